From an optimization exercise on the open Yosys and OpenROAD flow, aimed at small area; shortcuts taken in it are not production practice. At most, simulation tests tie the RTL to the original design; equivalence was not proved. The runs stand in the order in which they began. Some may have run side by side, so a run need not build on the results above it, and the first need not be the original design. Not every run is shown, and edits may drop behaviour that the tests do not exercise. The RTL of runs 6 and 22 was laid out without a check of its function. The clock port is modelled as an ideal driver; clocking choices that lean on that would not hold on a real chip.

==> design/flow/design.v <==
`timescale 1ns / 1ps
module PreG(Sys_CLK, Sys_RST, gateout, cnt
    );
input Sys_CLK;
input Sys_RST;
output gateout;
output [27:0] cnt;
reg [27:0] cnt1;
reg gatebuf;
always @(posedge Sys_CLK or negedge Sys_RST)
begin
	if (!Sys_RST)
	begin
	gatebuf <= 1'b0;
	cnt1 <= 28'd0;
	end
	else if (cnt1 == 28'd250)
	begin
	gatebuf <= ~gatebuf;
	cnt1 <= 28'd0;
	end
	else
	begin
	cnt1 <= cnt1 + 28'd1;
	end
end
assign gateout = gatebuf;
assign cnt = cnt1;
endmodule
`timescale 1ns / 1ps
module RealG(clk, rst_n, D_in, pregate, Realgate, d_rise
    );
input clk, rst_n, D_in, pregate;
output Realgate;
output d_rise;
reg Realgate;
reg d_buf, d_buf1;
always @(posedge clk or negedge rst_n)
begin
if (!rst_n)
begin
d_buf <= 1'b0;
d_buf1 <= 1'b0;
end
else
begin
d_buf <= D_in;
d_buf1 <= d_buf;
end
end
assign d_rise = d_buf & ~d_buf1;
always @(posedge clk or negedge rst_n)
begin
if (!rst_n)
Realgate <= 1'b0;
else if (d_rise)
Realgate <= pregate;
end
endmodule
`timescale 1ns / 1ps
module Count(clk, rst_n, ce, gate, cnt_out
    );
input clk, rst_n, ce, gate;
output [19:0] cnt_out;
reg [19:0] cnt, cnt_out;
reg gatebuf;     
always @(posedge clk or negedge rst_n)
begin
if (!rst_n)
gatebuf <= 1'b0;
else if (ce)
gatebuf <= gate;
end
always @(posedge clk or negedge rst_n)
begin
if (!rst_n)
begin
cnt <= 20'd0;
cnt_out <= 20'd0;
end
else if (ce)
begin
if ((gatebuf == 1'b0) && (gate == 1'b1))         
begin
cnt <= 20'd1;
end
else if ((gatebuf == 1'b1) && (gate == 1'b0))    
begin
cnt_out <= cnt;
end
else if (gatebuf == 1'b1)                        
begin
cnt <= cnt + 1'b1;
end
end
end
endmodule
`timescale 1ns / 1ps
module    rate(
        input                clk,
        input                rst_n,
        input                sig_in,
        input                fgate,
        output    reg    [19:0]    cnt_high,
        output    reg    [19:0]    cnt_low,
        output                high_pulse,
        output                low_pulse
);
reg        sig_in_buffer;
reg        sig_in_buffer1;
always @(posedge clk or negedge rst_n)
begin
    if(!rst_n)
    begin
        sig_in_buffer  <= 0;
        sig_in_buffer1 <= 0;
    end
    else
    begin
        sig_in_buffer  <= sig_in;
        sig_in_buffer1 <= sig_in_buffer;
    end
end
assign        high_pulse =  (sig_in_buffer == 1 && sig_in_buffer1 == 0) ? 1 : 0;
assign        low_pulse  =  (sig_in_buffer == 0 && sig_in_buffer1 == 1) ? 1 : 0;
reg        fstart;
reg        fstart_d;
always @(posedge clk or negedge rst_n)
begin
    if(!rst_n)
        fstart <= 0;
    else if(high_pulse)
        fstart <= fgate;
end
always @(posedge clk or negedge rst_n)
begin
    if(!rst_n)
        fstart_d <= 0;
    else
        fstart_d <= fstart;
end
wire       fstart_fall = fstart_d & ~fstart;
reg        [2:0]        state_high;
reg        [2:0]        state_low;
reg        [19:0]        cnt_high_temp;
reg        [19:0]        cnt_low_temp;
always @(posedge clk or negedge rst_n)
begin
    if(!rst_n)
        state_high <= 0;
    else
    case(state_high)
    2'd0 :
    begin
        if(high_pulse)
            state_high <= 2'd1;
        else
            state_high <= 2'd0;
    end
    2'd1 :
    begin
        if(low_pulse)
            state_high <= 2'd0;
        else
            state_high <= 2'd1;
    end
    default : ;
    endcase
end
always @(posedge clk or negedge rst_n)
begin
    if(!rst_n)
        state_low <= 0;
    else
    case(state_low)
    2'd0 :
    begin
        if(low_pulse)
            state_low <= 2'd1;
        else
            state_low <= 2'd0;
    end
    2'd1 :
    begin
        if(high_pulse)
            state_low <= 2'd0;
        else
            state_low <= 2'd1;
    end
    default : ;
    endcase
end
always @(posedge clk or negedge rst_n)
begin
    if(!rst_n)
        cnt_high_temp <= 0;
    else if(fstart)
    begin
        if(state_high == 1)
            cnt_high_temp <= cnt_high_temp + 1;
        else
            cnt_high_temp <= cnt_high_temp;
    end
    else
        cnt_high_temp <= 0;
end
always @(posedge clk or negedge rst_n)
begin
    if(!rst_n)
        cnt_low_temp <= 0;
    else if(fstart)
    begin
        if(state_low == 1)
            cnt_low_temp <= cnt_low_temp + 1;
        else
            cnt_low_temp <= cnt_low_temp;
    end
    else
        cnt_low_temp <= 0;
end
always @(posedge clk or negedge rst_n)
begin
    if(!rst_n)
    begin
        cnt_high <= 0;
        cnt_low <= 0;
    end
    else if(fstart_fall)
    begin
        cnt_high <= cnt_high_temp;
        cnt_low  <= cnt_low_temp;
    end
end
endmodule
`timescale 1ns / 1ps
module uart_clk(clk50, rst_n, tick_p, tick_n);
input clk50;
input rst_n;
output tick_p;
output tick_n;
reg [15:0] cnt;
always @(posedge clk50 or negedge rst_n)
begin
  if (!rst_n)
    cnt <= 16'd0;
  else if (cnt == 16'd3)
    cnt <= 16'd0;
  else
    cnt <= cnt + 16'd1;
end
assign tick_p = (cnt == 16'd1);
assign tick_n = (cnt == 16'd3);
endmodule
`timescale 1ns / 1ps
module uart_rx(clk, rst_n, ce, rx, dataout, rdsig, dataerror, frameerror);
input clk;
input rst_n;
input ce;               
input rx;               
output [7:0] dataout;   
output rdsig;
output dataerror;       
output frameerror;      
reg [7:0] dataout;
reg rdsig, dataerror;
reg frameerror;
reg [7:0] cnt;
reg rxbuf, rxfall, receive;
parameter paritymode = 1'b0;
reg presult, idle;
always @(posedge clk or negedge rst_n)    
begin
  if (!rst_n) begin
    rxbuf <= 1'b1;
    rxfall <= 1'b0;
  end
  else if (ce) begin
    rxbuf <= rx;
    rxfall <= rxbuf & (~rx);
  end
end
always @(posedge clk or negedge rst_n)
begin
  if (!rst_n)
    receive <= 1'b0;
  else if (ce) begin
    if (rxfall && (~idle)) begin
      receive <= 1'b1;
    end
    else if(cnt == 8'd168) begin
      receive <= 1'b0;
    end
  end
end
always @(posedge clk or negedge rst_n)
begin
  if (!rst_n) begin
    cnt <= 8'd0;
    idle <= 1'b0;
    rdsig <= 1'b0;
    dataout <= 8'd0;
    presult <= 1'b0;
    dataerror <= 1'b0;
    frameerror <= 1'b0;
  end
  else if (ce) begin
  if(receive == 1'b1) begin
   case (cnt)
   8'd0:begin
      idle <= 1'b1;
      cnt <= cnt + 8'd1;
      rdsig <= 1'b0;
   end
   8'd24:begin
      idle <= 1'b1;
      dataout[0] <= rx;
      presult <= paritymode^rx;
      cnt <= cnt + 8'd1;
      rdsig <= 1'b0;
   end
   8'd40:begin
      idle <= 1'b1;
      dataout[1] <= rx;
      presult <= presult^rx;
      cnt <= cnt + 8'd1;
      rdsig <= 1'b0;
   end
   8'd56:begin
      idle <= 1'b1;
      dataout[2] <= rx;
      presult <= presult^rx;
      cnt <= cnt + 8'd1;
      rdsig <= 1'b0;
   end
   8'd72:begin
      idle <= 1'b1;
      dataout[3] <= rx;
      presult <= presult^rx;
      cnt <= cnt + 8'd1;
      rdsig <= 1'b0;
   end
   8'd88:begin
      idle <= 1'b1;
      dataout[4] <= rx;
      presult <= presult^rx;
      cnt <= cnt + 8'd1;
      rdsig <= 1'b0;
   end
   8'd104:begin
      idle <= 1'b1;
      dataout[5] <= rx;
      presult <= presult^rx;
      cnt <= cnt + 8'd1;
      rdsig <= 1'b0;
   end
   8'd120:begin
      idle <= 1'b1;
      dataout[6] <= rx;
      presult <= presult^rx;
      cnt <= cnt + 8'd1;
      rdsig <= 1'b0;
   end
   8'd136:begin
      idle <= 1'b1;
      dataout[7] <= rx;
      presult <= presult^rx;
      cnt <= cnt + 8'd1;
      rdsig <= 1'b1;
   end
   8'd152:begin
      idle <= 1'b1;
      if(presult == rx)
        dataerror <= 1'b0;
      else
        dataerror <= 1'b1;
      cnt <= cnt + 8'd1;
      rdsig <= 1'b1;
   end
   8'd168:begin
     idle <= 1'b1;
     if(1'b1 == rx)
       frameerror <= 1'b0;
     else
       frameerror <= 1'b1;
     cnt <= cnt + 8'd1;
     rdsig <= 1'b1;
   end
   default: begin
      cnt <= cnt + 8'd1;
   end
   endcase
  end
  else begin
    cnt <= 8'd0;
    idle <= 1'b0;
    rdsig <= 1'b0;
  end
  end
end
endmodule
`timescale 1ns / 1ps
module uart_tx(clk, rst_n, ce, datain, wrsig, idle, tx);
input clk;
input rst_n;
input ce;                  
input [7:0] datain;        
input wrsig;               
output idle;               
output tx;                 
reg idle, tx;
reg send;
reg wrsigbuf, wrsigrise;
reg presult;
reg [7:0] cnt;
parameter paritymode = 1'b0;
always @(posedge clk or negedge rst_n)
begin
  if (!rst_n) begin
    wrsigbuf <= 1'b0;
    wrsigrise <= 1'b0;
  end
  else if (ce) begin
    wrsigbuf <= wrsig;
    wrsigrise <= (~wrsigbuf) & wrsig;
  end
end
always @(posedge clk or negedge rst_n)
begin
  if (!rst_n)
    send <= 1'b0;
  else if (ce) begin
    if (wrsigrise && (~idle))
    begin
      send <= 1'b1;
    end
    else if(cnt == 8'd168)
    begin
      send <= 1'b0;
    end
  end
end
always @(posedge clk or negedge rst_n)
begin
  if (!rst_n) begin
    tx <= 1'b1;
    cnt <= 8'd0;
    idle <= 1'b0;
    presult <= 1'b0;
  end
  else if (ce) begin
  if(send == 1'b1)  begin
    case(cnt)
    8'd0: begin
         tx <= 1'b0;          
         idle <= 1'b1;
         cnt <= cnt + 8'd1;
    end
    8'd16: begin
         tx <= datain[0];
         presult <= datain[0]^paritymode;
         idle <= 1'b1;
         cnt <= cnt + 8'd1;
    end
    8'd32: begin
         tx <= datain[1];
         presult <= datain[1]^presult;
         idle <= 1'b1;
         cnt <= cnt + 8'd1;
    end
    8'd48: begin
         tx <= datain[2];
         presult <= datain[2]^presult;
         idle <= 1'b1;
         cnt <= cnt + 8'd1;
    end
    8'd64: begin
         tx <= datain[3];
         presult <= datain[3]^presult;
         idle <= 1'b1;
         cnt <= cnt + 8'd1;
    end
    8'd80: begin
         tx <= datain[4];
         presult <= datain[4]^presult;
         idle <= 1'b1;
         cnt <= cnt + 8'd1;
    end
    8'd96: begin
         tx <= datain[5];
         presult <= datain[5]^presult;
         idle <= 1'b1;
         cnt <= cnt + 8'd1;
    end
    8'd112: begin
         tx <= datain[6];
         presult <= datain[6]^presult;
         idle <= 1'b1;
         cnt <= cnt + 8'd1;
    end
    8'd128: begin
         tx <= datain[7];
         presult <= datain[7]^presult;
         idle <= 1'b1;
         cnt <= cnt + 8'd1;
    end
    8'd144: begin
         tx <= presult;       
         presult <= datain[0]^paritymode;
         idle <= 1'b1;
         cnt <= cnt + 8'd1;
    end
    8'd160: begin
         tx <= 1'b1;          
         idle <= 1'b1;
         cnt <= cnt + 8'd1;
    end
    8'd168: begin
         tx <= 1'b1;
         idle <= 1'b0;
         cnt <= cnt + 8'd1;
    end
    default: begin
          cnt <= cnt + 8'd1;
    end
   endcase
  end
  else  begin
    tx <= 1'b1;
    cnt <= 8'd0;
    idle <= 1'b0;
  end
  end
end
endmodule
module uart_ctrl(
      input                   clk,
      input                   rst_n,
      input                   ce_p,                  
      input                   ce_n,                  
      input                   rdsig,                 
      input      [7:0]        rxdata,                
      output                  wrsig,                 
      output     [7:0]        dataout,               
      input      [27:0]       Num_x,
      input      [27:0]       Num_s,
      input      [31:0]       cnt_high,
      input      [31:0]       cnt_low
);
reg [17:0] uart_wait;
reg [15:0] uart_cnt;
reg rx_data_valid;
reg [159:0] store;                              
reg [2:0] uart_stat;
reg [8:0] k;                                    
reg [7:0] dataout_reg;
reg data_sel;
reg wrsig_reg;
assign dataout = data_sel ?  dataout_reg : rxdata ;
assign wrsig = data_sel ?  wrsig_reg : rdsig;
always @(posedge clk or negedge rst_n)
begin
  if (!rst_n)
    store <= 160'd0;
  else if (ce_p) begin
    store[8*0  +: 8] <= 8'h0a;
    store[8*1  +: 8] <= Num_x[7:0];
    store[8*2  +: 8] <= Num_x[15:8];
    store[8*3  +: 8] <= Num_x[23:16];
    store[8*4  +: 8] <= {4'b0, Num_x[27:24]};
    store[8*5  +: 8] <= 8'h0a;
    store[8*6  +: 8] <= Num_s[7:0];
    store[8*7  +: 8] <= Num_s[15:8];
    store[8*8  +: 8] <= Num_s[23:16];
    store[8*9  +: 8] <= {4'b0, Num_s[27:24]};
    store[8*10 +: 8] <= 8'h0a;
    store[8*11 +: 8] <= cnt_high[7:0];
    store[8*12 +: 8] <= cnt_high[15:8];
    store[8*13 +: 8] <= cnt_high[23:16];
    store[8*14 +: 8] <= cnt_high[31:24];
    store[8*15 +: 8] <= cnt_low[7:0];
    store[8*16 +: 8] <= cnt_low[15:8];
    store[8*17 +: 8] <= cnt_low[23:16];
    store[8*18 +: 8] <= cnt_low[31:24];
    store[8*19 +: 8] <= 8'h0a;
  end
end
always @(posedge clk or negedge rst_n)
begin
  if (!rst_n) begin
    uart_wait <= 0;
    rx_data_valid <= 1'b0;
  end
  else if (ce_n) begin
    if(rdsig == 1'b1) begin
      uart_wait <= 0;
      rx_data_valid <=1'b0;
    end
    else begin
      if (uart_wait == 18'h01fff) begin
        uart_wait <= 0;
        rx_data_valid <=1'b1;
      end
      else begin
        uart_wait <= uart_wait+1'b1;
        rx_data_valid <=1'b0;
      end
    end
  end
end
always @(posedge clk or negedge rst_n)
begin
  if (!rst_n) begin
    uart_cnt <= 0;
    uart_stat <= 3'b000;
    data_sel <= 1'b0;
    k <= 0;
    dataout_reg <= 8'd0;
    wrsig_reg <= 1'b0;
  end
  else if (ce_p) begin
  if(rdsig == 1'b1) begin
    uart_cnt <= 0;
    uart_stat <= 3'b000;
    data_sel<=1'b0;
    k<=0;
  end
  else begin
    case(uart_stat)
    3'b000: begin
       if (rx_data_valid == 1'b1) begin
         uart_stat <= 3'b001;
         data_sel<=1'b1;
       end
    end
    3'b001: begin
       if (k == 18 ) begin             
         if(uart_cnt ==0) begin
           dataout_reg <= store[8*18 +: 8];
           uart_cnt <= uart_cnt + 1'b1;
           wrsig_reg <= 1'b1;
         end
         else if(uart_cnt ==254) begin
           uart_cnt <= 0;
           wrsig_reg <= 1'b0;
           uart_stat <= 3'b010;
           k <= 0;
         end
         else begin
           uart_cnt <= uart_cnt + 1'b1;
           wrsig_reg <= 1'b0;
         end
       end
       else begin                      
         if(uart_cnt ==0) begin
           dataout_reg <= store[8*k +: 8];
           uart_cnt <= uart_cnt + 1'b1;
           wrsig_reg <= 1'b1;
         end
         else if(uart_cnt ==254) begin
           uart_cnt <= 0;
           wrsig_reg <= 1'b0;
           k <= k + 1'b1;
         end
         else begin
           uart_cnt <= uart_cnt + 1'b1;
           wrsig_reg <= 1'b0;
         end
       end
    end
    3'b010: begin
       uart_stat <= 3'b000;
       data_sel<=1'b0;
    end
    default:uart_stat <= 3'b000;
    endcase
  end
  end
end
endmodule
`timescale 1ns / 1ps
module uart_top(Sys_CLK, Uart_Rx, Uart_Tx, Sys_RST, Num_x, Num_s, cnt_high, cnt_low);
input Sys_CLK;
input Sys_RST;
input Uart_Rx;
output Uart_Tx;
input [27:0] Num_x, Num_s;
input [31:0] cnt_high, cnt_low;
wire tick_p, tick_n;
wire [7:0] txdata, rxdata;
wire idle;
wire rdsig, wrsig;
wire dataerror;
wire frameerror;
uart_clk u0 (
      .clk50                   (Sys_CLK),
      .rst_n                   (Sys_RST),
      .tick_p                  (tick_p),
      .tick_n                  (tick_n)
 );
uart_rx u1 (
      .clk                     (Sys_CLK),
      .rst_n                   (Sys_RST),
      .ce                      (tick_p),
      .rx                      (Uart_Rx),
      .dataout                 (rxdata),
      .rdsig                   (rdsig),
      .dataerror               (dataerror),
      .frameerror              (frameerror)
);
uart_tx u2 (
      .clk                     (Sys_CLK),
      .rst_n                   (Sys_RST),
      .ce                      (tick_p),
      .datain                  (txdata),
      .wrsig                   (wrsig),
      .idle                    (idle),
      .tx                      (Uart_Tx)
 );
uart_ctrl u3 (
      .clk                     (Sys_CLK),
      .rst_n                   (Sys_RST),
      .ce_p                    (tick_p),
      .ce_n                    (tick_n),
      .rdsig                   (rdsig),
      .rxdata                  (rxdata),
      .wrsig                   (wrsig),
      .dataout                 (txdata),
      .Num_x                   (Num_x),
      .Num_s                   (Num_s),
      .cnt_high                (cnt_high),
      .cnt_low                 (cnt_low)
 );
endmodule
`timescale 1ns / 1ps
module DFM(Sys_CLK, Sys_RST, D8, Uart_Tx);
input Sys_CLK, Sys_RST, D8;    
output Uart_Tx;                
wire Realgate1, pregateout, d8_rise;
wire [19:0] Num_s, Num_x;
wire [19:0] cnt_high, cnt_low;
wire high_pulse, low_pulse;
PreG PreG1 (
    .Sys_CLK(Sys_CLK),
    .Sys_RST(Sys_RST),
    .gateout(pregateout),
    .cnt()
    );
RealG RealG_1 (
    .clk(Sys_CLK),
    .rst_n(Sys_RST),
    .D_in(D8),
    .pregate(pregateout),
    .Realgate(Realgate1),
    .d_rise(d8_rise)
    );
Count Count_fs (
    .clk(Sys_CLK),
    .rst_n(Sys_RST),
    .ce(1'b1),
    .gate(Realgate1),
    .cnt_out(Num_s)
    );
Count Count_fx (
    .clk(Sys_CLK),
    .rst_n(Sys_RST),
    .ce(d8_rise),
    .gate(Realgate1),
    .cnt_out(Num_x)
    );
rate rate1 (
    .clk(Sys_CLK),
    .rst_n(Sys_RST),
    .sig_in(D8),
    .fgate(pregateout),
    .cnt_high(cnt_high),
    .cnt_low(cnt_low),
    .high_pulse(high_pulse),
    .low_pulse(low_pulse)
    );
uart_top uart_top1 (
    .Sys_CLK(Sys_CLK),
    .Uart_Rx(1'b1),
    .Uart_Tx(Uart_Tx),
    .Sys_RST(Sys_RST),
    .Num_x({8'b0, Num_x}),
    .Num_s({8'b0, Num_s}),
    .cnt_high({12'b0, cnt_high}),
    .cnt_low({12'b0, cnt_low})
    );
endmodule
==> design/flow/run.sh <==
#!/bin/bash
# synth_recipe.tcl (not shown) runs the flow's synth.tcl, then flattens the netlist and writes it again
# the make line also repeats each setting of config.mk as NAME=value (left out here)
make -C /OpenROAD-flow-scripts/flow DESIGN_CONFIG=/design/flow/config.mk WORK_HOME=/design/flow/orfs CLKGATE_MAP_FILE= SYNTH_SCRIPT=/design/flow/synth_recipe.tcl finish
==> design/flow/config.mk <==
export PLATFORM = sky130hd
export DESIGN_NAME = DFM
export DESIGN_NICKNAME = DFM
export VERILOG_FILES = /design/flow/design.v
export SDC_FILE = /design/flow/constraint.sdc
export NUM_CORES = 4
export LEC_CHECK = 0
export CAP_MARGIN = 20
export CORE_MARGIN = 2
export CORE_UTILIZATION = 40
export SLEW_MARGIN = 20
==> design/flow/constraint.sdc <==
create_clock -name core_clock -period 10.0 [get_ports {Sys_CLK}]
set_input_delay 2.0000 -clock core_clock [delete_from_list [all_inputs] [get_ports {Sys_CLK}]]
set_output_delay 2.0000 -clock core_clock [all_outputs]
set_load 0.01 [all_outputs]
==> impl_metrics.py, run 1 <==
metrics = {
    "run_status": {
        "outcome": "no timing/DRC/antenna violations",
    },
    "sta": {
        "worstMarginPinSlew_ns": 1.059,
        "tns_ns": 0,
        "setup_ws_ns": 6.399,
        "fin_crit_ns": 3.601,
        "relSlewSlack": 0.2939,
        "setup_viol": 0,
        "fmax_ghz": 0.2777,
        "hold_viol_final": 0,
        "rsz0062_at_grt": "no",
        "min_period_over_period": 0.3601,
        "drv_slew": 0,
        "skew_ns": 0.02615,
    },
    "global_route": {
        "grt_pass1_vias": 11570,
        "grt_first_pass_wirelength_um": 59080,
        "grt_overflow": 0,
        "grt_max_degree": 143,
        "antenna_found_initial": 0,
        "track_usage": 0.1631,
    },
    "clock_tree": {
        "cts-hold-fix-buffers": 0,
        "cts_root_buf": "clkbuf_16",
        "cts_max_level": 2,
        "post_cts_buffers": 0,
        "cts_resized": 0,
        "cts_buffers": 41,
        "cts_tree": "done",
        "cts.sink_count": 363,
        "insertion_delay_ns": 0.56,
        "clk_pin_slew_ns": 0.05,
        "cts.path.max_buffers": 3,
    },
    "placed_design": {
        "io_buffers": 3,
        "dp_slack_ns": 5.794,
        "placed_area_um2": 17370,
        "dp_cells": 2140,
        "routabilityCongestion": 0.8148,
        "hpwl_um": 22620,
    },
    "final_layout": {
        "drive_gt1_frac": 0.1154,
        "layout_commonest_cell": "nand2_1",
        "largestRegisters": "uart_top1.u3.store x81, PreG1.cnt1 x28",
        "largest_register": "uart_top1.u3.store",
        "final_cell_mix": "367 x nand2_1, 362 x dfrtp_1, 85 x nor2_1",
        "syn2layout_area_growth_pct": 10.90,
        "nNetsFinal": 1663,
        "fin_area_um2": 18710,
        "final_cells": 2212,
        "largest_reg_flops": 81,
        "diodes": 0,
    },
    "synth": {
        "async_reset_ff_frac": 1.000,
        "syn-num-nets": 1683,
        "yosysSeqAreaShare": 0.5385,
        "synth_area_um2": 16870,
        "synth.distinct_cells": 70,
        "postSynthRegisterBits": 363,
        "ys_warn_count": 8,
        "synthCells": 1664,
        "syn_avg_cell_area_um2": 10.14,
        "synth-edff-count": 0,
        "synth-main-ff-cell": "dfrtp_1",
    },
    "worst_setup_path": {
        "critPathMaxStageDelay_ns": 0.53,
        "slowest_stage": "clkdlybuf4s50_1",
        "crit_fanout": 2,
        "worst-path-buf-inv": 1,
        "crit_arrival_ns": 1.60,
        "crit_path_start_kind": "flip-flop",
        "path_delay_family": "buffers and inverters",
        "regToRegSetupSlack_ns": 6.65,
        "worstSetupEndpointType": "output port",
        "required_ns": 8.00,
        "crit_chain": "clkdlybuf4s50_1",
        "worstSetupPathType": "reg2out",
    },
    "routing": {
        "dr.pass1.iters": 5,
        "routed_wl_um": 34570,
        "drc_errors": 0,
        "postRouteAntennaNets": 0,
        "via_per_inst": 5.243,
        "drtIter0Drc": 768,
        "num_vias": 11600,
        "routedWlPerCell_um": 15.63,
    },
    "floorplanning": {
        "row_count": 75,
        "dieHeight_um": 209.4,
        "die_width_um": 209.4,
        "core_um2": 41760,
        "start_util": 0.4040,
        "dieArea_um2": 43840,
        "boundaryPins": 4,
    },
    "min_path": {
        "holdCritPathClass": "reg2reg",
    },
    "flow_run": {
        "drv_cap": 0,
    },
}
[synth_stat cells, types with 5 or more instances]
master,instances,area (um2)
nand2_1,367,1378
dfrtp_1,362,9059
nor2_1,85,319.1
mux2_2,84,945.9
o21ai_0,72,360.4
nand3_1,69,345.3
xnor2_1,66,578.1
clkbuf_1,48,180.2
xor2_1,48,420.4
nand4_1,38,237.7
and2_1,34,212.7
a21oi_1,30,150.1
inv_1,30,112.6
nor3_1,28,140.1
mux2i_1,27,270.3
and3_1,26,162.7
buf_2,25,125.1
nor4_1,24,150.1
o31ai_1,23,172.7
or3_1,20,125.1
ha_1,16,200.2
nor2b_1,11,68.82
and4_1,10,87.58
a21boi_0,9,67.56
a211oi_1,8,60.06
a31oi_1,7,43.79
nor4b_1,7,61.31
a22o_1,6,52.55
a221oi_1,5,43.79
nand2b_1,5,31.28
[per-stage QoR]
step                utilization  hold WS, ns
CTS                      0.4479       0.4498
global route             0.4481       0.4728
detailed placement       0.4161       0.4426
floorplan                     -       0.3529
finish                   0.4481       0.4471
global placement         0.4160       0.4380
[final cells by class]
class                           instances  area [um2]
Fill cell                            3947       23050
Sequential cell                       363        9085
Multi-Input combinational cell       1193        7375
Clock buffer                           60        1230
Tap cell                              539       674.4
Timing Repair Buffer                   14       130.1
Inverter                               31       116.4
Clock inverter                         12       100.1
[logic make-up (layout without fill, tap and decap cells)]
family | after synthesis | after routing | share of synthesized area
multiplexers | 113 | 113 | 0.07476
AND/OR/NAND/NOR | 759 | 759 | 0.2182
AO/OA/AOI/OAI | 189 | 189 | 0.07001
XOR/XNOR | 115 | 115 | 0.06015
adder cells (fa/ha/maj) | 17 | 17 | 0.01246
buffers and inverters | 108 | 117 | 0.02596
flip-flops | 363 | 363 | 0.5385
[per-layer routing]
metal | routed length (um) | part of all wire | vias to the layer above | global-route usage
met1 | 16880 | 0.49 | 5722 | 0.2278
met3 | 1046 | 0.030 | 57 | 0.02828
met4 | 822 | 0.024 | 0 | 0.05172
met2 | 15820 | 0.46 | 133 | 0.2597
met5 | 0 | 0 | - | 0
li1 | - | - | 5685 | -
[worst reg2reg max path, stage by stage, from the launching register on]
cell	delay (ns)
dfrtp_1	0.41
inv_1	0.07
ha_1	0.20
nor3b_1	0.40
and4_2	0.28
buf_4	0.69
nand3_1	0.59
nor4_1	0.47
xor2_1	0.17
[worst paths after layout]
| check | to | cells after the start | from |
|---|---|---|---|
| max in group asynchronous | Count_fx.cnt_out[10] | 3 | Sys_RST |
| worst min register to register | uart_top1.u2.wrsigrise | 1 | uart_top1.u2.wrsigbuf |
| min in group asynchronous | Count_fx.cnt[3] | 1 | Sys_RST |
| worst min-delay path | uart_top1.u2.wrsigrise | 1 | uart_top1.u2.wrsigbuf |
| worst max register to register | uart_top1.u3.k[5] | 8 | uart_top1.u0.cnt[1] |
| worst max-delay path | Uart_Tx | 1 | uart_top1.u2.tx |
Power of run 1 is not shown: the default activity estimate is doubtful for this run.
==> run 2: changes to the inputs <==
==> design/flow/design.v (replaced) <==
`timescale 1ns / 1ps
module DFM(Sys_CLK, Sys_RST, D8, Uart_Tx);
input Sys_CLK, Sys_RST, D8;
output Uart_Tx;
reg d_buf, d_buf1;
wire d_rise = d_buf & ~d_buf1;
reg [7:0] pc;       
reg pg;             
reg rg;             
reg rg_d;           
reg gb_x;           
reg [19:0] t_x, t_h, t_l;    
reg [19:0] num_x, c_h, c_l;  
always @(posedge Sys_CLK or negedge Sys_RST)
  if (!Sys_RST) begin
    d_buf <= 1'b0; d_buf1 <= 1'b0;
    pc <= 8'd0; pg <= 1'b0;
    rg <= 1'b0; rg_d <= 1'b0; gb_x <= 1'b0;
    t_x <= 20'd0; t_h <= 20'd0; t_l <= 20'd0;
    num_x <= 20'd0; c_h <= 20'd0; c_l <= 20'd0;
  end else begin
    d_buf <= D8; d_buf1 <= d_buf;
    if (pc == 8'd250) begin pc <= 8'd0; pg <= ~pg; end
    else pc <= pc + 8'd1;
    rg_d <= rg;
    if (d_rise) begin
      rg <= pg;
      gb_x <= rg;
      t_x <= rg ? t_x + 20'd1 : 20'd0;
      if (gb_x & ~rg) num_x <= t_x;
    end
    if (rg) begin
      t_h <= t_h + {19'd0, d_buf1};
      t_l <= t_l + {19'd0, ~d_buf1};
    end else begin
      t_h <= 20'd0;
      t_l <= 20'd0;
    end
    if (rg_d & ~rg) begin
      c_h <= t_h;
      c_l <= t_l;
    end
  end
wire [19:0] num_s = c_h + c_l;
reg [1:0] ph;       
reg [7:0] rr;       
reg [5:0] sl;       
reg armed;          
reg [7:0] snap;     
wire tick = (ph == 2'd1);
reg [7:0] nb;       
always @(*)
  case (sl)
    6'd0:  nb = num_x[7:0];
    6'd1:  nb = num_x[15:8];
    6'd2:  nb = {4'd0, num_x[19:16]};
    6'd5:  nb = num_s[7:0];
    6'd6:  nb = num_s[15:8];
    6'd7:  nb = {4'd0, num_s[19:16]};
    6'd10: nb = c_h[7:0];
    6'd11: nb = c_h[15:8];
    6'd12: nb = {4'd0, c_h[19:16]};
    6'd14: nb = c_l[7:0];
    6'd15: nb = c_l[15:8];
    6'd16: nb = {4'd0, c_l[19:16]};
    6'd3, 6'd8, 6'd13, 6'd17: nb = 8'd0;
    default: nb = 8'h0a;
  endcase
always @(posedge Sys_CLK or negedge Sys_RST)
  if (!Sys_RST) begin
    ph <= 2'd0; rr <= 8'd27; sl <= 6'd33; armed <= 1'b0; snap <= 8'd0;
  end else begin
    ph <= ph + 2'd1;
    if (tick) begin
      if (sl[5] && rr == 8'd28) begin
        sl <= 6'd0; rr <= 8'd252;
        if (!sl[0]) armed <= 1'b1;
      end else begin
        rr <= (rr == 8'd254) ? 8'd0 : rr + 8'd1;
        if (rr == 8'd251) sl <= sl + 6'd1;
      end
      if (rr == 8'd250 || (sl[5] && rr == 8'd27)) snap <= nb;
    end
  end
reg txb;
always @(*)
  case (rr[7:4])
    4'd0: txb = 1'b0;
    4'd1: txb = snap[0];
    4'd2: txb = snap[1];
    4'd3: txb = snap[2];
    4'd4: txb = snap[3];
    4'd5: txb = snap[4];
    4'd6: txb = snap[5];
    4'd7: txb = snap[6];
    4'd8: txb = snap[7];
    4'd9: txb = ^snap;
    default: txb = 1'b1;
  endcase
assign Uart_Tx = (armed && sl <= 6'd18) ? txb : 1'b1;
endmodule
==> run 2 against run 1 <==
Net effect: still clean on timing, DRC and antenna; global-route usage rose by 2.0 points; sequential share of layout area fell by 7.7 points; final cell count fell by 47%; worst hold slack got worse by 0.046 ns.
==> impl_metrics.py, run 2 <==
metrics = {
    "clock_tree": {
        "cts.sink_count": 159,
        "clk_pin_slew_ns": 0.06,
        "cts-hold-fix-buffers": 0,
        "cts_tree": "done",
        "cts.path.max_buffers": 2,
        "cts_resized": 0,
        "cts_max_level": 4,
        "cts_root_buf": "clkbuf_16",
        "post_cts_buffers": 0,
        "cts_buffers": 17,
        "insertion_delay_ns": 0.44,
    },
    "min_path": {
        "holdCritPathClass": "reg2reg",
        "worst_hold_startpoint": "d_buf",
    },
    "final_layout": {
        "drive_gt1_frac": 0.1344,
        "final_cell_mix": "153 x dfrtp_1, 85 x nand2_1, 61 x o21ai_0, 61 x mux2_2, 44 x nor2_1",
        "layout_commonest_cell": "dfrtp_1",
        "syn2layout_area_growth_pct": 9.466,
        "diodes": 0,
        "nNetsFinal": 919,
        "fillCellCount": 2116,
    },
    "synth": {
        "synth.distinct_cells": 72,
        "synth_fa_ha_area_frac": 0.05000,
        "synthTopCellsByArea": "dfrtp_1 43%, mux2_2 7.7%, ha_1 4.8%",
        "muxShareOfSynthArea": 0.08413,
        "yosys.cell_count.top_type": "dfrtp_1",
        "syn_avg_cell_area_um2": 9.976,
        "syn-num-nets": 931,
        "postSynthRegisterBits": 159,
        "yosys.area_share.simple": 0.1803,
        "ys_warn_count": 1,
        "yosysTopAreaCell": "dfrtp_1",
        "synth-edff-count": 0,
        "synthCells": 893,
        "synth_common_cells": "153 x dfrtp_1, 85 x nand2_1, 61 x mux2_2, 61 x o21ai_0, 44 x nor2_1",
        "synth-main-ff-cell": "dfrtp_1",
        "synth_area_um2": 8909,
        "synth-compound-area-share": 0.1524,
        "async_reset_ff_frac": 1.000,
        "synth_top_area_share": 0.4298,
        "yosysSeqAreaShare": 0.4475,
        "synth_top_family_by_area": "simple AND/OR/NAND/NOR gates",
        "synthXorXnorAreaFrac": 0.05702,
    },
    "global_route": {
        "track_usage": 0.1829,
        "grt_overflow": 0,
        "grt_first_pass_wirelength_um": 34490,
        "grt_max_degree": 88,
        "antenna_found_initial": 0,
        "grt_pass1_vias": 6387,
    },
    "sta": {
        "tns_ns": 0,
        "skew_ns": 0.01598,
        "min_period_over_period": 0.4543,
        "rsz0062_at_grt": "no",
        "relSlewSlack": 0.3006,
        "worstMarginPinSlew_ns": 1.049,
        "fmax_ghz": 0.2201,
        "setup_viol": 0,
        "drv_slew": 0,
        "fin_crit_ns": 4.543,
        "hold_viol_final": 0,
    },
    "floorplanning": {
        "boundaryPins": 4,
        "dieArea_um2": 23480,
        "core_um2": 21820,
        "dieHeight_um": 153.2,
        "die_width_um": 153.2,
        "start_util": 0.4082,
        "row_count": 54,
    },
    "run_status": {
        "outcome": "no timing/DRC/antenna violations",
    },
    "routing": {
        "routed_wl_um": 20470,
        "dr.pass1.iters": 5,
        "drtIter0Drc": 569,
        "via_per_inst": 5.627,
        "drc_errors": 0,
        "postRouteAntennaNets": 0,
        "num_vias": 6600,
        "routedWlPerCell_um": 17.45,
    },
    "worst_setup_path": {
        "timing.rr.end": "snap[2]",
        "worstSetupEndpointType": "output port",
        "crit_path_start_kind": "flip-flop",
        "r2r_start": "sl[2]",
        "cp-startpoint": "rr[4]",
        "worstSetupPathType": "reg2out",
        "crit_arrival_ns": 2.54,
        "crit_fanout": 10,
        "required_ns": 8.00,
        "crit_end": "Uart_Tx",
        "regToRegSetupSlack_ns": 7.29,
        "r2r_cells": 6,
    },
    "flow_run": {
        "drv_cap": 0,
    },
    "placed_design": {
        "io_buffers": 3,
        "hpwl_um": 14520,
        "routabilityCongestion": 0.9520,
    },
}
run 2: changes by cell type after synthesis, moves of 19 or more:
cell	delta
nand2_1	-282
dfrtp_1	-209
nor2_1	-41
nand3_1	-33
xor2_1	-29
xnor2_1	-27
mux2_2	-23
mux2i_1	-23
nor4_1	-23
nor3_1	-22
nand4_1	-21
buf_2	-19
clkbuf_1	-19
run 2: through the flow:
stage                     hold WS [ns]  setup WS [ns]  std cells    util  cell area, um2
after floorplan                 0.3519          6.402        893       -            8909
after global placement          0.3946          5.884       1142  0.4204            9174
after detailed placement        0.4001          5.897       1142  0.4204            9174
after CTS                       0.4142          5.426       1173  0.4469            9752
after global routing            0.4228          5.287       1173  0.4469            9752
final                           0.4007          5.457       1173  0.4469            9752
run 2: worst min path at each step:
stage | to | slack (ns) | cells past startpoint
global route | d_buf1 | 0.42 | 0
detailed placement | d_buf1 | 0.40 | 0
floorplan | rg_d | 0.35 | 0
CTS | d_buf1 | 0.41 | 0
global placement | d_buf1 | 0.39 | 0
finish | d_buf1 | 0.40 | 0
run 2: routing by layer:
metal | part of all wire | vias to the layer above | GRT usage
met2 | 0.45 | 132 | 0.2749
met5 | 0 | - | 0
met1 | 0.49 | 3221 | 0.2626
met3 | 0.038 | 35 | 0.04168
met4 | 0.022 | 0 | 0.05864
li1 | - | 3212 | -
run 2: final cells by class:
| class | count | area [um2] | area share |
|---|---|---|---|
| repair buffers | 7 | 61.31 | 0.006287 |
| clock buffers | 20 | 446.7 | 0.04580 |
| well taps | 280 | 350.3 | 0.03593 |
| flip-flops and latches | 159 | 3986 | 0.4088 |
| inverters | 27 | 101.3 | 0.01039 |
| multi-input cells | 669 | 4674 | 0.4793 |
| clock inverters | 11 | 131.4 | 0.01347 |
run 2: critical path, cell delays in order (launching register included):
cell and delay (ns):
dfstp_2 0.63, mux4_2 0.52, nand2_1 0.07, o21ai_0 0.07, o22ai_1 0.18, nand4_1 0.13
clkdlybuf4s50_1 0.49
run 2: logic make-up after synthesis:
logic type	count (synthesis)
and+or+nand+nor	305
AOI/OAI and AO/OA	205
DFF	159
muxes	66
buffers and inverters	65
xor gates and xnor gates	58
adders and majority gates	35
Power of run 2 is not shown: the default activity estimate is doubtful for this run.
==> run 3: changes to the inputs <==
==> design/flow/design.v (replaced) <==
`timescale 1ns / 1ps
module DFM(Sys_CLK, Sys_RST, D8, Uart_Tx);
input Sys_CLK, Sys_RST, D8;
output Uart_Tx;
function [19:0] inc20;
  input [19:0] t;
  input ci, clr;
  integer i;
  reg c;
  begin
    c = ci;
    for (i = 0; i < 20; i = i + 1) begin
      inc20[i] = ~clr & (t[i] ^ c);
      c = c & t[i];
    end
  end
endfunction
reg d_buf, d_buf1;
wire d_rise = d_buf & ~d_buf1;
reg [7:0] pc;       
reg pg;             
reg rg;             
reg rg_d;           
reg gb_x;           
reg [19:0] t_x, t_h, t_l;    
reg [19:0] num_x, c_h, c_l;  
reg [7:0] pc_n;
reg pcc;
integer j;
always @(*) begin
  pcc = 1'b1;
  for (j = 0; j < 8; j = j + 1) begin
    pc_n[j] = pc[j] ^ pcc;
    pcc = pcc & pc[j];
  end
end
reg z_a, z_b;
always @(posedge Sys_CLK or negedge Sys_RST)
  if (!Sys_RST) begin
    d_buf <= 1'b0; d_buf1 <= 1'b0;
    pc <= 8'd0; pg <= 1'b0;
    rg <= 1'b0; rg_d <= 1'b0; gb_x <= 1'b0;
    z_a <= 1'b1; z_b <= 1'b1;
  end else begin
    d_buf <= D8; d_buf1 <= d_buf;
    if (pc == 8'd250) begin pc <= 8'd0; pg <= ~pg; end
    else pc <= pc_n;
    rg_d <= rg;
    if (d_rise) begin
      rg <= pg;
      gb_x <= rg;
    end
    z_a <= 1'b0;
    z_b <= z_a;
  end
always @(posedge Sys_CLK) begin
  t_x <= inc20(t_x, d_rise & rg, ~rg & (d_rise | ~gb_x));
  if ((d_rise & gb_x & ~rg) | z_b) num_x <= t_x;
  t_h <= inc20(t_h, rg & d_buf1, ~rg);
  t_l <= inc20(t_l, rg & ~d_buf1, ~rg);
  if ((rg_d & ~rg) | z_b) begin
    c_h <= t_h;
    c_l <= t_l;
  end
end
reg [19:0] num_s;
reg sc;
always @(*) begin
  sc = 1'b0;
  for (j = 0; j < 20; j = j + 1) begin
    num_s[j] = c_h[j] ^ c_l[j] ^ sc;
    sc = (c_h[j] & c_l[j]) | (sc & (c_h[j] | c_l[j]));
  end
end
reg [1:0] ph;       
reg [7:0] rr;       
reg [5:0] sl;       
reg armed;          
reg [7:0] snap;     
wire tick = ~ph[1] & ph[0];
reg [7:0] rr_n;
reg [5:0] sl_n;
reg rc;
always @(*) begin
  rc = 1'b1;
  for (j = 0; j < 8; j = j + 1) begin
    rr_n[j] = rr[j] ^ rc;
    rc = rc & rr[j];
  end
  rc = 1'b1;
  for (j = 0; j < 6; j = j + 1) begin
    sl_n[j] = sl[j] ^ rc;
    rc = rc & sl[j];
  end
end
reg [7:0] nb;       
always @(*)
  case (sl)
    6'd0:  nb = num_x[7:0];
    6'd1:  nb = num_x[15:8];
    6'd2:  nb = {4'd0, num_x[19:16]};
    6'd5:  nb = num_s[7:0];
    6'd6:  nb = num_s[15:8];
    6'd7:  nb = {4'd0, num_s[19:16]};
    6'd10: nb = c_h[7:0];
    6'd11: nb = c_h[15:8];
    6'd12: nb = {4'd0, c_h[19:16]};
    6'd14: nb = c_l[7:0];
    6'd15: nb = c_l[15:8];
    6'd16: nb = {4'd0, c_l[19:16]};
    6'd3, 6'd8, 6'd13, 6'd17: nb = 8'd0;
    default: nb = 8'h0a;
  endcase
always @(posedge Sys_CLK or negedge Sys_RST)
  if (!Sys_RST) begin
    ph <= 2'd0; rr <= 8'd27; sl <= 6'd33; armed <= 1'b0;
  end else begin
    ph <= {ph[1] ^ ph[0], ~ph[0]};
    if (tick) begin
      if (sl[5] && rr == 8'd28) begin
        sl <= 6'd0; rr <= 8'd252;
        if (!sl[0]) armed <= 1'b1;
      end else begin
        rr <= (rr == 8'd254) ? 8'd0 : rr_n;
        if (rr == 8'd251) sl <= sl_n;
      end
    end
  end
always @(posedge Sys_CLK)
  if (tick && (rr == 8'd250 || (sl[5] && rr == 8'd27))) snap <= nb;
reg txb;
always @(*)
  case (rr[7:4])
    4'd0: txb = 1'b0;
    4'd1: txb = snap[0];
    4'd2: txb = snap[1];
    4'd3: txb = snap[2];
    4'd4: txb = snap[3];
    4'd5: txb = snap[4];
    4'd6: txb = snap[5];
    4'd7: txb = snap[6];
    4'd8: txb = snap[7];
    4'd9: txb = ^snap;
    default: txb = 1'b1;
  endcase
assign Uart_Tx = (armed && sl <= 6'd18) ? txb : 1'b1;
endmodule
==> run 3 against run 2 <==
Net effect: synthesized cell count fell by 35%; critical path type is now reg2reg; still clean on timing, DRC and antenna; core utilization grew 1.4 points; non-clock buffer count stayed put; global-route usage down 2.9 points; critical path depth increased by 23; die area down 17%; sequential share of layout area increased by 8.4 points; setup slack got worse by 3.9 ns; clock-buffer cell count rose by 2; highest routed layer unchanged.
==> impl_metrics.py, run 3 <==
metrics = {
    "run_status": {
        "outcome": "no timing/DRC/antenna violations",
    },
    "floorplanning": {
        "dieArea_um2": 19400,
        "core_um2": 17960,
        "row_count": 49,
        "start_util": 0.4075,
        "boundaryPins": 4,
        "dieHeight_um": 139.3,
        "die_width_um": 139.3,
    },
    "worst_setup_path": {
        "worstSetupEndpointType": "flip-flop",
        "path_delay_family": "adder cells",
        "crit_path_start_kind": "flip-flop",
        "timing.rr.end": "snap[3]",
        "r2r_cells": 29,
        "crit_fanout": 2,
        "r2r_start": "c_h[0]",
        "regToRegSetupSlack_ns": 1.54,
        "slowest_stage": "or4_1",
        "worst-path-buf-inv": 6,
        "worstSetupPathType": "reg2reg",
        "cp_common_cell": "fa_1",
        "required_ns": 10.17,
        "critPathMaxStageDelay_ns": 0.49,
        "crit_arrival_ns": 8.63,
    },
    "placed_design": {
        "routabilityCongestion": 0.8889,
        "io_buffers": 3,
        "hpwl_um": 9923,
    },
    "sta": {
        "setup_viol": 0,
        "drv_slew": 0,
        "fmax_ghz": 0.1182,
        "skew_ns": 0.01220,
        "worstMarginPinSlew_ns": 1.122,
        "relSlewSlack": 0.2451,
        "rsz0062_at_grt": "no",
        "hold_viol_final": 0,
        "fin_crit_ns": 8.462,
        "tns_ns": 0,
        "min_period_over_period": 0.8462,
    },
    "clock_tree": {
        "cts_max_level": 4,
        "cts-hold-fix-buffers": 0,
        "clk_pin_slew_ns": 0.06,
        "post_cts_buffers": 0,
        "cts_root_buf": "clkbuf_16",
        "cts_resized": 0,
        "insertion_delay_ns": 0.43,
        "cts.path.max_buffers": 2,
        "cts_tree": "done",
        "cts_buffers": 17,
        "cts.sink_count": 161,
    },
    "min_path": {
        "worst_hold_startpoint": "z_a",
        "holdCritPathClass": "reg2reg",
        "min_path_cells": 0,
        "hold_path_end": "z_b",
    },
    "routing": {
        "num_vias": 4244,
        "via_per_inst": 5.113,
        "dr.pass1.iters": 5,
        "postRouteAntennaNets": 0,
        "drtIter0Drc": 308,
        "routedWlPerCell_um": 16.42,
        "drc_errors": 0,
        "routed_wl_um": 13630,
    },
    "global_route": {
        "antenna_found_initial": 0,
        "track_usage": 0.1541,
        "grt_pass1_vias": 4371,
        "grtUsageMet2": 0.2503,
        "grt_overflow": 0,
        "use_met3": 0.03648,
        "grt_max_degree": 43,
        "grt.met1_usage": 0.2012,
        "busiest_layer": "met2",
        "grt_first_pass_wirelength_um": 23060,
    },
    "synth": {
        "ys_warn_count": 1,
        "syn-num-nets": 680,
        "synth_top_area_share": 0.2789,
        "syn_avg_cell_area_um2": 12.67,
        "synth-main-ff-cell": "edfxtp_1",
        "synth-edff-count": 68,
        "postSynthRegisterBits": 161,
        "synthTopCellsByArea": "edfxtp_1 28%, dfxtp_1 16%, ha_1 14%",
        "synth_area_um2": 7321,
        "synth.distinct_cells": 58,
        "synth_common_cells": "81 x ha_1, 68 x edfxtp_1, 60 x dfxtp_1",
        "yosysTopAreaCell": "edfxtp_1",
        "async_reset_ff_frac": 0.2050,
        "yosysSeqAreaShare": 0.5572,
        "synthCells": 578,
        "yosys.cell_count.top_type": "ha_1",
    },
    "final_layout": {
        "drive_gt1_frac": 0.08319,
        "multi_input_area_um2": 2973,
        "layout_commonest_cell": "ha_1",
        "syn2layout_area_growth_pct": 12.97,
        "diodes": 0,
        "nNetsFinal": 690,
        "final_cell_mix": "81 x ha_1, 68 x edfxtp_1, 60 x dfxtp_1",
        "fillCellCount": 1576,
        "ff_latch_area_um2": 4079,
    },
    "flow_run": {
        "drv_cap": 0,
    },
}
-- run 3: cell count changes after synthesis, sizes merged, moves of 24 or more --
cell / change
ha: +47
inv: +24
edfxtp: +68
dfxtp: +60
nand2: -57
mux2: -61
o21ai: -47
a21oi: -28
xnor2: -27
dfrtp: -128
-- run 3: per-layer routing --
| metal | vias to the layer above | share of wire |
|---|---|---|
| met2 | 104 | 0.48 |
| met3 | 20 | 0.048 |
| li1 | 2057 | - |
| met5 | - | 0 |
| met1 | 2063 | 0.46 |
| met4 | 0 | 0.019 |
-- run 3: cells by family (layout without fill, tap and decap cells) --
group,Yosys count,count (layout),synth area share
DFF,161,161,0.5572
and+or+nand+nor,164,164,0.1265
other,1,1,0.0005122
muxes,3,3,0.005811
xor gates and xnor gates,14,14,0.01675
AOI/OAI and AO/OA,69,69,0.06888
adders and majority gates,99,99,0.1877
buffers and inverters,67,90,0.03674
-- run 3: stage by stage --
step	utilization	hold WS, ns	instances	setup WS, ns	instance area, um2
floorplan	-	0.3452	578	2.085	7321
detailed placement	0.4225	0.3481	798	1.646	7590
CTS	0.4604	0.3577	830	1.631	8270
global placement	0.4225	0.3470	798	1.803	7590
global route	0.4604	0.3591	830	1.225	8270
finish	0.4604	0.3574	830	1.538	8270
-- run 3: worst max-delay path by stage --
| stage | depth (start not counted) | start | to |
|---|---|---|---|
| 2_1_floorplan | 29 | c_h[0] | snap[3] |
| 3_3_place_gp | 29 | c_h[0] | snap[3] |
| 3_5_place_dp | 29 | c_h[0] | snap[3] |
| 4_1_cts | 29 | c_h[0] | snap[3] |
| 5_1_grt | 29 | c_h[0] | snap[3] |
| 6_report | 29 | c_h[0] | snap[3] |
-- run 3: layout make-up --
class / count / area share
inverters: 51 / 0.02315
flip-flops and latches: 161 / 0.4932
well taps: 229 / 0.03464
clock buffers: 22 / 0.05885
repair buffers: 7 / 0.007262
multi-input cells: 350 / 0.3595
clock inverters: 10 / 0.02345
-- run 3: worst register-to-register path: cells and delay by family, from the launching register on --
kind / cells / cell delay [ns]
compound gates: 2 / 0.26
buf+inv: 6 / 0.43
fa+ha+maj: 19 / 6.52
xor+xnor: 1 / 0.17
flops: 1 / 0.36
simple gates: 1 / 0.49
Power of run 3 is not shown: the default activity estimate is doubtful for this run.
==> run 4: changes to the inputs <==
==> design/flow/design.v (replaced) <==
`timescale 1ns / 1ps
module DFM(Sys_CLK, Sys_RST, D8, Uart_Tx);
input Sys_CLK, Sys_RST, D8;
output Uart_Tx;
function [19:0] inc20;
  input [19:0] t;
  input ci, clr;
  integer i;
  reg c;
  begin
    c = ci;
    for (i = 0; i < 20; i = i + 1) begin
      inc20[i] = ~clr & (t[i] ^ c);
      c = c & t[i];
    end
  end
endfunction
integer j;
reg [1:0] q;        
reg [7:0] rr;       
reg [5:0] sl;       
reg armed;          
wire tick = q[1] & q[0];
wire z = sl[5] & sl[0];      
wire sl_end = sl[5] & (rr == 8'd28);
wire rr_wrap = (rr == 8'd254);
wire rr_251 = (rr == 8'd251);
reg [7:0] rr_n;
reg [5:0] sl_n;
reg rc;
always @(*) begin
  rc = tick;
  for (j = 0; j < 8; j = j + 1) begin
    rr_n[j] = rr[j] ^ rc;
    rc = rc & rr[j];
  end
  rc = tick & rr_251;
  for (j = 0; j < 6; j = j + 1) begin
    sl_n[j] = sl[j] ^ rc;
    rc = rc & sl[j];
  end
end
always @(posedge Sys_CLK or negedge Sys_RST)
  if (!Sys_RST) begin
    q <= 2'd2; rr <= 8'd27; sl <= 6'd33; armed <= 1'b0;
  end else begin
    q <= {q[1] ^ q[0], ~q[0]};
    if (tick & sl_end) begin
      rr <= 8'd252;
      sl <= 6'd0;
    end else begin
      rr <= (tick & rr_wrap) ? 8'd0 : rr_n;
      sl <= sl_n;
    end
    if (tick & sl_end & ~sl[0]) armed <= 1'b1;
  end
reg d_buf, d_buf1;
wire d_rise = d_buf & ~d_buf1;
reg [7:0] pc;       
reg pg;             
reg rg;             
reg rg_d;           
reg gb_x;           
reg [19:0] t_x, t_h, t_l;    
reg [19:0] num_x, c_h, c_l;  
wire pc_end = (pc[6:0] == 7'd0);
wire [7:0] pc_n = {pc[6:2], pc[1] | pc_end, pc[0], ~(pc[7] ^ pc[1] ^ pc[0])};
always @(posedge Sys_CLK or negedge Sys_RST)
  if (!Sys_RST) begin
    d_buf <= 1'b0; d_buf1 <= 1'b0;
    pc <= 8'h04; pg <= 1'b0;
    rg <= 1'b0; rg_d <= 1'b0; gb_x <= 1'b0;
  end else begin
    d_buf <= D8; d_buf1 <= d_buf;
    pc <= pc_n;
    if (pc_end) pg <= ~pg;
    rg_d <= rg;
    if (d_rise) begin
      rg <= pg;
      gb_x <= rg;
    end
  end
always @(posedge Sys_CLK) begin
  t_x <= inc20(t_x, d_rise & rg, ~rg & (d_rise | ~gb_x));
  if ((d_rise & gb_x & ~rg) | z) num_x <= t_x;
  t_h <= inc20(t_h, rg & d_buf1, ~rg);
  t_l <= inc20(t_l, rg & ~d_buf1, ~rg);
  if ((rg_d & ~rg) | z) begin
    c_h <= t_h;
    c_l <= t_l;
  end
end
reg [19:0] num_s;
reg sc;
always @(*) begin
  sc = 1'b0;
  for (j = 0; j < 20; j = j + 1) begin
    num_s[j] = c_h[j] ^ c_l[j] ^ sc;
    sc = (c_h[j] & c_l[j]) | (sc & (c_h[j] | c_l[j]));
  end
end
reg [7:0] nb;       
always @(*)
  case (sl)
    6'd0:  nb = num_x[7:0];
    6'd1:  nb = num_x[15:8];
    6'd2:  nb = {4'd0, num_x[19:16]};
    6'd5:  nb = num_s[7:0];
    6'd6:  nb = num_s[15:8];
    6'd7:  nb = {4'd0, num_s[19:16]};
    6'd10: nb = c_h[7:0];
    6'd11: nb = c_h[15:8];
    6'd12: nb = {4'd0, c_h[19:16]};
    6'd14: nb = c_l[7:0];
    6'd15: nb = c_l[15:8];
    6'd16: nb = {4'd0, c_l[19:16]};
    6'd3, 6'd8, 6'd13, 6'd17: nb = 8'd0;
    default: nb = 8'h0a;
  endcase
reg [7:0] snap;     
always @(posedge Sys_CLK)
  if (tick & ((rr == 8'd250) | (sl[5] & (rr == 8'd27)))) snap <= nb;
reg txb;
always @(*)
  case (rr[7:4])
    4'd0: txb = 1'b0;
    4'd1: txb = snap[0];
    4'd2: txb = snap[1];
    4'd3: txb = snap[2];
    4'd4: txb = snap[3];
    4'd5: txb = snap[4];
    4'd6: txb = snap[5];
    4'd7: txb = snap[6];
    4'd8: txb = snap[7];
    4'd9: txb = ^snap;
    default: txb = 1'b1;
  endcase
assign Uart_Tx = (armed && sl <= 6'd18) ? txb : 1'b1;
endmodule
==> run 4 against run 3 <==
Net effect: still clean on timing, DRC and antenna; maximum frequency increased by 4.3%; global-route usage fell by 0.49 points; first-iteration DRC count is 26% lower; register-to-register slack improved by 0.35 ns; clock-buffer cell count shrank 3; core utilization shrank 0.59 points; sequential share of layout area up 0.36 points; clock skew shrank 0.0051 ns; synthesized area is 1.4% lower; final cell count decreased by 3.0%; highest routed layer unchanged.
==> impl_metrics.py, run 4 <==
metrics = {
    "run_status": {
        "outcome": "no timing/DRC/antenna violations",
    },
    "final_layout": {
        "drive_gt1_frac": 0.1128,
        "diodes": 0,
        "fillCellCount": 1604,
        "nNetsFinal": 655,
        "multi_input_area_um2": 2930,
        "final_cells": 805,
        "layout_commonest_cell": "ha_1",
        "final_cell_mix": "71 x ha_1, 68 x edfxtp_1, 60 x dfxtp_1",
        "ff_latch_area_um2": 4029,
        "syn2layout_area_growth_pct": 12.34,
    },
    "global_route": {
        "antenna_found_initial": 0,
        "grt_pass1_vias": 4128,
        "track_usage": 0.1492,
        "grt_max_degree": 49,
        "grt_first_pass_wirelength_um": 22000,
        "grt_overflow": 0,
    },
    "clock_tree": {
        "insertion_delay_ns": 0.42,
        "clk_pin_slew_ns": 0.06,
        "cts.sink_count": 159,
        "cts-hold-fix-buffers": 0,
        "cts_resized": 0,
        "cts_tree": "done",
        "cts.path.max_buffers": 2,
        "cts_root_buf": "clkbuf_16",
        "post_cts_buffers": 0,
        "cts_max_level": 4,
        "cts_buffers": 17,
    },
    "worst_setup_path": {
        "crit_path_start_kind": "flip-flop",
        "crit_fanout": 2,
        "r2r_start": "c_h[0]",
        "cp_common_cell": "fa_1",
        "crit_arrival_ns": 8.27,
        "slowest_stage": "fa_1",
        "path_delay_family": "adder cells",
        "r2r_cells": 28,
        "worstSetupEndpointType": "flip-flop",
        "critPathMaxStageDelay_ns": 0.42,
        "worstSetupPathType": "reg2reg",
        "regToRegSetupSlack_ns": 1.89,
        "timing.rr.end": "snap[2]",
        "required_ns": 10.16,
        "worst-path-buf-inv": 6,
    },
    "sta": {
        "fin_crit_ns": 8.112,
        "hold_viol_final": 0,
        "hold_ws_ns": 0.3710,
        "drv_slew": 0,
        "fmax_ghz": 0.1233,
        "worstMarginPinSlew_ns": 0.8656,
        "rsz0062_at_grt": "no",
        "setup_viol": 0,
        "skew_ns": 0.007078,
        "relSlewSlack": 0.4215,
        "tns_ns": 0,
        "min_period_over_period": 0.8112,
    },
    "synth": {
        "yosysTopAreaCell": "edfxtp_1",
        "synthTopCellsByArea": "edfxtp_1 28%, dfxtp_1 17%, ha_1 12%",
        "synthXorXnorAreaFrac": 0.02063,
        "synth.distinct_cells": 57,
        "synthCells": 555,
        "syn-num-nets": 647,
        "synth_area_um2": 7218,
        "synth_fa_ha_area_frac": 0.1730,
        "syn_avg_cell_area_um2": 13.01,
        "synth-compound-area-share": 0.04888,
        "ys_warn_count": 1,
        "synth_top_family_by_area": "adder cells",
        "synth_common_cells": "71 x ha_1, 68 x edfxtp_1, 60 x dfxtp_1",
        "async_reset_ff_frac": 0.1950,
        "yosys.area_share.simple": 0.1387,
        "yosysSeqAreaShare": 0.5582,
        "synth-edff-count": 68,
        "synth-main-ff-cell": "edfxtp_1",
        "postSynthRegisterBits": 159,
        "synth_top_area_share": 0.2829,
        "yosys.cell_count.top_type": "ha_1",
        "muxShareOfSynthArea": 0.02236,
    },
    "placed_design": {
        "hpwl_um": 9699,
        "io_buffers": 3,
        "dp_cells": 773,
        "routabilityCongestion": 0.9065,
    },
    "floorplanning": {
        "core_um2": 17840,
        "boundaryPins": 4,
        "dieArea_um2": 19140,
        "dieHeight_um": 138.3,
        "row_count": 49,
        "die_width_um": 138.3,
        "start_util": 0.4046,
    },
    "routing": {
        "num_vias": 4022,
        "routedWlPerCell_um": 16.61,
        "dr.pass1.iters": 7,
        "via_per_inst": 4.996,
        "postRouteAntennaNets": 0,
        "drtIter0Drc": 227,
        "routed_wl_um": 13370,
        "drc_errors": 0,
    },
    "min_path": {
        "hold_path_end": "d_buf1",
        "worst_hold_startpoint": "d_buf",
        "min_path_cells": 0,
        "holdCritPathClass": "reg2reg",
    },
    "flow_run": {
        "drv_cap": 0,
    },
}
## run 4: worst register-to-register path: cells and delay by family (launching register included)
| kind | cells | cell delay, ns |
|---|---|---|
| buf+inv | 6 | 0.38 |
| compound gates | 1 | 0.20 |
| fa+ha+maj | 19 | 6.74 |
| simple gates | 2 | 0.16 |
| flops | 1 | 0.35 |
## run 4: cell families after synthesis
family,Yosys count
AOI/OAI and AO/OA,42
buffers and inverters,66
and+or+nand+nor,168
xor gates and xnor gates,17
adders and majority gates,89
muxes,14
DFF,159
## run 4: how the worst max path moves through the flow
stage	start	end	slack [ns]	depth (start not counted)
global placement	c_h[0]	snap[2]	2.08	28
global route	c_h[0]	snap[2]	1.54	28
floorplan	c_h[0]	snap[2]	2.37	28
detailed placement	c_l[0]	snap[2]	1.96	28
finish	c_h[0]	snap[2]	1.89	28
CTS	c_l[0]	snap[2]	1.92	28
## run 4: area by class of cell
class,count,area share
sequential,159,0.4968
multi-input combinational,330,0.3614
clock buffer,19,0.05724
tap,229,0.03533
inverter,44,0.02037
clock inverter,13,0.01774
timing repair buffer,11,0.01111
## run 4: layer usage
metal | track usage | up-vias | part of all wire
met5 | 0 | - | 0
li1 | - | 1966 | -
met2 | 0.2327 | 84 | 0.47
met1 | 0.1918 | 1944 | 0.46
met3 | 0.03879 | 28 | 0.042
met4 | 0.07895 | 0 | 0.032
## run 4: metrics by stage
step / worst slack (ns) / area, um2 / utilization
final: 1.888 / 8109 / 0.4545
after global routing: 1.541 / 8109 / 0.4545
after CTS: 1.917 / 8109 / 0.4545
after detailed placement: 1.960 / 7501 / 0.4204
after global placement: 2.077 / 7501 / 0.4204
after floorplan: 2.371 / 7218 / -
Power of run 4 is not shown: the default activity estimate is doubtful for this run.
==> run 5: changes to the inputs <==
==> design/flow/flow/run.sh (new file) <==
#!/bin/bash
export CTS_ARGS="-sink_clustering_enable -repair_clock_nets -dont_use_dummy_load -buf_list sky130_fd_sc_hd__clkbuf_8"
bash standard.sh > standard.log 2>&1
==> design/flow/standard.sh (new file) <==
#!/bin/bash
# synth_recipe.tcl (not shown) runs the flow's synth.tcl, then flattens the netlist and writes it again
# the make line also repeats each setting of config.mk as NAME=value (left out here)
make -C /OpenROAD-flow-scripts/flow DESIGN_CONFIG=/design/flow/config.mk WORK_HOME=/design/flow/orfs CLKGATE_MAP_FILE= SYNTH_SCRIPT=/design/flow/synth_recipe.tcl "${@:-finish}"
removed: design/flow/run.sh
==> run 5 against run 4 <==
Net effect: still clean on timing, DRC and antenna; worst hold slack better by 0.0039 ns; sequential cell count unchanged; core utilization decreased by 2.1 points; setup slack lost 0.017 ns; sequential share of layout area up 2.4 points; first-iteration DRC count fell by 17%; maximum frequency shrank 0.21%; cell area fell by 4.6%; clock-buffer cell count down 2; critical path type unchanged; largest cell class unchanged.
==> impl_metrics.py, run 5 <==
metrics = {
    "final_layout": {
        "final_cells": 790,
        "diodes": 0,
        "syn2layout_area_growth_pct": 7.159,
        "layout_commonest_cell": "ha_1",
        "drive_gt1_frac": 0.08913,
        "nNetsFinal": 655,
        "fillCellCount": 1634,
        "final_cell_mix": "71 x ha_1, 68 x edfxtp_1, 60 x dfxtp_1",
    },
    "floorplanning": {
        "dieArea_um2": 19140,
        "die_width_um": 138.3,
        "start_util": 0.4046,
        "core_um2": 17840,
        "dieHeight_um": 138.3,
        "row_count": 49,
        "boundaryPins": 4,
    },
    "synth": {
        "synth-main-ff-cell": "edfxtp_1",
        "synthTopCellsByArea": "edfxtp_1 28%, dfxtp_1 17%, ha_1 12%",
        "syn_avg_cell_area_um2": 13.01,
        "ys_warn_count": 1,
        "synth-edff-count": 68,
        "async_reset_ff_frac": 0.1950,
        "synth_top_area_share": 0.2829,
        "syn-num-nets": 647,
        "synthCells": 555,
        "synth_area_um2": 7218,
        "yosysTopAreaCell": "edfxtp_1",
        "yosysSeqAreaShare": 0.5582,
        "postSynthRegisterBits": 159,
        "yosys.cell_count.top_type": "ha_1",
        "synth.distinct_cells": 57,
        "synth_common_cells": "71 x ha_1, 68 x edfxtp_1, 60 x dfxtp_1",
    },
    "worst_setup_path": {
        "crit_path_start_kind": "flip-flop",
        "timing.rr.end": "snap[2]",
        "slowest_stage": "fa_1",
        "crit_arrival_ns": 8.30,
        "critPathMaxStageDelay_ns": 0.42,
        "worst-path-buf-inv": 6,
        "r2r_cells": 28,
        "cp_common_cell": "fa_1",
        "r2r_start": "c_h[0]",
        "worstSetupEndpointType": "flip-flop",
        "required_ns": 10.17,
        "crit_fanout": 2,
        "regToRegSetupSlack_ns": 1.87,
        "worstSetupPathType": "reg2reg",
        "cp-startpoint": "c_h[0]",
        "path_delay_family": "adder cells",
    },
    "sta": {
        "rsz0062_at_grt": "no",
        "skew_ns": 0.02655,
        "relSlewSlack": 0.4268,
        "tns_ns": 0,
        "worstMarginPinSlew_ns": 0.8577,
        "hold_viol_final": 0,
        "fmax_ghz": 0.1230,
        "fin_crit_ns": 8.129,
        "setup_viol": 0,
        "drv_slew": 0,
        "min_period_over_period": 0.8129,
    },
    "min_path": {
        "min_path_cells": 0,
        "holdCritPathClass": "reg2reg",
        "worst_hold_startpoint": "d_buf",
        "hold_path_end": "d_buf1",
    },
    "routing": {
        "dr.pass1.iters": 9,
        "routed_wl_um": 13220,
        "drc_errors": 0,
        "routedWlPerCell_um": 16.74,
        "drtIter0Drc": 188,
        "num_vias": 3934,
        "postRouteAntennaNets": 0,
        "via_per_inst": 4.980,
    },
    "global_route": {
        "grt_pass1_vias": 4056,
        "antenna_found_initial": 0,
        "grt_overflow": 0,
        "track_usage": 0.1488,
        "grt_first_pass_wirelength_um": 21890,
        "grt_max_degree": 49,
    },
    "clock_tree": {
        "cts-hold-fix-buffers": 0,
        "insertion_delay_ns": 0.46,
        "cts_tree": "done",
        "cts_max_level": 4,
        "clk_pin_slew_ns": 0.08,
        "cts.path.max_buffers": 2,
        "cts.sink_count": 159,
        "cts_resized": 0,
        "cts_buffers": 17,
        "post_cts_buffers": 0,
        "cts_root_buf": "clkbuf_8",
    },
    "placed_design": {
        "io_buffers": 3,
        "hpwl_um": 9699,
        "routabilityCongestion": 0.9065,
        "dp_cells": 773,
    },
    "run_status": {
        "outcome": "no timing/DRC/antenna violations",
    },
    "flow_run": {
        "drv_cap": 0,
    },
}
==> run 5: cell types whose count changed in the layout (fill, tap and decap cells not counted), sizes merged <==
cell      change
bufinv        -2
clkbuf        -2
clkinv        -1
clkinvlp      -1
inv           -9
==> run 5: area by class of cell <==
type,instances,area [um2],area share
clock buffers,17,234.0,0.03025
repair buffers,11,90.09,0.01165
well taps,229,286.5,0.03704
multi-input cells,330,2930,0.3788
flip-flops and latches,159,4029,0.5209
inverters,44,165.2,0.02135
==> run 5: cell families (layout without fill, tap and decap cells) <==
family | count (synthesis) | in the layout | synth area share
fa+ha+maj | 89 | 89 | 0.1730
mux | 14 | 14 | 0.02236
compound gates | 42 | 42 | 0.04888
flops | 159 | 159 | 0.5582
simple gates | 168 | 168 | 0.1387
buf+inv | 66 | 72 | 0.03831
xor+xnor | 17 | 17 | 0.02063
==> run 5: per-layer routing <==
metal | up-vias | GRT usage | wire [um]
met4 | 0 | 0.06552 | 297
met3 | 20 | 0.03914 | 475
met5 | - | 0 | 0
li1 | 1935 | - | -
met1 | 1911 | 0.1953 | 6112
met2 | 68 | 0.2335 | 6338
==> run 5: worst max path at each step <==
stage,cells after the start,to
after floorplan,28,snap[2]
after global placement,28,snap[2]
after detailed placement,28,snap[2]
after CTS,28,snap[2]
after global routing,28,snap[2]
final,28,snap[2]
==> run 5: per-stage QoR <==
step / instance area, um2 / hold WS [ns] / setup WS (ns) / utilization
floorplan: 7218 / 0.3465 / 2.371 / -
global route: 7735 / 0.3865 / 1.518 / 0.4336
CTS: 7735 / 0.3774 / 1.901 / 0.4336
global placement: 7501 / 0.3553 / 2.077 / 0.4204
finish: 7735 / 0.3749 / 1.871 / 0.4336
detailed placement: 7501 / 0.3595 / 1.960 / 0.4204
Power of run 5 is not shown: the default activity estimate is doubtful for this run.
==> run 6: changes to the inputs <==
--- a/design/flow/design.v
+++ b/design/flow/design.v
@@ -90,33 +90,43 @@
     c_l <= t_l;
   end
 end
-reg [19:0] num_s;
-reg sc;
+reg c8, c16, sc;
 always @(*) begin
   sc = 1'b0;
-  for (j = 0; j < 20; j = j + 1) begin
-    num_s[j] = c_h[j] ^ c_l[j] ^ sc;
+  c8 = 1'b0;
+  for (j = 0; j < 16; j = j + 1) begin
     sc = (c_h[j] & c_l[j]) | (sc & (c_h[j] | c_l[j]));
+    if (j == 7) c8 = sc;
+  end
+  c16 = sc;
+end
+wire gx = (sl <= 6'd2);
+wire gs = (sl >= 6'd5) & (sl <= 6'd7);
+wire gh = (sl >= 6'd10) & (sl <= 6'd12);
+wire gl = (sl >= 6'd14) & (sl <= 6'd16);
+reg [1:0] bj;
+always @(*)
+  case (sl)
+    6'd0, 6'd5, 6'd10, 6'd14: bj = 2'd0;
+    6'd1, 6'd6, 6'd11, 6'd15: bj = 2'd1;
+    default: bj = 2'd2;
+  endcase
+wire [7:0] xj = bj[1] ? {4'd0, num_x[19:16]} : bj[0] ? num_x[15:8] : num_x[7:0];
+wire [7:0] hj = bj[1] ? {4'd0, c_h[19:16]} : bj[0] ? c_h[15:8] : c_h[7:0];
+wire [7:0] lj = bj[1] ? {4'd0, c_l[19:16]} : bj[0] ? c_l[15:8] : c_l[7:0];
+wire [7:0] p = ({8{gx}} & xj) | ({8{gh | gs}} & hj);
+wire [7:0] qq = {8{gl | gs}} & lj;
+wire ci = gs & (bj[1] ? c16 : bj[0] ? c8 : 1'b0);
+reg [7:0] sm;
+always @(*) begin
+  sc = ci;
+  for (j = 0; j < 8; j = j + 1) begin
+    sm[j] = p[j] ^ qq[j] ^ sc;
+    sc = (p[j] & qq[j]) | (sc & (p[j] | qq[j]));
   end
 end
-reg [7:0] nb;       
-always @(*)
-  case (sl)
-    6'd0:  nb = num_x[7:0];
-    6'd1:  nb = num_x[15:8];
-    6'd2:  nb = {4'd0, num_x[19:16]};
-    6'd5:  nb = num_s[7:0];
-    6'd6:  nb = num_s[15:8];
-    6'd7:  nb = {4'd0, num_s[19:16]};
-    6'd10: nb = c_h[7:0];
-    6'd11: nb = c_h[15:8];
-    6'd12: nb = {4'd0, c_h[19:16]};
-    6'd14: nb = c_l[7:0];
-    6'd15: nb = c_l[15:8];
-    6'd16: nb = {4'd0, c_l[19:16]};
-    6'd3, 6'd8, 6'd13, 6'd17: nb = 8'd0;
-    default: nb = 8'h0a;
-  endcase
+wire hdr = ~(gx | gs | gh | gl) & (sl != 6'd3) & (sl != 6'd8) & (sl != 6'd13) & (sl != 6'd17);
+wire [7:0] nb = {sm[7:5], sm[4] & ~(gs & bj[1]), sm[3] | hdr, sm[2], sm[1] | hdr, sm[0]};
 reg [7:0] snap;     
 always @(posedge Sys_CLK)
   if (tick & ((rr == 8'd250) | (sl[5] & (rr == 8'd27)))) snap <= nb;
==> design/flow/flow/run.sh (replaced) <==
#!/bin/bash
export CTS_ARGS="-sink_clustering_enable -repair_clock_nets -dont_use_dummy_load -root_buf sky130_fd_sc_hd__clkbuf_8 -buf_list \"sky130_fd_sc_hd__clkbuf_4 sky130_fd_sc_hd__clkbuf_8\""
bash standard.sh > standard.log 2>&1
==> run 6 against run 5 <==
Net effect: maximum frequency is 42% higher; first-iteration DRC count decreased by 1.6%; non-clock buffer count down 4; critical path type unchanged; final cell count is 2.2% lower; clock skew grew 0.018 ns; clock-buffer cell count unchanged; core utilization up 0.55 points; cell area fell by 2.2%.
==> impl_metrics.py, run 6 <==
metrics = {
    "routing": {
        "routed_wl_um": 12340,
        "drc_errors": 0,
        "drtIter0Drc": 185,
        "postRouteAntennaNets": 0,
        "dr.pass1.iters": 5,
        "routedWlPerCell_um": 15.96,
        "via_per_inst": 5.088,
        "num_vias": 3933,
    },
    "worst_setup_path": {
        "worstSetupEndpointType": "flip-flop",
        "cp_common_cell": "fa_1",
        "critPathMaxStageDelay_ns": 0.77,
        "required_ns": 10.15,
        "crit_fanout": 25,
        "crit_arrival_ns": 5.89,
        "cp-startpoint": "sl[0]",
        "crit_chain": "inv_1 -> ha_1 -> mux2_4 -> o211ai_4 -> mux2i_1 -> o22ai_1 -> o21ai_0 -> fa_1 -> fa_1 -> fa_1 -> fa_1 -> fa_1 -> fa_1 -> inv_1 -> fa_1",
        "slowest_stage": "o211ai_4",
        "r2r_start": "sl[0]",
        "crit_path_start_kind": "flip-flop",
        "worstSetupPathType": "reg2reg",
    },
    "synth": {
        "synth_area_um2": 7046,
        "synth_top_family_by_area": "adder cells",
        "synth_common_cells": "74 x ha_1, 68 x edfxtp_1, 60 x dfxtp_1",
        "yosys.cell_count.top_type": "ha_1",
        "yosys.area_share.simple": 0.1213,
        "synth-edff-count": 68,
        "syn-num-nets": 624,
        "synth_fa_ha_area_frac": 0.1556,
        "synthCells": 540,
        "synthXorXnorAreaFrac": 0.01989,
        "syn_avg_cell_area_um2": 13.05,
        "synth-main-ff-cell": "edfxtp_1",
        "synth-compound-area-share": 0.07334,
        "synth_top_area_share": 0.2898,
        "ys_warn_count": 3,
        "synth.distinct_cells": 56,
        "async_reset_ff_frac": 0.1950,
        "yosysSeqAreaShare": 0.5718,
        "synthTopCellsByArea": "edfxtp_1 29%, dfxtp_1 17%, ha_1 13%",
        "muxShareOfSynthArea": 0.04120,
        "yosysTopAreaCell": "edfxtp_1",
        "postSynthRegisterBits": 159,
    },
    "clock_tree": {
        "cts_resized": 0,
        "clk_pin_slew_ns": 0.06,
        "cts.path.max_buffers": 2,
        "cts_buffers": 17,
        "post_cts_buffers": 0,
        "cts-hold-fix-buffers": 0,
        "cts.sink_count": 159,
        "cts_root_buf": "clkbuf_8",
        "cts_max_level": 4,
        "insertion_delay_ns": 0.46,
        "cts_tree": "done",
    },
    "sta": {
        "fmax_ghz": 0.1742,
        "setup_viol": 0,
        "rsz0062_at_grt": "no",
        "hold_viol_final": 0,
        "tns_ns": 0,
        "relSlewSlack": 0.3427,
        "setup_ws_ns": 4.260,
        "skew_ns": 0.04407,
        "drv_slew": 0,
        "fin_crit_ns": 5.740,
        "min_period_over_period": 0.5740,
        "worstMarginPinSlew_ns": 0.9812,
    },
    "placed_design": {
        "routabilityCongestion": 0.9635,
        "dp_slack_ns": 4.325,
        "hpwl_um": 8913,
        "io_buffers": 3,
    },
    "floorplanning": {
        "core_um2": 17240,
        "start_util": 0.4088,
        "dieHeight_um": 136.7,
        "dieArea_um2": 18690,
        "boundaryPins": 4,
        "die_width_um": 136.7,
        "row_count": 48,
    },
    "final_layout": {
        "layout_commonest_cell": "ha_1",
        "syn2layout_area_growth_pct": 7.405,
        "fillCellCount": 1574,
        "drive_gt1_frac": 0.07664,
        "nNetsFinal": 634,
        "final_cell_mix": "74 x ha_1, 68 x edfxtp_1, 60 x dfxtp_1",
        "diodes": 0,
    },
    "min_path": {
        "holdCritPathClass": "reg2reg",
        "worst_hold_startpoint": "d_buf",
    },
    "global_route": {
        "grt_max_degree": 49,
        "antenna_found_initial": 0,
        "grt_first_pass_wirelength_um": 20710,
        "grt_overflow": 0,
        "grt_pass1_vias": 4037,
        "track_usage": 0.1482,
    },
    "run_status": {
        "outcome": "no timing/DRC/antenna violations",
    },
    "flow_run": {
        "drv_cap": 0,
    },
}
run 6: final cells by class:
class / instances / area, um2 / share of cell area
clock buffer: 17 / 234.0 / 0.03092
inverter: 13 / 48.80 / 0.006448
multi-input combinational: 352 / 2914 / 0.3851
sequential: 159 / 4029 / 0.5324
tap: 225 / 281.5 / 0.03720
timing repair buffer: 7 / 60.06 / 0.007937
run 6: worst max-delay path: cells and delay by family (launching register included):
kind	cells	cell delay, ns
flops	1	0.60
mux	2	0.51
compound gates	3	1.06
buf+inv	2	0.18
fa+ha+maj	8	3.11
run 6: cell families (layout without fill, tap and decap cells):
group	Yosys count	after routing
flip-flops	159	159
AND/OR/NAND/NOR	152	152
adder cells (fa/ha/maj)	84	84
AO/OA/AOI/OAI	73	73
buffers and inverters	29	37
multiplexers	27	27
XOR/XNOR	16	16
run 6: metal layers:
metal  part of all wire  GRT usage  vias to the layer above
li1                   -          -                     1955
met1               0.47     0.1926                     1886
met2               0.46     0.2294                       64
met3              0.040    0.04556                       28
met4              0.028    0.06250                        0
met5                  0          0                        -
run 6: stage by stage:
step,cell area [um2],hold slack [ns],util,cells
finish,7567,0.3787,0.4390,773
global route,7567,0.3971,0.4390,773
CTS,7562,0.3851,0.4387,773
detailed placement,7328,0.3613,0.4252,756
global placement,7328,0.3554,0.4252,756
floorplan,7046,0.3465,-,540
run 6: worst paths after layout:
| path | endpoint | slack [ns] | cells after the start |
|---|---|---|---|
| setup reg to reg | snap[6] | 4.26 | 15 |
| hold / removal | d_buf1 | 0.38 | 0 |
| hold reg to reg | d_buf1 | 0.38 | 0 |
| setup / recovery | snap[6] | 4.26 | 15 |
| min in group asynchronous | pc[3] | 1.96 | 2 |
| max in group asynchronous | sl[0] | 7.70 | 2 |
Power of run 6 is not shown: the default activity estimate is doubtful for this run.
==> run 7: changes to the inputs <==
--- a/design/flow/design.v
+++ b/design/flow/design.v
@@ -90,15 +90,16 @@
     c_l <= t_l;
   end
 end
-reg c8, c16, sc;
+reg c8, c16, cc;
+integer k;
 always @(*) begin
-  sc = 1'b0;
+  cc = 1'b0;
   c8 = 1'b0;
-  for (j = 0; j < 16; j = j + 1) begin
-    sc = (c_h[j] & c_l[j]) | (sc & (c_h[j] | c_l[j]));
-    if (j == 7) c8 = sc;
+  for (k = 0; k < 16; k = k + 1) begin
+    cc = (c_h[k] & c_l[k]) | (cc & (c_h[k] | c_l[k]));
+    if (k == 7) c8 = cc;
   end
-  c16 = sc;
+  c16 = cc;
 end
 wire gx = (sl <= 6'd2);
 wire gs = (sl >= 6'd5) & (sl <= 6'd7);
@@ -118,11 +119,13 @@
 wire [7:0] qq = {8{gl | gs}} & lj;
 wire ci = gs & (bj[1] ? c16 : bj[0] ? c8 : 1'b0);
 reg [7:0] sm;
+reg sc;
+integer m;
 always @(*) begin
   sc = ci;
-  for (j = 0; j < 8; j = j + 1) begin
-    sm[j] = p[j] ^ qq[j] ^ sc;
-    sc = (p[j] & qq[j]) | (sc & (p[j] | qq[j]));
+  for (m = 0; m < 8; m = m + 1) begin
+    sm[m] = p[m] ^ qq[m] ^ sc;
+    sc = (p[m] & qq[m]) | (sc & (p[m] | qq[m]));
   end
 end
 wire hdr = ~(gx | gs | gh | gl) & (sl != 6'd3) & (sl != 6'd8) & (sl != 6'd13) & (sl != 6'd17);
==> design/flow/flow/run.sh (replaced) <==
#!/bin/bash
# Standard layout, with clock tree synthesis using clkbuf_8 buffers and no
# dummy loads (the default tree is built from clkbuf_16 plus balancing loads).
export CTS_ARGS="-sink_clustering_enable -repair_clock_nets -dont_use_dummy_load -root_buf sky130_fd_sc_hd__clkbuf_8 -buf_list sky130_fd_sc_hd__clkbuf_8"
bash standard.sh > standard.log 2>&1
==> run 7 against run 6 <==
Net effect: maximum frequency rose by 4.2%; synthesized cell count fell by 3.3%; synthesized area fell by 0.96%; wire length fell by 5.1%; critical path type unchanged.
==> impl_metrics.py, run 7 <==
metrics = {
    "global_route": {
        "track_usage": 0.1407,
        "grt_first_pass_wirelength_um": 19690,
        "grt_pass1_vias": 3873,
        "antenna_found_initial": 0,
        "grt_max_degree": 49,
        "grt_overflow": 0,
    },
    "routing": {
        "via_per_inst": 5.077,
        "routed_wl_um": 11700,
        "postRouteAntennaNets": 0,
        "num_vias": 3838,
        "dr.pass1.iters": 4,
        "drtIter0Drc": 226,
        "drc_errors": 0,
        "routedWlPerCell_um": 15.48,
    },
    "worst_setup_path": {
        "critPathMaxStageDelay_ns": 0.63,
        "worstSetupEndpointType": "flip-flop",
        "crit_fanout": 25,
        "path_delay_family": "adder cells",
        "worstSetupPathType": "reg2reg",
        "timing.rr.end": "snap[6]",
        "crit_arrival_ns": 5.70,
        "regToRegSetupSlack_ns": 4.49,
        "cp_common_cell": "fa_1",
        "crit_chain": "inv_1 -> ha_1 -> mux2_4 -> o211ai_4 -> a221oi_1 -> a21oi_1 -> o21ai_0 -> fa_1 -> fa_1 -> fa_1 -> fa_1 -> fa_1 -> fa_1 -> inv_1 -> fa_1",
        "crit_path_start_kind": "flip-flop",
        "worst-path-buf-inv": 2,
        "required_ns": 10.19,
        "slowest_stage": "o211ai_4",
        "r2r_start": "sl[0]",
        "r2r_cells": 15,
    },
    "clock_tree": {
        "cts-hold-fix-buffers": 0,
        "post_cts_buffers": 0,
        "clk_pin_slew_ns": 0.08,
        "insertion_delay_ns": 0.45,
        "cts_root_buf": "clkbuf_8",
        "cts.path.max_buffers": 2,
        "cts_buffers": 17,
        "cts_resized": 0,
        "cts_tree": "done",
        "cts_max_level": 4,
        "cts.sink_count": 159,
    },
    "final_layout": {
        "diodes": 0,
        "nNetsFinal": 617,
        "syn2layout_area_growth_pct": 7.638,
        "layout_commonest_cell": "ha_1",
        "drive_gt1_frac": 0.1055,
        "final_cell_mix": "74 x ha_1, 68 x edfxtp_1, 60 x dfxtp_1",
    },
    "sta": {
        "min_period_over_period": 0.5511,
        "fmax_ghz": 0.1815,
        "worstMarginPinSlew_ns": 0.8557,
        "fin_crit_ns": 5.511,
        "hold_viol_final": 0,
        "tns_ns": 0,
        "setup_viol": 0,
        "relSlewSlack": 0.4282,
        "skew_ns": 0.03869,
        "rsz0062_at_grt": "no",
        "drv_slew": 0,
    },
    "synth": {
        "synth_common_cells": "74 x ha_1, 68 x edfxtp_1, 60 x dfxtp_1",
        "synth-edff-count": 68,
        "ys_warn_count": 1,
        "syn-num-nets": 606,
        "synth_area_um2": 6978,
        "synthCells": 522,
        "synth-main-ff-cell": "edfxtp_1",
        "syn_avg_cell_area_um2": 13.37,
        "yosysSeqAreaShare": 0.5774,
        "synth_top_area_share": 0.2926,
        "synthTopCellsByArea": "edfxtp_1 29%, dfxtp_1 17%, ha_1 13%",
        "async_reset_ff_frac": 0.1950,
        "postSynthRegisterBits": 159,
        "yosysTopAreaCell": "edfxtp_1",
        "synth.distinct_cells": 56,
        "yosys.cell_count.top_type": "ha_1",
    },
    "floorplanning": {
        "dieHeight_um": 136.1,
        "start_util": 0.4062,
        "core_um2": 17180,
        "boundaryPins": 4,
        "dieArea_um2": 18520,
        "die_width_um": 136.1,
        "row_count": 48,
    },
    "min_path": {
        "worst_hold_startpoint": "pc[3]",
        "holdCritPathClass": "reg2reg",
        "min_path_cells": 0,
        "hold_path_end": "pc[4]",
    },
    "placed_design": {
        "hpwl_um": 8544,
        "routabilityCongestion": 0.9000,
        "io_buffers": 3,
    },
    "run_status": {
        "outcome": "no timing/DRC/antenna violations",
    },
    "flow_run": {
        "drv_cap": 0,
    },
}
run 7: cell count changes in the layout (fill, tap and decap cells not counted), sizes merged, moves of 6 or more:
cell,change
mux2,+9
nand2,-11
a211o,-6
mux2i,-16
nor2b,+7
a21o,+8
run 7: area by class of cell:
class / instances / area [um2]
timing repair buffer: 9 / 75.07
inverter: 11 / 41.29
tap: 225 / 281.5
multi-input combinational: 335 / 2850
clock buffer: 17 / 234.0
fill: 1592 / 9666
sequential: 159 / 4029
run 7: worst max path at each step:
stage | cells after the start | end | from | slack, ns
after floorplan | 16 | snap[6] | sl[0] | 5.05
after global placement | 15 | snap[6] | sl[0] | 4.71
after detailed placement | 15 | snap[6] | sl[0] | 4.55
after CTS | 15 | snap[6] | sl[0] | 4.52
after global routing | 15 | snap[6] | sl[0] | 4.26
final | 15 | snap[6] | sl[0] | 4.49
run 7: stage by stage:
| step | instance area, um2 | worst slack (ns) | hold slack, ns | utilization | cells |
|---|---|---|---|---|---|
| 2_1_floorplan | 6978 | 5.050 | 0.3465 | - | 522 |
| 3_3_place_gp | 7277 | 4.711 | 0.3596 | 0.4237 | 739 |
| 3_5_place_dp | 7277 | 4.547 | 0.3615 | 0.4237 | 739 |
| 4_1_cts | 7511 | 4.524 | 0.3660 | 0.4373 | 756 |
| 5_1_grt | 7511 | 4.262 | 0.3797 | 0.4373 | 756 |
| 6_report | 7511 | 4.489 | 0.3658 | 0.4373 | 756 |
run 7: cell families (layout without fill, tap and decap cells):
family,after synthesis,after routing,share of synthesized area
muxes,20,20,0.03371
DFF,159,159,0.5774
adders and majority gates,85,85,0.1590
AOI/OAI and AO/OA,74,74,0.07764
and+or+nand+nor,139,139,0.1142
buffers and inverters,28,37,0.01668
xor gates and xnor gates,17,17,0.02134
run 7: layer usage:
| layer | wire length, um | vias up | part of all wire | global-route usage |
|---|---|---|---|---|
| met1 | 5511 | 1846 | 0.47 | 0.1777 |
| met2 | 5496 | 79 | 0.47 | 0.2247 |
| met4 | 216 | 0 | 0.018 | 0.05729 |
| li1 | - | 1899 | - | - |
| met5 | 0 | - | 0 | 0 |
| met3 | 479 | 14 | 0.041 | 0.04362 |
Power of run 7 is not shown: the default activity estimate is doubtful for this run.
==> run 8: changes to the inputs <==
==> design/flow/flow/run.sh (replaced) <==
#!/bin/bash
# Standard layout, except for the clock tree: clkbuf_8 root, clkbuf_4 leaf
# buffers and no dummy loads; leaf buffers whose clock-pin slew would come out
# high are swapped for clkbuf_8 before routing.
set -e
export CTS_ARGS="-sink_clustering_enable -repair_clock_nets -dont_use_dummy_load -root_buf sky130_fd_sc_hd__clkbuf_8 -buf_list sky130_fd_sc_hd__clkbuf_4"
bash standard.sh cts > standard_cts.log 2>&1
openroad -no_init -exit flow/clkfix.tcl > clkfix.log 2>&1
bash standard.sh > standard_finish.log 2>&1
==> design/flow/flow/clkfix.tcl (new file) <==
# Swap clock leaf buffers (clkbuf_4) for clkbuf_8 where the estimated slew at
# a flip-flop clock pin they drive is over the limit below.
set limit_ps 95
set res orfs/results/sky130hd/DFM/base
set plat $::env(FLOW_HOME)/platforms/sky130hd
read_db $res/4_cts.odb
read_liberty $plat/lib/sky130_fd_sc_hd__tt_025C_1v80.lib
read_sdc $res/4_cts.sdc
source $plat/setRC.tcl
set_propagated_clock [all_clocks]
estimate_parasitics -placement
set block [ord::get_db_block]
set big [[ord::get_db] findMaster sky130_fd_sc_hd__clkbuf_8]
set changed 0
foreach inst [$block getInsts] {
  if {[[$inst getMaster] getName] ne "sky130_fd_sc_hd__clkbuf_4"} { continue }
  set net [[$inst findITerm X] getNet]
  if {$net eq "NULL"} { continue }
  set worst 0
  foreach pin [get_pins -of_objects [get_nets [$net getName]] -filter "direction == input"] {
    foreach p {slew_max_rise slew_max_fall} {
      set s [expr {[sta::time_sta_ui [get_property $pin $p]]}]
      set worst [expr {max($worst, $s)}]
    }
  }
  puts "[$inst getName] [$net getName] worst slew $worst"
  if {$worst * 1000.0 > $limit_ps} {
    $inst swapMaster $big
    incr changed
  }
}
puts "upsized $changed"
if {$changed} {
  detailed_placement
  check_placement
}
write_db $res/4_cts.odb
==> run 8 against run 7 <==
Net effect: clock skew shrank 0.0011 ns; non-clock buffer count is the same; maximum frequency shrank 0.32%; sequential cell count is the same; die area is the same; sequential share of layout area is the same; highest routed layer unchanged; register-to-register slack lost 0.02 ns; synthesized area is the same; critical path depth is the same.
==> impl_metrics.py, run 8 <==
metrics = {
    "routing": {
        "drc_errors": 0,
        "num_vias": 3826,
        "postRouteAntennaNets": 0,
        "dr.pass1.iters": 5,
        "drtIter0Drc": 206,
        "routed_wl_um": 11710,
        "via_per_inst": 5.061,
        "routedWlPerCell_um": 15.49,
    },
    "synth": {
        "synth_common_cells": "74 x ha_1, 68 x edfxtp_1, 60 x dfxtp_1",
        "synth_fa_ha_area_frac": 0.1590,
        "yosys.cell_count.top_type": "ha_1",
        "synthXorXnorAreaFrac": 0.02134,
        "syn_avg_cell_area_um2": 13.37,
        "synth-compound-area-share": 0.07764,
        "synthTopCellsByArea": "edfxtp_1 29%, dfxtp_1 17%, ha_1 13%",
        "synthCells": 522,
        "yosysTopAreaCell": "edfxtp_1",
        "yosysSeqAreaShare": 0.5774,
        "muxShareOfSynthArea": 0.03371,
        "yosys.area_share.simple": 0.1142,
        "postSynthRegisterBits": 159,
        "syn-num-nets": 606,
        "async_reset_ff_frac": 0.1950,
        "synth.distinct_cells": 56,
        "synth-edff-count": 68,
        "synth_area_um2": 6978,
        "synth_top_family_by_area": "adder cells",
        "synth-main-ff-cell": "edfxtp_1",
        "ys_warn_count": 1,
        "synth_top_area_share": 0.2926,
    },
    "sta": {
        "relSlewSlack": 0.4266,
        "setup_viol": 0,
        "fin_crit_ns": 5.528,
        "worstMarginPinSlew_ns": 0.8580,
        "skew_ns": 0.03756,
        "tns_ns": 0,
        "min_period_over_period": 0.5528,
        "hold_viol_final": 0,
        "rsz0062_at_grt": "no",
        "fmax_ghz": 0.1809,
        "drv_slew": 0,
    },
    "floorplanning": {
        "core_um2": 17180,
        "dieArea_um2": 18520,
        "dieHeight_um": 136.1,
        "start_util": 0.4062,
        "boundaryPins": 4,
        "die_width_um": 136.1,
        "row_count": 48,
    },
    "global_route": {
        "grt_first_pass_wirelength_um": 19720,
        "antenna_found_initial": 0,
        "grt_max_degree": 49,
        "grt_overflow": 0,
        "track_usage": 0.1406,
        "grt_pass1_vias": 3868,
    },
    "final_layout": {
        "fillCellCount": 1587,
        "diodes": 0,
        "layout_commonest_cell": "ha_1",
        "final_cell_mix": "74 x ha_1, 68 x edfxtp_1, 60 x dfxtp_1",
        "nNetsFinal": 617,
        "syn2layout_area_growth_pct": 7.638,
        "drive_gt1_frac": 0.1055,
    },
    "worst_setup_path": {
        "crit_fanout": 25,
        "crit_arrival_ns": 5.71,
        "crit_path_start_kind": "flip-flop",
        "worstSetupPathType": "reg2reg",
        "worstSetupEndpointType": "flip-flop",
        "required_ns": 10.18,
    },
    "clock_tree": {
        "cts_resized": 0,
        "post_cts_buffers": 0,
        "cts-hold-fix-buffers": 0,
        "cts_max_level": 4,
        "cts_root_buf": "clkbuf_8",
        "cts_tree": "done",
        "insertion_delay_ns": 0.45,
        "cts_buffers": 17,
        "cts.path.max_buffers": 2,
        "clk_pin_slew_ns": 0.08,
        "cts.sink_count": 159,
    },
    "flow_run": {
        "drv_cap": 0,
    },
    "placed_design": {
        "io_buffers": 3,
        "hpwl_um": 8544,
        "routabilityCongestion": 0.9000,
    },
    "min_path": {
        "holdCritPathClass": "reg2reg",
    },
    "run_status": {
        "outcome": "no timing/DRC/antenna violations",
    },
}
## run 8: critical path, stage by stage (launching register included)
cell      delay (ns)
dfstp_2         0.61
inv_1           0.11
ha_1            0.24
mux2_4          0.28
o211ai_4        0.63
a221oi_1        0.13
a21oi_1         0.18
o21ai_0         0.13
fa_1            0.48
fa_1            0.39
fa_1            0.40
fa_1            0.41
fa_1            0.40
fa_1            0.37
inv_1           0.08
fa_1            0.40
## run 8: metal layers
layer | vias up | track usage | wire [um] | share of wire
met5 | - | 0 | 0 | 0
met4 | 0 | 0.05208 | 210 | 0.018
met3 | 13 | 0.04362 | 372 | 0.032
met2 | 61 | 0.2253 | 5575 | 0.48
met1 | 1856 | 0.1791 | 5556 | 0.47
li1 | 1896 | - | - | -
## run 8: path summary, 6_finish.rpt
path / from / to / slack, ns / depth (start not counted)
hold / removal: pc[3] / pc[4] / 0.37 / 0
max in group asynchronous: Sys_RST / rr[4] / 7.69 / 2
hold reg to reg: pc[3] / pc[4] / 0.37 / 0
setup / recovery: sl[0] / snap[6] / 4.47 / 15
setup reg to reg: sl[0] / snap[6] / 4.47 / 15
min in group asynchronous: Sys_RST / rr[6] / 1.97 / 2
## run 8: area by class of cell
class	count	area (um2)	area share
repair buffers	9	75.07	0.009995
well taps	225	281.5	0.03748
flip-flops and latches	159	4029	0.5364
inverters	11	41.29	0.005497
multi-input cells	335	2850	0.3795
clock buffers	17	234.0	0.03115
## run 8: cell families after synthesis
kind of cell,after synthesis
xor+xnor,17
mux,20
buf+inv,28
fa+ha+maj,85
flops,159
simple gates,139
compound gates,74
## run 8: per-stage QoR
stage / worst slack [ns] / hold slack, ns / std cells / util / cell area [um2]
2_1_floorplan: 5.050 / 0.3465 / 522 / - / 6978
3_3_place_gp: 4.711 / 0.3596 / 739 / 0.4237 / 7277
3_5_place_dp: 4.547 / 0.3615 / 739 / 0.4237 / 7277
4_1_cts: 4.514 / 0.3616 / 756 / 0.4315 / 7411
5_1_grt: 4.263 / 0.3801 / 756 / 0.4373 / 7511
6_report: 4.472 / 0.3669 / 756 / 0.4373 / 7511
Power of run 8 is not shown: the default activity estimate is doubtful for this run.
==> run 9: changes to the inputs <==
--- a/design/flow/flow/clkfix.tcl
+++ b/design/flow/flow/clkfix.tcl
@@ -19,7 +19,7 @@
   set worst 0
   foreach pin [get_pins -of_objects [get_nets [$net getName]] -filter "direction == input"] {
     foreach p {slew_max_rise slew_max_fall} {
-      set s [expr {[sta::time_sta_ui [get_property $pin $p]]}]
+      set s [get_property $pin $p]
       set worst [expr {max($worst, $s)}]
     }
   }
==> run 9 against run 8 <==
Net effect: still clean on timing, DRC and antenna; synthesized cell count unchanged; clock-buffer cell count unchanged; critical path type unchanged; critical endpoint unchanged; die area unchanged.
==> impl_metrics.py, run 9 <==
metrics = {
    "synth": {
        "async_reset_ff_frac": 0.1950,
        "synthXorXnorAreaFrac": 0.02134,
        "yosys.cell_count.top_type": "ha_1",
        "syn_avg_cell_area_um2": 13.37,
        "syn-num-nets": 606,
        "postSynthRegisterBits": 159,
        "synth_top_area_share": 0.2926,
        "ys_warn_count": 1,
        "synth.distinct_cells": 56,
        "synth_top_family_by_area": "adder cells",
        "muxShareOfSynthArea": 0.03371,
        "yosysSeqAreaShare": 0.5774,
        "synth_common_cells": "74 x ha_1, 68 x edfxtp_1, 60 x dfxtp_1",
        "synthCells": 522,
        "yosysTopAreaCell": "edfxtp_1",
        "synth-main-ff-cell": "edfxtp_1",
        "synthTopCellsByArea": "edfxtp_1 29%, dfxtp_1 17%, ha_1 13%",
        "yosys.area_share.simple": 0.1142,
        "synth_area_um2": 6978,
        "synth-edff-count": 68,
        "synth_fa_ha_area_frac": 0.1590,
        "synth-compound-area-share": 0.07764,
    },
    "worst_setup_path": {
        "worstSetupEndpointType": "flip-flop",
        "cp-startpoint": "sl[0]",
        "crit_path_start_kind": "flip-flop",
        "worstSetupPathType": "reg2reg",
        "crit_arrival_ns": 5.70,
        "r2r_cells": 15,
        "r2r_start": "sl[0]",
        "crit_fanout": 25,
        "required_ns": 10.16,
    },
    "sta": {
        "fmax_ghz": 0.1806,
        "hold_viol_final": 0,
        "skew_ns": 0.02573,
        "drv_slew": 0,
        "min_period_over_period": 0.5537,
        "worstMarginPinSlew_ns": 0.8613,
        "tns_ns": 0,
        "fin_crit_ns": 5.537,
        "setup_viol": 0,
        "rsz0062_at_grt": "no",
        "relSlewSlack": 0.4244,
    },
    "placed_design": {
        "hpwl_um": 8544,
        "io_buffers": 3,
        "routabilityCongestion": 0.9000,
        "placed_area_um2": 7277,
    },
    "floorplanning": {
        "boundaryPins": 4,
        "die_width_um": 136.1,
        "row_count": 48,
        "core_um2": 17180,
        "start_util": 0.4062,
        "dieHeight_um": 136.1,
        "dieArea_um2": 18520,
    },
    "routing": {
        "num_vias": 3818,
        "routedWlPerCell_um": 15.50,
        "postRouteAntennaNets": 0,
        "via_per_inst": 5.050,
        "drc_errors": 0,
        "routed_wl_um": 11720,
        "dr.pass1.iters": 4,
        "drtIter0Drc": 181,
    },
    "global_route": {
        "grt_pass1_vias": 3882,
        "antenna_found_initial": 0,
        "track_usage": 0.1406,
        "grt_max_degree": 49,
        "grt_first_pass_wirelength_um": 19730,
        "grt_overflow": 0,
    },
    "clock_tree": {
        "cts_resized": 0,
        "post_cts_buffers": 0,
        "cts.sink_count": 159,
        "cts_buffers": 17,
        "cts.path.max_buffers": 2,
        "cts_root_buf": "clkbuf_8",
        "cts_max_level": 4,
        "insertion_delay_ns": 0.43,
        "cts_tree": "done",
        "cts-hold-fix-buffers": 0,
        "clk_pin_slew_ns": 0.08,
    },
    "final_layout": {
        "diodes": 0,
        "final_cell_mix": "74 x ha_1, 68 x edfxtp_1, 60 x dfxtp_1",
        "fin_area_um2": 7473,
        "fillCellCount": 1595,
        "syn2layout_area_growth_pct": 7.101,
        "nNetsFinal": 617,
        "multi_input_area_um2": 2850,
        "layout_commonest_cell": "ha_1",
        "drive_gt1_frac": 0.1055,
        "ff_latch_area_um2": 4029,
    },
    "flow_run": {
        "drv_cap": 0,
    },
    "min_path": {
        "holdCritPathClass": "reg2reg",
        "min_path_cells": 0,
        "worst_hold_startpoint": "pc[3]",
    },
    "run_status": {
        "outcome": "no timing/DRC/antenna violations",
    },
}
-- run 9: cell counts after synthesis --
Identical to the previous run, type by type.
-- run 9: area by class of cell --
type	count	area share
Clock buffer	17	0.02628
Timing Repair Buffer	9	0.01005
Inverter	11	0.005525
Multi-Input combinational cell	335	0.3814
Tap cell	225	0.03767
Sequential cell	159	0.5391
-- run 9: logic make-up (layout without fill, tap and decap cells) --
group	count (synthesis)	after routing
flops	159	159
simple gates	139	139
fa+ha+maj	85	85
compound gates	74	74
buf+inv	28	37
mux	20	20
xor+xnor	17	17
-- run 9: per-layer routing --
layer,vias to the layer above,track usage,wire [um]
li1,1898,-,-
met1,1852,0.1784,5582
met2,54,0.2261,5584
met3,14,0.03915,342
met4,0,0.05903,207
met5,-,0,0
-- run 9: worst paths after layout --
kind                                end  slack [ns]
worst max-delay path            snap[6]        4.46
worst min-delay path              pc[4]        0.37
worst max register to register  snap[6]        4.46
worst min register to register    pc[4]        0.37
max in group asynchronous         rr[4]        7.67
min in group asynchronous         sl[4]        1.98
-- run 9: per-stage QoR --
step                utilization  cells  setup slack (ns)  hold WS [ns]
global route             0.4351    756             4.263        0.3802
detailed placement       0.4237    739             4.547        0.3615
floorplan                     -    522             5.050        0.3465
CTS                      0.4315    756             4.514        0.3616
finish                   0.4351    756             4.463        0.3669
global placement         0.4237    739             4.711        0.3596
-- run 9: critical path, stage by stage (launching register included) --
cell	delay, ns
dfstp_2	0.61
inv_1	0.12
ha_1	0.24
mux2_4	0.28
o211ai_4	0.63
a221oi_1	0.14
a21oi_1	0.18
o21ai_0	0.13
fa_1	0.48
fa_1	0.39
fa_1	0.40
fa_1	0.41
fa_1	0.40
fa_1	0.37
inv_1	0.08
fa_1	0.40
Power of run 9 is not shown: the default activity estimate is doubtful for this run.
==> run 10: changes to the inputs <==
==> design/flow/design.v (replaced) <==
`timescale 1ns / 1ps
module DFM(Sys_CLK, Sys_RST, D8, Uart_Tx);
input Sys_CLK, Sys_RST, D8;
output Uart_Tx;
function [19:0] inc20;
  input [19:0] t;
  input ci, clr;
  integer i;
  reg c;
  begin
    c = ci;
    for (i = 0; i < 20; i = i + 1) begin
      inc20[i] = ~clr & (t[i] ^ c);
      c = c & t[i];
    end
  end
endfunction
integer j;
reg [1:0] q;
reg [7:0] v;
reg [5:0] sl;
reg armed;          
wire tick = ~q[1] & q[0];
wire z = (sl == 6'd23);      
wire sl_end = sl_last & (v == 8'd44);
reg [7:0] v_n;
reg [5:0] sl_n;
reg rc;
always @(*) begin
  rc = tick;
  for (j = 0; j < 8; j = j + 1) begin
    v_n[j] = v[j] ^ rc;
    rc = rc & v[j];
  end
  v_n[0] = v_n[0] | rc;       
  rc = tick & (v == 8'd12);
  for (j = 0; j < 6; j = j + 1) begin
    sl_n[j] = sl[j] ^ rc;
    rc = rc & sl[j];
  end
end
always @(posedge Sys_CLK or negedge Sys_RST)
  if (!Sys_RST) begin
    q <= 2'd0; v <= 8'd43; sl <= 6'd23; armed <= 1'b0;
  end else begin
    q <= {q[1] ^ q[0], ~q[0]};
    if (tick & sl_end) begin
      v <= 8'd13;
      sl <= 6'd54;
    end else begin
      v <= v_n;
      sl <= sl_n;
    end
    if (tick & sl_end & ~z) armed <= 1'b1;
  end
reg d_buf, d_buf1;
wire d_rise = d_buf & ~d_buf1;
reg [7:0] pc;       
reg pg;             
reg rg;             
reg rg_d;           
reg gb_x;           
reg [19:0] t_x, t_h, t_l;    
reg [19:0] num_x, c_h, c_l;  
wire pc_end = pc[7] & ~pc[6] & ~pc[5] & (pc[3:0] == 4'd0);
wire [7:0] pc_n = {pc[6:5], pc[4] & ~pc_end, pc[3:0], ~(pc[7] ^ pc[6] ^ pc[5])};
always @(posedge Sys_CLK or negedge Sys_RST)
  if (!Sys_RST) begin
    d_buf <= 1'b0; d_buf1 <= 1'b0;
    pc <= 8'h00; pg <= 1'b0;
    rg <= 1'b0; rg_d <= 1'b0; gb_x <= 1'b0;
  end else begin
    d_buf <= D8; d_buf1 <= d_buf;
    pc <= pc_n;
    if (pc_end) pg <= ~pg;
    rg_d <= rg;
    if (d_rise) begin
      rg <= pg;
      gb_x <= rg;
    end
  end
always @(posedge Sys_CLK) begin
  t_x <= inc20(t_x, d_rise & rg, ~rg & (d_rise | ~gb_x));
  if ((d_rise & gb_x & ~rg) | z) num_x <= t_x;
  t_h <= inc20(t_h, rg & d_buf1, ~rg);
  t_l <= inc20(t_l, rg & ~d_buf1, ~rg);
  if ((rg_d & ~rg) | z) begin
    c_h <= t_h;
    c_l <= t_l;
  end
end
reg c8, c16, cc;
integer k;
always @(*) begin
  cc = 1'b0;
  c8 = 1'b0;
  for (k = 0; k < 16; k = k + 1) begin
    cc = (c_h[k] & c_l[k]) | (cc & (c_h[k] | c_l[k]));
    if (k == 7) c8 = cc;
  end
  c16 = cc;
end
wire sl_last = (sl == 6'd22) | (sl == 6'd23);
reg gx, gs, gh, gl, hdr, txon;
reg [1:0] bj;
always @(*)
  case (sl)
    6'd54: begin {gx, gs, gh, gl, hdr} = 5'b10000; bj = 2'd0; txon = 1'b1; end
    6'd55: begin {gx, gs, gh, gl, hdr} = 5'b10000; bj = 2'd1; txon = 1'b1; end
    6'd56: begin {gx, gs, gh, gl, hdr} = 5'b10000; bj = 2'd2; txon = 1'b1; end
    6'd57: begin {gx, gs, gh, gl, hdr} = 5'b00000; bj = 2'd2; txon = 1'b1; end
    6'd58: begin {gx, gs, gh, gl, hdr} = 5'b00001; bj = 2'd2; txon = 1'b1; end
    6'd59: begin {gx, gs, gh, gl, hdr} = 5'b01000; bj = 2'd0; txon = 1'b1; end
    6'd60: begin {gx, gs, gh, gl, hdr} = 5'b01000; bj = 2'd1; txon = 1'b1; end
    6'd61: begin {gx, gs, gh, gl, hdr} = 5'b01000; bj = 2'd2; txon = 1'b1; end
    6'd62: begin {gx, gs, gh, gl, hdr} = 5'b00000; bj = 2'd2; txon = 1'b1; end
    6'd63: begin {gx, gs, gh, gl, hdr} = 5'b00001; bj = 2'd2; txon = 1'b1; end
    6'd0: begin {gx, gs, gh, gl, hdr} = 5'b00100; bj = 2'd0; txon = 1'b1; end
    6'd1: begin {gx, gs, gh, gl, hdr} = 5'b00100; bj = 2'd1; txon = 1'b1; end
    6'd2: begin {gx, gs, gh, gl, hdr} = 5'b00100; bj = 2'd2; txon = 1'b1; end
    6'd3: begin {gx, gs, gh, gl, hdr} = 5'b00000; bj = 2'd2; txon = 1'b1; end
    6'd4: begin {gx, gs, gh, gl, hdr} = 5'b00010; bj = 2'd0; txon = 1'b1; end
    6'd5: begin {gx, gs, gh, gl, hdr} = 5'b00010; bj = 2'd1; txon = 1'b1; end
    6'd6: begin {gx, gs, gh, gl, hdr} = 5'b00010; bj = 2'd2; txon = 1'b1; end
    6'd7: begin {gx, gs, gh, gl, hdr} = 5'b00000; bj = 2'd2; txon = 1'b1; end
    6'd8: begin {gx, gs, gh, gl, hdr} = 5'b00001; bj = 2'd2; txon = 1'b1; end
    6'd9: begin {gx, gs, gh, gl, hdr} = 5'b00001; bj = 2'd2; txon = 1'b0; end
    6'd10: begin {gx, gs, gh, gl, hdr} = 5'b00001; bj = 2'd2; txon = 1'b0; end
    6'd11: begin {gx, gs, gh, gl, hdr} = 5'b00001; bj = 2'd2; txon = 1'b0; end
    6'd12: begin {gx, gs, gh, gl, hdr} = 5'b00001; bj = 2'd2; txon = 1'b0; end
    6'd13: begin {gx, gs, gh, gl, hdr} = 5'b00001; bj = 2'd2; txon = 1'b0; end
    6'd14: begin {gx, gs, gh, gl, hdr} = 5'b00001; bj = 2'd2; txon = 1'b0; end
    6'd15: begin {gx, gs, gh, gl, hdr} = 5'b00001; bj = 2'd2; txon = 1'b0; end
    6'd16: begin {gx, gs, gh, gl, hdr} = 5'b00001; bj = 2'd2; txon = 1'b0; end
    6'd17: begin {gx, gs, gh, gl, hdr} = 5'b00001; bj = 2'd2; txon = 1'b0; end
    6'd18: begin {gx, gs, gh, gl, hdr} = 5'b00001; bj = 2'd2; txon = 1'b0; end
    6'd19: begin {gx, gs, gh, gl, hdr} = 5'b00001; bj = 2'd2; txon = 1'b0; end
    6'd20: begin {gx, gs, gh, gl, hdr} = 5'b00001; bj = 2'd2; txon = 1'b0; end
    6'd21: begin {gx, gs, gh, gl, hdr} = 5'b00001; bj = 2'd2; txon = 1'b0; end
    6'd22: begin {gx, gs, gh, gl, hdr} = 5'b00001; bj = 2'd2; txon = 1'b0; end
    6'd23: begin {gx, gs, gh, gl, hdr} = 5'b00001; bj = 2'd2; txon = 1'b0; end
    6'd24: begin {gx, gs, gh, gl, hdr} = 5'b00001; bj = 2'd2; txon = 1'b0; end
    6'd25: begin {gx, gs, gh, gl, hdr} = 5'b00001; bj = 2'd2; txon = 1'b0; end
    6'd26: begin {gx, gs, gh, gl, hdr} = 5'b00001; bj = 2'd2; txon = 1'b0; end
    6'd27: begin {gx, gs, gh, gl, hdr} = 5'b00001; bj = 2'd2; txon = 1'b0; end
    6'd28: begin {gx, gs, gh, gl, hdr} = 5'b00001; bj = 2'd2; txon = 1'b0; end
    6'd29: begin {gx, gs, gh, gl, hdr} = 5'b00001; bj = 2'd2; txon = 1'b0; end
    6'd30: begin {gx, gs, gh, gl, hdr} = 5'b00001; bj = 2'd2; txon = 1'b0; end
    6'd31: begin {gx, gs, gh, gl, hdr} = 5'b00001; bj = 2'd2; txon = 1'b0; end
    6'd32: begin {gx, gs, gh, gl, hdr} = 5'b00001; bj = 2'd2; txon = 1'b0; end
    6'd33: begin {gx, gs, gh, gl, hdr} = 5'b00001; bj = 2'd2; txon = 1'b0; end
    6'd34: begin {gx, gs, gh, gl, hdr} = 5'b00001; bj = 2'd2; txon = 1'b0; end
    6'd35: begin {gx, gs, gh, gl, hdr} = 5'b00001; bj = 2'd2; txon = 1'b0; end
    6'd36: begin {gx, gs, gh, gl, hdr} = 5'b00001; bj = 2'd2; txon = 1'b0; end
    6'd37: begin {gx, gs, gh, gl, hdr} = 5'b00001; bj = 2'd2; txon = 1'b0; end
    6'd38: begin {gx, gs, gh, gl, hdr} = 5'b00001; bj = 2'd2; txon = 1'b0; end
    6'd39: begin {gx, gs, gh, gl, hdr} = 5'b00001; bj = 2'd2; txon = 1'b0; end
    6'd40: begin {gx, gs, gh, gl, hdr} = 5'b00001; bj = 2'd2; txon = 1'b0; end
    6'd41: begin {gx, gs, gh, gl, hdr} = 5'b00001; bj = 2'd2; txon = 1'b0; end
    6'd42: begin {gx, gs, gh, gl, hdr} = 5'b00001; bj = 2'd2; txon = 1'b0; end
    6'd43: begin {gx, gs, gh, gl, hdr} = 5'b00001; bj = 2'd2; txon = 1'b0; end
    6'd44: begin {gx, gs, gh, gl, hdr} = 5'b00001; bj = 2'd2; txon = 1'b0; end
    6'd45: begin {gx, gs, gh, gl, hdr} = 5'b00001; bj = 2'd2; txon = 1'b0; end
    6'd46: begin {gx, gs, gh, gl, hdr} = 5'b00001; bj = 2'd2; txon = 1'b0; end
    6'd47: begin {gx, gs, gh, gl, hdr} = 5'b00001; bj = 2'd2; txon = 1'b0; end
    6'd48: begin {gx, gs, gh, gl, hdr} = 5'b00001; bj = 2'd2; txon = 1'b0; end
    6'd49: begin {gx, gs, gh, gl, hdr} = 5'b00001; bj = 2'd2; txon = 1'b0; end
    6'd50: begin {gx, gs, gh, gl, hdr} = 5'b00001; bj = 2'd2; txon = 1'b0; end
    6'd51: begin {gx, gs, gh, gl, hdr} = 5'b00001; bj = 2'd2; txon = 1'b0; end
    6'd52: begin {gx, gs, gh, gl, hdr} = 5'b00001; bj = 2'd2; txon = 1'b0; end
    6'd53: begin {gx, gs, gh, gl, hdr} = 5'b00001; bj = 2'd2; txon = 1'b0; end
  endcase
wire [2:0] lane = {bj == 2'd2, bj == 2'd1, bj == 2'd0};
wire [2:0] sx = {3{gx}} & lane;
wire [2:0] shh = {3{gh | gs}} & lane;
wire [2:0] sll = {3{gl | gs}} & lane;
wire [19:0] xz = num_x, hz = c_h, lz = c_l;
reg [7:0] p, qq;
integer n;
always @(*)
  for (n = 0; n < 8; n = n + 1) begin
    p[n] = (sx[0] & xz[n]) | (sx[1] & xz[8+n]) | (shh[0] & hz[n]) | (shh[1] & hz[8+n]);
    qq[n] = (sll[0] & lz[n]) | (sll[1] & lz[8+n]);
    if (n < 4) begin
      p[n] = p[n] | (sx[2] & xz[16+n]) | (shh[2] & hz[16+n]);
      qq[n] = qq[n] | (sll[2] & lz[16+n]);
    end
  end
wire ci = gs & (bj[1] ? c16 : bj[0] ? c8 : 1'b0);
reg [7:0] sm;
reg sc;
integer m;
always @(*) begin
  sc = ci;
  for (m = 0; m < 8; m = m + 1) begin
    sm[m] = p[m] ^ qq[m] ^ sc;
    sc = (p[m] & qq[m]) | (sc & (p[m] | qq[m]));
  end
end
wire [7:0] nb = {sm[7:5], sm[4] & ~(gs & bj[1]), sm[3] | hdr, sm[2], sm[1] | hdr, sm[0]};
reg [7:0] snap;     
always @(posedge Sys_CLK)
  if (tick & ((v == 8'd11) | (sl_last & (v == 8'd43)))) snap <= nb;
reg txb;
always @(*)
  case (v[7:4])
    4'd1: txb = 1'b0;
    4'd2: txb = snap[0];
    4'd3: txb = snap[1];
    4'd4: txb = snap[2];
    4'd5: txb = snap[3];
    4'd6: txb = snap[4];
    4'd7: txb = snap[5];
    4'd8: txb = snap[6];
    4'd9: txb = snap[7];
    4'd10: txb = ^snap;
    default: txb = 1'b1;
  endcase
assign Uart_Tx = (armed & txon) ? txb : 1'b1;
endmodule
==> design/flow/flow/run.sh (replaced) <==
#!/bin/bash
# Standard layout, except:
#  * ports are buffered with buf_1 instead of the default buffer cell;
#  * the clock tree uses a clkbuf_8 root and clkbuf_4 leaf buffers, without
#    dummy loads; leaf buffers whose clock-pin slew would come out high are
#    swapped for clkbuf_8 before routing (flow/clkfix.tcl).
set -e
export BUFFER_PORTS_ARGS="-buffer_cell sky130_fd_sc_hd__buf_1"
export CTS_ARGS="-sink_clustering_enable -repair_clock_nets -dont_use_dummy_load -root_buf sky130_fd_sc_hd__clkbuf_8 -buf_list sky130_fd_sc_hd__clkbuf_4"
bash standard.sh cts > standard_cts.log 2>&1
openroad -no_init -exit flow/clkfix.tcl > clkfix.log 2>&1
bash standard.sh > standard_finish.log 2>&1
==> run 10 against run 9 <==
Net effect: still clean; register-to-register slack gained 0.32 ns; core utilization grew 0.32 points; synthesized cell count shrank 1.3%; setup slack gained 0.32 ns; wire length grew 0.71%; clock skew grew 0.0029 ns; sequential cell count is the same; clock-buffer cell count is the same; critical path type unchanged; largest cell class unchanged.
==> impl_metrics.py, run 10 <==
metrics = {
    "routing": {
        "postRouteAntennaNets": 0,
        "dr.pass1.iters": 7,
        "drc_errors": 0,
        "routed_wl_um": 11800,
        "via_per_inst": 5.142,
        "routedWlPerCell_um": 15.86,
        "num_vias": 3826,
        "drtIter0Drc": 293,
    },
    "sta": {
        "hold_ws_ns": 0.3785,
        "fin_crit_ns": 5.221,
        "rsz0062_at_grt": "no",
        "tns_ns": 0,
        "min_period_over_period": 0.5221,
        "hold_viol_final": 0,
        "drv_slew": 0,
        "skew_ns": 0.02862,
        "relSlewSlack": 0.4440,
        "setup_ws_ns": 4.779,
        "setup_viol": 0,
        "worstMarginPinSlew_ns": 0.8320,
        "fmax_ghz": 0.1915,
    },
    "floorplanning": {
        "boundaryPins": 4,
        "dieHeight_um": 134.6,
        "core_um2": 16640,
        "start_util": 0.4100,
        "die_width_um": 134.6,
        "row_count": 47,
        "dieArea_um2": 18120,
    },
    "clock_tree": {
        "insertion_delay_ns": 0.44,
        "post_cts_buffers": 0,
        "cts_tree": "done",
        "cts_buffers": 17,
        "cts-hold-fix-buffers": 0,
        "cts_max_level": 4,
        "cts_resized": 0,
        "clk_pin_slew_ns": 0.09,
        "cts_root_buf": "clkbuf_8",
        "cts.sink_count": 159,
        "cts.path.max_buffers": 2,
    },
    "synth": {
        "synth_common_cells": "72 x ha_1, 68 x edfxtp_1, 60 x dfxtp_1",
        "synthCells": 515,
        "synth.distinct_cells": 59,
        "ys_warn_count": 1,
        "synth-edff-count": 68,
        "synth_area_um2": 6824,
        "yosysSeqAreaShare": 0.5904,
        "syn-num-nets": 597,
        "postSynthRegisterBits": 159,
        "yosys.cell_count.top_type": "ha_1",
        "synth-main-ff-cell": "edfxtp_1",
        "synth_top_area_share": 0.2992,
        "yosysTopAreaCell": "edfxtp_1",
        "synthTopCellsByArea": "edfxtp_1 30%, dfxtp_1 18%, ha_1 13%",
        "async_reset_ff_frac": 0.1950,
        "syn_avg_cell_area_um2": 13.25,
    },
    "worst_setup_path": {
        "worst-path-buf-inv": 1,
        "crit_chain": "a222oi_1 -> a21boi_2 -> o21bai_1 -> a211o_1 -> a221o_1 -> fa_1 -> fa_1 -> fa_1 -> fa_1 -> fa_1 -> fa_1 -> inv_1 -> fa_1 -> xor2_1 -> xnor2_1",
        "path_delay_family": "adder cells",
        "required_ns": 10.17,
        "crit_fanout": 3,
        "critPathMaxStageDelay_ns": 0.48,
        "crit_path_start_kind": "flip-flop",
        "cp_common_cell": "fa_1",
        "r2r_start": "c_l[4]",
        "worstSetupPathType": "reg2reg",
        "cp-startpoint": "c_l[4]",
        "crit_arrival_ns": 5.39,
        "worstSetupEndpointType": "flip-flop",
        "slowest_stage": "fa_1",
    },
    "min_path": {
        "worst_hold_startpoint": "pc[0]",
        "holdCritPathClass": "reg2reg",
    },
    "final_layout": {
        "multi_input_area_um2": 2703,
        "syn2layout_area_growth_pct": 6.894,
        "nNetsFinal": 608,
        "drive_gt1_frac": 0.09542,
        "fillCellCount": 1495,
        "ff_latch_area_um2": 4029,
        "final_cell_mix": "72 x ha_1, 68 x edfxtp_1, 60 x dfxtp_1",
        "diodes": 0,
        "layout_commonest_cell": "ha_1",
    },
    "global_route": {
        "grt_pass1_vias": 3816,
        "grt_first_pass_wirelength_um": 19890,
        "grt_overflow": 0,
        "antenna_found_initial": 0,
        "track_usage": 0.1439,
        "grt_max_degree": 49,
    },
    "placed_design": {
        "hpwl_um": 8595,
        "io_buffers": 3,
        "dp_slack_ns": 4.776,
        "routabilityCongestion": 0.9065,
    },
    "run_status": {
        "outcome": "no timing/DRC/antenna violations",
    },
    "flow_run": {
        "drv_cap": 0,
    },
}
[run 10: changes by cell type after synthesis, sizes merged, moves of 4 or more]
cell    previous run  this run
a21oi             13         9
o211ai             7         0
nand4              0         4
a22oi              9        18
nor2              13        21
a222oi             0         5
nand2             20        13
nor4               5         1
a21o               9         3
or2                2         9
mux2              12         2
inv               11        15
[run 10: through the flow]
stage          instance area (um2)  instances  utilization
4_1_cts                       7219        744       0.4338
6_report                      7295        744       0.4383
2_1_floorplan                 6824        515            -
3_3_place_gp                  7086        727       0.4258
5_1_grt                       7295        744       0.4383
3_5_place_dp                  7086        727       0.4258
[run 10: logic make-up after synthesis]
group,count (synthesis),share of synthesized area
compound gates,74,0.07921
xor+xnor,15,0.01925
fa+ha+maj,81,0.1555
buf+inv,29,0.01797
flops,159,0.5904
mux,7,0.01063
simple gates,150,0.1271
[run 10: worst paths after layout]
check | to | slack (ns) | depth (start not counted)
setup / recovery | snap[7] | 4.78 | 15
hold / removal | pc[1] | 0.38 | 0
setup reg to reg | snap[7] | 4.78 | 15
hold reg to reg | pc[1] | 0.38 | 0
max in group asynchronous | rg | 7.86 | 1
min in group asynchronous | gb_x | 1.63 | 1
[run 10: cell type report]
class,count,area share
Tap cell,220,0.03774
Sequential cell,159,0.5523
Inverter,15,0.007719
Clock buffer,17,0.02693
Multi-Input combinational cell,327,0.3705
Timing Repair Buffer,6,0.004803
[run 10: metal layers]
layer	vias up	track usage	share of wire
li1	1868	-	-
met1	1846	0.1936	0.47
met2	84	0.2225	0.46
met3	28	0.03078	0.039
met4	0	0.06901	0.028
met5	-	0	0
[run 10: worst reg2reg max path: stages (launching register included)]
cell	delay, ns
edfxtp_1	0.43
a222oi_1	0.35
a21boi_2	0.23
o21bai_1	0.10
a211o_1	0.31
a221o_1	0.38
fa_1	0.46
fa_1	0.46
fa_1	0.48
fa_1	0.47
fa_1	0.44
fa_1	0.36
inv_1	0.08
fa_1	0.17
xor2_1	0.16
xnor2_1	0.09
Power of run 10 is not shown: the default activity estimate is doubtful for this run.
==> run 11: changes to the inputs <==
--- a/design/flow/flow/clkfix.tcl
+++ b/design/flow/flow/clkfix.tcl
@@ -1,6 +1,6 @@
 # Swap clock leaf buffers (clkbuf_4) for clkbuf_8 where the estimated slew at
 # a flip-flop clock pin they drive is over the limit below.
-set limit_ps 95
+set limit_ps 115
 set res orfs/results/sky130hd/DFM/base
 set plat $::env(FLOW_HOME)/platforms/sky130hd
 read_db $res/4_cts.odb
==> run 11 against run 10 <==
Net effect: via count fell by 0.21%; synthesized cell count is the same; clock skew is 0.0098 ns higher; global-route usage about the same; critical path depth unchanged; final cell count unchanged; clock-buffer cell count stayed put; largest cell class unchanged; setup slack got worse by 0.029 ns; cell area is 0.43% lower.
==> impl_metrics.py, run 11 <==
metrics = {
    "worst_setup_path": {
        "required_ns": 10.15,
        "crit_arrival_ns": 5.40,
        "crit_fanout": 3,
        "regToRegSetupSlack_ns": 4.75,
        "worstSetupEndpointType": "flip-flop",
        "worstSetupPathType": "reg2reg",
        "crit_path_start_kind": "flip-flop",
    },
    "routing": {
        "via_per_inst": 5.132,
        "routed_wl_um": 11790,
        "num_vias": 3818,
        "routedWlPerCell_um": 15.85,
        "wl_met3_um": 508,
        "drc_errors": 0,
        "wl_met2_um": 5420,
        "dr.pass1.iters": 5,
        "wl_met1_um": 5571,
        "postRouteAntennaNets": 0,
        "top_layer": "met4",
        "drtIter0Drc": 251,
    },
    "sta": {
        "skew_ns": 0.03842,
        "hold_ws_ns": 0.3782,
        "setup_viol": 0,
        "fin_crit_ns": 5.250,
        "tns_ns": 0,
        "rsz0062_at_grt": "no",
        "worstMarginPinSlew_ns": 0.8387,
        "drv_slew": 0,
        "hold_viol_final": 0,
        "min_period_over_period": 0.5250,
        "relSlewSlack": 0.4395,
        "fmax_ghz": 0.1905,
    },
    "clock_tree": {
        "cts-hold-fix-buffers": 0,
        "cts.sink_count": 159,
        "insertion_delay_ns": 0.44,
        "cts.path.max_buffers": 2,
        "clk_pin_slew_ns": 0.10,
        "cts_root_buf": "clkbuf_8",
        "cts_resized": 0,
        "post_cts_buffers": 0,
        "cts_buffers": 17,
        "cts_max_level": 4,
        "cts_tree": "done",
    },
    "floorplanning": {
        "core_um2": 16640,
        "boundaryPins": 4,
        "start_util": 0.4100,
        "dieHeight_um": 134.6,
        "row_count": 47,
        "die_width_um": 134.6,
        "dieArea_um2": 18120,
    },
    "synth": {
        "synthCells": 515,
        "synthTopCellsByArea": "edfxtp_1 30%, dfxtp_1 18%, ha_1 13%",
        "synth_top_area_share": 0.2992,
        "syn-num-nets": 597,
        "synth.distinct_cells": 59,
        "postSynthRegisterBits": 159,
        "synth-edff-count": 68,
        "async_reset_ff_frac": 0.1950,
        "yosysTopAreaCell": "edfxtp_1",
        "synth_area_um2": 6824,
        "ys_warn_count": 1,
        "synth-main-ff-cell": "edfxtp_1",
        "yosys.cell_count.top_type": "ha_1",
        "yosysSeqAreaShare": 0.5904,
        "synth_common_cells": "72 x ha_1, 68 x edfxtp_1, 60 x dfxtp_1",
        "syn_avg_cell_area_um2": 13.25,
    },
    "final_layout": {
        "diodes": 0,
        "utilization": 0.4364,
        "syn2layout_area_growth_pct": 6.436,
        "final_cell_mix": "72 x ha_1, 68 x edfxtp_1, 60 x dfxtp_1",
        "fin_area_um2": 7263,
        "nNetsFinal": 608,
        "layout_commonest_cell": "ha_1",
        "drive_gt1_frac": 0.09542,
    },
    "global_route": {
        "track_usage": 0.1441,
        "grt_overflow": 0,
        "grt_first_pass_wirelength_um": 19880,
        "grt_pass1_vias": 3834,
        "antenna_found_initial": 0,
        "grt_max_degree": 49,
    },
    "placed_design": {
        "routabilityCongestion": 0.9065,
        "io_buffers": 3,
        "hpwl_um": 8595,
        "placed_area_um2": 7086,
    },
    "flow_run": {
        "drv_cap": 0,
    },
    "min_path": {
        "holdCritPathClass": "reg2reg",
    },
    "run_status": {
        "outcome": "no timing/DRC/antenna violations",
    },
}
## run 11: cell counts after synthesis
Identical to the previous run, type by type.
## run 11: critical path: stages (launching register included)
cell      delay, ns
edfxtp_1       0.43
a222oi_1       0.33
a21boi_2       0.23
o21bai_1       0.10
a211o_1        0.31
a221o_1        0.38
fa_1           0.46
fa_1           0.46
fa_1           0.48
fa_1           0.48
fa_1           0.44
fa_1           0.36
inv_1          0.08
fa_1           0.18
xor2_1         0.16
xnor2_1        0.09
## run 11: cells by family after synthesis
kind of cell             count (synthesis)  synth area share
AO/OA/AOI/OAI                           74           0.07921
XOR/XNOR                                15           0.01925
adder cells (fa/ha/maj)                 81            0.1555
buffers and inverters                   29           0.01797
flip-flops                             159            0.5904
multiplexers                             7           0.01063
AND/OR/NAND/NOR                        150            0.1271
## run 11: final cells by class
cell class,instances,area [um2]
well taps,220,275.3
flip-flops and latches,159,4029
repair buffers,6,35.03
clock buffers,17,165.2
inverters,15,56.30
multi-input cells,327,2703
fillers,1494,9379
## run 11: worst paths after layout
path / from / depth (start not counted) / endpoint
worst max-delay path: c_h[4] / 15 / snap[7]
worst min-delay path: pc[0] / 0 / pc[1]
worst max register to register: c_h[4] / 15 / snap[7]
worst min register to register: pc[0] / 0 / pc[1]
max in group asynchronous: Sys_RST / 1 / v[4]
min in group asynchronous: Sys_RST / 1 / v[6]
## run 11: routing by layer
metal / GRT usage / up-vias
li1: - / 1861
met1: 0.1929 / 1857
met2: 0.2211 / 75
met3: 0.04204 / 25
met4: 0.05731 / 0
met5: 0 / -
## run 11: stage by stage
stage / setup slack (ns) / instances
2_1_floorplan: 5.049 / 515
6_report: 4.750 / 744
4_1_cts: 4.750 / 744
5_1_grt: 4.498 / 744
3_5_place_dp: 4.776 / 727
3_3_place_gp: 4.879 / 727
Power of run 11 is not shown: the default activity estimate is doubtful for this run.
==> run 12: changes to the inputs <==
==> design/flow/design.v (replaced) <==
`timescale 1ns / 1ps
module DFM(Sys_CLK, Sys_RST, D8, Uart_Tx);
input Sys_CLK, Sys_RST, D8;
output Uart_Tx;
function [19:0] inc20;
  input [19:0] t;
  input ci, clr;
  integer i;
  reg c;
  begin
    c = ci;
    for (i = 0; i < 20; i = i + 1) begin
      inc20[i] = ~clr & (t[i] ^ c);
      c = c & t[i];
    end
  end
endfunction
integer j;
reg [1:0] q;
reg [7:0] v;
reg [5:0] sl;
reg armed;          
wire tick = ~q[1] & q[0];
wire z = (sl == 6'd47);      
wire sl_end = sl_last & (v == 8'd44);
reg [7:0] v_n;
reg [5:0] sl_n;
reg rc;
always @(*) begin
  rc = tick;
  for (j = 0; j < 8; j = j + 1) begin
    v_n[j] = v[j] ^ rc;
    rc = rc & v[j];
  end
  v_n[0] = v_n[0] | rc;       
  rc = tick & (v == 8'd12);
  for (j = 0; j < 6; j = j + 1) begin
    sl_n[j] = sl[j] ^ rc;
    rc = rc & sl[j];
  end
end
always @(posedge Sys_CLK or negedge Sys_RST)
  if (!Sys_RST) begin
    q <= 2'd0; v <= 8'd43; sl <= 6'd47; armed <= 1'b0;
  end else begin
    q <= {q[1] ^ q[0], ~q[0]};
    if (tick & sl_end) begin
      v <= 8'd13;
      sl <= 6'd14;
    end else begin
      v <= v_n;
      sl <= sl_n;
    end
    if (tick & sl_end & ~z) armed <= 1'b1;
  end
reg d_buf, d_buf1;
wire d_rise = d_buf & ~d_buf1;
reg [7:0] pc;       
reg pg;             
reg rg;             
reg rg_d;           
reg gb_x;           
reg [19:0] t_x, t_h, t_l;    
reg [19:0] num_x, c_h, c_l;  
wire pc_end = pc[7] & ~pc[6] & ~pc[5] & (pc[3:0] == 4'd0);
wire [7:0] pc_n = {pc[6:5], pc[4] & ~pc_end, pc[3:0], ~(pc[7] ^ pc[6] ^ pc[5])};
always @(posedge Sys_CLK) begin
  d_buf <= D8; d_buf1 <= d_buf;
  rg_d <= rg;
end
always @(posedge Sys_CLK or negedge Sys_RST)
  if (!Sys_RST) begin
    pc <= 8'h00; pg <= 1'b0;
    rg <= 1'b0; gb_x <= 1'b0;
  end else begin
    pc <= pc_n;
    if (pc_end) pg <= ~pg;
    if (d_rise) begin
      rg <= pg;
      gb_x <= rg;
    end
  end
always @(posedge Sys_CLK) begin
  t_x <= inc20(t_x, d_rise & rg, ~rg & (d_rise | ~gb_x));
  if ((d_rise & gb_x & ~rg) | z) num_x <= t_x;
  t_h <= inc20(t_h, rg & d_buf1, ~rg);
  t_l <= inc20(t_l, rg & ~d_buf1, ~rg);
  if ((rg_d & ~rg) | z) begin
    c_h <= t_h;
    c_l <= t_l;
  end
end
reg c8, c16, cc;
integer k;
always @(*) begin
  cc = 1'b0;
  c8 = 1'b0;
  for (k = 0; k < 16; k = k + 1) begin
    cc = (c_h[k] & c_l[k]) | (cc & (c_h[k] | c_l[k]));
    if (k == 7) c8 = cc;
  end
  c16 = cc;
end
wire sl_last = (sl == 6'd46) | (sl == 6'd47);
reg gx, gs, gh, gl, hdr, txon;
reg [1:0] bj;
always @(*)
  case (sl)
    6'd14: begin {gx, gs, gh, gl, hdr} = 5'b10000; bj = 2'd0; txon = 1'b1; end
    6'd15: begin {gx, gs, gh, gl, hdr} = 5'b10000; bj = 2'd1; txon = 1'b1; end
    6'd16: begin {gx, gs, gh, gl, hdr} = 5'b10000; bj = 2'd2; txon = 1'b1; end
    6'd17: begin {gx, gs, gh, gl, hdr} = 5'b00000; bj = 2'd2; txon = 1'b1; end
    6'd18: begin {gx, gs, gh, gl, hdr} = 5'b00001; bj = 2'd2; txon = 1'b1; end
    6'd19: begin {gx, gs, gh, gl, hdr} = 5'b01000; bj = 2'd0; txon = 1'b1; end
    6'd20: begin {gx, gs, gh, gl, hdr} = 5'b01000; bj = 2'd1; txon = 1'b1; end
    6'd21: begin {gx, gs, gh, gl, hdr} = 5'b01000; bj = 2'd2; txon = 1'b1; end
    6'd22: begin {gx, gs, gh, gl, hdr} = 5'b00000; bj = 2'd2; txon = 1'b1; end
    6'd23: begin {gx, gs, gh, gl, hdr} = 5'b00001; bj = 2'd2; txon = 1'b1; end
    6'd24: begin {gx, gs, gh, gl, hdr} = 5'b00100; bj = 2'd0; txon = 1'b1; end
    6'd25: begin {gx, gs, gh, gl, hdr} = 5'b00100; bj = 2'd1; txon = 1'b1; end
    6'd26: begin {gx, gs, gh, gl, hdr} = 5'b00100; bj = 2'd2; txon = 1'b1; end
    6'd27: begin {gx, gs, gh, gl, hdr} = 5'b00000; bj = 2'd2; txon = 1'b1; end
    6'd28: begin {gx, gs, gh, gl, hdr} = 5'b00010; bj = 2'd0; txon = 1'b1; end
    6'd29: begin {gx, gs, gh, gl, hdr} = 5'b00010; bj = 2'd1; txon = 1'b1; end
    6'd30: begin {gx, gs, gh, gl, hdr} = 5'b00010; bj = 2'd2; txon = 1'b1; end
    6'd31: begin {gx, gs, gh, gl, hdr} = 5'b00000; bj = 2'd2; txon = 1'b1; end
    6'd32: begin {gx, gs, gh, gl, hdr} = 5'b00001; bj = 2'd2; txon = 1'b1; end
    6'd33: begin {gx, gs, gh, gl, hdr} = 5'b00001; bj = 2'd2; txon = 1'b0; end
    6'd34: begin {gx, gs, gh, gl, hdr} = 5'b00001; bj = 2'd2; txon = 1'b0; end
    6'd35: begin {gx, gs, gh, gl, hdr} = 5'b00001; bj = 2'd2; txon = 1'b0; end
    6'd36: begin {gx, gs, gh, gl, hdr} = 5'b00001; bj = 2'd2; txon = 1'b0; end
    6'd37: begin {gx, gs, gh, gl, hdr} = 5'b00001; bj = 2'd2; txon = 1'b0; end
    6'd38: begin {gx, gs, gh, gl, hdr} = 5'b00001; bj = 2'd2; txon = 1'b0; end
    6'd39: begin {gx, gs, gh, gl, hdr} = 5'b00001; bj = 2'd2; txon = 1'b0; end
    6'd40: begin {gx, gs, gh, gl, hdr} = 5'b00001; bj = 2'd2; txon = 1'b0; end
    6'd41: begin {gx, gs, gh, gl, hdr} = 5'b00001; bj = 2'd2; txon = 1'b0; end
    6'd42: begin {gx, gs, gh, gl, hdr} = 5'b00001; bj = 2'd2; txon = 1'b0; end
    6'd43: begin {gx, gs, gh, gl, hdr} = 5'b00001; bj = 2'd2; txon = 1'b0; end
    6'd44: begin {gx, gs, gh, gl, hdr} = 5'b00001; bj = 2'd2; txon = 1'b0; end
    6'd45: begin {gx, gs, gh, gl, hdr} = 5'b00001; bj = 2'd2; txon = 1'b0; end
    6'd46: begin {gx, gs, gh, gl, hdr} = 5'b00001; bj = 2'd2; txon = 1'b0; end
    6'd47: begin {gx, gs, gh, gl, hdr} = 5'b00001; bj = 2'd2; txon = 1'b0; end
    6'd48: begin {gx, gs, gh, gl, hdr} = 5'b00001; bj = 2'd2; txon = 1'b0; end
    6'd49: begin {gx, gs, gh, gl, hdr} = 5'b00001; bj = 2'd2; txon = 1'b0; end
    6'd50: begin {gx, gs, gh, gl, hdr} = 5'b00001; bj = 2'd2; txon = 1'b0; end
    6'd51: begin {gx, gs, gh, gl, hdr} = 5'b00001; bj = 2'd2; txon = 1'b0; end
    6'd52: begin {gx, gs, gh, gl, hdr} = 5'b00001; bj = 2'd2; txon = 1'b0; end
    6'd53: begin {gx, gs, gh, gl, hdr} = 5'b00001; bj = 2'd2; txon = 1'b0; end
    6'd54: begin {gx, gs, gh, gl, hdr} = 5'b00001; bj = 2'd2; txon = 1'b0; end
    6'd55: begin {gx, gs, gh, gl, hdr} = 5'b00001; bj = 2'd2; txon = 1'b0; end
    6'd56: begin {gx, gs, gh, gl, hdr} = 5'b00001; bj = 2'd2; txon = 1'b0; end
    6'd57: begin {gx, gs, gh, gl, hdr} = 5'b00001; bj = 2'd2; txon = 1'b0; end
    6'd58: begin {gx, gs, gh, gl, hdr} = 5'b00001; bj = 2'd2; txon = 1'b0; end
    6'd59: begin {gx, gs, gh, gl, hdr} = 5'b00001; bj = 2'd2; txon = 1'b0; end
    6'd60: begin {gx, gs, gh, gl, hdr} = 5'b00001; bj = 2'd2; txon = 1'b0; end
    6'd61: begin {gx, gs, gh, gl, hdr} = 5'b00001; bj = 2'd2; txon = 1'b0; end
    6'd62: begin {gx, gs, gh, gl, hdr} = 5'b00001; bj = 2'd2; txon = 1'b0; end
    6'd63: begin {gx, gs, gh, gl, hdr} = 5'b00001; bj = 2'd2; txon = 1'b0; end
    6'd0: begin {gx, gs, gh, gl, hdr} = 5'b00001; bj = 2'd2; txon = 1'b0; end
    6'd1: begin {gx, gs, gh, gl, hdr} = 5'b00001; bj = 2'd2; txon = 1'b0; end
    6'd2: begin {gx, gs, gh, gl, hdr} = 5'b00001; bj = 2'd2; txon = 1'b0; end
    6'd3: begin {gx, gs, gh, gl, hdr} = 5'b00001; bj = 2'd2; txon = 1'b0; end
    6'd4: begin {gx, gs, gh, gl, hdr} = 5'b00001; bj = 2'd2; txon = 1'b0; end
    6'd5: begin {gx, gs, gh, gl, hdr} = 5'b00001; bj = 2'd2; txon = 1'b0; end
    6'd6: begin {gx, gs, gh, gl, hdr} = 5'b00001; bj = 2'd2; txon = 1'b0; end
    6'd7: begin {gx, gs, gh, gl, hdr} = 5'b00001; bj = 2'd2; txon = 1'b0; end
    6'd8: begin {gx, gs, gh, gl, hdr} = 5'b00001; bj = 2'd2; txon = 1'b0; end
    6'd9: begin {gx, gs, gh, gl, hdr} = 5'b00001; bj = 2'd2; txon = 1'b0; end
    6'd10: begin {gx, gs, gh, gl, hdr} = 5'b00001; bj = 2'd2; txon = 1'b0; end
    6'd11: begin {gx, gs, gh, gl, hdr} = 5'b00001; bj = 2'd2; txon = 1'b0; end
    6'd12: begin {gx, gs, gh, gl, hdr} = 5'b00001; bj = 2'd2; txon = 1'b0; end
    6'd13: begin {gx, gs, gh, gl, hdr} = 5'b00001; bj = 2'd2; txon = 1'b0; end
  endcase
wire [2:0] lane = {bj == 2'd2, bj == 2'd1, bj == 2'd0};
wire [2:0] sx = {3{gx}} & lane;
wire [2:0] shh = {3{gh | gs}} & lane;
wire [2:0] sll = {3{gl | gs}} & lane;
wire [19:0] xz = num_x, hz = c_h, lz = c_l;
reg [7:0] p, qq;
integer n;
always @(*)
  for (n = 0; n < 8; n = n + 1) begin
    p[n] = (sx[0] & xz[n]) | (sx[1] & xz[8+n]) | (shh[0] & hz[n]) | (shh[1] & hz[8+n]);
    qq[n] = (sll[0] & lz[n]) | (sll[1] & lz[8+n]);
    if (n < 4) begin
      p[n] = p[n] | (sx[2] & xz[16+n]) | (shh[2] & hz[16+n]);
      qq[n] = qq[n] | (sll[2] & lz[16+n]);
    end
  end
wire ci = gs & (bj[1] ? c16 : bj[0] ? c8 : 1'b0);
reg [7:0] sm;
reg sc;
integer m;
always @(*) begin
  sc = ci;
  for (m = 0; m < 8; m = m + 1) begin
    sm[m] = p[m] ^ qq[m] ^ sc;
    sc = (p[m] & qq[m]) | (sc & (p[m] | qq[m]));
  end
end
wire [7:0] nb = {sm[7:5], sm[4] & ~(gs & bj[1]), sm[3] | hdr, sm[2], sm[1] | hdr, sm[0]};
reg [7:0] snap;     
always @(posedge Sys_CLK)
  if (tick & ((v == 8'd11) | (sl_last & (v == 8'd43)))) snap <= nb;
reg txb;
always @(*)
  case (v[7:4])
    4'd1: txb = 1'b0;
    4'd2: txb = snap[0];
    4'd3: txb = snap[1];
    4'd4: txb = snap[2];
    4'd5: txb = snap[3];
    4'd6: txb = snap[4];
    4'd7: txb = snap[5];
    4'd8: txb = snap[6];
    4'd9: txb = snap[7];
    4'd10: txb = ^snap;
    default: txb = 1'b1;
  endcase
assign Uart_Tx = (armed & txon) ? txb : 1'b1;
endmodule
==> run 12 against run 11 <==
Net effect: global-route usage is 0.48 points lower; final cell count is 0.40% lower; synthesized area is 0.48% higher; still clean; worst hold slack worse by 0.022 ns; via count is 1.8% lower; first-iteration DRC count is 20% lower; cell area is 0.28% higher; clock skew is 0.012 ns lower; synthesized cell count is 0.58% lower; die area is 0.46% higher; clock-buffer cell count stayed put.
==> impl_metrics.py, run 12 <==
metrics = {
    "run_status": {
        "outcome": "no timing/DRC/antenna violations",
    },
    "min_path": {
        "worst_hold_startpoint": "d_buf",
        "hold_path_end": "d_buf1",
        "min_path_cells": 0,
        "holdCritPathClass": "reg2reg",
    },
    "routing": {
        "routed_wl_um": 11330,
        "routedWlPerCell_um": 15.29,
        "via_per_inst": 5.058,
        "drc_errors": 0,
        "postRouteAntennaNets": 0,
        "dr.pass1.iters": 5,
        "num_vias": 3748,
        "drtIter0Drc": 201,
    },
    "final_layout": {
        "multi_input_area_um2": 2733,
        "syn2layout_area_growth_pct": 6.223,
        "final_cell_mix": "72 x ha_1, 68 x edfxtp_1, 63 x dfxtp_1",
        "drive_gt1_frac": 0.09597,
        "final_cells": 741,
        "nNetsFinal": 605,
        "fillCellCount": 1526,
        "layout_commonest_cell": "ha_1",
        "diodes": 0,
        "ff_latch_area_um2": 4015,
    },
    "placed_design": {
        "routabilityCongestion": 0.8831,
        "hpwl_um": 8327,
        "dp_cells": 724,
        "io_buffers": 3,
    },
    "sta": {
        "min_period_over_period": 0.5237,
        "hold_viol_final": 0,
        "skew_ns": 0.02681,
        "fin_crit_ns": 5.237,
        "rsz0062_at_grt": "no",
        "worstMarginPinSlew_ns": 0.9193,
        "fmax_ghz": 0.1909,
        "hold_ws_ns": 0.3566,
        "drv_slew": 0,
        "setup_viol": 0,
        "tns_ns": 0,
        "relSlewSlack": 0.3860,
    },
    "synth": {
        "synth_common_cells": "72 x ha_1, 68 x edfxtp_1, 63 x dfxtp_1",
        "synth_area_um2": 6857,
        "yosys.cell_count.top_type": "ha_1",
        "synth.distinct_cells": 64,
        "synthCells": 512,
        "yosysSeqAreaShare": 0.5856,
        "syn-num-nets": 594,
        "ys_warn_count": 1,
        "synth-main-ff-cell": "edfxtp_1",
        "postSynthRegisterBits": 159,
        "yosysTopAreaCell": "edfxtp_1",
        "synth_top_area_share": 0.2978,
        "synth-edff-count": 68,
        "async_reset_ff_frac": 0.1761,
        "synthTopCellsByArea": "edfxtp_1 30%, dfxtp_1 18%, ha_1 13%",
        "syn_avg_cell_area_um2": 13.39,
    },
    "clock_tree": {
        "cts.sink_count": 159,
        "cts.path.max_buffers": 2,
        "cts_max_level": 4,
        "cts_root_buf": "clkbuf_8",
        "clk_pin_slew_ns": 0.10,
        "cts_tree": "done",
        "cts-hold-fix-buffers": 0,
        "post_cts_buffers": 0,
        "cts_resized": 0,
        "cts_buffers": 17,
        "insertion_delay_ns": 0.43,
    },
    "worst_setup_path": {
        "crit_path_start_kind": "flip-flop",
        "crit_arrival_ns": 5.41,
        "r2r_cells": 14,
        "regToRegSetupSlack_ns": 4.76,
        "timing.rr.end": "snap[7]",
        "r2r_start": "sl[0]",
        "worstSetupPathType": "reg2reg",
        "required_ns": 10.18,
        "worstSetupEndpointType": "flip-flop",
        "crit_fanout": 24,
    },
    "flow_run": {
        "drv_cap": 0,
    },
    "floorplanning": {
        "row_count": 47,
        "boundaryPins": 4,
        "start_util": 0.4120,
        "die_width_um": 134.9,
        "dieArea_um2": 18200,
        "core_um2": 16640,
        "dieHeight_um": 134.9,
    },
    "global_route": {
        "grt_first_pass_wirelength_um": 19000,
        "grt_overflow": 0,
        "antenna_found_initial": 0,
        "track_usage": 0.1393,
        "grt_pass1_vias": 3762,
        "grt_max_degree": 41,
    },
}
-- run 12: cell types whose count changed in the layout (fill, tap and decap cells not counted), sizes merged, moves of 5 or more --
| cell | previous run | this run |
|---|---|---|
| a22oi | 18 | 8 |
| mux2i | 5 | 11 |
| a221oi | 3 | 8 |
| o21ai | 13 | 8 |
-- run 12: kinds of logic after synthesis --
| family | Yosys count | share of synthesized area |
|---|---|---|
| AO/OA/AOI/OAI | 64 | 0.07445 |
| XOR/XNOR | 14 | 0.01788 |
| adder cells (fa/ha/maj) | 79 | 0.1518 |
| buffers and inverters | 31 | 0.01843 |
| flip-flops | 159 | 0.5856 |
| multiplexers | 14 | 0.02099 |
| AND/OR/NAND/NOR | 151 | 0.1308 |
-- run 12: final cells by class --
type / count / area share
sequential: 159 / 0.5513
multi-input combinational: 322 / 0.3752
tap: 220 / 0.03779
clock buffer: 17 / 0.02182
inverter: 16 / 0.008246
timing repair buffer: 7 / 0.005669
-- run 12: worst max-delay path: stages (launching register included) --
cell,delay (ns)
dfstp_2,0.85
nor2b_1,0.36
nor4_4,0.13
a222oi_1,0.32
inv_1,0.11
fa_1,0.44
fa_1,0.48
fa_1,0.47
fa_1,0.46
fa_1,0.46
fa_1,0.38
inv_1,0.09
fa_1,0.18
xor2_1,0.18
xnor2_1,0.09
-- run 12: per-stage QoR --
stage	util	cell area (um2)	setup WS [ns]
2_1_floorplan	-	6857	5.227
3_3_place_gp	0.4281	7124	4.937
3_5_place_dp	0.4281	7124	4.749
4_1_cts	0.4361	7258	4.739
5_1_grt	0.4376	7283	4.515
6_report	0.4376	7283	4.763
-- run 12: routing by layer --
layer  share of wire  global-route usage  vias to the layer above
met5               0                   0                        -
met4           0.023             0.06433                        0
met3           0.040             0.03604                       17
met2            0.48              0.2225                       65
met1            0.46              0.1777                     1811
li1                -                   -                     1855
-- run 12: worst max-delay path by stage --
stage,endpoint,cells after the start,start
floorplan,snap[7],16,sl[0]
global placement,snap[7],14,sl[0]
detailed placement,snap[7],14,sl[0]
CTS,snap[7],14,sl[0]
global route,snap[7],14,sl[0]
finish,snap[7],14,sl[0]
Power of run 12 is not shown: the default activity estimate is doubtful for this run.
==> run 13: changes to the inputs <==
--- a/design/flow/flow/clkfix.tcl
+++ b/design/flow/flow/clkfix.tcl
@@ -1,6 +1,6 @@
 # Swap clock leaf buffers (clkbuf_4) for clkbuf_8 where the estimated slew at
 # a flip-flop clock pin they drive is over the limit below.
-set limit_ps 115
+set limit_ps 130
 set res orfs/results/sky130hd/DFM/base
 set plat $::env(FLOW_HOME)/platforms/sky130hd
 read_db $res/4_cts.odb
==> run 13 against run 12 <==
Net effect: non-clock buffer count unchanged; synthesized cell count unchanged; global-route usage about the same.
==> impl_metrics.py, run 13 <==
metrics = {
    "global_route": {
        "grt_pass1_vias": 3759,
        "grt_max_degree": 41,
        "grtUsageMet2": 0.2225,
        "use_met3": 0.03829,
        "grt_overflow": 0,
        "grt_first_pass_wirelength_um": 19010,
        "grt.met1_usage": 0.1780,
        "antenna_found_initial": 0,
        "track_usage": 0.1389,
        "busiest_layer": "met2",
    },
    "routing": {
        "drc_errors": 0,
        "via_per_inst": 5.055,
        "dr.pass1.iters": 5,
        "drtIter0Drc": 203,
        "num_vias": 3746,
        "routed_wl_um": 11300,
        "routedWlPerCell_um": 15.26,
        "postRouteAntennaNets": 0,
    },
    "worst_setup_path": {
        "slowest_stage": "dfstp_2",
        "cp-startpoint": "sl[0]",
        "required_ns": 10.16,
        "crit_chain": "nor2b_1 -> nor4_4 -> a222oi_1 -> inv_1 -> fa_1 -> fa_1 -> fa_1 -> fa_1 -> fa_1 -> fa_1 -> inv_1 -> fa_1 -> xor2_1 -> xnor2_1",
        "critPathMaxStageDelay_ns": 0.86,
        "r2r_start": "sl[0]",
        "worst-path-buf-inv": 2,
        "crit_arrival_ns": 5.43,
        "worstSetupPathType": "reg2reg",
        "path_delay_family": "adder cells",
        "crit_path_start_kind": "flip-flop",
        "cp_common_cell": "fa_1",
        "worstSetupEndpointType": "flip-flop",
        "crit_fanout": 24,
    },
    "placed_design": {
        "routabilityCongestion": 0.8831,
        "hpwl_um": 8327,
        "placed_area_um2": 7124,
        "dp_cells": 724,
        "io_buffers": 3,
    },
    "clock_tree": {
        "cts_tree": "done",
        "cts-hold-fix-buffers": 0,
        "cts.path.max_buffers": 2,
        "cts_max_level": 4,
        "insertion_delay_ns": 0.42,
        "clk_pin_slew_ns": 0.10,
        "post_cts_buffers": 0,
        "cts_root_buf": "clkbuf_8",
        "cts_resized": 0,
        "cts.sink_count": 159,
        "cts_buffers": 17,
    },
    "final_layout": {
        "fin_area_um2": 7264,
        "layout_commonest_cell": "ha_1",
        "final_cell_mix": "72 x ha_1, 68 x edfxtp_1, 63 x dfxtp_1",
        "final_cells": 741,
        "utilization": 0.4365,
        "fillCellCount": 1528,
        "nNetsFinal": 605,
        "diodes": 0,
        "drive_gt1_frac": 0.09597,
        "syn2layout_area_growth_pct": 5.949,
    },
    "sta": {
        "setup_viol": 0,
        "fmax_ghz": 0.1898,
        "rsz0062_at_grt": "no",
        "relSlewSlack": 0.3864,
        "tns_ns": 0,
        "skew_ns": 0.03386,
        "hold_viol_final": 0,
        "min_period_over_period": 0.5268,
        "worstMarginPinSlew_ns": 0.9186,
        "fin_crit_ns": 5.268,
        "drv_slew": 0,
    },
    "floorplanning": {
        "row_count": 47,
        "start_util": 0.4120,
        "dieArea_um2": 18200,
        "boundaryPins": 4,
        "core_um2": 16640,
        "dieHeight_um": 134.9,
        "die_width_um": 134.9,
    },
    "synth": {
        "synth_area_um2": 6857,
        "yosysSeqAreaShare": 0.5856,
        "postSynthRegisterBits": 159,
        "synthTopCellsByArea": "edfxtp_1 30%, dfxtp_1 18%, ha_1 13%",
        "synth_top_area_share": 0.2978,
        "synth_common_cells": "72 x ha_1, 68 x edfxtp_1, 63 x dfxtp_1",
        "synth.distinct_cells": 64,
        "async_reset_ff_frac": 0.1761,
        "yosys.cell_count.top_type": "ha_1",
        "synthCells": 512,
        "syn_avg_cell_area_um2": 13.39,
        "ys_warn_count": 1,
        "synth-edff-count": 68,
        "synth-main-ff-cell": "edfxtp_1",
        "syn-num-nets": 594,
        "yosysTopAreaCell": "edfxtp_1",
    },
    "run_status": {
        "outcome": "no timing/DRC/antenna violations",
    },
    "flow_run": {
        "drv_cap": 0,
    },
    "min_path": {
        "worst_hold_startpoint": "d_buf",
        "holdCritPathClass": "reg2reg",
    },
}
[run 13: final timing paths]
| kind | to | slack, ns | depth (start not counted) |
|---|---|---|---|
| setup / recovery | snap[7] | 4.73 | 14 |
| hold / removal | d_buf1 | 0.35 | 0 |
| setup reg to reg | snap[7] | 4.73 | 14 |
| hold reg to reg | d_buf1 | 0.35 | 0 |
| max in group asynchronous | sl[2] | 8.12 | 2 |
| min in group asynchronous | q[1] | 1.55 | 2 |
[run 13: through the flow]
stage	hold WS, ns	setup WS, ns
2_1_floorplan	0.3235	5.227
3_3_place_gp	0.3319	4.937
3_5_place_dp	0.3355	4.749
4_1_cts	0.3560	4.739
5_1_grt	0.3596	4.515
6_report	0.3538	4.732
[run 13: kinds of logic (layout without fill, tap and decap cells)]
family                     Yosys count  in the layout  share of synthesized area
AOI/OAI and AO/OA                   64             64                    0.07445
adders and majority gates           79             79                     0.1518
muxes                               14             14                    0.02099
and+or+nand+nor                    151            151                     0.1308
DFF                                159            159                     0.5856
buffers and inverters               31             40                    0.01843
xor gates and xnor gates            14             14                    0.01788
[run 13: cell type report]
cell class,instances,area [um2],area share
Timing Repair Buffer,7,41.29,0.005684
Sequential cell,159,4015,0.5527
Inverter,16,60.06,0.008267
Tap cell,220,275.3,0.03789
Multi-Input combinational cell,322,2733,0.3762
Clock buffer,17,140.1,0.01929
[run 13: layer usage]
layer / vias up / wire, um
li1: 1859 / -
met5: - / 0
met4: 0 / 250
met1: 1803 / 5186
met3: 18 / 495
met2: 66 / 5371
[run 13: worst reg2reg max path: cells and delay by family (launching register included)]
family / cells / cell delay [ns]
buffers and inverters: 2 / 0.20
xor gates and xnor gates: 2 / 0.27
and+or+nand+nor: 2 / 0.50
DFF: 1 / 0.86
AOI/OAI and AO/OA: 1 / 0.34
adders and majority gates: 7 / 2.87
Power of run 13 is not shown: the default activity estimate is doubtful for this run.
==> run 14: changes to the inputs <==
==> design/flow/config.mk (replaced) <==
export PLATFORM = sky130hd
export DESIGN_NAME = DFM
export DESIGN_NICKNAME = DFM
export VERILOG_FILES = /design/flow/design.v
export SDC_FILE = /design/flow/constraint.sdc
export NUM_CORES = 4
export LEC_CHECK = 0
export CAP_MARGIN = 0
export CORE_MARGIN = 2
export CORE_UTILIZATION = 40
export SLEW_MARGIN = 0
==> run 14 against run 13 <==
Net effect: critical endpoint unchanged; clock skew unchanged; non-clock buffer count unchanged; maximum frequency unchanged; wire length unchanged; still clean; sequential share of layout area unchanged; global-route usage unchanged; die area unchanged; via count unchanged; highest routed layer unchanged; core utilization unchanged; final cell count unchanged; register-to-register slack about the same.
==> impl_metrics.py, run 14 <==
metrics = {
    "synth": {
        "synth-edff-count": 68,
        "synthTopCellsByArea": "edfxtp_1 30%, dfxtp_1 18%, ha_1 13%",
        "syn_avg_cell_area_um2": 13.39,
        "synth-main-ff-cell": "edfxtp_1",
        "synth.distinct_cells": 64,
        "syn-num-nets": 594,
        "yosys.cell_count.top_type": "ha_1",
        "synthCells": 512,
        "ys_warn_count": 1,
        "synth_fa_ha_area_frac": 0.1518,
        "synth_top_area_share": 0.2978,
        "synth_area_um2": 6857,
        "async_reset_ff_frac": 0.1761,
        "yosysSeqAreaShare": 0.5856,
        "postSynthRegisterBits": 159,
        "synth_common_cells": "72 x ha_1, 68 x edfxtp_1, 63 x dfxtp_1",
        "synthXorXnorAreaFrac": 0.01788,
        "synth_top_family_by_area": "adder cells",
        "yosysTopAreaCell": "edfxtp_1",
        "yosys.area_share.simple": 0.1308,
        "muxShareOfSynthArea": 0.02099,
        "synth-compound-area-share": 0.07445,
    },
    "sta": {
        "fmax_ghz": 0.1898,
        "tns_ns": 0,
        "relSlewSlack": 0.3864,
        "fin_crit_ns": 5.268,
        "worstMarginPinSlew_ns": 0.9186,
        "rsz0062_at_grt": "no",
        "skew_ns": 0.03386,
        "setup_viol": 0,
        "min_period_over_period": 0.5268,
        "hold_viol_final": 0,
        "drv_slew": 0,
    },
    "floorplanning": {
        "dieHeight_um": 134.9,
        "core_um2": 16640,
        "row_count": 47,
        "die_width_um": 134.9,
        "start_util": 0.4120,
        "boundaryPins": 4,
        "dieArea_um2": 18200,
    },
    "final_layout": {
        "final_cell_mix": "72 x ha_1, 68 x edfxtp_1, 63 x dfxtp_1",
        "fin_area_um2": 7264,
        "layout_commonest_cell": "ha_1",
        "nNetsFinal": 605,
        "drive_gt1_frac": 0.09597,
        "syn2layout_area_growth_pct": 5.949,
        "diodes": 0,
    },
    "min_path": {
        "holdCritPathClass": "reg2reg",
    },
    "clock_tree": {
        "clk_pin_slew_ns": 0.10,
        "cts_resized": 0,
        "cts_tree": "done",
        "cts.sink_count": 159,
        "insertion_delay_ns": 0.42,
        "cts_buffers": 17,
        "cts.path.max_buffers": 2,
        "cts_max_level": 4,
        "post_cts_buffers": 0,
        "cts-hold-fix-buffers": 0,
        "cts_root_buf": "clkbuf_8",
    },
    "routing": {
        "drc_errors": 0,
        "dr.pass1.iters": 5,
        "num_vias": 3746,
        "drtIter0Drc": 203,
        "postRouteAntennaNets": 0,
        "routed_wl_um": 11300,
        "routedWlPerCell_um": 15.26,
        "via_per_inst": 5.055,
    },
    "global_route": {
        "grt_overflow": 0,
        "grt_pass1_vias": 3759,
        "track_usage": 0.1389,
        "antenna_found_initial": 0,
        "grt_first_pass_wirelength_um": 19010,
        "grt_max_degree": 41,
    },
    "worst_setup_path": {
        "slowest_stage": "dfstp_2",
        "critPathMaxStageDelay_ns": 0.86,
        "worstSetupEndpointType": "flip-flop",
        "crit_chain": "nor2b_1 -> nor4_4 -> a222oi_1 -> inv_1 -> fa_1 -> fa_1 -> fa_1 -> fa_1 -> fa_1 -> fa_1 -> inv_1 -> fa_1 -> xor2_1 -> xnor2_1",
        "crit_fanout": 24,
        "crit_arrival_ns": 5.43,
        "worstSetupPathType": "reg2reg",
        "crit_path_start_kind": "flip-flop",
        "cp_common_cell": "fa_1",
        "required_ns": 10.16,
    },
    "placed_design": {
        "io_buffers": 3,
        "hpwl_um": 8327,
        "routabilityCongestion": 0.8831,
        "placed_area_um2": 7124,
    },
    "run_status": {
        "outcome": "no timing/DRC/antenna violations",
    },
    "flow_run": {
        "drv_cap": 0,
    },
}
run 14: cell counts in the layout (fill, tap and decap cells not counted):
Identical to the previous run, type by type.
run 14: cells by family (layout without fill, tap and decap cells):
logic type / after synthesis / in the layout
adder cells (fa/ha/maj): 79 / 79
AO/OA/AOI/OAI: 64 / 64
XOR/XNOR: 14 / 14
buffers and inverters: 31 / 40
multiplexers: 14 / 14
flip-flops: 159 / 159
AND/OR/NAND/NOR: 151 / 151
run 14: final cells by class:
| type | count | area [um2] |
|---|---|---|
| sequential | 159 | 4015 |
| timing repair buffer | 7 | 41.29 |
| tap | 220 | 275.3 |
| fill | 1528 | 9378 |
| multi-input combinational | 322 | 2733 |
| inverter | 16 | 60.06 |
| clock buffer | 17 | 140.1 |
run 14: per-stage QoR:
stage          hold WS [ns]  utilization  setup slack, ns  std cells
6_report             0.3538       0.4365            4.732        741
5_1_grt              0.3596       0.4365            4.515        741
4_1_cts              0.3560       0.4361            4.739        741
3_5_place_dp         0.3355       0.4281            4.749        724
3_3_place_gp         0.3319       0.4281            4.937        724
2_1_floorplan        0.3235            -            5.227        512
run 14: worst paths after layout:
| check | cells past startpoint | start | slack, ns | to |
|---|---|---|---|---|
| max in group asynchronous | 2 | Sys_RST | 8.12 | sl[2] |
| setup reg to reg | 14 | sl[0] | 4.73 | snap[7] |
| setup / recovery | 14 | sl[0] | 4.73 | snap[7] |
| min in group asynchronous | 2 | Sys_RST | 1.55 | q[1] |
| hold reg to reg | 0 | d_buf | 0.35 | d_buf1 |
| hold / removal | 0 | d_buf | 0.35 | d_buf1 |
run 14: critical path, delay by kind of cell (launching register included):
family / cells / cell delay (ns)
buffers and inverters: 2 / 0.20
adder cells (fa/ha/maj): 7 / 2.87
AND/OR/NAND/NOR: 2 / 0.49
AO/OA/AOI/OAI: 1 / 0.34
XOR/XNOR: 2 / 0.27
flip-flops: 1 / 0.86
run 14: routing by layer:
metal	GRT usage	part of all wire	vias to the layer above
met5	0	0	-
met4	0.05731	0.022	0
met3	0.03829	0.044	18
met2	0.2225	0.48	66
met1	0.1780	0.46	1803
li1	-	-	1859
Power of run 14 is not shown: the default activity estimate is doubtful for this run.
==> run 15: changes to the inputs <==
==> design/flow/config.mk (replaced) <==
export PLATFORM = sky130hd
export DESIGN_NAME = DFM
export DESIGN_NICKNAME = DFM
export VERILOG_FILES = /design/flow/design.v
export SDC_FILE = /design/flow/constraint.sdc
export NUM_CORES = 4
export LEC_CHECK = 0
export CAP_MARGIN = 20
export CORE_MARGIN = 2
export CORE_UTILIZATION = 65
export SLEW_MARGIN = 20
==> run 15 against run 14 <==
Net effect: critical path type unchanged; sequential share of layout area rose by 0.84 points; still clean; maximum frequency rose by 1.0%; final cell count fell by 11%; setup slack improved by 0.053 ns.
==> impl_metrics.py, run 15 <==
metrics = {
    "clock_tree": {
        "clk_pin_slew_ns": 0.10,
        "post_cts_buffers": 0,
        "cts.path.max_buffers": 2,
        "cts_root_buf": "clkbuf_8",
        "cts_tree": "done",
        "cts-hold-fix-buffers": 0,
        "cts.sink_count": 159,
        "insertion_delay_ns": 0.42,
        "cts_resized": 0,
        "cts_max_level": 4,
        "cts_buffers": 17,
    },
    "synth": {
        "synth.distinct_cells": 64,
        "syn-num-nets": 594,
        "synth_top_area_share": 0.2978,
        "syn_avg_cell_area_um2": 13.39,
        "synthTopCellsByArea": "edfxtp_1 30%, dfxtp_1 18%, ha_1 13%",
        "async_reset_ff_frac": 0.1761,
        "synth-main-ff-cell": "edfxtp_1",
        "yosysTopAreaCell": "edfxtp_1",
        "synth_area_um2": 6857,
        "synth-edff-count": 68,
        "yosysSeqAreaShare": 0.5856,
        "ys_warn_count": 1,
        "synthCells": 512,
        "postSynthRegisterBits": 159,
        "synth_common_cells": "72 x ha_1, 68 x edfxtp_1, 63 x dfxtp_1",
        "yosys.cell_count.top_type": "ha_1",
    },
    "placed_design": {
        "routabilityCongestion": 0.8847,
        "hpwl_um": 8276,
        "dp_cells": 641,
        "io_buffers": 3,
    },
    "floorplanning": {
        "boundaryPins": 4,
        "row_count": 37,
        "core_um2": 10280,
        "dieHeight_um": 106.7,
        "start_util": 0.6672,
        "dieArea_um2": 11390,
        "die_width_um": 106.7,
    },
    "global_route": {
        "grt_overflow": 0,
        "grt_max_degree": 49,
        "grt_first_pass_wirelength_um": 18840,
        "grt_pass1_vias": 3901,
        "track_usage": 0.2209,
        "antenna_found_initial": 0,
    },
    "sta": {
        "drv_slew": 0,
        "relSlewSlack": 0.4179,
        "hold_viol_final": 0,
        "worstMarginPinSlew_ns": 0.8710,
        "skew_ns": 0.04076,
        "rsz0062_at_grt": "no",
        "setup_viol": 0,
        "fin_crit_ns": 5.215,
        "hold_ws_ns": 0.3576,
        "tns_ns": 0,
        "min_period_over_period": 0.5215,
        "fmax_ghz": 0.1918,
    },
    "worst_setup_path": {
        "crit_fanout": 24,
        "timing.rr.end": "snap[7]",
        "required_ns": 10.13,
        "worstSetupPathType": "reg2reg",
        "r2r_start": "sl[0]",
        "crit_path_start_kind": "flip-flop",
        "worstSetupEndpointType": "flip-flop",
        "cp-startpoint": "sl[0]",
        "crit_end": "snap[7]",
        "regToRegSetupSlack_ns": 4.79,
        "r2r_cells": 14,
        "crit_arrival_ns": 5.34,
    },
    "min_path": {
        "holdCritPathClass": "reg2reg",
        "worst_hold_startpoint": "d_buf",
    },
    "final_layout": {
        "diodes": 0,
        "nNetsFinal": 606,
        "drive_gt1_frac": 0.09579,
        "syn2layout_area_growth_pct": 4.361,
        "layout_commonest_cell": "ha_1",
        "final_cells": 658,
        "final_cell_mix": "72 x ha_1, 68 x edfxtp_1, 63 x dfxtp_1",
        "utilization": 0.6963,
    },
    "routing": {
        "postRouteAntennaNets": 0,
        "wl_met1_um": 5022,
        "top_layer": "met4",
        "wl_met3_um": 426,
        "drc_errors": 0,
        "drtIter0Drc": 244,
        "wl_met2_um": 5446,
        "via_per_inst": 5.722,
        "dr.pass1.iters": 5,
        "num_vias": 3765,
        "routedWlPerCell_um": 16.98,
        "routed_wl_um": 11170,
    },
    "run_status": {
        "outcome": "no timing/DRC/antenna violations",
    },
    "flow_run": {
        "drv_cap": 0,
    },
}
==> run 15: cell type report <==
cell class	instances	area [um2]
Sequential cell	159	4015
Inverter	16	60.06
Timing Repair Buffer	8	48.80
Multi-Input combinational cell	322	2728
Fill cell	756	3122
Tap cell	136	170.2
Clock buffer	17	133.9
==> run 15: cell families after synthesis <==
| family | after synthesis | synth area share |
|---|---|---|
| AOI/OAI and AO/OA | 64 | 0.07445 |
| muxes | 14 | 0.02099 |
| DFF | 159 | 0.5856 |
| xor gates and xnor gates | 14 | 0.01788 |
| and+or+nand+nor | 151 | 0.1308 |
| adders and majority gates | 79 | 0.1518 |
| buffers and inverters | 31 | 0.01843 |
==> run 15: critical path, cell delays in order, from the launching register on <==
cell,delay [ns]
dfstp_2,0.87
nor2b_1,0.37
nor4_4,0.13
a222oi_1,0.31
inv_1,0.11
fa_1,0.44
fa_1,0.46
fa_1,0.46
fa_1,0.46
fa_1,0.44
fa_1,0.37
inv_1,0.07
fa_1,0.17
xor2_1,0.17
xnor2_1,0.09
==> run 15: metal layers <==
| metal | vias up | GRT usage |
|---|---|---|
| met5 | - | 0 |
| met1 | 1814 | 0.2859 |
| met3 | 25 | 0.05897 |
| met2 | 64 | 0.3553 |
| li1 | 1862 | - |
| met4 | 0 | 0.09091 |
==> run 15: how the worst min path moves through the flow <==
stage | endpoint | cells after the start
2_1_floorplan | d_buf1 | 0
3_3_place_gp | d_buf1 | 0
3_5_place_dp | d_buf1 | 0
4_1_cts | d_buf1 | 0
5_1_grt | d_buf1 | 0
6_report | d_buf1 | 0
==> run 15: stage by stage <==
| stage | setup WS [ns] | cell area [um2] |
|---|---|---|
| 2_1_floorplan | 5.227 | 6857 |
| 3_3_place_gp | 4.938 | 7022 |
| 3_5_place_dp | 4.827 | 7022 |
| 4_1_cts | 4.783 | 7156 |
| 5_1_grt | 4.522 | 7156 |
| 6_report | 4.785 | 7156 |
Power of run 15 is not shown: the default activity estimate is doubtful for this run.
==> run 16: changes to the inputs <==
--- a/design/flow/flow/clkfix.tcl
+++ b/design/flow/flow/clkfix.tcl
@@ -30,8 +30,10 @@
   }
 }
 puts "upsized $changed"
-if {$changed} {
-  detailed_placement
-  check_placement
-}
+# Downsize logic cells that synthesis sized up for speed, where timing allows.
+set_dont_use [get_lib_cells {sky130_fd_sc_hd__probe* sky130_fd_sc_hd__lpflow_*}]
+estimate_parasitics -placement
+repair_timing -recover_power 100 -verbose
+detailed_placement
+check_placement
 write_db $res/4_cts.odb
--- a/design/flow/config.mk
+++ b/design/flow/config.mk
@@ -7,5 +7,5 @@
 export LEC_CHECK = 0
 export CAP_MARGIN = 20
 export CORE_MARGIN = 2
-export CORE_UTILIZATION = 65
+export CORE_UTILIZATION = 40
 export SLEW_MARGIN = 20
==> run 16 against run 15 <==
Net effect: critical path depth did not move; clock skew down 0.0076 ns; first-iteration DRC count shrank 16%; worst hold slack got worse by 0.0037 ns; synthesized area stayed put; final cell count rose by 13%; sequential cell count stayed put; cell area rose by 1.6%; sequential share of layout area shrank 0.90 points.
==> impl_metrics.py, run 16 <==
metrics = {
    "placed_design": {
        "io_buffers": 3,
        "routabilityCongestion": 0.8831,
        "hpwl_um": 8327,
    },
    "sta": {
        "min_period_over_period": 0.5512,
        "tns_ns": 0,
        "drv_slew": 0,
        "fin_crit_ns": 5.512,
        "skew_ns": 0.03315,
        "setup_viol": 0,
        "relSlewSlack": 0.3898,
        "fmax_ghz": 0.1814,
        "worstMarginPinSlew_ns": 0.9154,
        "hold_viol_final": 0,
        "rsz0062_at_grt": "no",
    },
    "routing": {
        "postRouteAntennaNets": 0,
        "drc_errors": 0,
        "drtIter0Drc": 205,
        "top_layer": "met4",
        "routedWlPerCell_um": 15.24,
        "wl_met1_um": 5268,
        "wl_met2_um": 5391,
        "dr.pass1.iters": 4,
        "routed_wl_um": 11320,
        "num_vias": 3731,
        "wl_met3_um": 426,
        "via_per_inst": 5.022,
    },
    "flow_run": {
        "drv_cap": 0,
    },
    "synth": {
        "yosysTopAreaCell": "edfxtp_1",
        "ys_warn_count": 1,
        "synthCells": 512,
        "yosys.cell_count.top_type": "ha_1",
        "synth-edff-count": 68,
        "postSynthRegisterBits": 159,
        "yosysSeqAreaShare": 0.5856,
        "synth_top_area_share": 0.2978,
        "synthTopCellsByArea": "edfxtp_1 30%, dfxtp_1 18%, ha_1 13%",
        "synth_area_um2": 6857,
        "syn-num-nets": 594,
        "synth-main-ff-cell": "edfxtp_1",
        "synth.distinct_cells": 64,
        "synth_common_cells": "72 x ha_1, 68 x edfxtp_1, 63 x dfxtp_1",
        "syn_avg_cell_area_um2": 13.39,
        "async_reset_ff_frac": 0.1761,
    },
    "global_route": {
        "antenna_found_initial": 0,
        "grt_pass1_vias": 3755,
        "track_usage": 0.1388,
        "grt_first_pass_wirelength_um": 19000,
        "grt_max_degree": 41,
        "grt_overflow": 0,
    },
    "worst_setup_path": {
        "worst-path-buf-inv": 2,
        "cp_common_cell": "fa_1",
        "crit_chain": "nor2b_1 -> nor4_2 -> a222oi_1 -> inv_1 -> fa_1 -> fa_1 -> fa_1 -> fa_1 -> fa_1 -> fa_1 -> inv_1 -> fa_1 -> xor2_1 -> xnor2_1",
        "required_ns": 10.17,
        "worstSetupPathType": "reg2reg",
        "slowest_stage": "dfstp_1",
        "crit_fanout": 24,
        "path_delay_family": "adder cells",
        "crit_path_start_kind": "flip-flop",
        "crit_arrival_ns": 5.68,
        "critPathMaxStageDelay_ns": 1.12,
        "worstSetupEndpointType": "flip-flop",
    },
    "clock_tree": {
        "insertion_delay_ns": 0.42,
        "cts-hold-fix-buffers": 0,
        "cts_resized": 0,
        "cts.sink_count": 159,
        "cts_max_level": 4,
        "cts.path.max_buffers": 2,
        "cts_buffers": 17,
        "post_cts_buffers": 0,
        "clk_pin_slew_ns": 0.10,
        "cts_root_buf": "clkbuf_8",
        "cts_tree": "done",
    },
    "floorplanning": {
        "start_util": 0.4120,
        "core_um2": 16640,
        "row_count": 47,
        "dieHeight_um": 134.9,
        "boundaryPins": 4,
        "dieArea_um2": 18200,
        "die_width_um": 134.9,
    },
    "final_layout": {
        "diodes": 0,
        "layout_commonest_cell": "ha_1",
        "nNetsFinal": 607,
        "final_cell_mix": "72 x ha_1, 68 x edfxtp_1, 63 x dfxtp_1",
        "syn2layout_area_growth_pct": 6.058,
        "drive_gt1_frac": 0.09369,
    },
    "run_status": {
        "outcome": "no timing/DRC/antenna violations",
    },
    "min_path": {
        "holdCritPathClass": "reg2reg",
    },
}
## run 16: cell types whose count changed in the layout (fill, tap and decap cells not counted), sizes merged
cell    delta
clkbuf     +3
buf        -2
## run 16: final timing paths
kind | cells after the start | slack (ns) | from | endpoint
setup / recovery | 14 | 4.49 | sl[0] | snap[7]
hold / removal | 0 | 0.35 | d_buf | d_buf1
setup reg to reg | 14 | 4.49 | sl[0] | snap[7]
hold reg to reg | 0 | 0.35 | d_buf | d_buf1
max in group asynchronous | 2 | 7.88 | Sys_RST | sl[4]
min in group asynchronous | 2 | 1.67 | Sys_RST | q[1]
## run 16: logic make-up after synthesis
| logic type | after synthesis | share of synthesized area |
|---|---|---|
| buffers and inverters | 31 | 0.01843 |
| AND/OR/NAND/NOR | 151 | 0.1308 |
| adder cells (fa/ha/maj) | 79 | 0.1518 |
| flip-flops | 159 | 0.5856 |
| XOR/XNOR | 14 | 0.01788 |
| multiplexers | 14 | 0.02099 |
| AO/OA/AOI/OAI | 64 | 0.07445 |
## run 16: metal layers
layer | track usage | vias up
met5 | 0 | -
met2 | 0.2219 | 59
met3 | 0.03829 | 16
li1 | - | 1864
met1 | 0.1782 | 1792
met4 | 0.05731 | 0
## run 16: cell type report
type,count,area [um2]
Fill cell,1532,9370
Inverter,16,60.06
Tap cell,220,275.3
Multi-Input combinational cell,322,2723
Timing Repair Buffer,9,58.81
Sequential cell,159,4015
Clock buffer,17,140.1
## run 16: through the flow
stage | worst slack (ns) | std cells | hold WS, ns | util | instance area, um2
finish | 4.488 | 743 | 0.3539 | 0.4370 | 7272
global route | 4.171 | 743 | 0.3596 | 0.4370 | 7272
CTS | 4.739 | 741 | 0.3560 | 0.4361 | 7258
detailed placement | 4.749 | 724 | 0.3355 | 0.4281 | 7124
global placement | 4.937 | 724 | 0.3319 | 0.4281 | 7124
floorplan | 5.227 | 512 | 0.3235 | - | 6857
Power of run 16 is not shown: the default activity estimate is doubtful for this run.
==> run 17: changes to the inputs <==
--- a/design/flow/flow/clkfix.tcl
+++ b/design/flow/flow/clkfix.tcl
@@ -30,10 +30,33 @@
   }
 }
 puts "upsized $changed"
-# Downsize logic cells that synthesis sized up for speed, where timing allows.
+# Synthesis sizes some logic cells up for speed; the clock period leaves
+# plenty of slack, so swap them back to the smallest size of the same cell
+# and let repair_design fix any slew or capacitance limit this breaks.
+set db [ord::get_db]
+set down 0
+foreach inst [$block getInsts] {
+  set name [[$inst getMaster] getName]
+  if {[$inst isFixed]} { continue }
+  if {![regexp {^(sky130_fd_sc_hd__[a-z0-9]+)_([0-9]+)$} $name -> base size]} { continue }
+  if {$size <= 1} { continue }
+  if {[regexp {clkbuf|clkinv|^sky130_fd_sc_hd__df|^sky130_fd_sc_hd__edf|tap|fill|decap} $name]} { continue }
+  if {[regexp {^(input|output)} [$inst getName]]} { continue }
+  set best ""
+  foreach s {0 1} {
+    set m [$db findMaster ${base}_$s]
+    if {$m ne "NULL"} { set best $m; break }
+  }
+  if {$best ne "" && [$best getWidth] < [[$inst getMaster] getWidth]} {
+    $inst swapMaster $best
+    incr down
+  }
+}
+puts "downsized $down"
+estimate_parasitics -placement
 set_dont_use [get_lib_cells {sky130_fd_sc_hd__probe* sky130_fd_sc_hd__lpflow_*}]
-estimate_parasitics -placement
-repair_timing -recover_power 100 -verbose
+repair_design
+puts "setup slack [worst_slack -max] hold slack [worst_slack -min]"
 detailed_placement
 check_placement
 write_db $res/4_cts.odb
==> run 17 against run 16 <==
Net effect: cell area decreased by 0.76%; via count increased by 0.88%; sequential share of layout area increased by 0.42 points; synthesized area unchanged; critical path depth unchanged; setup slack improved by 0.25 ns; final cell count decreased by 0.13%; clock skew about the same; critical path type unchanged; critical endpoint unchanged; highest routed layer unchanged.
==> impl_metrics.py, run 17 <==
metrics = {
    "sta": {
        "tns_ns": 0,
        "setup_viol": 0,
        "relSlewSlack": 0.3868,
        "rsz0062_at_grt": "no",
        "worstMarginPinSlew_ns": 0.9181,
        "drv_slew": 0,
        "fin_crit_ns": 5.259,
        "fmax_ghz": 0.1901,
        "skew_ns": 0.03281,
        "hold_ws_ns": 0.3537,
        "hold_viol_final": 0,
        "min_period_over_period": 0.5259,
    },
    "floorplanning": {
        "core_um2": 16640,
        "dieHeight_um": 134.9,
        "start_util": 0.4120,
        "die_width_um": 134.9,
        "dieArea_um2": 18200,
        "boundaryPins": 4,
        "row_count": 47,
    },
    "global_route": {
        "track_usage": 0.1387,
        "antenna_found_initial": 0,
        "grt_max_degree": 37,
        "grt_overflow": 0,
        "grt.met1_usage": 0.1758,
        "grt_pass1_vias": 3760,
        "grtUsageMet2": 0.2248,
        "use_met3": 0.03829,
        "busiest_layer": "met2",
        "grt_first_pass_wirelength_um": 19000,
    },
    "clock_tree": {
        "cts_tree": "done",
        "clk_pin_slew_ns": 0.10,
        "cts_resized": 0,
        "cts_buffers": 17,
        "cts_root_buf": "clkbuf_8",
        "cts.path.max_buffers": 2,
        "cts-hold-fix-buffers": 0,
        "post_cts_buffers": 0,
        "cts.sink_count": 159,
        "cts_max_level": 4,
        "insertion_delay_ns": 0.42,
    },
    "routing": {
        "drtIter0Drc": 234,
        "via_per_inst": 5.073,
        "routed_wl_um": 11340,
        "postRouteAntennaNets": 0,
        "num_vias": 3764,
        "routedWlPerCell_um": 15.28,
        "drc_errors": 0,
        "dr.pass1.iters": 5,
    },
    "synth": {
        "synthTopCellsByArea": "edfxtp_1 30%, dfxtp_1 18%, ha_1 13%",
        "synth_common_cells": "72 x ha_1, 68 x edfxtp_1, 63 x dfxtp_1",
        "ys_warn_count": 1,
        "syn-num-nets": 594,
        "synth_top_area_share": 0.2978,
        "yosysSeqAreaShare": 0.5856,
        "synth-edff-count": 68,
        "synthCells": 512,
        "yosys.cell_count.top_type": "ha_1",
        "async_reset_ff_frac": 0.1761,
        "syn_avg_cell_area_um2": 13.39,
        "synth-main-ff-cell": "edfxtp_1",
        "synth.distinct_cells": 64,
        "postSynthRegisterBits": 159,
        "yosysTopAreaCell": "edfxtp_1",
        "synth_area_um2": 6857,
    },
    "run_status": {
        "outcome": "no timing/DRC/antenna violations",
    },
    "final_layout": {
        "fillCellCount": 1544,
        "drive_gt1_frac": 0.07663,
        "final_cell_mix": "72 x ha_1, 68 x edfxtp_1, 63 x dfxtp_1",
        "layout_commonest_cell": "ha_1",
        "ff_latch_area_um2": 4015,
        "diodes": 0,
        "syn2layout_area_growth_pct": 5.255,
        "final_cells": 742,
        "nNetsFinal": 606,
        "multi_input_area_um2": 2676,
    },
    "worst_setup_path": {
        "worstSetupPathType": "reg2reg",
        "r2r_start": "sl[0]",
        "crit_fanout": 24,
        "required_ns": 10.16,
        "crit_arrival_ns": 5.41,
        "r2r_cells": 14,
        "worstSetupEndpointType": "flip-flop",
        "timing.rr.end": "snap[7]",
        "crit_path_start_kind": "flip-flop",
        "regToRegSetupSlack_ns": 4.74,
    },
    "min_path": {
        "hold_path_end": "d_buf1",
        "min_path_cells": 0,
        "holdCritPathClass": "reg2reg",
        "worst_hold_startpoint": "d_buf",
    },
    "flow_run": {
        "drv_cap": 0,
    },
    "placed_design": {
        "io_buffers": 3,
        "dp_cells": 724,
        "hpwl_um": 8327,
        "routabilityCongestion": 0.8831,
    },
}
run 17: cells by family after synthesis:
group,after synthesis,share of synthesized area
compound gates,64,0.07445
xor+xnor,14,0.01788
fa+ha+maj,79,0.1518
buf+inv,31,0.01843
flops,159,0.5856
mux,14,0.02099
simple gates,151,0.1308
run 17: critical path, cell delays in order (launching register included):
cell and delay (ns):
dfstp_2 0.86, nand4bb_1 0.21, a21oi_1 0.18, a222oi_1 0.41
inv_1 0.11, fa_1 0.44, fa_1 0.48, fa_1 0.47
fa_1 0.46, fa_1 0.46, fa_1 0.38, inv_1 0.09
fa_1 0.18, xor2_1 0.18, xnor2_1 0.09
run 17: worst max-delay path by stage:
stage / cells past startpoint / to / start
6_report: 14 / snap[7] / sl[0]
5_1_grt: 23 / t_x[19] / rg
4_1_cts: 14 / snap[7] / sl[0]
3_5_place_dp: 14 / snap[7] / sl[0]
3_3_place_gp: 14 / snap[7] / sl[0]
2_1_floorplan: 16 / snap[7] / sl[0]
run 17: area by class of cell:
cell class	count	area share
timing repair buffer	8	0.006935
clock buffer	17	0.01942
inverter	16	0.008322
sequential	159	0.5563
multi-input combinational	322	0.3708
tap	220	0.03814
run 17: metrics by stage:
| stage | util | worst slack (ns) | cell area, um2 |
|---|---|---|---|
| global route | 0.4337 | 4.411 | 7217 |
| detailed placement | 0.4281 | 4.749 | 7124 |
| CTS | 0.4361 | 4.739 | 7258 |
| global placement | 0.4281 | 4.937 | 7124 |
| floorplan | - | 5.227 | 6857 |
| finish | 0.4337 | 4.741 | 7217 |
run 17: layer usage:
| layer | vias to the layer above | wire length (um) |
|---|---|---|
| met1 | 1813 | 5175 |
| met2 | 70 | 5393 |
| met4 | 0 | 252 |
| met3 | 18 | 520 |
| li1 | 1863 | - |
| met5 | - | 0 |
Power of run 17 is not shown: the default activity estimate is doubtful for this run.
==> run 18: changes to the inputs <==
--- a/design/flow/flow/clkfix.tcl
+++ b/design/flow/flow/clkfix.tcl
@@ -40,8 +40,7 @@
   if {[$inst isFixed]} { continue }
   if {![regexp {^(sky130_fd_sc_hd__[a-z0-9]+)_([0-9]+)$} $name -> base size]} { continue }
   if {$size <= 1} { continue }
-  if {[regexp {clkbuf|clkinv|^sky130_fd_sc_hd__df|^sky130_fd_sc_hd__edf|tap|fill|decap} $name]} { continue }
-  if {[regexp {^(input|output)} [$inst getName]]} { continue }
+  if {[regexp {clkbuf|clkinv|^sky130_fd_sc_hd__df|^sky130_fd_sc_hd__edf|^sky130_fd_sc_hd__buf_|tap|fill|decap} $name]} { continue }
   set best ""
   foreach s {0 1} {
     set m [$db findMaster ${base}_$s]
==> run 18 against run 17 <==
Net effect: critical endpoint unchanged; die area unchanged; core utilization down 0.053 points; via count decreased by 0.80%; wire length barely moved; sequential share of layout area up 0.068 points; non-clock buffer count fell by 1; sequential cell count stayed put; synthesized area is the same; first-iteration DRC count shrank 11%; global-route usage is the same.
==> impl_metrics.py, run 18 <==
metrics = {
    "global_route": {
        "antenna_found_initial": 0,
        "track_usage": 0.1387,
        "grt_overflow": 0,
        "grt_pass1_vias": 3755,
        "grt_first_pass_wirelength_um": 19000,
        "grt_max_degree": 41,
    },
    "clock_tree": {
        "cts_root_buf": "clkbuf_8",
        "cts.path.max_buffers": 2,
        "cts_tree": "done",
        "post_cts_buffers": 0,
        "clk_pin_slew_ns": 0.10,
        "cts-hold-fix-buffers": 0,
        "cts_resized": 0,
        "insertion_delay_ns": 0.43,
        "cts_max_level": 4,
        "cts_buffers": 17,
        "cts.sink_count": 159,
    },
    "floorplanning": {
        "row_count": 47,
        "core_um2": 16640,
        "boundaryPins": 4,
        "start_util": 0.4120,
        "die_width_um": 134.9,
        "dieHeight_um": 134.9,
        "dieArea_um2": 18200,
    },
    "placed_design": {
        "routabilityCongestion": 0.8831,
        "hpwl_um": 8327,
        "io_buffers": 3,
    },
    "final_layout": {
        "drive_gt1_frac": 0.07678,
        "nNetsFinal": 605,
        "diodes": 0,
        "fillCellCount": 1542,
        "final_cell_mix": "72 x ha_1, 68 x edfxtp_1, 63 x dfxtp_1",
        "syn2layout_area_growth_pct": 5.128,
        "layout_commonest_cell": "ha_1",
    },
    "synth": {
        "synth.distinct_cells": 64,
        "synthTopCellsByArea": "edfxtp_1 30%, dfxtp_1 18%, ha_1 13%",
        "yosys.cell_count.top_type": "ha_1",
        "synth-main-ff-cell": "edfxtp_1",
        "ys_warn_count": 1,
        "synth_common_cells": "72 x ha_1, 68 x edfxtp_1, 63 x dfxtp_1",
        "async_reset_ff_frac": 0.1761,
        "synth_top_area_share": 0.2978,
        "synth-edff-count": 68,
        "postSynthRegisterBits": 159,
        "yosysTopAreaCell": "edfxtp_1",
        "yosysSeqAreaShare": 0.5856,
        "syn_avg_cell_area_um2": 13.39,
        "synth_area_um2": 6857,
        "syn-num-nets": 594,
        "synthCells": 512,
    },
    "routing": {
        "drc_errors": 0,
        "via_per_inst": 5.039,
        "postRouteAntennaNets": 0,
        "num_vias": 3734,
        "routedWlPerCell_um": 15.29,
        "dr.pass1.iters": 5,
        "routed_wl_um": 11330,
        "drtIter0Drc": 208,
    },
    "sta": {
        "setup_viol": 0,
        "skew_ns": 0.03499,
        "fin_crit_ns": 5.250,
        "drv_slew": 0,
        "min_period_over_period": 0.5250,
        "fmax_ghz": 0.1905,
        "relSlewSlack": 0.3863,
        "tns_ns": 0,
        "worstMarginPinSlew_ns": 0.9188,
        "hold_viol_final": 0,
        "rsz0062_at_grt": "no",
    },
    "worst_setup_path": {
        "crit_arrival_ns": 5.40,
        "critPathMaxStageDelay_ns": 0.86,
        "crit_chain": "nand4bb_1 -> a21oi_1 -> a222oi_1 -> inv_1 -> fa_1 -> fa_1 -> fa_1 -> fa_1 -> fa_1 -> fa_1 -> inv_1 -> fa_1 -> xor2_1 -> xnor2_1",
        "cp_common_cell": "fa_1",
        "crit_fanout": 24,
        "r2r_cells": 14,
        "path_delay_family": "adder cells",
        "slowest_stage": "dfstp_2",
        "worstSetupEndpointType": "flip-flop",
        "worstSetupPathType": "reg2reg",
        "worst-path-buf-inv": 2,
        "required_ns": 10.15,
        "crit_path_start_kind": "flip-flop",
        "cp_num_cells": 14,
    },
    "flow_run": {
        "drv_cap": 0,
    },
    "min_path": {
        "holdCritPathClass": "reg2reg",
        "min_path_cells": 0,
    },
    "run_status": {
        "outcome": "no timing/DRC/antenna violations",
    },
}
-- run 18: changes by cell type in the layout (fill, tap and decap cells not counted), sizes merged --
cell,previous run,this run
clkbuf,20,17
buf,5,7
-- run 18: final timing paths --
check	start	to	slack [ns]
max in group asynchronous	Sys_RST	sl[2]	8.12
max	sl[0]	snap[7]	4.75
max reg2reg	sl[0]	snap[7]	4.75
min reg2reg	d_buf	d_buf1	0.35
min	d_buf	d_buf1	0.35
min in group asynchronous	Sys_RST	q[1]	1.55
-- run 18: stage by stage --
stage,hold slack [ns],std cells,instance area [um2],setup WS (ns),util
2_1_floorplan,0.3235,512,6857,5.227,-
3_3_place_gp,0.3319,724,7124,4.937,0.4281
3_5_place_dp,0.3355,724,7124,4.749,0.4281
4_1_cts,0.3560,741,7258,4.739,0.4361
5_1_grt,0.3596,741,7208,4.528,0.4331
6_report,0.3538,741,7208,4.750,0.4331
-- run 18: logic make-up (layout without fill, tap and decap cells) --
family                   Yosys count  after routing  synth area share
multiplexers                      14             14           0.02099
AO/OA/AOI/OAI                     64             64           0.07445
adder cells (fa/ha/maj)           79             79            0.1518
XOR/XNOR                          14             14           0.01788
buffers and inverters             31             40           0.01843
flip-flops                       159            159            0.5856
AND/OR/NAND/NOR                  151            151            0.1308
-- run 18: layout make-up --
| cell class | count | area (um2) | area share |
|---|---|---|---|
| Multi-Input combinational cell | 322 | 2676 | 0.3713 |
| Timing Repair Buffer | 7 | 41.29 | 0.005728 |
| Clock buffer | 17 | 140.1 | 0.01944 |
| Sequential cell | 159 | 4015 | 0.5570 |
| Inverter | 16 | 60.06 | 0.008332 |
| Tap cell | 220 | 275.3 | 0.03819 |
-- run 18: metal layers --
layer	global-route usage	part of all wire	wire [um]
met5	0	0	0
met3	0.03829	0.043	485
met4	0.05673	0.021	238
met2	0.2234	0.48	5416
met1	0.1770	0.46	5190
Power of run 18 is not shown: the default activity estimate is doubtful for this run.
==> run 19: changes to the inputs <==
==> design/flow/flow/run.sh (replaced) <==
#!/bin/bash
# Standard layout, except:
#  * the combinational logic of the standard synthesis is mapped again for
#    area (flow/resynth.tcl); the flip-flops are left exactly as synthesized;
#  * ports are buffered with buf_1 instead of the default buffer cell;
#  * the clock tree uses a clkbuf_8 root and clkbuf_4 leaf buffers, without
#    dummy loads; after it, leaf buffers whose clock-pin slew would come out
#    high are swapped for clkbuf_8, and logic cells that were sized up are
#    swapped back to the smallest size (flow/clkfix.tcl).
set -e
YOSYS=$FLOW_HOME/../tools/install/yosys/bin/yosys
[ -x "$YOSYS" ] || YOSYS=yosys
export BUFFER_PORTS_ARGS="-buffer_cell sky130_fd_sc_hd__buf_1"
export CTS_ARGS="-sink_clustering_enable -repair_clock_nets -dont_use_dummy_load -root_buf sky130_fd_sc_hd__clkbuf_8 -buf_list sky130_fd_sc_hd__clkbuf_4"
R=orfs/results/sky130hd/DFM/base
bash standard.sh synth > standard_synth.log 2>&1
cp $R/1_2_yosys.v synth_standard.v
$YOSYS -c flow/resynth.tcl > resynth.log 2>&1
rm -f $R/1_synth.odb $R/1_synth.sdc
bash standard.sh cts > standard_cts.log 2>&1
openroad -no_init -exit flow/clkfix.tcl > clkfix.log 2>&1
bash standard.sh > standard_finish.log 2>&1
==> design/flow/flow/area.abc (new file) <==
&get -n
&st
&dch -f
&nf -p -R 1000
&put
==> design/flow/flow/resynth.tcl (new file) <==
# Re-map the combinational logic of the standard synthesis for area.
# The flip-flops are kept as they are (black boxes, same instances, names
# and cell types); everything between them is flattened to gates and mapped
# again by ABC with an area-oriented script (flow/area.abc).
set lib $::env(FLOW_HOME)/platforms/sky130hd/lib/sky130_fd_sc_hd__tt_025C_1v80.lib
set res orfs/results/sky130hd/DFM/base
yosys read_liberty -ignore_miss_func $lib
yosys blackbox sky130_fd_sc_hd__df* sky130_fd_sc_hd__edf* sky130_fd_sc_hd__sdf* sky130_fd_sc_hd__sedf* sky130_fd_sc_hd__dl*
yosys read_verilog synth_standard.v
yosys hierarchy -top $::env(FLOW_TOP)
yosys flatten
yosys opt -purge
set dont_use {}
foreach c {sky130_fd_sc_hd__lpflow_bleeder_1 sky130_fd_sc_hd__lpflow_clkbufkapwr_1 sky130_fd_sc_hd__lpflow_clkbufkapwr_16 sky130_fd_sc_hd__lpflow_clkbufkapwr_2 sky130_fd_sc_hd__lpflow_clkbufkapwr_4 sky130_fd_sc_hd__lpflow_clkbufkapwr_8 sky130_fd_sc_hd__lpflow_clkinvkapwr_1 sky130_fd_sc_hd__lpflow_clkinvkapwr_16 sky130_fd_sc_hd__lpflow_clkinvkapwr_2 sky130_fd_sc_hd__lpflow_clkinvkapwr_4 sky130_fd_sc_hd__lpflow_clkinvkapwr_8 sky130_fd_sc_hd__lpflow_decapkapwr_12 sky130_fd_sc_hd__lpflow_decapkapwr_3 sky130_fd_sc_hd__lpflow_decapkapwr_4 sky130_fd_sc_hd__lpflow_decapkapwr_6 sky130_fd_sc_hd__lpflow_decapkapwr_8 sky130_fd_sc_hd__lpflow_inputiso0n_1 sky130_fd_sc_hd__lpflow_inputiso0p_1 sky130_fd_sc_hd__lpflow_inputiso1n_1 sky130_fd_sc_hd__lpflow_inputiso1p_1 sky130_fd_sc_hd__lpflow_inputisolatch_1 sky130_fd_sc_hd__lpflow_isobufsrc_1 sky130_fd_sc_hd__lpflow_isobufsrc_16 sky130_fd_sc_hd__lpflow_isobufsrc_2 sky130_fd_sc_hd__lpflow_isobufsrc_4 sky130_fd_sc_hd__lpflow_isobufsrc_8 sky130_fd_sc_hd__lpflow_isobufsrckapwr_16 sky130_fd_sc_hd__lpflow_lsbuf_lh_hl_isowell_tap_1 sky130_fd_sc_hd__lpflow_lsbuf_lh_hl_isowell_tap_2 sky130_fd_sc_hd__lpflow_lsbuf_lh_hl_isowell_tap_4 sky130_fd_sc_hd__lpflow_lsbuf_lh_isowell_4 sky130_fd_sc_hd__lpflow_lsbuf_lh_isowell_tap_1 sky130_fd_sc_hd__lpflow_lsbuf_lh_isowell_tap_2 sky130_fd_sc_hd__lpflow_lsbuf_lh_isowell_tap_4 sky130_fd_sc_hd__probe_p_8 sky130_fd_sc_hd__probec_p_8 } { lappend dont_use -dont_use $c }
yosys abc -script flow/area.abc -liberty $lib {*}$dont_use
yosys setundef -zero
yosys splitnets
yosys opt_clean -purge
yosys hilomap -singleton -hicell sky130_fd_sc_hd__conb_1 HI -locell sky130_fd_sc_hd__conb_1 LO
yosys select $::env(FLOW_TOP)
yosys write_verilog -noattr -noexpr -nohex -nodec -selected $res/1_2_yosys.v
yosys select -clear
yosys tee -o resynth_stat.txt stat -liberty $lib
==> run 19 against run 18 <==
Net effect: still clean on timing, DRC and antenna; core utilization up 1.0 points; via count up 13%; global-route usage grew 1.4 points; clock skew up 0.012 ns; clock-buffer cell count did not move; register-to-register slack improved by 0.60 ns; die area shrank 7.6%; critical path depth is 3 higher; sequential cell count unchanged; highest routed layer unchanged.
==> impl_metrics.py, run 19 <==
metrics = {
    "sta": {
        "skew_ns": 0.04670,
        "min_period_over_period": 0.4652,
        "rsz0062_at_grt": "no",
        "fin_crit_ns": 4.652,
        "hold_viol_final": 0,
        "tns_ns": 0,
        "fmax_ghz": 0.2149,
        "drv_slew": 0,
        "setup_viol": 0,
        "worstMarginPinSlew_ns": 0.8863,
        "relSlewSlack": 0.4041,
    },
    "synth": {
        "syn-num-nets": 547,
        "synth_area_um2": 6322,
        "ys_warn_count": 1,
        "syn_avg_cell_area_um2": 11.62,
        "synthCells": 544,
    },
    "global_route": {
        "antenna_found_initial": 0,
        "grt_pass1_vias": 3976,
        "grt_overflow": 0,
        "grt_first_pass_wirelength_um": 19610,
        "track_usage": 0.1527,
        "grt_max_degree": 51,
    },
    "final_layout": {
        "syn2layout_area_growth_pct": 7.342,
        "layout_commonest_cell": "edfxtp_1",
        "nNetsFinal": 573,
        "utilization": 0.4431,
        "final_cell_mix": "68 x edfxtp_1, 63 x dfxtp_1, 55 x nor2_1",
        "final_cells": 779,
        "diodes": 0,
        "drive_gt1_frac": 0.05458,
    },
    "clock_tree": {
        "post_cts_buffers": 0,
        "cts-hold-fix-buffers": 0,
        "clk_pin_slew_ns": 0.10,
        "cts_resized": 0,
        "insertion_delay_ns": 0.45,
        "cts_root_buf": "clkbuf_8",
        "cts.sink_count": 159,
        "cts_buffers": 17,
        "cts_max_level": 4,
        "cts_tree": "done",
        "cts.path.max_buffers": 2,
    },
    "min_path": {
        "worst_hold_startpoint": "pc[0]",
        "holdCritPathClass": "reg2reg",
    },
    "placed_design": {
        "dp_cells": 762,
        "routabilityCongestion": 0.8907,
        "hpwl_um": 8433,
        "io_buffers": 3,
    },
    "floorplanning": {
        "die_width_um": 129.7,
        "dieHeight_um": 129.7,
        "row_count": 45,
        "start_util": 0.4128,
        "core_um2": 15310,
        "dieArea_um2": 16830,
        "boundaryPins": 4,
    },
    "worst_setup_path": {
        "crit_chain": "o21ai_0 -> or4_1 -> o22ai_1 -> a22oi_1 -> or4_1 -> or2_0 -> nand2_1 -> nand2_1 -> maj3_1 -> or2_0 -> a21boi_0 -> nor2_1 -> nor2_1 -> o21bai_1 -> maj3_1 -> a21oi_1 -> xnor2_1",
        "crit_arrival_ns": 4.82,
        "r2r_start": "sl[0]",
        "crit_fanout": 21,
        "critPathMaxStageDelay_ns": 0.82,
        "slowest_stage": "dfstp_2",
        "worstSetupPathType": "reg2reg",
        "required_ns": 10.17,
        "cp-startpoint": "sl[0]",
        "worstSetupEndpointType": "flip-flop",
        "crit_path_start_kind": "flip-flop",
    },
    "routing": {
        "num_vias": 4203,
        "dr.pass1.iters": 6,
        "postRouteAntennaNets": 0,
        "routedWlPerCell_um": 15.35,
        "drc_errors": 0,
        "drtIter0Drc": 356,
        "via_per_inst": 5.395,
        "routed_wl_um": 11960,
    },
    "run_status": {
        "outcome": "no timing/DRC/antenna violations",
    },
    "flow_run": {
        "drv_cap": 0,
    },
}
-- run 19: final timing paths --
kind / end / slack, ns / cells after the start
max in group asynchronous: sl[0] / 8.11 / 2
max: snap[7] / 5.35 / 17
min reg2reg: pc[1] / 0.36 / 0
min: pc[1] / 0.36 / 0
max reg2reg: snap[7] / 5.35 / 17
min in group asynchronous: q[0] / 1.55 / 2
-- run 19: metal layers --
layer,GRT usage,part of all wire
met2,0.2356,0.46
met4,0.06768,0.025
met3,0.04551,0.051
met1,0.2003,0.47
met5,0,0
-- run 19: critical path, delay by kind of cell (launching register included) --
kind / cells / cell delay [ns]
flip-flops: 1 / 0.82
AO/OA/AOI/OAI: 6 / 0.98
AND/OR/NAND/NOR: 8 / 1.81
adder cells (fa/ha/maj): 2 / 0.73
XOR/XNOR: 1 / 0.09
-- run 19: cell type report --
type	count	area, um2
Inverter	10	37.54
Timing Repair Buffer	7	41.29
Fill cell	1429	8528
Clock buffer	17	152.6
Tap cell	211	264.0
Sequential cell	159	4015
Multi-Input combinational cell	375	2276
-- run 19: through the flow --
step                hold slack, ns  area (um2)  setup slack, ns
floorplan                   0.3496        6322            5.650
global placement            0.3537        6639            5.451
detailed placement          0.3592        6639            5.338
CTS                         0.3918        6773            5.340
global route                0.3666        6787            4.938
finish                      0.3584        6787            5.348
Power of run 19 is not shown: the default activity estimate is doubtful for this run.
==> run 20: changes to the inputs <==
--- a/design/flow/flow/clkfix.tcl
+++ b/design/flow/flow/clkfix.tcl
@@ -1,6 +1,6 @@
 # Swap clock leaf buffers (clkbuf_4) for clkbuf_8 where the estimated slew at
 # a flip-flop clock pin they drive is over the limit below.
-set limit_ps 130
+set limit_ps 105
 set res orfs/results/sky130hd/DFM/base
 set plat $::env(FLOW_HOME)/platforms/sky130hd
 read_db $res/4_cts.odb
==> run 20 against run 19 <==
Net effect: synthesized cell count stayed put; synthesized area stayed put; critical path type unchanged; core utilization is 0.12 points higher.
==> impl_metrics.py, run 20 <==
metrics = {
    "global_route": {
        "grt_first_pass_wirelength_um": 19620,
        "grt.met1_usage": 0.2006,
        "grt_max_degree": 51,
        "grt_pass1_vias": 3981,
        "busiest_layer": "met2",
        "antenna_found_initial": 0,
        "use_met3": 0.04551,
        "grt_overflow": 0,
        "grtUsageMet2": 0.2356,
        "track_usage": 0.1528,
    },
    "clock_tree": {
        "cts_root_buf": "clkbuf_8",
        "cts_max_level": 4,
        "clk_pin_slew_ns": 0.10,
        "cts_buffers": 17,
        "cts.sink_count": 159,
        "post_cts_buffers": 0,
        "cts.path.max_buffers": 2,
        "cts-hold-fix-buffers": 0,
        "cts_tree": "done",
        "cts_resized": 0,
        "insertion_delay_ns": 0.44,
    },
    "floorplanning": {
        "row_count": 45,
        "dieArea_um2": 16830,
        "dieHeight_um": 129.7,
        "die_width_um": 129.7,
        "core_um2": 15310,
        "start_util": 0.4128,
        "boundaryPins": 4,
    },
    "routing": {
        "dr.pass1.iters": 5,
        "drc_errors": 0,
        "routedWlPerCell_um": 15.30,
        "drtIter0Drc": 393,
        "via_per_inst": 5.383,
        "num_vias": 4193,
        "postRouteAntennaNets": 0,
        "routed_wl_um": 11920,
    },
    "final_layout": {
        "drive_gt1_frac": 0.05458,
        "nNetsFinal": 573,
        "fin_area_um2": 6805,
        "layout_commonest_cell": "edfxtp_1",
        "final_cell_mix": "68 x edfxtp_1, 63 x dfxtp_1, 55 x nor2_1",
        "syn2layout_area_growth_pct": 7.639,
        "diodes": 0,
    },
    "worst_setup_path": {
        "crit_fanout": 21,
        "worstSetupEndpointType": "flip-flop",
        "crit_arrival_ns": 4.85,
        "r2r_start": "sl[0]",
        "crit_path_start_kind": "flip-flop",
        "timing.rr.end": "snap[7]",
        "worstSetupPathType": "reg2reg",
        "r2r_cells": 17,
        "regToRegSetupSlack_ns": 5.33,
        "required_ns": 10.18,
    },
    "synth": {
        "syn-num-nets": 547,
        "ys_warn_count": 1,
        "synth_area_um2": 6322,
        "syn_avg_cell_area_um2": 11.62,
        "synthCells": 544,
    },
    "placed_design": {
        "placed_area_um2": 6639,
        "routabilityCongestion": 0.8907,
        "io_buffers": 3,
        "hpwl_um": 8433,
    },
    "sta": {
        "fmax_ghz": 0.2142,
        "min_period_over_period": 0.4669,
        "setup_viol": 0,
        "hold_viol_final": 0,
        "relSlewSlack": 0.3976,
        "rsz0062_at_grt": "no",
        "worstMarginPinSlew_ns": 0.8941,
        "skew_ns": 0.02886,
        "fin_crit_ns": 4.669,
        "tns_ns": 0,
        "drv_slew": 0,
    },
    "min_path": {
        "min_path_cells": 0,
        "worst_hold_startpoint": "pc[0]",
        "holdCritPathClass": "reg2reg",
        "hold_path_end": "pc[1]",
    },
    "flow_run": {
        "drv_cap": 0,
    },
    "run_status": {
        "outcome": "no timing/DRC/antenna violations",
    },
}
## run 20: cell types whose count changed in the layout (fill, tap and decap cells not counted)
cell and change:
clkbuf_8 +3, clkbuf_4 -3
## run 20: worst max path at each step
| stage | from | to | slack [ns] | cells after the start |
|---|---|---|---|---|
| floorplan | sl[0] | snap[7] | 5.65 | 17 |
| global placement | sl[0] | snap[7] | 5.45 | 17 |
| detailed placement | sl[0] | snap[7] | 5.34 | 17 |
| CTS | sl[0] | snap[7] | 5.34 | 17 |
| global route | sl[0] | snap[7] | 4.94 | 17 |
| finish | sl[0] | snap[7] | 5.33 | 17 |
## run 20: area by class of cell
class	count	area, um2
Inverter	10	37.54
Clock buffer	17	171.4
Multi-Input combinational cell	375	2276
Sequential cell	159	4015
Fill cell	1426	8509
Tap cell	211	264.0
Timing Repair Buffer	7	41.29
## run 20: per-stage QoR
step                hold WS [ns]    util  worst slack [ns]  std cells
global placement          0.3537  0.4335             5.451        762
detailed placement        0.3592  0.4335             5.338        762
global route              0.3665  0.4444             4.938        779
floorplan                 0.3496       -             5.650        544
CTS                       0.3918  0.4422             5.340        779
finish                    0.3581  0.4444             5.331        779
## run 20: worst max-delay path, stage by stage, from the launching register on
cell and delay [ns]:
dfstp_2 0.83, o21ai_0 0.16, or4_1 0.51, o22ai_1 0.14, a22oi_1 0.11, or4_1 0.44, or2_0 0.26, nand2_1 0.07
nand2_1 0.08, maj3_1 0.34, or2_0 0.22, a21boi_0 0.25, nor2_1 0.08, nor2_1 0.15, o21bai_1 0.13, maj3_1 0.39
a21oi_1 0.20, xnor2_1 0.09
## run 20: metal layers
layer,share of wire,up-vias
met5,0,-
met4,0.025,0
met3,0.044,24
met2,0.45,104
met1,0.48,1989
li1,-,2076
Power of run 20 is not shown: the default activity estimate is doubtful for this run.
==> run 21: changes to the inputs <==
--- a/design/flow/flow/clkfix.tcl
+++ b/design/flow/flow/clkfix.tcl
@@ -1,6 +1,6 @@
 # Swap clock leaf buffers (clkbuf_4) for clkbuf_8 where the estimated slew at
 # a flip-flop clock pin they drive is over the limit below.
-set limit_ps 105
+set limit_ps 115
 set res orfs/results/sky130hd/DFM/base
 set plat $::env(FLOW_HOME)/platforms/sky130hd
 read_db $res/4_cts.odb
==> run 21 against run 20 <==
Net effect: clock skew up 0.0051 ns; sequential share of layout area up 0.11 points; critical path depth unchanged; core utilization down 0.082 points; still clean; setup slack better by 0.017 ns; critical endpoint unchanged; non-clock buffer count unchanged; die area unchanged.
==> impl_metrics.py, run 21 <==
metrics = {
    "final_layout": {
        "fillCellCount": 1427,
        "nNetsFinal": 573,
        "ff_latch_area_um2": 4015,
        "diodes": 0,
        "multi_input_area_um2": 2276,
        "drive_gt1_frac": 0.05458,
        "layout_commonest_cell": "edfxtp_1",
        "syn2layout_area_growth_pct": 7.441,
        "final_cell_mix": "68 x edfxtp_1, 63 x dfxtp_1, 55 x nor2_1",
    },
    "routing": {
        "drc_errors": 0,
        "dr.pass1.iters": 5,
        "routedWlPerCell_um": 15.33,
        "via_per_inst": 5.389,
        "postRouteAntennaNets": 0,
        "num_vias": 4198,
        "routed_wl_um": 11940,
        "drtIter0Drc": 356,
    },
    "clock_tree": {
        "cts_max_level": 4,
        "cts.path.max_buffers": 2,
        "cts_resized": 0,
        "cts_buffers": 17,
        "post_cts_buffers": 0,
        "cts.sink_count": 159,
        "insertion_delay_ns": 0.44,
        "cts_tree": "done",
        "cts-hold-fix-buffers": 0,
        "cts_root_buf": "clkbuf_8",
        "clk_pin_slew_ns": 0.10,
    },
    "global_route": {
        "grt_overflow": 0,
        "antenna_found_initial": 0,
        "grt_first_pass_wirelength_um": 19610,
        "grt_pass1_vias": 3976,
        "track_usage": 0.1527,
        "grt_max_degree": 51,
    },
    "synth": {
        "syn-num-nets": 547,
        "synth_area_um2": 6322,
        "synthCells": 544,
        "ys_warn_count": 1,
        "syn_avg_cell_area_um2": 11.62,
    },
    "sta": {
        "skew_ns": 0.03397,
        "relSlewSlack": 0.4069,
        "min_period_over_period": 0.4653,
        "fin_crit_ns": 4.653,
        "rsz0062_at_grt": "no",
        "setup_viol": 0,
        "worstMarginPinSlew_ns": 0.8822,
        "tns_ns": 0,
        "hold_viol_final": 0,
        "drv_slew": 0,
        "hold_ws_ns": 0.3583,
        "fmax_ghz": 0.2149,
    },
    "floorplanning": {
        "boundaryPins": 4,
        "die_width_um": 129.7,
        "start_util": 0.4128,
        "core_um2": 15310,
        "dieArea_um2": 16830,
        "row_count": 45,
        "dieHeight_um": 129.7,
    },
    "worst_setup_path": {
        "crit_arrival_ns": 4.83,
        "required_ns": 10.17,
        "crit_path_start_kind": "flip-flop",
        "worstSetupPathType": "reg2reg",
        "crit_fanout": 21,
        "worstSetupEndpointType": "flip-flop",
    },
    "min_path": {
        "holdCritPathClass": "reg2reg",
    },
    "placed_design": {
        "io_buffers": 3,
        "routabilityCongestion": 0.8907,
        "hpwl_um": 8433,
    },
    "run_status": {
        "outcome": "no timing/DRC/antenna violations",
    },
    "flow_run": {
        "drv_cap": 0,
    },
}
[run 21: critical path: stages, from the launching register on]
cell	delay (ns)
dfstp_2	0.82
o21ai_0	0.16
or4_1	0.51
o22ai_1	0.14
a22oi_1	0.10
or4_1	0.44
or2_0	0.26
nand2_1	0.07
nand2_1	0.08
maj3_1	0.34
or2_0	0.22
a21boi_0	0.25
nor2_1	0.08
nor2_1	0.15
o21bai_1	0.13
maj3_1	0.39
a21oi_1	0.20
xnor2_1	0.09
[run 21: path summary, 6_finish.rpt]
path | startpoint | endpoint | slack, ns | cells past startpoint
max | sl[0] | snap[7] | 5.35 | 17
min | pc[0] | pc[1] | 0.36 | 0
max reg2reg | sl[0] | snap[7] | 5.35 | 17
min reg2reg | pc[0] | pc[1] | 0.36 | 0
max in group asynchronous | Sys_RST | sl[0] | 8.12 | 2
min in group asynchronous | Sys_RST | q[0] | 1.55 | 2
[run 21: area by class of cell]
type	count	share of cell area
tap	211	0.03887
multi-input combinational	375	0.3351
sequential	159	0.5911
inverter	10	0.005526
clock buffer	17	0.02339
timing repair buffer	7	0.006078
[run 21: metrics by stage]
step                  util  instance area (um2)  setup slack, ns  instances
finish              0.4435                 6793            5.347        779
global route        0.4435                 6793            4.938        779
CTS                 0.4422                 6773            5.340        779
detailed placement  0.4335                 6639            5.338        762
global placement    0.4335                 6639            5.451        762
floorplan                -                 6322            5.650        544
[run 21: routing by layer]
metal	vias up	track usage	share of wire
li1	2076	-	-
met1	1972	0.2003	0.47
met2	125	0.2356	0.46
met3	25	0.04551	0.051
met4	0	0.06768	0.025
met5	-	0	0
Power of run 21 is not shown: the default activity estimate is doubtful for this run.
==> run 22: changes to the inputs <==
--- a/design/flow/design.v
+++ b/design/flow/design.v
@@ -21,7 +21,7 @@
 reg [5:0] sl;
 reg armed;          
 wire tick = ~q[1] & q[0];
-wire z = (sl == 6'd47);      
+wire z = (sl == 6'd55);      
 wire sl_end = sl_last & (v == 8'd44);
 reg [7:0] v_n;
 reg [5:0] sl_n;
@@ -41,12 +41,12 @@
 end
 always @(posedge Sys_CLK or negedge Sys_RST)
   if (!Sys_RST) begin
-    q <= 2'd0; v <= 8'd43; sl <= 6'd47; armed <= 1'b0;
+    q <= 2'd0; v <= 8'd43; sl <= 6'd55; armed <= 1'b0;
   end else begin
     q <= {q[1] ^ q[0], ~q[0]};
     if (tick & sl_end) begin
       v <= 8'd13;
-      sl <= 6'd14;
+      sl <= 6'd22;
     end else begin
       v <= v_n;
       sl <= sl_n;
@@ -101,38 +101,30 @@
   end
   c16 = cc;
 end
-wire sl_last = (sl == 6'd46) | (sl == 6'd47);
+wire sl_last = (sl == 6'd54) | (sl == 6'd55);
 reg gx, gs, gh, gl, hdr, txon;
 reg [1:0] bj;
 always @(*)
   case (sl)
-    6'd14: begin {gx, gs, gh, gl, hdr} = 5'b10000; bj = 2'd0; txon = 1'b1; end
-    6'd15: begin {gx, gs, gh, gl, hdr} = 5'b10000; bj = 2'd1; txon = 1'b1; end
-    6'd16: begin {gx, gs, gh, gl, hdr} = 5'b10000; bj = 2'd2; txon = 1'b1; end
-    6'd17: begin {gx, gs, gh, gl, hdr} = 5'b00000; bj = 2'd2; txon = 1'b1; end
-    6'd18: begin {gx, gs, gh, gl, hdr} = 5'b00001; bj = 2'd2; txon = 1'b1; end
-    6'd19: begin {gx, gs, gh, gl, hdr} = 5'b01000; bj = 2'd0; txon = 1'b1; end
-    6'd20: begin {gx, gs, gh, gl, hdr} = 5'b01000; bj = 2'd1; txon = 1'b1; end
-    6'd21: begin {gx, gs, gh, gl, hdr} = 5'b01000; bj = 2'd2; txon = 1'b1; end
-    6'd22: begin {gx, gs, gh, gl, hdr} = 5'b00000; bj = 2'd2; txon = 1'b1; end
-    6'd23: begin {gx, gs, gh, gl, hdr} = 5'b00001; bj = 2'd2; txon = 1'b1; end
-    6'd24: begin {gx, gs, gh, gl, hdr} = 5'b00100; bj = 2'd0; txon = 1'b1; end
-    6'd25: begin {gx, gs, gh, gl, hdr} = 5'b00100; bj = 2'd1; txon = 1'b1; end
-    6'd26: begin {gx, gs, gh, gl, hdr} = 5'b00100; bj = 2'd2; txon = 1'b1; end
-    6'd27: begin {gx, gs, gh, gl, hdr} = 5'b00000; bj = 2'd2; txon = 1'b1; end
-    6'd28: begin {gx, gs, gh, gl, hdr} = 5'b00010; bj = 2'd0; txon = 1'b1; end
-    6'd29: begin {gx, gs, gh, gl, hdr} = 5'b00010; bj = 2'd1; txon = 1'b1; end
-    6'd30: begin {gx, gs, gh, gl, hdr} = 5'b00010; bj = 2'd2; txon = 1'b1; end
-    6'd31: begin {gx, gs, gh, gl, hdr} = 5'b00000; bj = 2'd2; txon = 1'b1; end
-    6'd32: begin {gx, gs, gh, gl, hdr} = 5'b00001; bj = 2'd2; txon = 1'b1; end
-    6'd33: begin {gx, gs, gh, gl, hdr} = 5'b00001; bj = 2'd2; txon = 1'b0; end
-    6'd34: begin {gx, gs, gh, gl, hdr} = 5'b00001; bj = 2'd2; txon = 1'b0; end
-    6'd35: begin {gx, gs, gh, gl, hdr} = 5'b00001; bj = 2'd2; txon = 1'b0; end
-    6'd36: begin {gx, gs, gh, gl, hdr} = 5'b00001; bj = 2'd2; txon = 1'b0; end
-    6'd37: begin {gx, gs, gh, gl, hdr} = 5'b00001; bj = 2'd2; txon = 1'b0; end
-    6'd38: begin {gx, gs, gh, gl, hdr} = 5'b00001; bj = 2'd2; txon = 1'b0; end
-    6'd39: begin {gx, gs, gh, gl, hdr} = 5'b00001; bj = 2'd2; txon = 1'b0; end
-    6'd40: begin {gx, gs, gh, gl, hdr} = 5'b00001; bj = 2'd2; txon = 1'b0; end
+    6'd22: begin {gx, gs, gh, gl, hdr} = 5'b10000; bj = 2'd0; txon = 1'b1; end
+    6'd23: begin {gx, gs, gh, gl, hdr} = 5'b10000; bj = 2'd1; txon = 1'b1; end
+    6'd24: begin {gx, gs, gh, gl, hdr} = 5'b10000; bj = 2'd2; txon = 1'b1; end
+    6'd25: begin {gx, gs, gh, gl, hdr} = 5'b00000; bj = 2'd2; txon = 1'b1; end
+    6'd26: begin {gx, gs, gh, gl, hdr} = 5'b00001; bj = 2'd2; txon = 1'b1; end
+    6'd27: begin {gx, gs, gh, gl, hdr} = 5'b01000; bj = 2'd0; txon = 1'b1; end
+    6'd28: begin {gx, gs, gh, gl, hdr} = 5'b01000; bj = 2'd1; txon = 1'b1; end
+    6'd29: begin {gx, gs, gh, gl, hdr} = 5'b01000; bj = 2'd2; txon = 1'b1; end
+    6'd30: begin {gx, gs, gh, gl, hdr} = 5'b00000; bj = 2'd2; txon = 1'b1; end
+    6'd31: begin {gx, gs, gh, gl, hdr} = 5'b00001; bj = 2'd2; txon = 1'b1; end
+    6'd32: begin {gx, gs, gh, gl, hdr} = 5'b00100; bj = 2'd0; txon = 1'b1; end
+    6'd33: begin {gx, gs, gh, gl, hdr} = 5'b00100; bj = 2'd1; txon = 1'b1; end
+    6'd34: begin {gx, gs, gh, gl, hdr} = 5'b00100; bj = 2'd2; txon = 1'b1; end
+    6'd35: begin {gx, gs, gh, gl, hdr} = 5'b00000; bj = 2'd2; txon = 1'b1; end
+    6'd36: begin {gx, gs, gh, gl, hdr} = 5'b00010; bj = 2'd0; txon = 1'b1; end
+    6'd37: begin {gx, gs, gh, gl, hdr} = 5'b00010; bj = 2'd1; txon = 1'b1; end
+    6'd38: begin {gx, gs, gh, gl, hdr} = 5'b00010; bj = 2'd2; txon = 1'b1; end
+    6'd39: begin {gx, gs, gh, gl, hdr} = 5'b00000; bj = 2'd2; txon = 1'b1; end
+    6'd40: begin {gx, gs, gh, gl, hdr} = 5'b00001; bj = 2'd2; txon = 1'b1; end
     6'd41: begin {gx, gs, gh, gl, hdr} = 5'b00001; bj = 2'd2; txon = 1'b0; end
     6'd42: begin {gx, gs, gh, gl, hdr} = 5'b00001; bj = 2'd2; txon = 1'b0; end
     6'd43: begin {gx, gs, gh, gl, hdr} = 5'b00001; bj = 2'd2; txon = 1'b0; end
@@ -170,6 +162,14 @@
     6'd11: begin {gx, gs, gh, gl, hdr} = 5'b00001; bj = 2'd2; txon = 1'b0; end
     6'd12: begin {gx, gs, gh, gl, hdr} = 5'b00001; bj = 2'd2; txon = 1'b0; end
     6'd13: begin {gx, gs, gh, gl, hdr} = 5'b00001; bj = 2'd2; txon = 1'b0; end
+    6'd14: begin {gx, gs, gh, gl, hdr} = 5'b00001; bj = 2'd2; txon = 1'b0; end
+    6'd15: begin {gx, gs, gh, gl, hdr} = 5'b00001; bj = 2'd2; txon = 1'b0; end
+    6'd16: begin {gx, gs, gh, gl, hdr} = 5'b00001; bj = 2'd2; txon = 1'b0; end
+    6'd17: begin {gx, gs, gh, gl, hdr} = 5'b00001; bj = 2'd2; txon = 1'b0; end
+    6'd18: begin {gx, gs, gh, gl, hdr} = 5'b00001; bj = 2'd2; txon = 1'b0; end
+    6'd19: begin {gx, gs, gh, gl, hdr} = 5'b00001; bj = 2'd2; txon = 1'b0; end
+    6'd20: begin {gx, gs, gh, gl, hdr} = 5'b00001; bj = 2'd2; txon = 1'b0; end
+    6'd21: begin {gx, gs, gh, gl, hdr} = 5'b00001; bj = 2'd2; txon = 1'b0; end
   endcase
 wire [2:0] lane = {bj == 2'd2, bj == 2'd1, bj == 2'd0};
 wire [2:0] sx = {3{gx}} & lane;
==> run 22 against run 21 <==
Net effect: synthesized area down 0.20%; still clean; final cell count up 1.7%; critical path type unchanged; register-to-register slack better by 0.22 ns; largest cell class unchanged; worst hold slack worse by 0.00087 ns; highest routed layer unchanged; clock-buffer cell count did not move; sequential cell count did not move; clock skew is 0.0049 ns higher; critical endpoint unchanged; core utilization about the same.
==> impl_metrics.py, run 22 <==
metrics = {
    "synth": {
        "syn-num-nets": 559,
        "ys_warn_count": 1,
        "synthCells": 556,
        "synth_area_um2": 6310,
        "syn_avg_cell_area_um2": 11.35,
    },
    "placed_design": {
        "hpwl_um": 8678,
        "io_buffers": 3,
        "routabilityCongestion": 0.8819,
        "dp_cells": 775,
    },
    "final_layout": {
        "multi_input_area_um2": 2265,
        "fillCellCount": 1441,
        "syn2layout_area_growth_pct": 7.575,
        "layout_commonest_cell": "edfxtp_1",
        "final_cells": 792,
        "ff_latch_area_um2": 4015,
        "drive_gt1_frac": 0.05336,
        "diodes": 0,
        "final_cell_mix": "68 x edfxtp_1, 63 x nor2_1, 63 x dfxtp_1",
        "nNetsFinal": 586,
    },
    "floorplanning": {
        "core_um2": 15310,
        "dieArea_um2": 16790,
        "boundaryPins": 4,
        "start_util": 0.4120,
        "row_count": 45,
        "dieHeight_um": 129.6,
        "die_width_um": 129.6,
    },
    "flow_run": {
        "drv_cap": 0,
    },
    "routing": {
        "routedWlPerCell_um": 15.62,
        "routed_wl_um": 12370,
        "drtIter0Drc": 291,
        "drc_errors": 0,
        "num_vias": 4257,
        "postRouteAntennaNets": 0,
        "dr.pass1.iters": 5,
        "via_per_inst": 5.375,
    },
    "global_route": {
        "track_usage": 0.1589,
        "grt_max_degree": 51,
        "antenna_found_initial": 0,
        "grt_pass1_vias": 4031,
        "grt_overflow": 0,
        "grt_first_pass_wirelength_um": 20420,
    },
    "clock_tree": {
        "post_cts_buffers": 0,
        "cts-hold-fix-buffers": 0,
        "insertion_delay_ns": 0.45,
        "cts.path.max_buffers": 2,
        "cts_root_buf": "clkbuf_8",
        "cts.sink_count": 159,
        "clk_pin_slew_ns": 0.09,
        "cts_tree": "done",
        "cts_max_level": 4,
        "cts_resized": 0,
        "cts_buffers": 17,
    },
    "worst_setup_path": {
        "worstSetupEndpointType": "flip-flop",
        "crit_end": "snap[7]",
        "cp_common_cell": "nor2_1",
        "timing.rr.end": "snap[7]",
        "critPathMaxStageDelay_ns": 0.82,
        "cp-startpoint": "sl[5]",
        "regToRegSetupSlack_ns": 5.57,
        "crit_arrival_ns": 4.62,
        "slowest_stage": "a211oi_1",
        "worstSetupPathType": "reg2reg",
        "crit_fanout": 8,
        "crit_path_start_kind": "flip-flop",
        "r2r_start": "sl[5]",
        "crit_chain": "nand2b_1 -> or2_0 -> a211oi_1 -> a222oi_1 -> and2_0 -> nor2_1 -> and2_0 -> nor2_1 -> nor2_1 -> nand2_1 -> a21oi_1 -> and2_0 -> o21bai_1 -> nor2_1 -> clkinv_1 -> nand2_1 -> maj3_1 -> o21ai_0 -> xnor2_1",
        "required_ns": 10.18,
        "r2r_cells": 19,
    },
    "sta": {
        "drv_slew": 0,
        "relSlewSlack": 0.3781,
        "hold_viol_final": 0,
        "rsz0062_at_grt": "no",
        "worstMarginPinSlew_ns": 0.9272,
        "tns_ns": 0,
        "setup_viol": 0,
        "fin_crit_ns": 4.432,
        "skew_ns": 0.03889,
        "fmax_ghz": 0.2256,
        "min_period_over_period": 0.4432,
    },
    "run_status": {
        "outcome": "no timing/DRC/antenna violations",
    },
    "min_path": {
        "holdCritPathClass": "reg2reg",
    },
}
## run 22: worst min path at each step
stage               endpoint  depth (start not counted)  slack, ns   from
floorplan              pc[1]                          0       0.35  pc[0]
global placement       pc[1]                          0       0.35  pc[0]
detailed placement     pc[1]                          0       0.36  pc[0]
CTS                    pc[1]                          0       0.36  pc[0]
global route           pc[1]                          0       0.40  pc[0]
finish                 pc[1]                          0       0.36  pc[0]
## run 22: final cells by class
| class | count | share of cell area |
|---|---|---|
| flip-flops and latches | 159 | 0.5915 |
| multi-input cells | 389 | 0.3336 |
| well taps | 211 | 0.03889 |
| clock buffers | 17 | 0.02433 |
| repair buffers | 8 | 0.007189 |
| inverters | 8 | 0.004424 |
## run 22: metal layers
| metal | routed length [um] | track usage | up-vias |
|---|---|---|---|
| li1 | - | - | 2100 |
| met1 | 5783 | 0.2099 | 2008 |
| met2 | 5599 | 0.2433 | 122 |
| met3 | 660 | 0.04418 | 27 |
| met4 | 329 | 0.07400 | 0 |
| met5 | 0 | 0 | - |
## run 22: stage by stage
step	setup WS [ns]	hold WS [ns]	cell area [um2]	utilization
after floorplan	5.860	0.3496	6310	-
after global placement	5.835	0.3521	6634	0.4332
after detailed placement	5.695	0.3594	6634	0.4332
after CTS	5.666	0.3590	6768	0.4419
after global routing	5.001	0.3988	6788	0.4432
final	5.568	0.3574	6788	0.4432
## run 22: critical path: cells and delay by family, from the launching register on
kind | cells | cell delay, ns
AOI/OAI and AO/OA | 5 | 1.43
xor gates and xnor gates | 1 | 0.14
adders and majority gates | 1 | 0.20
buffers and inverters | 1 | 0.10
DFF | 1 | 0.58
and+or+nand+nor | 11 | 1.71
Power of run 22 is not shown: the default activity estimate is doubtful for this run.
==> run 23: changes to the inputs <==
==> design/flow/design.v: back to that of run 12 <==
--- a/design/flow/config.mk
+++ b/design/flow/config.mk
@@ -5,6 +5,7 @@
 export SDC_FILE = /design/flow/constraint.sdc
 export NUM_CORES = 4
 export LEC_CHECK = 0
+export ABC_AREA = 1
 export CAP_MARGIN = 20
 export CORE_MARGIN = 2
 export CORE_UTILIZATION = 40
==> run 23 against run 22 <==
Net effect: sequential share of layout area up 0.41 points; global-route usage about the same; die area fell by 0.81%; clock-buffer cell count unchanged; critical path type unchanged; still clean; worst hold slack better by 0.021 ns.
==> impl_metrics.py, run 23 <==
metrics = {
    "clock_tree": {
        "cts_buffers": 17,
        "cts_resized": 0,
        "cts_root_buf": "clkbuf_8",
        "insertion_delay_ns": 0.44,
        "cts-hold-fix-buffers": 0,
        "clk_pin_slew_ns": 0.09,
        "cts.path.max_buffers": 2,
        "cts_max_level": 4,
        "cts_tree": "done",
        "cts.sink_count": 159,
        "post_cts_buffers": 0,
    },
    "routing": {
        "dr.pass1.iters": 5,
        "drc_errors": 0,
        "num_vias": 4243,
        "routed_wl_um": 12340,
        "routedWlPerCell_um": 15.56,
        "via_per_inst": 5.351,
        "postRouteAntennaNets": 0,
        "drtIter0Drc": 323,
    },
    "global_route": {
        "grt_overflow": 0,
        "track_usage": 0.1594,
        "grt_max_degree": 52,
        "busiest_layer": "met2",
        "grt_first_pass_wirelength_um": 20270,
        "grtUsageMet2": 0.2571,
        "antenna_found_initial": 0,
        "grt.met1_usage": 0.2079,
        "grt_pass1_vias": 3993,
        "use_met3": 0.04583,
    },
    "sta": {
        "rsz0062_at_grt": "no",
        "skew_ns": 0.04469,
        "fin_crit_ns": 5.599,
        "tns_ns": 0,
        "worstMarginPinSlew_ns": 0.7306,
        "setup_viol": 0,
        "fmax_ghz": 0.1786,
        "relSlewSlack": 0.5129,
        "min_period_over_period": 0.5599,
        "drv_slew": 0,
        "hold_viol_final": 0,
    },
    "worst_setup_path": {
        "crit_path_start_kind": "flip-flop",
        "worstSetupPathType": "reg2reg",
        "r2r_start": "c_l[1]",
        "cp-startpoint": "c_l[1]",
        "worstSetupEndpointType": "flip-flop",
        "crit_arrival_ns": 5.75,
        "crit_fanout": 3,
        "required_ns": 10.15,
    },
    "final_layout": {
        "final_cell_mix": "68 x nor2_1, 68 x edfxtp_1, 63 x dfxtp_1",
        "diodes": 0,
        "syn2layout_area_growth_pct": 7.739,
        "drive_gt1_frac": 0.05326,
        "final_cells": 793,
        "nNetsFinal": 587,
    },
    "min_path": {
        "holdCritPathClass": "reg2reg",
        "worst_hold_startpoint": "d_buf",
    },
    "floorplanning": {
        "die_width_um": 129.1,
        "dieHeight_um": 129.1,
        "core_um2": 15260,
        "dieArea_um2": 16660,
        "start_util": 0.4101,
        "row_count": 45,
        "boundaryPins": 4,
    },
    "placed_design": {
        "dp_cells": 776,
        "hpwl_um": 8706,
        "routabilityCongestion": 0.9658,
        "io_buffers": 3,
    },
    "synth": {
        "synth_area_um2": 6257,
        "synthCells": 557,
        "syn-num-nets": 560,
        "ys_warn_count": 1,
        "syn_avg_cell_area_um2": 11.23,
    },
    "run_status": {
        "outcome": "no timing/DRC/antenna violations",
    },
    "flow_run": {
        "drv_cap": 0,
    },
}
[run 23: final cells by class]
type	instances	area, um2
clock buffers	17	171.4
fillers	1438	8517
inverters	7	26.28
multi-input cells	391	2216
flip-flops and latches	159	4015
well taps	211	264.0
repair buffers	8	48.80
[run 23: metal layers]
metal  part of all wire  wire length (um)
met1               0.46              5663
met5                  0                 0
met2               0.48              5932
met4              0.012               149
met3              0.048               596
[run 23: final timing paths]
| kind | slack, ns | cells past startpoint | end |
|---|---|---|---|
| setup / recovery | 4.40 | 27 | snap[7] |
| hold / removal | 0.38 | 0 | d_buf1 |
| setup reg to reg | 4.40 | 27 | snap[7] |
| hold reg to reg | 0.38 | 0 | d_buf1 |
| max in group asynchronous | 8.12 | 2 | sl[2] |
| min in group asynchronous | 1.56 | 2 | pc[0] |
[run 23: worst max-delay path, stage by stage (launching register included)]
cell,delay (ns)
edfxtp_1,0.42
o211ai_1,0.21
a21oi_1,0.10
a221o_1,0.27
o221ai_1,0.07
a21oi_1,0.09
a221oi_1,0.34
nor3_1,0.11
a221oi_1,0.21
o21ai_0,0.12
o21ai_0,0.09
a21oi_1,0.08
a221oi_1,0.22
nor2_1,0.08
a21oi_1,0.12
nor3_1,0.06
o21ai_0,0.22
or2_0,0.21
nand2_1,0.09
nor2_1,0.12
a21oi_1,0.08
maj3_1,0.38
maj3_1,0.37
maj3_1,0.41
maj3_1,0.40
o21ai_0,0.21
xnor2_1,0.12
xnor2_1,0.13
[run 23: through the flow]
| step | util | setup slack [ns] | cell area [um2] | hold WS, ns |
|---|---|---|---|---|
| final | 0.4418 | 4.401 | 6741 | 0.3780 |
| after global routing | 0.4418 | 3.852 | 6741 | 0.3812 |
| after CTS | 0.4408 | 4.434 | 6725 | 0.3689 |
| after detailed placement | 0.4320 | 4.551 | 6591 | 0.3624 |
| after global placement | 0.4320 | 4.698 | 6591 | 0.3584 |
| after floorplan | - | 4.965 | 6257 | 0.3448 |
Power of run 23 is not shown: the default activity estimate is doubtful for this run.
==> run 24: changes to the inputs <==
--- a/design/flow/flow/clkfix.tcl
+++ b/design/flow/flow/clkfix.tcl
@@ -10,24 +10,35 @@
 set_propagated_clock [all_clocks]
 estimate_parasitics -placement
 set block [ord::get_db_block]
-set big [[ord::get_db] findMaster sky130_fd_sc_hd__clkbuf_8]
+# For each leaf buffer, use the smallest of clkbuf_2, clkbuf_4 and clkbuf_8
+# whose estimated clock-pin slew stays under the limit.
+set sizes {}
+foreach m {sky130_fd_sc_hd__clkbuf_2 sky130_fd_sc_hd__clkbuf_4 sky130_fd_sc_hd__clkbuf_8} {
+  lappend sizes [[ord::get_db] findMaster $m]
+}
+proc leaf_slew {net} {
+  set worst 0
+  foreach pin [get_pins -of_objects [get_nets [$net getName]] -filter "direction == input"] {
+    foreach p {slew_max_rise slew_max_fall} {
+      set worst [expr {max($worst, [get_property $pin $p])}]
+    }
+  }
+  return $worst
+}
 set changed 0
 foreach inst [$block getInsts] {
   if {[[$inst getMaster] getName] ne "sky130_fd_sc_hd__clkbuf_4"} { continue }
   set net [[$inst findITerm X] getNet]
   if {$net eq "NULL"} { continue }
-  set worst 0
-  foreach pin [get_pins -of_objects [get_nets [$net getName]] -filter "direction == input"] {
-    foreach p {slew_max_rise slew_max_fall} {
-      set s [get_property $pin $p]
-      set worst [expr {max($worst, $s)}]
-    }
+  if {![string match "clknet_*" [$net getName]] || [string match "clknet_0_*" [$net getName]]} { continue }
+  foreach m $sizes {
+    $inst swapMaster $m
+    estimate_parasitics -placement
+    set worst [leaf_slew $net]
+    if {$worst * 1000.0 <= $limit_ps} { break }
   }
-  puts "[$inst getName] [$net getName] worst slew $worst"
-  if {$worst * 1000.0 > $limit_ps} {
-    $inst swapMaster $big
-    incr changed
-  }
+  puts "[$inst getName] [$net getName] [[$inst getMaster] getName] worst slew $worst"
+  incr changed
 }
 puts "upsized $changed"
 # Synthesis sizes some logic cells up for speed; the clock period leaves
==> run 24 against run 23 <==
Net effect: synthesized area stayed put; clock-buffer cell count stayed put; clock skew is 0.011 ns higher; sequential cell count stayed put; setup slack worse by 0.018 ns; still clean on timing, DRC and antenna; cell area hardly changed; core utilization hardly changed.
==> impl_metrics.py, run 24 <==
metrics = {
    "worst_setup_path": {
        "worst-path-buf-inv": 0,
        "slowest_stage": "edfxtp_1",
        "r2r_start": "c_l[1]",
        "critPathMaxStageDelay_ns": 0.42,
        "required_ns": 10.14,
        "cp-startpoint": "c_l[1]",
        "path_delay_family": "compound AO/OA/AOI/OAI gates",
        "crit_path_start_kind": "flip-flop",
        "cp_common_cell": "a21oi_1",
        "worstSetupEndpointType": "flip-flop",
        "worstSetupPathType": "reg2reg",
        "crit_fanout": 3,
        "crit_arrival_ns": 5.76,
    },
    "sta": {
        "relSlewSlack": 0.5135,
        "setup_viol": 0,
        "rsz0062_at_grt": "no",
        "drv_slew": 0,
        "skew_ns": 0.05582,
        "worstMarginPinSlew_ns": 0.7298,
        "hold_viol_final": 0,
        "min_period_over_period": 0.5617,
        "tns_ns": 0,
        "fmax_ghz": 0.1780,
        "fin_crit_ns": 5.617,
    },
    "clock_tree": {
        "cts.sink_count": 159,
        "cts.path.max_buffers": 2,
        "cts_tree": "done",
        "cts_root_buf": "clkbuf_8",
        "post_cts_buffers": 0,
        "cts_buffers": 17,
        "insertion_delay_ns": 0.44,
        "cts_resized": 0,
        "cts_max_level": 4,
        "clk_pin_slew_ns": 0.09,
        "cts-hold-fix-buffers": 0,
    },
    "flow_run": {
        "drv_cap": 0,
    },
    "global_route": {
        "grt_first_pass_wirelength_um": 20270,
        "antenna_found_initial": 0,
        "track_usage": 0.1594,
        "grt_pass1_vias": 3993,
        "grt_max_degree": 52,
        "grt_overflow": 0,
    },
    "run_status": {
        "outcome": "no timing/DRC/antenna violations",
    },
    "floorplanning": {
        "start_util": 0.4101,
        "die_width_um": 129.1,
        "dieHeight_um": 129.1,
        "core_um2": 15260,
        "boundaryPins": 4,
        "row_count": 45,
        "dieArea_um2": 16660,
    },
    "final_layout": {
        "drive_gt1_frac": 0.05326,
        "nNetsFinal": 587,
        "fillCellCount": 1439,
        "syn2layout_area_growth_pct": 7.658,
        "diodes": 0,
        "final_cell_mix": "68 x nor2_1, 68 x edfxtp_1, 63 x dfxtp_1",
    },
    "routing": {
        "via_per_inst": 5.366,
        "routedWlPerCell_um": 15.61,
        "num_vias": 4255,
        "routed_wl_um": 12380,
        "dr.pass1.iters": 5,
        "drtIter0Drc": 325,
        "postRouteAntennaNets": 0,
        "drc_errors": 0,
    },
    "synth": {
        "syn_avg_cell_area_um2": 11.23,
        "synthCells": 557,
        "ys_warn_count": 1,
        "synth_area_um2": 6257,
        "syn-num-nets": 560,
    },
    "placed_design": {
        "routabilityCongestion": 0.9658,
        "hpwl_um": 8706,
        "io_buffers": 3,
    },
    "min_path": {
        "worst_hold_startpoint": "d_buf",
        "holdCritPathClass": "reg2reg",
    },
}
run 24: worst paths after layout:
path                            slack, ns  depth (start not counted)  endpoint
worst max-delay path                 4.38                         28   snap[7]
worst min-delay path                 0.38                          0    d_buf1
worst max register to register       4.38                         28   snap[7]
worst min register to register       0.38                          0    d_buf1
max in group asynchronous            8.12                          2     sl[2]
min in group asynchronous            1.56                          2     pc[0]
run 24: metal layers:
metal	share of wire	wire [um]	track usage	up-vias
met5	0	0	0	-
met1	0.46	5721	0.2079	2054
met3	0.046	570	0.04583	12
li1	-	-	-	2097
met2	0.48	5937	0.2571	92
met4	0.012	149	0.05371	0
run 24: metrics by stage:
stage	setup slack [ns]	util	instance area [um2]	hold WS, ns	cells
floorplan	4.965	-	6257	0.3448	557
global placement	4.698	0.4320	6591	0.3584	776
detailed placement	4.551	0.4320	6591	0.3624	776
CTS	4.434	0.4408	6725	0.3689	793
global route	3.850	0.4415	6736	0.3812	793
finish	4.384	0.4415	6736	0.3780	793
run 24: final cells by class:
cell class              count  area, um2  area share
multi-input cells         391       2216      0.3289
inverters                   7      26.28    0.003900
flip-flops and latches    159       4015      0.5960
repair buffers              8      48.80    0.007244
well taps                 211      264.0     0.03919
clock buffers              17      166.4     0.02470
Power of run 24 is not shown: the default activity estimate is doubtful for this run.
==> run 25: changes to the inputs <==
--- a/design/flow/flow/run.sh
+++ b/design/flow/flow/run.sh
@@ -11,7 +11,7 @@
 YOSYS=$FLOW_HOME/../tools/install/yosys/bin/yosys
 [ -x "$YOSYS" ] || YOSYS=yosys
 export BUFFER_PORTS_ARGS="-buffer_cell sky130_fd_sc_hd__buf_1"
-export CTS_ARGS="-sink_clustering_enable -repair_clock_nets -dont_use_dummy_load -root_buf sky130_fd_sc_hd__clkbuf_8 -buf_list sky130_fd_sc_hd__clkbuf_4"
+export CTS_ARGS="-sink_clustering_enable -repair_clock_nets -dont_use_dummy_load -root_buf sky130_fd_sc_hd__clkbuf_4 -buf_list sky130_fd_sc_hd__clkbuf_4"
 R=orfs/results/sky130hd/DFM/base
 bash standard.sh synth > standard_synth.log 2>&1
 cp $R/1_2_yosys.v synth_standard.v
==> run 25 against run 24 <==
Net effect: first-iteration DRC count rose by 14%; synthesized area stayed put; via count about the same; critical endpoint unchanged.
==> impl_metrics.py, run 25 <==
metrics = {
    "sta": {
        "drv_slew": 0,
        "skew_ns": 0.05278,
        "relSlewSlack": 0.5135,
        "tns_ns": 0,
        "hold_viol_final": 0,
        "fin_crit_ns": 5.612,
        "rsz0062_at_grt": "no",
        "worstMarginPinSlew_ns": 0.7298,
        "fmax_ghz": 0.1782,
        "min_period_over_period": 0.5612,
        "setup_viol": 0,
    },
    "placed_design": {
        "hpwl_um": 8706,
        "routabilityCongestion": 0.9658,
        "io_buffers": 3,
    },
    "floorplanning": {
        "dieArea_um2": 16660,
        "core_um2": 15260,
        "die_width_um": 129.1,
        "boundaryPins": 4,
        "dieHeight_um": 129.1,
        "row_count": 45,
        "start_util": 0.4101,
    },
    "global_route": {
        "antenna_found_initial": 1,
        "grt_overflow": 0,
        "track_usage": 0.1594,
        "grt_max_degree": 52,
        "grt_pass1_vias": 3990,
        "grt_first_pass_wirelength_um": 20310,
    },
    "worst_setup_path": {
        "cp-startpoint": "c_l[1]",
        "crit_fanout": 3,
        "worstSetupPathType": "reg2reg",
        "r2r_start": "c_l[1]",
        "worstSetupEndpointType": "flip-flop",
        "r2r_cells": 27,
        "regToRegSetupSlack_ns": 4.39,
        "crit_path_start_kind": "flip-flop",
        "timing.rr.end": "snap[7]",
        "required_ns": 10.26,
        "crit_arrival_ns": 5.88,
    },
    "clock_tree": {
        "cts_buffers": 17,
        "cts_root_buf": "clkbuf_4",
        "cts-hold-fix-buffers": 0,
        "cts_tree": "done",
        "clk_pin_slew_ns": 0.09,
        "insertion_delay_ns": 0.56,
        "cts_resized": 0,
        "cts_max_level": 4,
        "cts.path.max_buffers": 2,
        "post_cts_buffers": 0,
        "cts.sink_count": 159,
    },
    "final_layout": {
        "drive_gt1_frac": 0.05326,
        "syn2layout_area_growth_pct": 7.739,
        "fillCellCount": 1439,
        "nNetsFinal": 587,
        "final_cell_mix": "68 x nor2_1, 68 x edfxtp_1, 63 x dfxtp_1",
    },
    "routing": {
        "drtIter0Drc": 372,
        "drc_errors": 0,
        "dr.pass1.iters": 6,
        "routed_wl_um": 12360,
        "via_per_inst": 5.348,
        "routedWlPerCell_um": 15.54,
        "num_vias": 4252,
        "postRouteAntennaNets": 0,
    },
    "min_path": {
        "min_path_cells": 0,
        "worst_hold_startpoint": "d_buf",
        "holdCritPathClass": "reg2reg",
        "hold_path_end": "d_buf1",
    },
    "synth": {
        "syn-num-nets": 560,
        "synthCells": 557,
        "ys_warn_count": 1,
        "syn_avg_cell_area_um2": 11.23,
        "synth_area_um2": 6257,
    },
    "flow_run": {
        "drv_cap": 0,
    },
    "run_status": {
        "outcome": "no timing/DRC/antenna violations",
    },
}
==> run 25: cell count changes in the layout (fill, tap and decap cells not counted) <==
cell and delta:
diode_2 +2
==> run 25: critical path, cell delays in order, from the launching register on <==
cell	delay, ns
edfxtp_1	0.42
o211ai_1	0.21
a21oi_1	0.10
a221o_1	0.27
o221ai_1	0.07
a21oi_1	0.09
a221oi_1	0.35
nor3_1	0.11
a221oi_1	0.22
o21ai_0	0.12
o21ai_0	0.09
a21oi_1	0.08
a221oi_1	0.21
nor2_1	0.08
a21oi_1	0.12
nor3_1	0.06
o21ai_0	0.21
or2_0	0.20
nand2_1	0.09
nor2_1	0.12
a21oi_1	0.08
maj3_1	0.38
maj3_1	0.37
maj3_1	0.42
maj3_1	0.40
o21ai_0	0.21
xnor2_1	0.12
xnor2_1	0.14
==> run 25: metal layers <==
metal	GRT usage	wire [um]	share of wire	up-vias
li1	-	-	-	2095
met1	0.2093	5708	0.46	2043
met2	0.2558	5886	0.48	103
met3	0.04170	600	0.049	11
met4	0.05946	163	0.013	0
met5	0	0	0	-
==> run 25: stage by stage <==
stage	cells	hold WS, ns	setup WS, ns	utilization	cell area (um2)
5_1_grt	795	0.3815	3.867	0.4418	6741
2_1_floorplan	557	0.3448	4.965	-	6257
3_5_place_dp	776	0.3624	4.551	0.4320	6591
6_report	795	0.3814	4.388	0.4418	6741
3_3_place_gp	776	0.3584	4.698	0.4320	6591
4_1_cts	793	0.3692	4.434	0.4403	6719
==> run 25: cell type report <==
type / instances / area, um2 / share of cell area
diodes: 2 / 5.005 / 0.0007424
clock buffers: 17 / 166.4 / 0.02468
repair buffers: 8 / 48.80 / 0.007238
inverters: 7 / 26.28 / 0.003898
multi-input cells: 391 / 2216 / 0.3287
well taps: 211 / 264.0 / 0.03916
flip-flops and latches: 159 / 4015 / 0.5956
==> run 25: worst max path at each step <==
stage	endpoint
2_1_floorplan	snap[7]
3_3_place_gp	snap[7]
3_5_place_dp	snap[7]
4_1_cts	snap[7]
5_1_grt	snap[7]
6_report	snap[7]
Power of run 25 is not shown: the default activity estimate is doubtful for this run.
==> run 26: changes to the inputs <==
==> design/flow/flow/run.sh (replaced) <==
#!/bin/bash
# Standard layout, except:
#  * the combinational logic of the standard synthesis is mapped again for
#    area (flow/resynth.tcl); the flip-flops are left exactly as synthesized;
#  * ports are buffered with buf_1 instead of the default buffer cell;
#  * the clock tree uses a clkbuf_8 root and clkbuf_4 leaf buffers, without
#    dummy loads; after it, each leaf buffer is resized to the smallest of
#    clkbuf_2/4/8 that keeps its clock-pin slew low, and logic cells that
#    were sized up are swapped back to the smallest size (flow/clkfix.tcl).
set -e
YOSYS=$FLOW_HOME/../tools/install/yosys/bin/yosys
[ -x "$YOSYS" ] || YOSYS=yosys
export BUFFER_PORTS_ARGS="-buffer_cell sky130_fd_sc_hd__buf_1"
export CTS_ARGS="-sink_clustering_enable -repair_clock_nets -dont_use_dummy_load -root_buf sky130_fd_sc_hd__clkbuf_8 -buf_list sky130_fd_sc_hd__clkbuf_4"
R=orfs/results/sky130hd/DFM/base
bash standard.sh synth > standard_synth.log 2>&1
cp $R/1_2_yosys.v synth_standard.v
$YOSYS -c flow/resynth.tcl > resynth.log 2>&1
rm -f $R/1_synth.odb $R/1_synth.sdc
bash standard.sh cts > standard_cts.log 2>&1
openroad -no_init -exit flow/clkfix.tcl > clkfix.log 2>&1
bash standard.sh > standard_finish.log 2>&1
--- a/design/flow/flow/clkfix.tcl
+++ b/design/flow/flow/clkfix.tcl
@@ -1,5 +1,6 @@
-# Swap clock leaf buffers (clkbuf_4) for clkbuf_8 where the estimated slew at
-# a flip-flop clock pin they drive is over the limit below.
+# Clock leaf buffers: each gets the smallest of clkbuf_2, clkbuf_4 and
+# clkbuf_8 whose estimated clock-pin slew stays under the limit below. Then
+# logic cells that synthesis sized up are swapped back to the smallest size.
 set limit_ps 115
 set res orfs/results/sky130hd/DFM/base
 set plat $::env(FLOW_HOME)/platforms/sky130hd
==> run 26 against run 25 <==
Net effect: synthesized cell count is the same; die area is the same; maximum frequency is essentially flat; wire length grew 0.17%; first-iteration DRC count shrank 13%; clock-buffer cell count is the same; sequential share of layout area is essentially flat; critical path type unchanged.
==> impl_metrics.py, run 26 <==
metrics = {
    "run_status": {
        "outcome": "no timing/DRC/antenna violations",
    },
    "worst_setup_path": {
        "critPathMaxStageDelay_ns": 0.42,
        "crit_fanout": 3,
        "worstSetupEndpointType": "flip-flop",
        "crit_path_start_kind": "flip-flop",
        "slowest_stage": "edfxtp_1",
        "worstSetupPathType": "reg2reg",
        "cp_common_cell": "a21oi_1",
        "required_ns": 10.14,
        "crit_arrival_ns": 5.76,
    },
    "synth": {
        "ys_warn_count": 1,
        "synth_area_um2": 6257,
        "synthCells": 557,
        "syn-num-nets": 560,
        "syn_avg_cell_area_um2": 11.23,
    },
    "sta": {
        "fin_crit_ns": 5.617,
        "relSlewSlack": 0.5135,
        "setup_viol": 0,
        "min_period_over_period": 0.5617,
        "skew_ns": 0.05582,
        "fmax_ghz": 0.1780,
        "tns_ns": 0,
        "rsz0062_at_grt": "no",
        "drv_slew": 0,
        "hold_viol_final": 0,
        "worstMarginPinSlew_ns": 0.7298,
    },
    "clock_tree": {
        "clk_pin_slew_ns": 0.09,
        "cts.path.max_buffers": 2,
        "cts_buffers": 17,
        "insertion_delay_ns": 0.44,
        "cts_tree": "done",
        "cts_root_buf": "clkbuf_8",
        "cts_resized": 0,
        "cts.sink_count": 159,
        "post_cts_buffers": 0,
        "cts_max_level": 4,
        "cts-hold-fix-buffers": 0,
    },
    "global_route": {
        "grt_pass1_vias": 3993,
        "grt_first_pass_wirelength_um": 20270,
        "grt_max_degree": 52,
        "track_usage": 0.1594,
        "grt_overflow": 0,
        "antenna_found_initial": 0,
    },
    "routing": {
        "postRouteAntennaNets": 0,
        "dr.pass1.iters": 5,
        "num_vias": 4255,
        "via_per_inst": 5.366,
        "drtIter0Drc": 325,
        "routed_wl_um": 12380,
        "drc_errors": 0,
        "routedWlPerCell_um": 15.61,
    },
    "floorplanning": {
        "dieHeight_um": 129.1,
        "die_width_um": 129.1,
        "dieArea_um2": 16660,
        "start_util": 0.4101,
        "core_um2": 15260,
        "boundaryPins": 4,
        "row_count": 45,
    },
    "final_layout": {
        "final_cell_mix": "68 x nor2_1, 68 x edfxtp_1, 63 x dfxtp_1",
        "fillCellCount": 1439,
        "drive_gt1_frac": 0.05326,
        "syn2layout_area_growth_pct": 7.658,
        "nNetsFinal": 587,
        "diodes": 0,
    },
    "min_path": {
        "holdCritPathClass": "reg2reg",
    },
    "flow_run": {
        "drv_cap": 0,
    },
    "placed_design": {
        "hpwl_um": 8706,
        "routabilityCongestion": 0.9658,
        "io_buffers": 3,
    },
}
==> run 26: metrics by stage <==
stage            util  setup slack (ns)  std cells  hold slack (ns)  instance area (um2)
5_1_grt        0.4415             3.850        793           0.3812                 6736
3_3_place_gp   0.4320             4.698        776           0.3584                 6591
2_1_floorplan       -             4.965        557           0.3448                 6257
6_report       0.4415             4.384        793           0.3780                 6736
4_1_cts        0.4408             4.434        793           0.3689                 6725
3_5_place_dp   0.4320             4.551        776           0.3624                 6591
==> run 26: per-layer routing <==
layer  part of all wire  up-vias  wire length, um  GRT usage
met2               0.48       92             5937     0.2571
met4              0.012        0              149    0.05371
met3              0.046       12              570    0.04583
met1               0.46     2054             5721     0.2079
met5                  0        -                0          0
li1                   -     2097                -          -
==> run 26: critical path, delay by kind of cell, from the launching register on <==
family                     cells  cell delay [ns]
adders and majority gates      4             1.56
AOI/OAI and AO/OA             15             2.44
and+or+nand+nor                7             0.66
xor gates and xnor gates       2             0.25
DFF                            1             0.42
==> run 26: layout make-up <==
cell class	count	area [um2]	share of cell area
Multi-Input combinational cell	391	2216	0.3289
Sequential cell	159	4015	0.5960
Clock buffer	17	166.4	0.02470
Inverter	7	26.28	0.003900
Tap cell	211	264.0	0.03919
Timing Repair Buffer	8	48.80	0.007244
==> run 26: path summary, 6_finish.rpt <==
check / from / to / slack (ns) / cells past startpoint
setup / recovery: c_l[1] / snap[7] / 4.38 / 28
hold / removal: d_buf / d_buf1 / 0.38 / 0
setup reg to reg: c_l[1] / snap[7] / 4.38 / 28
hold reg to reg: d_buf / d_buf1 / 0.38 / 0
max in group asynchronous: Sys_RST / sl[2] / 8.12 / 2
min in group asynchronous: Sys_RST / pc[0] / 1.56 / 2
Power of run 26 is not shown: the default activity estimate is doubtful for this run.
==> run 27: changes to the inputs <==
--- a/design/flow/design.v
+++ b/design/flow/design.v
@@ -17,8 +17,10 @@
 endfunction
 integer j;
 reg [1:0] q;
-reg [7:0] v;
-reg [5:0] sl;
+reg [7:0] vs;
+reg [5:0] ss;
+wire [7:0] v = vs ^ 8'd43;
+wire [5:0] sl = ss ^ 6'd47;
 reg armed;          
 wire tick = ~q[1] & q[0];
 wire z = (sl == 6'd47);      
@@ -41,15 +43,15 @@
 end
 always @(posedge Sys_CLK or negedge Sys_RST)
   if (!Sys_RST) begin
-    q <= 2'd0; v <= 8'd43; sl <= 6'd47; armed <= 1'b0;
+    q <= 2'd0; vs <= 8'd0; ss <= 6'd0; armed <= 1'b0;
   end else begin
     q <= {q[1] ^ q[0], ~q[0]};
     if (tick & sl_end) begin
-      v <= 8'd13;
-      sl <= 6'd14;
+      vs <= 8'd13 ^ 8'd43;
+      ss <= 6'd14 ^ 6'd47;
     end else begin
-      v <= v_n;
-      sl <= sl_n;
+      vs <= v_n ^ 8'd43;
+      ss <= sl_n ^ 6'd47;
     end
     if (tick & sl_end & ~z) armed <= 1'b1;
   end
==> design/flow/flow/area.abc (replaced) <==
&get -n
&st
&dch -f
&nf -p -R 1000
&st
&dch -f
&nf -p -R 1000
&put
==> run 27 against run 26 <==
Net effect: die area about the same; worst hold slack improved by 0.018 ns; clock skew grew 0.024 ns; synthesized area hardly changed; cell area shrank 0.41%; clock-buffer cell count unchanged; sequential cell count did not move; non-clock buffer count shrank 2; core utilization down 0.18 points.
==> impl_metrics.py, run 27 <==
metrics = {
    "routing": {
        "via_per_inst": 5.342,
        "drc_errors": 0,
        "postRouteAntennaNets": 0,
        "dr.pass1.iters": 6,
        "routedWlPerCell_um": 15.81,
        "num_vias": 4188,
        "drtIter0Drc": 304,
        "routed_wl_um": 12400,
    },
    "sta": {
        "worstMarginPinSlew_ns": 0.8782,
        "tns_ns": 0,
        "skew_ns": 0.07979,
        "fmax_ghz": 0.1902,
        "drv_slew": 0,
        "min_period_over_period": 0.5257,
        "setup_viol": 0,
        "relSlewSlack": 0.4145,
        "fin_crit_ns": 5.257,
        "hold_viol_final": 0,
        "rsz0062_at_grt": "no",
    },
    "global_route": {
        "antenna_found_initial": 0,
        "track_usage": 0.1590,
        "grt_max_degree": 49,
        "grt_pass1_vias": 4028,
        "grt_first_pass_wirelength_um": 20220,
        "grt_overflow": 0,
    },
    "worst_setup_path": {
        "crit_fanout": 10,
        "worst-path-buf-inv": 2,
        "crit_arrival_ns": 5.36,
        "critPathMaxStageDelay_ns": 0.49,
        "crit_path_start_kind": "flip-flop",
        "r2r_cells": 20,
        "worstSetupPathType": "reg2reg",
        "required_ns": 10.10,
        "path_delay_family": "simple AND/OR/NAND/NOR gates",
        "cp_num_cells": 20,
        "cp_common_cell": "a21oi_1",
        "worstSetupEndpointType": "flip-flop",
        "slowest_stage": "dfrtp_1",
        "crit_chain": "nor3_1 -> o21ai_0 -> a21oi_1 -> nand2_1 -> nor2_1 -> nand2_1 -> a311oi_1 -> nor2_1 -> or3_1 -> a21oi_1 -> nand2b_1 -> a21oi_1 -> nand2b_1 -> a21oi_1 -> clkinv_1 -> maj3_1 -> clkinv_1 -> maj3_1 -> maj3_1 -> xnor2_1",
    },
    "final_layout": {
        "syn2layout_area_growth_pct": 7.261,
        "drive_gt1_frac": 0.03490,
        "final_cell_mix": "68 x edfxtp_1, 63 x a21oi_1, 63 x dfxtp_1",
        "layout_commonest_cell": "edfxtp_1",
        "diodes": 0,
        "nNetsFinal": 578,
    },
    "placed_design": {
        "io_buffers": 3,
        "hpwl_um": 8862,
        "routabilityCongestion": 0.9247,
    },
    "clock_tree": {
        "cts_root_buf": "clkbuf_8",
        "cts_resized": 0,
        "cts_tree": "done",
        "cts_max_level": 4,
        "cts.path.max_buffers": 2,
        "clk_pin_slew_ns": 0.10,
        "post_cts_buffers": 0,
        "insertion_delay_ns": 0.43,
        "cts.sink_count": 159,
        "cts_buffers": 17,
        "cts-hold-fix-buffers": 0,
    },
    "synth": {
        "synthCells": 550,
        "syn-num-nets": 553,
        "synth_area_um2": 6255,
        "syn_avg_cell_area_um2": 11.37,
        "ys_warn_count": 1,
    },
    "run_status": {
        "outcome": "no timing/DRC/antenna violations",
    },
    "floorplanning": {
        "dieHeight_um": 129.0,
        "boundaryPins": 4,
        "start_util": 0.4099,
        "core_um2": 15260,
        "row_count": 45,
        "die_width_um": 129.0,
        "dieArea_um2": 16650,
    },
    "min_path": {
        "min_path_cells": 0,
        "holdCritPathClass": "reg2reg",
    },
    "flow_run": {
        "drv_cap": 0,
    },
}
==> run 27: changes by cell type in the layout (fill, tap and decap cells not counted), moves of 6 or more <==
cell,delta
a211oi_1,-6
a21oi_1,+14
clkinv_1,+8
dfrtp_1,+9
dfstp_2,-9
nand3_1,-9
nor2_1,-26
nor3_1,-6
o21ai_0,+11
==> run 27: final cells by class <==
cell class	count	area (um2)
Fill cell	1426	8549
Inverter	15	56.30
Sequential cell	159	4004
Timing Repair Buffer	6	33.78
Clock buffer	17	156.4
Tap cell	211	264.0
Multi-Input combinational cell	376	2195
==> run 27: metal layers <==
metal | GRT usage | vias up | routed length, um
met2 | 0.2527 | 81 | 5804
li1 | - | 2099 | -
met4 | 0.06266 | 0 | 185
met5 | 0 | - | 0
met3 | 0.04624 | 12 | 461
met1 | 0.2061 | 1996 | 5946
==> run 27: worst register-to-register path: stages, from the launching register on <==
cell and delay (ns):
dfrtp_1 0.49, nor3_1 0.47, o21ai_0 0.27, a21oi_1 0.45, nand2_1 0.17, nor2_1 0.41
nand2_1 0.14, a311oi_1 0.32, nor2_1 0.10, or3_1 0.33, a21oi_1 0.18, nand2b_1 0.09
a21oi_1 0.17, nand2b_1 0.09, a21oi_1 0.23, clkinv_1 0.10, maj3_1 0.39, clkinv_1 0.06
maj3_1 0.20, maj3_1 0.20, xnor2_1 0.07
==> run 27: path summary, 6_finish.rpt <==
check                           startpoint      end  slack (ns)
worst max register to register       ss[2]  snap[7]        4.74
min in group asynchronous          Sys_RST    pc[0]        1.55
worst min-delay path                 pc[2]    pc[3]        0.40
worst max-delay path                 ss[2]  snap[7]        4.74
worst min register to register       pc[2]    pc[3]        0.40
max in group asynchronous          Sys_RST    ss[3]        8.16
==> run 27: through the flow <==
step / setup slack (ns) / cells / utilization / hold WS (ns) / instance area (um2)
after floorplan: 5.527 / 550 / - / 0.3546 / 6255
after global placement: 5.101 / 767 / 0.4302 / 0.3606 / 6564
after detailed placement: 4.883 / 767 / 0.4302 / 0.3709 / 6564
after CTS: 4.804 / 784 / 0.4390 / 0.3984 / 6698
after global routing: 4.249 / 784 / 0.4397 / 0.4064 / 6709
final: 4.743 / 784 / 0.4397 / 0.3958 / 6709
Power of run 27 is not shown: the default activity estimate is doubtful for this run.

[re-timing with driven ports]
The flow's constraints put no driver on any port. The routed layouts listed below were extracted and timed again, unchanged, in two steps.
Step 1 sets driving cells, clkbuf_16 on the clock port and buf_2 on the other inputs (assumed; they add their load-dependent delay and slew).
Step 2 times the ports against the registers' clock, not the clock port: input delays grow and output delays shrink by t, the midpoint of the rising clock arrivals with the driver on.
Slacks: no drivers / after step 1 / after step 2; pairs: no drivers / after step 1.
run	t (ns)	setup slack, ns	latest minus earliest clock arrival (ns)	worst slew at a driven data input, ns
run 1	0.597	6.399 / 6.346 / 5.916	0.028 / 0.028	0.05
run 2	0.480	5.457 / 5.411 / 5.891	0.018 / 0.018	0.04
run 3	0.467	1.538 / 1.538 / 1.538	0.013 / 0.013	0.03
run 4	0.466	1.888 / 1.888 / 1.888	0.007 / 0.008	0.03
run 5	0.482	1.871 / 1.871 / 1.871	0.030 / 0.030	0.03
run 6	0.476	4.260 / 4.260 / 4.260	0.045 / 0.044	0.03
run 7	0.471	4.489 / 4.489 / 4.489	0.039 / 0.039	0.03
run 8	0.471	4.472 / 4.472 / 4.472	0.038 / 0.038	0.03
run 9	0.457	4.463 / 4.463 / 4.463	0.030 / 0.030	0.03
run 10	0.465	4.779 / 4.779 / 4.779	0.028 / 0.028	0.03
run 11	0.458	4.750 / 4.750 / 4.750	0.040 / 0.039	0.03
run 12	0.448	4.763 / 4.763 / 4.763	0.027 / 0.027	0.03
run 13	0.442	4.732 / 4.732 / 4.732	0.034 / 0.034	0.03
run 14	0.442	4.732 / 4.732 / 4.732	0.034 / 0.034	0.03
run 15	0.432	4.785 / 4.785 / 4.785	0.041 / 0.041	0.03
run 16	0.441	4.488 / 4.488 / 4.488	0.033 / 0.033	0.03
run 17	0.443	4.741 / 4.741 / 4.741	0.033 / 0.033	0.03
run 18	0.442	4.750 / 4.750 / 4.750	0.035 / 0.035	0.03
run 19	0.457	5.348 / 5.348 / 5.348	0.046 / 0.046	0.03
run 20	0.462	5.331 / 5.331 / 5.331	0.031 / 0.031	0.03
run 21	0.454	5.347 / 5.347 / 5.347	0.035 / 0.034	0.03
run 22	0.465	5.568 / 5.568 / 5.568	0.040 / 0.039	0.03
run 23	0.455	4.401 / 4.401 / 4.401	0.045 / 0.044	0.03
run 24	0.450	4.384 / 4.384 / 4.384	0.056 / 0.055	0.03
run 25	0.565	4.388 / 4.388 / 4.388	0.053 / 0.053	0.03
run 26	0.450	4.384 / 4.384 / 4.384	0.056 / 0.055	0.03
run 27	0.428	4.743 / 4.743 / 4.743	0.080 / 0.080	0.03
After both steps setup and hold are still met in every run listed. The setup slack of run 1, which loses most, moves by -0.053 ns with the drivers and by -0.483 ns with both steps. The worst setup slack also covers recovery checks on asynchronous resets.
